Context: an optimization exercise on an open-source flow, tuned for small area and a short achievable clock period. The choices shown serve that exercise and are no tape-out recipe. At most, simulation tests tie the RTL to the original design; equivalence was not proved. Order is by start time. A run may have started before the one above it ended, and the first run may already hold edits. Some runs may be left out. An edit can pass the tests and still lose a function that they never use. For runs 3 and 4, only the layout was checked, not whether the RTL still works. No activity file was given, so power comes from the tool's default toggle rates.

## design/flow/design.v

```verilog
`timescale 1ns / 1ps
module Mux16to1(r0, r1, r2, r3, r4, r5, r6, r7, r8, r9, r10, r11, r12, r13, r14, r15, ctrl, Bus_out);  
input [15:0] r0, r1, r2, r3, r4, r5, r6, r7, r8, r9, r10, r11, r12, r13, r14, r15; 
input [3:0]ctrl;
output reg [15:0]Bus_out;
	always @ (ctrl or r0 or r1 or r2 or r3 or r4 or r5 or r6 or r7 or r8 or r9 or r10 or r11 or r12 or r13 or r14 or r15)
	begin
		case(ctrl)
			4'b0000: Bus_out = r0;
			4'b0001: Bus_out = r1;
			4'b0010: Bus_out = r2;
			4'b0011: Bus_out = r3;
			4'b0100: Bus_out = r4;
			4'b0101: Bus_out = r5;
			4'b0110: Bus_out = r6;
			4'b0111: Bus_out = r7;
			4'b1000: Bus_out = r8;
			4'b1001: Bus_out = r9;
			4'b1010: Bus_out = r10;
			4'b1011: Bus_out = r11;
			4'b1100: Bus_out = r12;
			4'b1101: Bus_out = r13;
			4'b1110: Bus_out = r14;
			4'b1111: Bus_out = r15;	
		endcase
	end
endmodule
module regfile(D_in, wEnable, reset, clk, r);
	 input [15:0] D_in;
	 input clk, wEnable, reset;
	 output reg [15:0] r;
 always @( posedge clk )
	begin
	if (reset) r <= 4'b0000;
	else
		begin			
			if (wEnable)
			begin
				r <= D_in;
			end
			else
			begin
				r <= r;
			end
		end
	end
endmodule
module RegBank(ALUBus, r0, r1, r2, r3, r4, r5, r6, r7, r8, r9, r10, r11, r12, r13, r14, r15, regEnable, clk, reset);
	input clk, reset;
	input [15:0] ALUBus;
	input [15:0] regEnable;
	output [15:0] r0, r1, r2, r3, r4, r5, r6, r7, r8, r9, r10, r11, r12, r13, r14, r15;
	wire [15:0] in1 = 16'b0;							 
	wire [15:0] in2 = 16'b0000_0000_0000_0001;	 
regfile Inst0(
	.D_in(ALUBus),						 
	.wEnable(regEnable[0]),
	.reset(reset), 
	.clk(clk),
	.r(r0));
regfile Inst1(
	.D_in(ALUBus),						 
	.wEnable(regEnable[1]),
	.reset(reset), 
	.clk(clk),
	.r(r1));
regfile Inst2(
	.D_in(ALUBus),
	.wEnable(regEnable[2]),
	.reset(reset), 
	.clk(clk),
	.r(r2));
regfile Inst3(
	.D_in(ALUBus),
	.wEnable(regEnable[3]),
	.reset(reset), 
	.clk(clk),
	.r(r3));
regfile Inst4(
	.D_in(ALUBus),
	.wEnable(regEnable[4]),
	.reset(reset), 
	.clk(clk),
	.r(r4));
regfile Inst5(
	.D_in(ALUBus),
	.wEnable(regEnable[5]),
	.reset(reset), 
	.clk(clk),
	.r(r5));
regfile Inst6(
	.D_in(ALUBus),
	.wEnable(regEnable[6]),
	.reset(reset), 
	.clk(clk),
	.r(r6));
regfile Inst7(
	.D_in(ALUBus),
	.wEnable(regEnable[7]),
	.reset(reset), 
	.clk(clk),
	.r(r7));
regfile Inst8(
	.D_in(ALUBus),
	.wEnable(regEnable[8]),
	.reset(reset), 
	.clk(clk),
	.r(r8));
regfile Inst9(
	.D_in(ALUBus),
	.wEnable(regEnable[9]),
	.reset(reset), 
	.clk(clk),
	.r(r9));
regfile Inst10(
	.D_in(ALUBus),
	.wEnable(regEnable[10]),
	.reset(reset), 
	.clk(clk),
	.r(r10));
regfile Inst11(
	.D_in(ALUBus),
	.wEnable(regEnable[11]),
	.reset(reset), 
	.clk(clk),
	.r(r11));
regfile Inst12(
	.D_in(ALUBus),
	.wEnable(regEnable[12]),
	.reset(reset), 
	.clk(clk),
	.r(r12));
regfile Inst13(
	.D_in(ALUBus),
	.wEnable(regEnable[13]),
	.reset(reset), 
	.clk(clk),
	.r(r13));
regfile Inst14(
	.D_in(ALUBus),
	.wEnable(regEnable[14]),
	.reset(reset), 
	.clk(clk),
	.r(r14));
regfile Inst15(
	.D_in(ALUBus),
	.wEnable(regEnable[15]),
	.reset(reset), 
	.clk(clk),
	.r(r15));
endmodule
module flagsUpdate(clk, flagsOut, flagsIn);
	input [4:0] flagsIn;
	input clk;
	output reg [4:0] flagsOut;
	always @(posedge clk)
	begin
		flagsOut <= flagsIn;
	end
endmodule
module _3710alu(A, B, C, Cin, inst, Flags);
input [15:0] A, B, inst;
input Cin;
output reg [15:0] C;
output reg [4:0] Flags;
reg [7:0] Opcode;
reg [15:0] tempB;
parameter ADD = 8'b0000_0101;
parameter ADDU = 8'b0000_0110;
parameter ADDC = 8'b0000_0111;
parameter ADDCU = 8'b0000_0100;
parameter SUB = 8'b0000_1001;
parameter CMP = 8'b0000_1011;
parameter AND = 8'b0000_0001;
parameter OR = 8'b0000_0010;
parameter XOR = 8'b0000_0011;
parameter NOT = 8'b0000_1111;
parameter NOP_WAIT = 8'b0000_0000;  
parameter LSH = 8'b1000_0100;
parameter RSH = 8'b1000_1111;
parameter ADDI = 8'b0101_xxxx;
parameter ADDUI = 8'b0110_xxxx;
parameter ADDCI = 8'b0111_xxxx;
parameter SUBI = 8'b1001_xxxx;
parameter ADDCUI = 8'b1011_xxxx;
always@ (A, B, Cin, inst)
begin
  Opcode = {inst[15:12],inst[7:4]};
	C = 16'b0;
	Flags = 5'b0;
	casex(Opcode)
		ADD:
			begin
			C = $signed(A) + $signed(B);
			if (C == 16'b0) Flags[3] = 1'b1;
			else Flags[3] = 1'b0;
			if($signed(A) & $signed(B) & $signed(C)) Flags[2] = 1'b1;
			else Flags [2] = 1'b0;
			Flags[1:0] = 2'b00; Flags[4] = 1'b0;
			tempB = 16'b0;
			end
		ADDU:
			begin
			{Flags[0], C} = A + B;
			if ({Flags[0], C} == 17'b0) Flags[3] = 1'b1;
			else Flags[3] = 1'b0;
			Flags[2:1] = 2'b00; Flags[4] = 1'b0;
			tempB = 16'b0;
			end
		ADDC:
			begin
			C = $signed(A) + $signed(B) + {15'b0, Cin};
			if (C == 16'b0) Flags[3] = 1'b1;
			else Flags[3] = 1'b0;
			if($signed(A) & $signed(B) & $signed(C)) Flags[2] = 1'b1;
			else Flags[2] = 1'b0;
			Flags[1:0] = 2'b00; Flags[4] = 1'b0;
			tempB = 16'b0;
			end
		ADDCU:
			begin
			{Flags[0], C} = A + B + {15'b0, Cin};
			if ({Flags[0], C} == 17'b0) Flags[3] = 1'b1;
			else Flags[3] = 1'b0;
			Flags[2:1] = 2'b00; Flags[4] = 1'b0;
			tempB = 16'b0;
			end
		ADDCUI:
			begin
			if (inst[7] == 1'b1) tempB = {8'b1, inst[7:0]};
			else tempB = {8'b0, inst[7:0]};
			{Flags[0], C} = A + tempB + {15'b0, Cin};
			if ({Flags[0], C} == 17'b0) Flags[3] = 1'b1;
			else Flags[3] = 1'b0;
			Flags[2:1] = 2'b00; Flags[4] = 1'b0;
			end
		SUB:  
			begin
			C = $signed(A) - $signed(B);
			if (C == 16'b0) Flags[3] = 1'b1;
			else Flags[3] = 1'b0;
			if($signed(A) & $signed(B) & $signed(C)) Flags[2] = 1'b1;
			else Flags[2] = 1'b0;
			Flags[1:0] = 2'b00; Flags[4] = 1'b0;
			tempB = 16'b0;
			end
		CMP:
			begin
			if ($signed(A) < $signed(B)) begin Flags[4] = 1'b1; Flags[1] = 1'b1; end
			else begin Flags[4] = 1'b0; Flags[1] = 1'b0; end
			C = 16'b0;
			Flags[3:2] = 2'b00; Flags[0] = 1'b0;
			tempB = 16'b0;
			end
		AND:
			begin
			C = A & B;
			Flags = 5'b0;
			tempB = 16'b0;
			end
		OR:
			begin
			C = A | B;
			Flags = 5'b0;
			tempB = 16'b0;
			end
		XOR:
			begin
			C = A ^ B;
			Flags = 5'b0;
			tempB = 16'b0;
			end
		NOT:
			begin
			C = ~A;
			Flags = 5'b0;
			tempB = 16'b0;
			end
		NOP_WAIT:
			begin
			tempB = 16'b0;
			end
		LSH:
			begin
			C = A << B;
			Flags = 5'b0;
			tempB = 16'b0;
			end
		RSH:
			begin
			C = A >> B;
			Flags = 5'b0;
			tempB = 16'b0;
			end
		ADDI:
			begin
			if (inst[7] == 1'b1) tempB = {8'b1, inst[7:0]};
			else tempB = {8'b0, inst[7:0]};
			C = $signed(A) + tempB;
			if (C == 16'b0) Flags[3] = 1'b1;
			else Flags[3] = 1'b0;
			if ( $signed(A) & tempB & $signed(C) ) Flags[2] = 1'b1;
			else Flags[2] = 1'b0;
			Flags[4] = 1'b0; Flags[1:0] = 1'b0;
			end
		ADDUI:
			begin
			{Flags[0], C} = A + {inst[7:0]};
         if ({Flags[0], C} == 17'b0) Flags[3] = 1'b1;
         else Flags[3] = 1'b0;
         Flags[2:1] = 2'b00; Flags[4] = 1'b0;
         tempB = 16'b0;
			end
		ADDCI:
			begin
			if (inst[7] == 1'b1) tempB = {8'b1, inst[7:0]};
			else tempB = {8'b0, inst[7:0]};
			C = $signed(A) + tempB + {15'b0, Cin};
			if (C == 16'b0) Flags[3] = 1'b1;
         else Flags[3] = 1'b0;
         if($signed(A) & tempB & $signed(C)) Flags[2] = 1'b1;
         else Flags[2] = 1'b0;
         Flags[1:0] = 2'b00; Flags[4] = 1'b0;
			end
		SUBI:
			begin
			if (inst[7] == 1'b0) tempB = {8'b1, inst[7:0]};
			else tempB = {8'b0, inst[7:0]};
			C = $signed(A) - tempB;
			if (C == 16'b0) Flags[3] = 1'b1;
			else Flags[3] = 1'b0;
			if ( $signed(A) & $signed(tempB) & $signed(C) ) Flags[2] = 1'b1;
			else Flags[2] = 1'b0;
			Flags[4] = 1'b0; Flags[1:0] = 1'b0;
			end
		default:
			begin
				C = 16'b0;
				Flags = 5'b0;
				tempB = 16'b0;
			end
		endcase
	end
endmodule
module FSM (
	DOUT,
	clk,
	reset,
	LD_mux,
	LD_PC,
	PC_mux,
	opcode_out,
	Reg_en,
	Mux_A,
	Mux_B,
	Flag_en,
	PC_en,
	wen,
	uartSel
);
input clk, reset;
input [15:0] DOUT;
output reg LD_mux, PC_mux, PC_en, wen, LD_PC, uartSel;
output reg [15:0] Reg_en;
output reg [7:0] opcode_out;
output reg [4:0] Flag_en;
output reg [3:0] Mux_A, Mux_B;
reg [3:0] state;
reg [3:0] DOUT1;
parameter reset1 = 4'b1111;  
parameter first = 4'b0000;  
parameter r1 = 4'b0001;
parameter r2 = 4'b0010;
parameter store1 = 4'b0011;
parameter store2 = 4'b0100;
parameter store1int = 4'b1110;
parameter load1 = 4'b0101;
parameter load2 = 4'b0110;
parameter jump1 = 4'b0111;
parameter jump2 = 4'b1000;
parameter jal1 = 4'b1010;
parameter jal2 = 4'b1011;
parameter jal3 = 4'b1100;
parameter stop = 4'b1001;
always@ (posedge clk)
begin
	case(state)
	reset1:
		if (reset)
			state <= reset1;
		else
			state <= first;
	first:
		if (reset)
			state <= reset1;
		else
		begin
			if(DOUT[15:12] == 4'b0100)
			begin
				if(DOUT[7:4] == 4'b0000)
				begin
				  state <= load1;
				end
				else if(DOUT[7:4] == 4'b0100)
				begin
				  state <= store1;
				end
				else if(DOUT[7:4] == 4'b1100)
				begin
				  state <= jump1;
				end
				else if(DOUT[7:4] == 4'b1000)
				begin
				  state <= jal1;
				end
			end
			else  
			begin
				state <= r1;
			end
		end
	r1:
		if (reset)
			state <= reset1;
		else
			state <= r2;
	r2:
		if (reset)
			state <= reset1;
		else
			state <= reset1;
	store1:
		if (reset)
			state <= reset1;
		else
			state <= store1int;
	store1int:
		if (reset)
			state <= reset1;
		else
			state <= store2;
	store2:
		if (reset)
			state <= reset1;
		else
			state <= reset1;  
	load1:
		if (reset)
			state <= reset1;
		else
			state <= load2;
	load2:
		if (reset)
			state <= reset1;
		else
			state <= reset1;
	jump1:
		if (reset)
			state <= reset1;
		else
			state <= jump2;
	jump2:
		if (reset)
			state <= reset1;
		else
			state <= first;
	jal1:
		if (reset)
			state <= reset1;
		else
			state <= jal2;
	jal2:
		if (reset)
			state <= reset1;
		else
			state <= jal3;
	jal3:
		if (reset)
			state <= reset1;
		else
			state <= first;
	stop:
		if(reset)
			state <= reset1;
		else
			state <= stop;
	default:
		state <= reset1;
	endcase
end
always@ (posedge clk)
begin
	if (state == load1)
		DOUT1 <= DOUT[11:8];
end
always@(*)
begin
	case(state)
	reset1: begin
		PC_en = 1'b0;
		LD_mux = 1'b0;
		LD_PC = 1'b0;
		Reg_en = 16'b0000_0000_0000_0000;
		Flag_en = 5'b00000;
		PC_mux = 1'b1;
		wen = 1'b0;
		Mux_A = 4'b000;
		Mux_B = 4'b000;
		opcode_out = 8'b0000_0000;
		uartSel = 1'b0;
		end
    first: begin
	   PC_en = 1'b0;
	   Reg_en = 16'b0000_0000_0000_0000;
	   Flag_en = 4'b0000;
	   PC_mux = 1'b1;
		LD_mux = 1'b0;
		LD_PC = 1'b0;
		wen = 1'b0;
		Mux_A = 4'b000;
		Mux_B = 4'b000;
		opcode_out = 8'b0000_0000;
		uartSel = 1'b0;
	   end
    r1: begin
        Mux_A = 4'b000;
		  Mux_B = 4'b000;
		  Reg_en = 16'b0;
        opcode_out = {DOUT[15:12], DOUT[7:4]};  
		  PC_en = 1'b0;
		  LD_mux = 1'b0;
		  LD_PC = 1'b0;
		  Flag_en = 5'b00000;
		  PC_mux = 1'b1;
		  wen = 1'b0;
		  uartSel = 1'b0;
		  end
    r2: begin
		PC_en = 1'b1;  
		LD_mux = 1'b0;
		LD_PC = 1'b0;
		Mux_A = DOUT[11:8];  
      Mux_B = DOUT [3:0];
		  case(DOUT[11:8])
			4'b0000: Reg_en = 16'b0000_0000_0000_0001;
			4'b0001: Reg_en = 16'b0000_0000_0000_0010;
			4'b0010: Reg_en = 16'b0000_0000_0000_0100;
			4'b0011: Reg_en = 16'b0000_0000_0000_1000;
			4'b0100: Reg_en = 16'b0000_0000_0001_0000;
			4'b0101: Reg_en = 16'b0000_0000_0010_0000;
			4'b0110: Reg_en = 16'b0000_0000_0100_0000;
			4'b0111: Reg_en = 16'b0000_0000_1000_0000;
			4'b1000: Reg_en = 16'b0000_0001_0000_0000;
			4'b1001: Reg_en = 16'b0000_0010_0000_0000;
			4'b1010: Reg_en = 16'b0000_0100_0000_0000;
			4'b1011: Reg_en = 16'b0000_1000_0000_0000;
			4'b1100: Reg_en = 16'b0001_0000_0000_0000;
			4'b1101: Reg_en = 16'b0010_0000_0000_0000;
			4'b1110: Reg_en = 16'b0100_0000_0000_0000;
			4'b1111: Reg_en = 16'b1000_0000_0000_0000;
			default: Reg_en = 16'b0000_0000_0000_0000;
			endcase
		Flag_en = 5'b00000;
		PC_mux = 1'b1;
		wen = 1'b0;
		opcode_out = 8'b0000_0000;
		uartSel = 1'b0;
		end
    store1: begin
        PC_mux = 1'b0;
        Mux_A = DOUT[3:0];  
        Mux_B = DOUT[11:8];  
		  uartSel = 1'b1;
        wen = 1'b1;
        Reg_en = 16'b0000_0000_0000_0000;
        PC_en = 1'b0;
		  LD_mux = 1'b0;
		  LD_PC = 1'b0;
		  Flag_en = 5'b00000;
		  opcode_out = 8'b0000_0000;
 		  end
	 store1int: begin
        PC_mux = 1'b0;
        Mux_A = DOUT[3:0];  
        Mux_B = DOUT[11:8];  
		  uartSel = 1'b1;
        wen = 1'b1;
        Reg_en = 16'b0000_0000_0000_0000;
        PC_en = 1'b0;
		  LD_mux = 1'b0;
		  LD_PC = 1'b0;
		  Flag_en = 5'b00000;
		  opcode_out = 8'b0000_0000;
 		  end
    store2: begin
        PC_en = 1'b1;
        PC_mux = 1'b1;
		  uartSel = 1'b0;
        wen = 1'b0;
		  LD_mux = 1'b0;
		  LD_PC = 1'b0;
		  Reg_en = 16'b0000_0000_0000_0000;
		  Flag_en = 5'b00000;
		  Mux_A = 4'b000;
		  Mux_B = 4'b000;
		  opcode_out = 8'b0000_0000;
		  end
    load1: begin
        PC_en = 1'b0;
        Mux_A = DOUT[3:0];
        Mux_B = 4'b0000;  
        wen = 1'b0;
        LD_mux = 1'b1;
        PC_mux = 1'b0;
        Reg_en = 16'b0000_0000_0000_0000;
		  LD_PC = 1'b0;
	     Flag_en = 5'b00000;
		  opcode_out = 8'b0000_0000;
		  uartSel = 1'b0;
		  end
    load2: begin
		  LD_PC = 1'b0;
		  case(DOUT1[3:0])
		  4'b0000: Reg_en = 16'b0000_0000_0000_0001;
		  4'b0001: Reg_en = 16'b0000_0000_0000_0010;
		  4'b0010: Reg_en = 16'b0000_0000_0000_0100;
		  4'b0011: Reg_en = 16'b0000_0000_0000_1000;
		  4'b0100: Reg_en = 16'b0000_0000_0001_0000;
		  4'b0101: Reg_en = 16'b0000_0000_0010_0000;
	  	  4'b0110: Reg_en = 16'b0000_0000_0100_0000;
		  4'b0111: Reg_en = 16'b0000_0000_1000_0000;
		  4'b1000: Reg_en = 16'b0000_0001_0000_0000;
		  4'b1001: Reg_en = 16'b0000_0010_0000_0000;
		  4'b1010: Reg_en = 16'b0000_0100_0000_0000;
		  4'b1011: Reg_en = 16'b0000_1000_0000_0000;
		  4'b1100: Reg_en = 16'b0001_0000_0000_0000;
		  4'b1101: Reg_en = 16'b0010_0000_0000_0000;
		  4'b1110: Reg_en = 16'b0100_0000_0000_0000;
		  4'b1111: Reg_en = 16'b1000_0000_0000_0000;
		  default: Reg_en = 16'b0000_0000_0000_0000;
		  endcase
        PC_en = 1'b1;
        PC_mux = 1'b1;
		  LD_mux = 1'b1;
		  Flag_en = 5'b00000;
		  wen = 1'b0;
		  Mux_A = 4'b000;
		  Mux_B = 4'b000;
		  opcode_out = 8'b0000_0000;
		  uartSel = 1'b0;
	     end
    jump1: begin
		LD_mux = 1'b1;
      PC_en = 1'b1;
      PC_mux = 1'b1;
      Reg_en = 16'b0000_0000_0000_0000;
      Flag_en = 4'b0000;
      Mux_A = DOUT[3:0];
		LD_PC = 1'b1;
		wen = 1'b0;
		Mux_B = 4'b0;
		opcode_out = 8'b0000_0000;
		uartSel = 1'b0;
		end
    jump2: begin
        PC_en = 1'b0;
        PC_mux = 1'b1;
		  LD_PC = 1'b0;
		  LD_mux = 1'b0;
		  Reg_en = 16'b0000_0000_0000_0000;
		  Flag_en = 5'b00000;
		  wen = 1'b0;
		  Mux_A = 4'b000;
		  Mux_B = 4'b000;
		  opcode_out = 8'b0000_0000;
		  uartSel = 1'b0;
		  end
		jal1: 
		begin
		LD_mux = 1'b1;
        PC_en = 1'b1;
        PC_mux = 1'b1;
        Reg_en = 16'b1000_0000_0000_0000;
        Flag_en = 4'b0000;
        Mux_A = 4'b0000;
		Mux_B = 4'b0000;
		LD_PC = 1'b0;
		wen = 1'b0;
		opcode_out = 8'b0000_0000;
		uartSel = 1'b0;
		end
	    jal2: begin
        LD_mux = 1'b1;
        PC_en = 1'b1;
        PC_mux = 1'b1;
        Reg_en = 16'b0000_0000_0000_0000;
        Flag_en = 4'b0000;
        Mux_A = DOUT[3:0];
				LD_PC = 1'b0;
				wen = 1'b0;
		Mux_B = 4'b000;
				opcode_out = 8'b0000_0000;
				uartSel = 1'b0;
		  end
    	jal3: begin
        PC_en = 1'b0;
        PC_mux = 1'b1;
				LD_PC = 1'b0;
				LD_mux = 1'b0;
				Reg_en = 16'b0000_0000_0000_0000;
				Flag_en = 5'b00000;
				wen = 1'b0;
		Mux_A = 4'b0000;
		Mux_B = 4'b0000;
				opcode_out = 8'b0000_0000;
				uartSel = 1'b0;
		  end
		stop: begin
			PC_en = 1'b0;
			LD_mux = 1'b0;
			LD_PC = 1'b0;
			Reg_en = 16'b0000_0000_0000_0000;
			Flag_en = 5'b00000;
			PC_mux = 1'b1;
			wen = 1'b0;
			Mux_A = 4'b000;
			Mux_B = 4'b000;
			opcode_out = 8'b0000_0000;
			uartSel = 1'b0;
		end
		default: begin
		PC_en = 1'b0;
		LD_mux = 1'b0;
		LD_PC = 1'b0;
		Reg_en = 16'b0000_0000_0000_0000;
		Flag_en = 5'b00000;
		PC_mux = 1'b0;
		wen = 1'b0;
		Mux_A = 4'b000;
		Mux_B = 4'b000;
		opcode_out = 8'b0000_0000;
		uartSel = 1'b0;
		end
endcase
end
endmodule
`timescale 1ns / 1ps
module mux(
  a,
  b,
  sel,
  out
);
	output reg[15:0] out;
	input [15:0] a, b;
	input sel;
	always @(a or b or sel)
		if (sel == 1'b0) out = a;
		else out = b;
endmodule
module pc (clk, reset, PC_en, LD_pc_out, PC_out, LD_PC);
input clk, reset, PC_en, LD_PC;
input [15:0] LD_pc_out;
output reg [15:0] PC_out;
always @ ( posedge clk)
  begin
    if (reset) 
	 begin
	 PC_out <= 16'b0000_0000_0000_0000;
	 end
	 if(PC_en)
	 begin
	  if(LD_PC)
		 begin
			PC_out <= LD_pc_out;
		 end
	  else 
		 begin
			PC_out <= PC_out + 1'b1;
		 end
      end
	end
endmodule
module cpuDatapath(clk, reset, uart, mem_rdata, mem_addr, mem_wdata, mem_we);
input clk, reset;
input [7:0] uart;
input [15:0] mem_rdata;
output [15:0] mem_addr;
output [15:0] mem_wdata;
output mem_we;
wire [15:0] DOUT, regEnable, PC_out;
wire LD_mux, PC_mux, we_a, PC_en;
wire [7:0]  opcode_out;
wire [4:0] Flag_en;
wire LD_PC;
wire [15:0] LD_pc_out;
wire[15:0] memAddr;
wire [15:0] aluOut, regFileInput;
wire [4:0] ALUtoFlags, flags_output;
wire [15:0]r0, r1, r2, r3, r4, r5, r6, r7, r8, r9, r10, r11, r12, r13, r14, r15;
wire [15:0]muxtoALUA, muxtoALUB;
wire [3:0] ctrlA, ctrlB;
wire Cin = 1'b0;
wire uartSel;
wire [15:0] uarttoALU;
wire [15:0] trueUart = {8'b0, uart[7:0]};
assign DOUT = mem_rdata;
assign mem_addr = memAddr;
assign mem_wdata = uarttoALU;
assign mem_we = we_a;
mux ld_mux (
  .b(DOUT),
  .a(aluOut),
  .sel(LD_mux),
  .out(regFileInput)
);
mux pc_mux (
  .b(PC_out),
  .a(muxtoALUA),
  .sel(PC_mux),
  .out(memAddr)
);
mux ld_pc_mux (
  .b(muxtoALUA),
  .a(PC_out),
  .sel(LD_PC),
  .out(LD_pc_out)
);
pc programcounter (
    .clk(clk),
    .reset(reset),
    .PC_en(PC_en),
    .LD_pc_out(LD_pc_out),
    .PC_out(PC_out),
    .LD_PC(LD_PC)
  );
FSM mainFsm(
  .clk(clk),
  .reset(reset),
  .DOUT(DOUT),
  .LD_mux(LD_mux),
  .PC_mux(PC_mux),
  .PC_en(PC_en),
  .wen(we_a),  
  .Mux_A(ctrlA),
  .Mux_B(ctrlB),
  .Reg_en(regEnable),
  .opcode_out(opcode_out),
  .Flag_en(Flag_en),
  .LD_PC(LD_PC),
  .uartSel(uartSel)
);
RegBank reg_bank(
  .ALUBus(regFileInput),
  .regEnable(regEnable),
  .clk(clk),
  .reset(reset),
  .r0(r0),
  .r1(r1),
  .r2(r2),
  .r3(r3),
  .r4(r4),
  .r5(r5),
  .r6(r6),
  .r7(r7),
  .r8(r8),
  .r9(r9),
  .r10(r10),
  .r11(r11),
  .r12(r12),
  .r13(r13),
  .r14(r14),
  .r15(r15)
);
Mux16to1 muxA(
	.r0(r0),
	.r1(r1),
	.r2(r2),
	.r3(r3),
	.r4(r4),
	.r5(r5),
	.r6(r6),
	.r7(r7),
	.r8(r8),
	.r9(r9),
	.r10(r10),
	.r11(r11),
	.r12(r12),
	.r13(r13),
	.r14(r14),
	.r15(r15),
   .ctrl(ctrlA),
	.Bus_out(muxtoALUA)
);
Mux16to1 muxB(
	.r0(r0),
	.r1(r1),
	.r2(r2),
	.r3(r3),
	.r4(r4),
	.r5(r5),
	.r6(r6),
	.r7(r7),
	.r8(r8),
	.r9(r9),
	.r10(r10),
	.r11(r11),
	.r12(r12),
	.r13(r13),
	.r14(r14),
	.r15(r15),
   .ctrl(ctrlB),
	.Bus_out(muxtoALUB)
);
mux uartMux (
	.a(muxtoALUB),
	.b(trueUart),
	.sel(uartSel),
	.out(uarttoALU)
);
_3710alu alu(
	.A(muxtoALUA),
	.B(uarttoALU),
	.Cin(Cin),
	.inst(DOUT),
	.C(aluOut),  
	.Flags(ALUtoFlags)
);
flagsUpdate flags(
	.flagsIn(ALUtoFlags),
	.flagsOut(flags_output),
	.clk(clk)
);
endmodule
```

## design/flow/run.sh

```bash
#!/bin/bash
# synth_recipe.tcl (not shown) runs the flow's synth.tcl, then flattens the netlist and writes it again
# the make line also repeats each setting of config.mk as NAME=value (left out here)
make -C /OpenROAD-flow-scripts/flow DESIGN_CONFIG=/design/flow/config.mk WORK_HOME=/design/flow/orfs CLKGATE_MAP_FILE= SYNTH_SCRIPT=/design/flow/synth_recipe.tcl finish
```

## design/flow/config.mk

```make
export PLATFORM = sky130hd
export DESIGN_NAME = cpuDatapath
export DESIGN_NICKNAME = cpuDatapath
export VERILOG_FILES = /design/flow/design.v
export SDC_FILE = /design/flow/constraint.sdc
export NUM_CORES = 4
export LEC_CHECK = 0
export CAP_MARGIN = 20
export CORE_MARGIN = 2
export CORE_UTILIZATION = 45
export PLACE_DENSITY = 0.6
export SLEW_MARGIN = 20
```

## design/flow/constraint.sdc

```tcl
create_clock -name core_clock -period 10.0 [get_ports {clk}]
set_input_delay 2.0000 -clock core_clock [delete_from_list [all_inputs] [get_ports {clk}]]
set_output_delay 2.0000 -clock core_clock [all_outputs]
set_load 0.01 [all_outputs]
```

==> key figures, run 1 <==
Status
  • Status: finished clean

GRT
  • Largest net degree at the start of global routing: 102
  • First-pass GRT wire length: 185800 um
  • M2 GR Usage: 71.70%
  • Met3 usage: 15.93%
  • Total GRT Usage: 48.47%
  • Vias in the first global route: 24830
  • Overflow after GRT: 0
  • M1 GR Usage: 57.73%
  • Initial antenna violation count: 8
  • GR peak layer: met2

Synth
  • Synthesized cell area: 23100 um2
  • Syn Area/Cell: 8.146 um2
  • Number of synthesized register bits: 296
  • Sequential area share after synthesis: 26.69%
  • Ys flop type: dfxtp_1
  • Distinct cells, synth: 128
  • Cell count after synthesis: 2836
  • Ys async rst share: 0%
  • EDFF count, synth: 24
  • Yosys warns: 7

Drt
  • Iter 0 DRT Violations: 4342
  • ANT nets after route: 0
  • WL per Instance: 37.51 um
  • # DRC: 0
  • Via count: 26620
  • Routed WL: 133400 um
  • DR vias/cell: 7.483
  • TritonRoute pass-1 iters: 9

Power
  • P per Cell Area: 453.0 nW/um2
  • Peak VDD IR: 0.2373 mV
  • Switch share: 57.53%
  • Internal power: 5.007 mW
  • Pleak: 8.814 nW
  • Clock group share of total power: 11.5%
  • Switching power total: 6.783 mW
  • Pwr Total: 11.79 mW
  • Comb power frac: 77.0%
  • Seq pwr share: 11.5%

Setup path
  • Worst Path Arrival: 7260 ps
  • CP top delay family: buffers and inverters
  • CP max-delay cell: a211oi_2
  • CP bufs+invs: 5
  • Slowest Stage Delay on Critical Path: 1040 ps
  • Worst R2R Path Depth: 23
  • Required time worst endpoint: 8000 ps
  • Worst Setup End Kind: output pin
  • Largest fanout on the critical path: 14
  • Type of element launching the critical path: input pin
  • Critical path depth: 12
  • CP Cell Sequence: clkdlybuf4s50_1, buf_4, nand2_1, a211oi_2, buf_4, nand2_1, o21ai_0, a211oi_1, nor3_2, inv_2, o21ai_0, clkdlybuf4s50_1
  • Crit Path Class: in -> out

Floorplanning
  • DIE AREA: 53170 um2
  • IO Pins: 59
  • # rows: 83
  • Placeable Area: 50990 um2
  • Die Ht: 230.6 um
  • Die X: 230.6 um
  • Starting density of the core: 45.31%

STA
  • Final period utilization: 92.56%
  • Period minus WS final: 9256 ps
  • Unrepaired setup endpoints after global routing: no
  • Max-slew violations: 0
  • Max frequency: 108.0 MHz
  • Worst relative slew slack: 9.482%
  • Worst slew pin tran: 1347 ps
  • Final worst slack: 744.5 ps
  • Final setup fails: 0
  • Setup Skew: 25.45 ps
  • Setup TNS: 0 ps
  • Final Hold Fails: 0

Clock network
  • Clock Sinks: 296
  • Reg clk slew, reported paths: 60 ps
  • Deepest clock path buffer count: 3
  • CTS tree: built
  • Post-CTS Hold Buffers: 0
  • Post-CTS setup buffer count: 0
  • Post-CTS Resized: 0
  • H-tree levels: 2
  • Clock root cell: clkbuf_16
  • Clock Latency Late Sink: 570 ps
  • Inserted Clock Buffers: 36

Place
  • Pre-CTS setup slack: 702.2 ps
  • IO Port Bufs: 58
  • DP HPWL: 95630 um
  • Routability cong.: 1.138

Hold path
  • Worst min-delay path class: reg -> reg
  • WHS Path Cells: 2

Flow run
  • Max-Cap Viols: 0

Final layout
  • Nets@finish: 2944
  • Synth-to-Final Area Change: 12.65%
  • Share of layout cells above drive strength 1: 14.72%
  • Fill cells: 4882
-- synth_stat cells, types with 18 or more instances --
master,instances,area (um2)
or3_1,18,112.6
a21oi_1,113,565.5
and3_1,29,181.4
nand4_1,42,262.8
dfxtp_1,272,5445
nand2_1,162,608.1
a311oi_1,19,166.4
buf_1,28,105.1
nor2_1,241,904.6
buf_2,75,375.4
a22o_1,24,210.2
a221oi_1,28,245.2
nor3_1,62,310.3
mux2_2,20,225.2
a211oi_1,94,705.7
inv_1,54,202.7
ha_1,65,813.3
o22ai_1,91,569.3
a31oi_1,33,206.5
mux2i_1,96,960.9
nand3_1,118,590.6
o32ai_1,72,630.6
edfxtp_1,24,720.7
nor3b_1,24,180.2
xnor2_1,49,429.2
clkbuf_1,135,506.7
a22oi_1,30,225.2
o211ai_1,19,142.6
nand2b_1,169,1057
o2111ai_1,19,166.4
o21ai_0,138,690.7
-- kinds of logic (layout without fill, tap and decap cells) --
logic type,Yosys count,in the layout,share of synthesized area (%)
compound gates,955,955,31.79
xor+xnor,61,61,2.313
fa+ha+maj,67,67,3.694
buf+inv,339,376,6.710
flops,296,296,26.69
mux,119,119,5.378
other cells,0,4,0
simple gates,999,999,23.43
-- worst paths after layout --
check                                    startpoint                                 end  slack [ps]
hold reg to reg   reg_bank.Inst14.r[9]$_SDFFE_PP0P_   reg_bank.Inst14.r[9]$_SDFFE_PP0P_         500
setup / recovery                       mem_rdata[8]                        mem_addr[14]         740
setup reg to reg         mainFsm.state[0]$_DFFE_PP_  reg_bank.Inst10.r[14]$_SDFFE_PP0P_        1700
hold / removal    reg_bank.Inst14.r[9]$_SDFFE_PP0P_   reg_bank.Inst14.r[9]$_SDFFE_PP0P_         500
-- worst reg2reg max path, delay by kind of cell, from the launching register on --
family	cells	cell delay (ps)
AOI/OAI and AO/OA	13	3920
and+or+nand+nor	5	1990
buffers and inverters	3	910
DFF	1	710
adders and majority gates	1	390
xor gates and xnor gates	1	200
-- registers in the layout (all words and copies together) (netlist names), named ones only --
signal / flops
reg_bank.Inst14.r: 16
reg_bank.Inst9.r: 16
mainFsm.state: 4
reg_bank.Inst12.r: 16
reg_bank.Inst0.r: 16
programcounter.PC_out: 16
mainFsm.DOUT1: 4
reg_bank.Inst2.r: 16
reg_bank.Inst13.r: 16
reg_bank.Inst7.r: 16
reg_bank.Inst1.r: 16
reg_bank.Inst6.r: 16
reg_bank.Inst10.r: 16
reg_bank.Inst8.r: 16
reg_bank.Inst11.r: 16
reg_bank.Inst5.r: 16
reg_bank.Inst3.r: 16
reg_bank.Inst4.r: 16
reg_bank.Inst15.r: 16
-- power groups by stage --
| stage | clock [mW] | sequential, mW | combinational (mW) |
|---|---|---|---|
| 5_1_grt | 1.39 | 1.37 | 9.33 |
| 6_report | 1.35 | 1.36 | 9.08 |
| 3_5_place_dp | 0 | 1.38 | 8.56 |
| 2_1_floorplan | 0 | 1.34 | 5.25 |
| 3_3_place_gp | 0 | 1.38 | 8.52 |
| 4_1_cts | 1.35 | 1.36 | 8.60 |
-- cells in the final DEF (no fill, tap or decap), types with 30 or more instances in the layout --
cell,count
nand2_1,161
a211oi_1,93
a31oi_1,31
nand4_1,42
nor2_1,239
ha_1,65
buf_4,185
o21ai_0,137
clkdlybuf4s50_1,57
nor3_1,61
dfxtp_1,272
o32ai_1,72
xnor2_1,49
nand2b_1,168
clkbuf_16,37
mux2i_1,96
a21oi_1,111
inv_1,54
a22oi_1,30
o22ai_1,91
nand3_1,117
-- area by class of cell --
type | count | area, um2 | area share [%]
Antenna cell | 4 | 10.01 | 0.03846
Clock buffer | 50 | 1035 | 3.976
Clock inverter | 10 | 136.4 | 0.5241
Inverter | 69 | 259.0 | 0.9952
Multi-Input combinational cell | 2201 | 15530 | 59.68
Sequential cell | 296 | 6166 | 23.69
Tap cell | 680 | 850.8 | 3.269
Timing Repair Buffer | 247 | 2036 | 7.822
-- stage by stage --
step           std cells  util, %  hold WS (ps)  instance area [um2]
6_report            3557    51.04         499.9                26020
3_5_place_dp        3493    48.68         493.8                24820
3_3_place_gp        3492    48.63         487.7                24800
2_1_floorplan       2836        -         446.1                23100
5_1_grt             3553    51.02         521.3                26010
4_1_cts             3553    50.97         501.5                25990
-- per-layer routing --
layer | wire (um) | part of all wire, % | vias up
met5 | 98 | 0.073 | -
met4 | 13440 | 10 | 10
met3 | 17170 | 13 | 720
met2 | 54860 | 41 | 2334
met1 | 47860 | 36 | 12650
li1 | - | - | 10910
==> inputs of run 2 (changes only) <==
==> design/flow/design.v (replaced) <==
module regfile(clk, reset, wen, wsel, wdata, rsel, rdata);
input clk, reset, wen;
input [3:0] wsel, rsel;
input [15:0] wdata;
output [15:0] rdata;
wire [255:0] all;
wire [15:0] wd = reset ? 16'b0 : wdata;
genvar i;
generate for (i = 0; i < 16; i = i + 1) begin : regs
	reg [15:0] q;
	always @(posedge clk)
		if (reset | (wen & (wsel == i)))
			q <= wd;
	assign all[16*i +: 16] = q;
end endgenerate
assign rdata = all[16*rsel +: 16];
endmodule
module _3710alu(A, B, inst, C);
input [15:0] A, B, inst;
output reg [15:0] C;
wire [3:0] hi = inst[15:12];
wire [3:0] lo = inst[7:4];
wire [7:0] imm = inst[7:0];
wire rform  = (hi == 4'b0000);
wire immadd = (hi == 4'b0101) | (hi == 4'b0111) | (hi == 4'b1011) | (hi == 4'b0110);
wire immsub = (hi == 4'b1001);
wire sub    = immsub | (rform & (lo == 4'b1001));
wire b8     = (hi == 4'b0110) ? 1'b0 : (imm[7] ^ immsub);
wire [15:0] opb = (immadd | immsub) ? {7'b0, b8, imm} : B;
wire [15:0] sum = A + (opb ^ {16{sub}}) + {15'b0, sub};
wire right = lo[0];
wire [15:0] ar;
wire [15:0] sl;
genvar i;
generate for (i = 0; i < 16; i = i + 1) begin : rev
	assign ar[i] = right ? A[15-i] : A[i];
end endgenerate
assign sl = (|B[15:4]) ? 16'b0 : (ar << B[3:0]);
wire [15:0] shres;
generate for (i = 0; i < 16; i = i + 1) begin : rev2
	assign shres[i] = right ? sl[15-i] : sl[i];
end endgenerate
always @(*)
begin
	C = 16'b0;
	if (immadd | immsub)
		C = sum;
	else if (rform)
		case (lo)
		4'b0101, 4'b0110, 4'b0111, 4'b0100, 4'b1001: C = sum;
		4'b0001: C = A & B;
		4'b0010: C = A | B;
		4'b0011: C = A ^ B;
		4'b1111: C = ~A;
		default: C = 16'b0;
		endcase
	else if (hi == 4'b1000 && (lo == 4'b0100 || lo == 4'b1111))
		C = shres;
end
endmodule
module FSM (clk, reset, rdata, state);
input clk, reset;
input [15:0] rdata;
output reg [3:0] state;
localparam RST   = 4'd0,  FIRST = 4'd1,  R1   = 4'd2,  R2   = 4'd3,
           L1    = 4'd4,  L2    = 4'd5,  J1   = 4'd6,  J2   = 4'd7,
           S1    = 4'd8,  S1I   = 4'd9,  S2   = 4'd10, JAL1 = 4'd12,
           JAL2  = 4'd13, JAL3  = 4'd14;
always @(posedge clk)
begin
	if (reset)
		state <= RST;
	else
		case (state)
		RST:   state <= FIRST;
		FIRST:
			if (rdata[15:12] == 4'b0100)
				case (rdata[7:4])
				4'b0000: state <= L1;
				4'b0100: state <= S1;
				4'b1100: state <= J1;
				4'b1000: state <= JAL1;
				default: state <= FIRST;
				endcase
			else
				state <= R1;
		R1:    state <= R2;
		R2:    state <= RST;
		S1:    state <= S1I;
		S1I:   state <= S2;
		S2:    state <= RST;
		L1:    state <= L2;
		L2:    state <= RST;
		J1:    state <= J2;
		J2:    state <= FIRST;
		JAL1:  state <= JAL2;
		JAL2:  state <= JAL3;
		JAL3:  state <= FIRST;
		default: state <= RST;
		endcase
end
endmodule
module cpuDatapath(clk, reset, uart, mem_rdata, mem_addr, mem_wdata, mem_we);
input clk, reset;
input [7:0] uart;
input [15:0] mem_rdata;
output [15:0] mem_addr;
output [15:0] mem_wdata;
output mem_we;
localparam RST   = 4'd0,  FIRST = 4'd1,  R1   = 4'd2,  R2   = 4'd3,
           L1    = 4'd4,  L2    = 4'd5,  J1   = 4'd6,  J2   = 4'd7,
           S1    = 4'd8,  S1I   = 4'd9,  S2   = 4'd10, JAL1 = 4'd12,
           JAL2  = 4'd13, JAL3  = 4'd14;
wire [3:0] state;
reg [15:0] pc, ir, p1, p2;
wire [15:0] rd, alu;
FSM mainFsm(.clk(clk), .reset(reset), .rdata(mem_rdata), .state(state));
wire st_r2   = (state == R2);
wire st_jal1 = (state == JAL1);
wire addr_r  = (state == S1) | (state == S1I) | (state == L1);
wire pc_en   = st_r2 | (state == S2) | (state == L2) | (state == J1) |
               st_jal1 | (state == JAL2);
wire wen     = st_r2 | (state == L2) | st_jal1;
wire [3:0] rsel = (state == S1) ? uart[3:0] :
                  (state == R1) ? mem_rdata[11:8] : mem_rdata[3:0];
wire [3:0] wsel = st_jal1 ? 4'b1111 : ir[11:8];
regfile reg_bank(.clk(clk), .reset(reset), .wen(wen), .wsel(wsel),
	.wdata(st_r2 ? alu : mem_rdata), .rsel(rsel), .rdata(rd));
_3710alu alu0(.A(p1), .B(p2), .inst(ir), .C(alu));
always @(posedge clk)
begin
	ir <= mem_rdata;
	p1 <= rd;
	p2 <= p1;
	if (pc_en)
		pc <= (state == J1) ? p1 : pc + 16'd1;
	else if (reset)
		pc <= 16'b0;
end
assign mem_addr  = addr_r ? p1 : pc;
assign mem_we    = (state == S1) | (state == S1I);
assign mem_wdata = {8'b0, uart};
endmodule
==> run 2 against run 1 <==
Effect of this change: register-to-register slack improved by 3200 ps; sequential share of layout area grew 27 points; core utilization increased by 1.0 points; critical path type unchanged; critical path depth is 10 lower.
==> key figures, run 2 <==
Status
  • Status: finished clean (unchanged)

STA
  • Final period utilization: 50.90% (was 92.56%)
  • Worst relative slew slack: 29.01% (was 9.482%)
  • Setup Skew: 22.53 ps (was 25.45 ps)
  • Setup TNS: 0 ps (unchanged)
  • Unrepaired setup endpoints after global routing: no (unchanged)
  • Final Hold Fails: 0 (unchanged)
  • Max frequency: 196.5 MHz (was 108.0 MHz)
  • Period minus WS final: 5090 ps (was 9256 ps)
  • Worst slew pin tran: 1063 ps (was 1347 ps)
  • Max-slew violations: 0 (unchanged)
  • Final setup fails: 0 (unchanged)

Clock network
  • H-tree levels: 2 (unchanged)
  • Deepest clock path buffer count: 3 (unchanged)
  • Reg clk slew, reported paths: 60 ps (about the same)
  • Post-CTS Resized: 0 (unchanged)
  • Post-CTS Hold Buffers: 0 (unchanged)
  • Inserted Clock Buffers: 35 (was 36)
  • CTS tree: built (unchanged)
  • Clock Sinks: 324 (was 296)
  • Clock Latency Late Sink: 540 ps (was 570 ps)
  • Post-CTS setup buffer count: 0 (unchanged)
  • Clock root cell: clkbuf_16 (unchanged)

GRT
  • Overflow after GRT: 0 (unchanged)
  • Initial antenna violation count: 0 (was 8)
  • Largest net degree at the start of global routing: 65 (was 102)
  • Vias in the first global route: 9763 (was 24830)
  • First-pass GRT wire length: 60860 um (was 185800 um)
  • Total GRT Usage: 22.35% (was 48.47%)

Setup path
  • Worst R2R Path Depth: 15 (was 23)
  • CP top delay family: buffers and inverters (unchanged)
  • Cell mode on critical path: clkdlybuf4s50_1
  • Required time worst endpoint: 8000 ps (about the same)
  • Worst Setup End Kind: output pin (unchanged)
  • Critical path depth: 2 (was 12)
  • CP Cell Sequence: clkdlybuf4s50_1, clkdlybuf4s50_1 (was clkdlybuf4s50_1, buf_4, nand2_1, a211oi_2, buf_4, nand2_1, o21ai_0, a211oi_1, nor3_2, inv_2, o21ai_0, clkdlybuf4s50_1)
  • Type of element launching the critical path: input pin (unchanged)
  • R2R Setup Slk: 4940 ps (was 1700 ps)
  • Largest fanout on the critical path: 2 (was 14)
  • Worst Path Arrival: 3090 ps (was 7260 ps)
  • Slowest Stage Delay on Critical Path: 560 ps (was 1040 ps)
  • CP bufs+invs: 2 (was 5)
  • Crit Path Class: in -> out (unchanged)
  • CP max-delay cell: clkdlybuf4s50_1 (was a211oi_2)

Final layout
  • Reg with most FFs: reg_bank.regs.q
  • Share of layout cells above drive strength 1: 19.33% (was 14.72%)
  • Fill cells: 2930 (was 4882)
  • Antenna Cells: 0 (was 4)
  • Largest register FFs: 256
  • Synth-to-Final Area Change: 13.17% (was 12.65%)
  • Most common cell after layout, fill and taps aside: edfxtp_1 (was dfxtp_1)
  • Post-route cell area: 18070 um2 (was 26020 um2)
  • Most frequent cells in the layout: edfxtp_1, nand2_1, mux4_2 (was dfxtp_1, nor2_1, buf_4)
  • Nets@finish: 1276 (was 2944)

Place
  • IO Port Bufs: 42 (was 58)
  • Placed cell area: 16890 um2 (was 24820 um2)
  • Routability cong.: 0.9293 (was 1.138)
  • DP HPWL: 25360 um (was 95630 um)

Synth
  • Cell count after synthesis: 1161 (was 2836)
  • Syn Area/Cell: 13.75 um2 (was 8.146 um2)
  • Sequential area share after synthesis: 57.68% (was 26.69%)
  • Top cell type's share of synthesized area: 51.16% (was 23.57%)
  • Commonest cells in the netlist: edfxtp_1, nand2_1, mux4_2 (was dfxtp_1, nor2_1, nand2b_1)
  • Number of synthesized register bits: 324 (was 296)
  • Distinct cells, synth: 69 (was 128)
  • Synthesized cell area: 15970 um2 (was 23100 um2)
  • EDFF count, synth: 272 (was 24)
  • Ys async rst share: 0% (unchanged)
  • Yosys warns: 4 (was 7)
  • Ys flop type: edfxtp_1 (was dfxtp_1)
  • Cell with the most instances after synthesis: edfxtp_1 (was dfxtp_1)
  • Post-synth top area cell: edfxtp_1 (was dfxtp_1)
  • Top cells by area, synth: edfxtp_1, mux4_2, dfxtp_1 (was dfxtp_1, nand2b_1, mux2i_1)

Drt
  • DR vias/cell: 5.916 (was 7.483)
  • # DRC: 0 (unchanged)
  • WL per Instance: 23.99 um (was 37.51 um)
  • Via count: 9944 (was 26620)
  • Routed WL: 40330 um (was 133400 um)
  • TritonRoute pass-1 iters: 5 (was 9)
  • Iter 0 DRT Violations: 1009 (was 4342)
  • ANT nets after route: 0 (unchanged)

Floorplanning
  • Die Ht: 192.4 um (was 230.6 um)
  • Die X: 192.4 um (was 230.6 um)
  • Placeable Area: 34710 um2 (was 50990 um2)
  • IO Pins: 59 (unchanged)
  • DIE AREA: 37000 um2 (was 53170 um2)
  • # rows: 68 (was 83)
  • Starting density of the core: 46.00% (was 45.31%)

Power
  • Peak VDD IR: 0.1382 mV (was 0.2373 mV)
  • P per Cell Area: 211.6 nW/um2 (was 453.0 nW/um2)
  • Pleak: 6.538 nW (was 8.814 nW)
  • Pwr Total: 3.822 mW (was 11.79 mW)

Hold path
  • Worst min-delay path class: reg -> reg (unchanged)
  • WHS Path Cells: 0 (was 2)

Flow run
  • Max-Cap Viols: 0 (unchanged)
run 2: changes by cell type after synthesis, sizes merged, moves of 95 or more:
cell,before,now
buf,135,40
clkbuf,135,39
dfxtp,272,52
edfxtp,24,272
nand2b,169,8
nand3,121,14
nor2,250,68
run 2: cells by family (layout without fill, tap and decap cells):
logic type / count (synthesis) / after routing / synth area share [%]
flops: 324 / 324 / 57.68
other cells: 1 / 8 / 0.02349
compound gates: 224 / 224 / 9.192
mux: 146 / 146 / 15.62
fa+ha+maj: 50 / 50 / 3.965
xor+xnor: 47 / 47 / 2.578
buf+inv: 120 / 178 / 3.675
simple gates: 249 / 249 / 7.272
run 2: final cells by class:
type	instances	area (um2)	share of cell area, %
inverters	41	153.9	0.8517
repair buffers	74	679.4	3.760
clock inverters	20	207.7	1.150
well taps	455	569.3	3.151
flip-flops and latches	324	9209	50.97
multi-input cells	724	6314	34.94
clock buffers	43	935.9	5.180
run 2: per-layer routing:
metal | global-route usage (%) | share of wire, % | routed length (um) | vias up
li1 | - | - | - | 4549
met1 | 31.54 | 45 | 18000 | 5023
met2 | 35.38 | 47 | 18990 | 310
met3 | 4.092 | 6.0 | 2428 | 62
met4 | 6.753 | 2.2 | 906 | 0
met5 | 0 | 0 | 0 | -
run 2: power by group:
group | switching, mW | internal (mW)
combinational | 0.420 | 0.350
sequential | 0.150 | 1.61
clock | 0.536 | 0.753
run 2: path summary, 6_finish.rpt:
path / start / endpoint
worst max-delay path: uart[2] / mem_wdata[2]
worst min-delay path: p1[15]$_DFF_P_ / p2[15]$_DFF_P_
worst max register to register: ir[4]$_DFF_P_ / reg_bank.regs[2].q[12]$_DFFE_PP_
worst min register to register: p1[15]$_DFF_P_ / p2[15]$_DFF_P_
run 2: through the flow:
stage                     util [%]  std cells  worst slack (ps)  hold WS, ps
after detailed placement     48.67       1617              4679        549.3
after floorplan                  -       1168              5750        416.8
after global placement       48.53       1613              4721        553.1
after CTS                    51.96       1680              4783        557.5
after global routing         52.05       1681              4573        580.5
final                        52.05       1681              4910        558.9
==> inputs of run 3 (changes only) <==
--- a/design/flow/design.v
+++ b/design/flow/design.v
@@ -16,33 +16,40 @@
 assign rdata = all[16*rsel +: 16];
 endmodule
-module _3710alu(A, B, inst, C);
-input [15:0] A, B, inst;
+module aluPre(B, inst, OPB, SUB);
+input [15:0] B, inst;
+output [15:0] OPB;
+output SUB;
+wire [3:0] hi = inst[15:12];
+wire [3:0] lo = inst[7:4];
+wire [7:0] imm = inst[7:0];
+wire immadd = (hi == 4'b0101) | (hi == 4'b0111) | (hi == 4'b1011) | (hi == 4'b0110);
+wire immsub = (hi == 4'b1001);
+wire b8     = (hi == 4'b0110) ? 1'b0 : (imm[7] ^ immsub);
+assign SUB  = immsub | ((hi == 4'b0000) & (lo == 4'b1001));
+assign OPB  = ((immadd | immsub) ? {7'b0, b8, imm} : B) ^ {16{SUB}};
+endmodule
+module _3710alu(A, OPB, CIN, inst, C);
+input [15:0] A, OPB, inst;
+input CIN;
 output reg [15:0] C;
 wire [3:0] hi = inst[15:12];
 wire [3:0] lo = inst[7:4];
-wire [7:0] imm = inst[7:0];
 wire rform  = (hi == 4'b0000);
-wire immadd = (hi == 4'b0101) | (hi == 4'b0111) | (hi == 4'b1011) | (hi == 4'b0110);
-wire immsub = (hi == 4'b1001);
-wire sub    = immsub | (rform & (lo == 4'b1001));
-wire b8     = (hi == 4'b0110) ? 1'b0 : (imm[7] ^ immsub);
-wire [15:0] opb = (immadd | immsub) ? {7'b0, b8, imm} : B;
-wire [15:0] sum = A + (opb ^ {16{sub}}) + {15'b0, sub};
+wire immop  = (hi == 4'b0101) | (hi == 4'b0111) | (hi == 4'b1011) |
+              (hi == 4'b0110) | (hi == 4'b1001);
+wire [15:0] B = OPB;    
+wire [15:0] sum = A + OPB + {15'b0, CIN};
 wire right = lo[0];
-wire [15:0] ar;
-wire [15:0] sl;
+wire [15:0] ar, sl, shres;
 genvar i;
 generate for (i = 0; i < 16; i = i + 1) begin : rev
 	assign ar[i] = right ? A[15-i] : A[i];
+	assign shres[i] = right ? sl[15-i] : sl[i];
 end endgenerate
 assign sl = (|B[15:4]) ? 16'b0 : (ar << B[3:0]);
-wire [15:0] shres;
-generate for (i = 0; i < 16; i = i + 1) begin : rev2
-	assign shres[i] = right ? sl[15-i] : sl[i];
-end endgenerate
 always @(*)
 begin
 	C = 16'b0;
-	if (immadd | immsub)
+	if (immop)
 		C = sum;
 	else if (rform)
@@ -65,6 +72,6 @@
 localparam RST   = 4'd0,  FIRST = 4'd1,  R1   = 4'd2,  R2   = 4'd3,
            L1    = 4'd4,  L2    = 4'd5,  J1   = 4'd6,  J2   = 4'd7,
-           S1    = 4'd8,  S1I   = 4'd9,  S2   = 4'd10, JAL1 = 4'd12,
-           JAL2  = 4'd13, JAL3  = 4'd14;
+           S1    = 4'd8,  S1I   = 4'd9,  S2   = 4'd10, WB   = 4'd11,
+           JAL1  = 4'd12, JAL2  = 4'd13, JAL3 = 4'd14;
 always @(posedge clk)
 begin
@@ -73,5 +80,5 @@
 	else
 		case (state)
-		RST:   state <= FIRST;
+		RST, WB: state <= FIRST;
 		FIRST:
 			if (rdata[15:12] == 4'b0100)
@@ -86,5 +93,5 @@
 				state <= R1;
 		R1:    state <= R2;
-		R2:    state <= RST;
+		R2:    state <= WB;
 		S1:    state <= S1I;
 		S1I:   state <= S2;
@@ -110,27 +117,31 @@
 localparam RST   = 4'd0,  FIRST = 4'd1,  R1   = 4'd2,  R2   = 4'd3,
            L1    = 4'd4,  L2    = 4'd5,  J1   = 4'd6,  J2   = 4'd7,
-           S1    = 4'd8,  S1I   = 4'd9,  S2   = 4'd10, JAL1 = 4'd12,
-           JAL2  = 4'd13, JAL3  = 4'd14;
+           S1    = 4'd8,  S1I   = 4'd9,  S2   = 4'd10, WB   = 4'd11,
+           JAL1  = 4'd12, JAL2  = 4'd13, JAL3 = 4'd14;
 wire [3:0] state;
 reg [15:0] pc, ir, p1, p2;
-wire [15:0] rd, alu;
+reg cin;
+wire [15:0] rd, alu, opb;
+wire sub;
 FSM mainFsm(.clk(clk), .reset(reset), .rdata(mem_rdata), .state(state));
-wire st_r2   = (state == R2);
+wire st_wb   = (state == WB);
 wire st_jal1 = (state == JAL1);
 wire addr_r  = (state == S1) | (state == S1I) | (state == L1);
-wire pc_en   = st_r2 | (state == S2) | (state == L2) | (state == J1) |
+wire pc_en   = (state == R2) | (state == S2) | (state == L2) | (state == J1) |
                st_jal1 | (state == JAL2);
-wire wen     = st_r2 | (state == L2) | st_jal1;
+wire wen     = st_wb | (state == L2) | st_jal1;
 wire [3:0] rsel = (state == S1) ? uart[3:0] :
                   (state == R1) ? mem_rdata[11:8] : mem_rdata[3:0];
 wire [3:0] wsel = st_jal1 ? 4'b1111 : ir[11:8];
 regfile reg_bank(.clk(clk), .reset(reset), .wen(wen), .wsel(wsel),
-	.wdata(st_r2 ? alu : mem_rdata), .rsel(rsel), .rdata(rd));
-_3710alu alu0(.A(p1), .B(p2), .inst(ir), .C(alu));
+	.wdata(st_wb ? p2 : mem_rdata), .rsel(rsel), .rdata(rd));
+aluPre alu_pre(.B(p1), .inst(ir), .OPB(opb), .SUB(sub));
+_3710alu alu0(.A(p1), .OPB(p2), .CIN(cin), .inst(ir), .C(alu));
 always @(posedge clk)
 begin
 	ir <= mem_rdata;
 	p1 <= rd;
-	p2 <= p1;
+	p2 <= (state == R2) ? alu : opb;
+	cin <= sub;
 	if (pc_en)
 		pc <= (state == J1) ? p1 : pc + 16'd1;
==> run 3 against run 2 <==
Effect of this change: non-clock buffer count rose by 14; sequential cell count rose by 1; design area rose by 6.6%; combinational power rose by 56%; critical path type unchanged; die area rose by 6.3%; area after synthesis rose by 6.5%; critical endpoint is now mem_wdata[0]; clock power rose by 8%; first-iteration DRC count fell by 11%; wire length rose by 11%; largest cell class unchanged; register-to-register slack improved by 1300 ps; via count rose by 9.9%.
==> key figures, run 3 <==
GRT
  • Overflow after GRT: 0 (unchanged)
  • Vias in the first global route: 10750 (was 9763)
  • First-pass GRT wire length: 66890 um (was 60860 um)
  • Initial antenna violation count: 0 (unchanged)
  • Total GRT Usage: 22.92% (was 22.35%)
  • Largest net degree at the start of global routing: 65 (unchanged)

Synth
  • Post-synth top area cell: edfxtp_1 (unchanged)
  • Number of synthesized register bits: 325 (was 324)
  • Top cell type's share of synthesized area: 48.05% (was 51.16%)
  • Synthesized cell area: 17000 um2 (was 15970 um2)
  • EDFF count, synth: 272 (unchanged)
  • Cell count after synthesis: 1257 (was 1161)
  • Yosys warns: 4 (unchanged)
  • Sequential area share after synthesis: 54.29% (was 57.68%)
  • Distinct cells, synth: 90 (was 69)
  • Syn Area/Cell: 13.52 um2 (was 13.75 um2)
  • Cell with the most instances after synthesis: edfxtp_1 (unchanged)
  • Top cells by area, synth: edfxtp_1, mux4_2, dfxtp_1 (unchanged)
  • Commonest cells in the netlist: edfxtp_1, nand2_1, mux2i_1 (was edfxtp_1, nand2_1, mux4_2)
  • Ys async rst share: 0% (unchanged)
  • Ys flop type: edfxtp_1 (unchanged)

Floorplanning
  • IO Pins: 59 (unchanged)
  • Starting density of the core: 45.46% (was 46.00%)
  • DIE AREA: 39350 um2 (was 37000 um2)
  • Die X: 198.4 um (was 192.4 um)
  • Die Ht: 198.4 um (was 192.4 um)
  • Placeable Area: 37400 um2 (was 34710 um2)
  • # rows: 71 (was 68)

Clock network
  • Reg clk slew, reported paths: 70 ps (was 60 ps)
  • Clock Latency Late Sink: 540 ps (about the same)
  • CTS tree: built (unchanged)
  • Post-CTS Hold Buffers: 0 (unchanged)
  • Clock root cell: clkbuf_16 (unchanged)
  • Deepest clock path buffer count: 3 (unchanged)
  • Post-CTS Resized: 0 (unchanged)
  • Clock Sinks: 325 (was 324)
  • Inserted Clock Buffers: 36 (was 35)
  • H-tree levels: 2 (unchanged)
  • Post-CTS setup buffer count: 0 (unchanged)

STA
  • Setup Skew: 40.72 ps (was 22.53 ps)
  • Unrepaired setup endpoints after global routing: no (unchanged)
  • Setup TNS: 0 ps (unchanged)
  • Final Hold Fails: 0 (unchanged)
  • Worst slew pin tran: 1145 ps (was 1063 ps)
  • Final period utilization: 50.89% (was 50.90%)
  • Period minus WS final: 5089 ps (was 5090 ps)
  • Worst relative slew slack: 23.65% (was 29.01%)
  • Final setup fails: 0 (unchanged)
  • Max frequency: 196.5 MHz (about the same)
  • Max-slew violations: 0 (unchanged)

Setup path
  • CP max-delay cell: clkdlybuf4s50_1 (unchanged)
  • Type of element launching the critical path: input pin (unchanged)
  • CP Cell Sequence: clkdlybuf4s50_1, clkdlybuf4s50_1 (unchanged)
  • Cell mode on critical path: clkdlybuf4s50_1 (unchanged)
  • Largest fanout on the critical path: 2 (unchanged)
  • Worst Path Arrival: 3090 ps (about the same)
  • CP bufs+invs: 2 (unchanged)
  • Crit Path Class: in -> out (unchanged)
  • Slowest Stage Delay on Critical Path: 560 ps (about the same)
  • CP top delay family: buffers and inverters (unchanged)
  • Required time worst endpoint: 8000 ps (about the same)
  • Worst Setup End Kind: output pin (unchanged)

Place
  • Routability cong.: 0.9276 (was 0.9293)
  • IO Port Bufs: 42 (unchanged)
  • Placed cell count: 1758 (was 1617)
  • DP HPWL: 27660 um (was 25360 um)

Final layout
  • Nets@finish: 1346 (was 1276)
  • Share of layout cells above drive strength 1: 17.97% (was 19.33%)
  • Reg with most FFs: reg_bank.regs.q (unchanged)
  • Most common cell after layout, fill and taps aside: edfxtp_1 (unchanged)
  • Synth-to-Final Area Change: 13.33% (was 13.17%)
  • Largest register FFs: 256 (unchanged)
  • Antenna Cells: 0 (unchanged)
  • Final cell count without fillers: 1824 (was 1681)
  • Most frequent cells in the layout: edfxtp_1, nand2_1, mux2i_1 (was edfxtp_1, nand2_1, mux4_2)

Power
  • Pleak: 7.035 nW (was 6.538 nW)
  • P per Cell Area: 222.3 nW/um2 (was 211.6 nW/um2)
  • Peak VDD IR: 0.1350 mV (was 0.1382 mV)

Drt
  • Iter 0 DRT Violations: 902 (was 1009)
  • TritonRoute pass-1 iters: 5 (unchanged)
  • DR WL met2: 21770 um (was 18990 um)
  • DR vias/cell: 5.993 (was 5.916)
  • Routed WL: 44710 um (was 40330 um)
  • WL per Instance: 24.51 um (was 23.99 um)
  • Met3 WL: 2492 um (was 2428 um)
  • Via count: 10930 (was 9944)
  • M1 WL: 18830 um (was 18000 um)
  • # DRC: 0 (unchanged)
  • ANT nets after route: 0 (unchanged)
  • Highest routed layer: met4 (unchanged)

Status
  • Status: finished clean (unchanged)

Flow run
  • Max-Cap Viols: 0 (unchanged)

Hold path
  • Worst min-delay path class: reg -> reg (unchanged)
## run 3: where the power goes
group	internal [mW]	switching (mW)
Sequential	1.60	0.0966
Clock	0.824	0.565
Combinational	0.526	0.672
Total	2.95	1.33
## run 3: path summary, 6_finish.rpt
check | startpoint | end | slack, ps | depth (start not counted)
worst max-delay path | uart[0] | mem_wdata[0] | 4910 | 2
worst min-delay path | ir[2]$_DFF_P_ | p2[2]$_DFF_P_ | 630 | 3
worst max register to register | p2[1]$_DFF_P_ | p2[13]$_DFF_P_ | 6240 | 10
worst min register to register | ir[2]$_DFF_P_ | p2[2]$_DFF_P_ | 630 | 3
## run 3: cells by family (layout without fill, tap and decap cells)
kind of cell	Yosys count	count (layout)	share of synthesized area (%)
adder cells (fa/ha/maj)	35	35	2.664
AND/OR/NAND/NOR	274	274	7.919
XOR/XNOR	42	42	2.164
AO/OA/AOI/OAI	241	241	9.502
buffers and inverters	150	199	4.556
multiplexers	189	189	18.89
other	1	8	0.02206
flip-flops	325	325	54.29
## run 3: worst register-to-register path, stage by stage, from the launching register on
cell       delay, ps
dfxtp_1          310
buf_4            370
inv_2            190
ha_1             370
a211o_1          340
a2111oi_0        640
nor2_1           210
a31oi_1          470
mux2_2           420
o211ai_1         190
a22oi_1          100
## run 3: final cells by class
cell class | count | area [um2]
multi-input cells | 789 | 7211
fillers | 3152 | 18130
flip-flops and latches | 325 | 9230
clock buffers | 41 | 949.7
clock inverters | 25 | 306.5
inverters | 45 | 168.9
well taps | 511 | 639.4
repair buffers | 88 | 760.7
## run 3: routing by layer
layer	global-route usage [%]	vias up
met2	37.78	355
met1	30.87	5532
met3	2.930	96
met5	0	-
li1	-	4949
met4	9.329	0
## run 3: through the flow
stage	instance area, um2	total power, mW	setup slack [ps]	utilization, %	hold WS (ps)
3_5_place_dp	17970	2.904	4898	48.04	622.7
2_1_floorplan	17030	2.575	5881	-	574.0
4_1_cts	19220	4.299	4901	51.40	624.3
6_report	19270	4.282	4911	51.51	626.9
5_1_grt	19270	4.483	4880	51.51	668.4
3_3_place_gp	17960	2.886	4905	48.02	625.3
==> inputs of run 4 (changes only) <==
--- a/design/flow/config.mk
+++ b/design/flow/config.mk
@@ -10,3 +10,4 @@
 export CORE_UTILIZATION = 45
 export PLACE_DENSITY = 0.6
+export SETUP_SLACK_MARGIN = 5
 export SLEW_MARGIN = 20
==> run 4 against run 3 <==
Effect of this change: critical path depth stayed put; sequential cell count stayed put; worst setup slack better by 280 ps; critical path type unchanged; largest power group unchanged.
==> key figures, run 4 <==
Status
  • Status: finished clean (unchanged)

Setup path
  • Required time worst endpoint: 8000 ps (about the same)
  • CP max-delay cell: clkdlybuf4s50_1 (unchanged)
  • CP top delay family: buffers and inverters (unchanged)
  • CP bufs+invs: 2 (unchanged)
  • Slowest Stage Delay on Critical Path: 520 ps (was 560 ps)
  • Crit Path Class: in -> out (unchanged)
  • Worst reg2reg startpoint: p2[1]$_DFF_P_ (unchanged)
  • Largest fanout on the critical path: 2 (unchanged)
  • Worst Setup SP: uart[0] (unchanged)
  • Worst Path Arrival: 2810 ps (was 3090 ps)
  • Worst Setup End Kind: output pin (unchanged)
  • Type of element launching the critical path: input pin (unchanged)
  • CP Cell Sequence: clkdlybuf4s50_1, dlygate4sd2_1 (was clkdlybuf4s50_1, clkdlybuf4s50_1)

GRT
  • Vias in the first global route: 10740 (was 10750)
  • Largest net degree at the start of global routing: 65 (unchanged)
  • Overflow after GRT: 0 (unchanged)
  • Initial antenna violation count: 0 (unchanged)
  • Total GRT Usage: 22.92% (about the same)
  • First-pass GRT wire length: 66870 um (was 66890 um)

Final layout
  • Most common cell after layout, fill and taps aside: edfxtp_1 (unchanged)
  • Antenna Cells: 0 (unchanged)
  • Synth-to-Final Area Change: 13.31% (was 13.33%)
  • Largest register FFs: 256 (unchanged)
  • Share of layout cells above drive strength 1: 18.13% (was 17.97%)
  • Nets@finish: 1346 (unchanged)
  • Multi-input gate area: 7211 um2 (unchanged)
  • Most frequent cells in the layout: edfxtp_1, nand2_1, mux2i_1 (unchanged)
  • Fill cells: 3154 (was 3152)
  • Reg with most FFs: reg_bank.regs.q (unchanged)
  • Storage cell area: 9233 um2 (was 9230 um2)

Synth
  • Cell count after synthesis: 1257 (unchanged)
  • Commonest cells in the netlist: edfxtp_1, nand2_1, mux2i_1 (unchanged)
  • Top cell type's share of synthesized area: 48.05% (unchanged)
  • Top cells by area, synth: edfxtp_1, mux4_2, dfxtp_1 (unchanged)
  • Sequential area share after synthesis: 54.29% (unchanged)
  • Distinct cells, synth: 90 (unchanged)
  • EDFF count, synth: 272 (unchanged)
  • Syn Area/Cell: 13.52 um2 (unchanged)
  • Ys async rst share: 0% (unchanged)
  • Cell with the most instances after synthesis: edfxtp_1 (unchanged)
  • Number of synthesized register bits: 325 (unchanged)
  • Ys flop type: edfxtp_1 (unchanged)
  • Post-synth top area cell: edfxtp_1 (unchanged)
  • Yosys warns: 4 (unchanged)
  • Synthesized cell area: 17000 um2 (unchanged)

Clock network
  • Inserted Clock Buffers: 36 (unchanged)
  • Post-CTS Hold Buffers: 0 (unchanged)
  • Clock Sinks: 325 (unchanged)
  • Clock root cell: clkbuf_16 (unchanged)
  • Clock Latency Late Sink: 540 ps (about the same)
  • H-tree levels: 2 (unchanged)
  • Deepest clock path buffer count: 3 (unchanged)
  • Reg clk slew, reported paths: 60 ps (was 70 ps)
  • CTS tree: built (unchanged)

Power
  • Seq pwr share: 39.6% (about the same)
  • P per Cell Area: 222.3 nW/um2 (about the same)
  • Peak VDD IR: 0.1351 mV (was 0.1350 mV)
  • Switching power total: 1.334 mW (was 1.333 mW)
  • Comb power frac: 28.0% (about the same)
  • Pleak: 7.041 nW (was 7.035 nW)
  • Clock group share of total power: 32.5% (was 32.4%)
  • Internal power: 2.948 mW (was 2.949 mW)
  • Switch share: 31.15% (was 31.13%)

Floorplanning
  • Die X: 198.4 um (unchanged)
  • IO Pins: 59 (unchanged)
  • DIE AREA: 39350 um2 (unchanged)
  • Starting density of the core: 45.46% (unchanged)
  • Die Ht: 198.4 um (unchanged)
  • Placeable Area: 37400 um2 (unchanged)
  • # rows: 71 (unchanged)

Drt
  • DR vias/cell: 5.976 (was 5.993)
  • WL per Instance: 24.45 um (was 24.51 um)
  • Routed WL: 44600 um (was 44710 um)
  • Via count: 10900 (was 10930)
  • TritonRoute pass-1 iters: 5 (unchanged)
  • # DRC: 0 (unchanged)
  • ANT nets after route: 0 (unchanged)
  • Iter 0 DRT Violations: 889 (was 902)

Place
  • IO Port Bufs: 42 (unchanged)
  • DP HPWL: 27660 um (unchanged)
  • Routability cong.: 0.9276 (unchanged)

STA
  • Setup Skew: 42.84 ps (was 40.72 ps)
  • Final setup fails: 0 (unchanged)
  • Worst relative slew slack: 24.00% (was 23.65%)
  • Max-slew violations: 0 (unchanged)
  • Setup TNS: 0 ps (unchanged)
  • Worst slew pin tran: 1140 ps (was 1145 ps)
  • Unrepaired setup endpoints after global routing: no (unchanged)
  • Max frequency: 207.8 MHz (was 196.5 MHz)
  • Final period utilization: 48.13% (was 50.89%)
  • Hold WS: 597.0 ps (was 626.9 ps)
  • Period minus WS final: 4813 ps (was 5089 ps)
  • Final Hold Fails: 0 (unchanged)

Flow run
  • Max-Cap Viols: 0 (unchanged)

Hold path
  • Worst min-delay path class: reg -> reg (unchanged)
  • Hold Crit Start: mainFsm.state[2]$_SDFF_PP0_ (was ir[2]$_DFF_P_)
==> run 4: cell counts after synthesis <==
No cell type changed its count.
==> run 4: cell families after synthesis <==
family / after synthesis / share of synthesized area (%)
flip-flops: 325 / 54.29
other: 1 / 0.02206
AND/OR/NAND/NOR: 274 / 7.919
buffers and inverters: 150 / 4.556
AO/OA/AOI/OAI: 241 / 9.502
multiplexers: 189 / 18.89
adder cells (fa/ha/maj): 35 / 2.664
XOR/XNOR: 42 / 2.164
==> run 4: area by class of cell <==
type                            count  area share, %
Clock inverter                     25          1.591
Sequential cell                   325          47.93
Multi-Input combinational cell    789          37.43
Tap cell                          511          3.319
Inverter                           45         0.8769
Clock buffer                       41          4.930
Timing Repair Buffer               88          3.923
==> run 4: path summary, 6_finish.rpt <==
check,slack [ps],cells past startpoint,end
max,5190,2,mem_wdata[0]
min,600,2,mainFsm.state[2]$_SDFF_PP0_
max reg2reg,6250,10,p2[13]$_DFF_P_
min reg2reg,600,2,mainFsm.state[2]$_SDFF_PP0_
==> run 4: through the flow <==
step | cell area, um2 | std cells | worst slack [ps] | utilization (%) | total power, mW
6_report | 19260 | 1824 | 5187 | 51.51 | 4.283
5_1_grt | 19260 | 1824 | 5053 | 51.51 | 4.483
4_1_cts | 19220 | 1824 | 5116 | 51.38 | 4.298
3_5_place_dp | 17970 | 1758 | 4898 | 48.04 | 2.904
3_3_place_gp | 17960 | 1758 | 4905 | 48.02 | 2.886
2_1_floorplan | 17030 | 1264 | 5881 | - | 2.575
==> run 4: metal layers <==
metal | track usage, % | vias to the layer above | routed length [um]
met5 | 0 | - | 0
met2 | 37.78 | 333 | 21830
li1 | - | 4952 | -
met1 | 30.86 | 5516 | 18960
met3 | 2.930 | 100 | 2180
met4 | 9.329 | 0 | 1623
==> run 4: tightest hold or removal path, cell delays in order, from the launching register on <==
cell and delay (ps):
dfxtp_2 410, nand2_1 90, a21oi_1 50
==> run 4: power groups by stage <==
| stage | clock, mW | combinational [mW] | sequential (mW) |
|---|---|---|---|
| global placement | 0 | 1.17 | 1.72 |
| finish | 1.39 | 1.20 | 1.69 |
| floorplan | 0 | 0.894 | 1.68 |
| global route | 1.47 | 1.30 | 1.71 |
| CTS | 1.42 | 1.19 | 1.69 |
| detailed placement | 0 | 1.18 | 1.72 |
==> run 4: repair_timing <==
| action | CTS | global route |
|---|---|---|
| buffers inserted | 0 | 0 |
| endpoints found under the setup margin | 4 | 16 |
| hold endpoints to repair | 0 | 0 |
| pin swaps | 0 | 0 |
| gates resized for setup | 4 | 2 |
==> inputs of run 5 (changes only) <==
--- a/design/flow/design.v
+++ b/design/flow/design.v
@@ -14,5 +14,13 @@
 	assign all[16*i +: 16] = q;
 end endgenerate
-assign rdata = all[16*rsel +: 16];
+wire [15:0] oh = 16'b1 << rsel;
+reg [15:0] acc;
+integer j;
+always @(*) begin
+	acc = 16'b0;
+	for (j = 0; j < 16; j = j + 1)
+		acc = acc | (all[16*j +: 16] & {16{oh[j]}});
+end
+assign rdata = acc;
 endmodule
 module aluPre(B, inst, OPB, SUB);
@@ -29,7 +37,7 @@
 assign OPB  = ((immadd | immsub) ? {7'b0, b8, imm} : B) ^ {16{SUB}};
 endmodule
-module _3710alu(A, OPB, CIN, inst, C);
+module _3710alu(A, OPB, CIN, RIGHT, inst, C);
 input [15:0] A, OPB, inst;
-input CIN;
+input CIN, RIGHT;
 output reg [15:0] C;
 wire [3:0] hi = inst[15:12];
@@ -40,10 +48,9 @@
 wire [15:0] B = OPB;    
 wire [15:0] sum = A + OPB + {15'b0, CIN};
-wire right = lo[0];
 wire [15:0] ar, sl, shres;
 genvar i;
 generate for (i = 0; i < 16; i = i + 1) begin : rev
-	assign ar[i] = right ? A[15-i] : A[i];
-	assign shres[i] = right ? sl[15-i] : sl[i];
+	assign ar[i] = RIGHT ? A[15-i] : A[i];
+	assign shres[i] = RIGHT ? sl[15-i] : sl[i];
 end endgenerate
 assign sl = (|B[15:4]) ? 16'b0 : (ar << B[3:0]);
@@ -66,44 +73,52 @@
 end
 endmodule
-module FSM (clk, reset, rdata, state);
+module FSM (clk, reset, rdata, state, addr_r, we);
 input clk, reset;
 input [15:0] rdata;
 output reg [3:0] state;
+output reg addr_r, we;
 localparam RST   = 4'd0,  FIRST = 4'd1,  R1   = 4'd2,  R2   = 4'd3,
            L1    = 4'd4,  L2    = 4'd5,  J1   = 4'd6,  J2   = 4'd7,
            S1    = 4'd8,  S1I   = 4'd9,  S2   = 4'd10, WB   = 4'd11,
            JAL1  = 4'd12, JAL2  = 4'd13, JAL3 = 4'd14;
-always @(posedge clk)
+reg [3:0] nstate;
+always @(*)
 begin
 	if (reset)
-		state <= RST;
+		nstate = RST;
 	else
 		case (state)
-		RST, WB: state <= FIRST;
+		RST, WB: nstate = FIRST;
 		FIRST:
 			if (rdata[15:12] == 4'b0100)
 				case (rdata[7:4])
-				4'b0000: state <= L1;
-				4'b0100: state <= S1;
-				4'b1100: state <= J1;
-				4'b1000: state <= JAL1;
-				default: state <= FIRST;
+				4'b0000: nstate = L1;
+				4'b0100: nstate = S1;
+				4'b1100: nstate = J1;
+				4'b1000: nstate = JAL1;
+				default: nstate = FIRST;
 				endcase
 			else
-				state <= R1;
-		R1:    state <= R2;
-		R2:    state <= WB;
-		S1:    state <= S1I;
-		S1I:   state <= S2;
-		S2:    state <= RST;
-		L1:    state <= L2;
-		L2:    state <= RST;
-		J1:    state <= J2;
-		J2:    state <= FIRST;
-		JAL1:  state <= JAL2;
-		JAL2:  state <= JAL3;
-		JAL3:  state <= FIRST;
-		default: state <= RST;
+				nstate = R1;
+		R1:    nstate = R2;
+		R2:    nstate = WB;
+		S1:    nstate = S1I;
+		S1I:   nstate = S2;
+		S2:    nstate = RST;
+		L1:    nstate = L2;
+		L2:    nstate = RST;
+		J1:    nstate = J2;
+		J2:    nstate = FIRST;
+		JAL1:  nstate = JAL2;
+		JAL2:  nstate = JAL3;
+		JAL3:  nstate = FIRST;
+		default: nstate = RST;
 		endcase
+end
+always @(posedge clk)
+begin
+	state  <= nstate;
+	addr_r <= (nstate == S1) | (nstate == S1I) | (nstate == L1);
+	we     <= (nstate == S1) | (nstate == S1I);
 end
 endmodule
@@ -120,12 +135,14 @@
            JAL1  = 4'd12, JAL2  = 4'd13, JAL3 = 4'd14;
 wire [3:0] state;
-reg [15:0] pc, ir, p1, p2;
-reg cin;
+wire addr_r;
+reg [15:0] pc, p1, p2;
+reg [3:0] dreg;
+reg cin, right;
 wire [15:0] rd, alu, opb;
 wire sub;
-FSM mainFsm(.clk(clk), .reset(reset), .rdata(mem_rdata), .state(state));
+FSM mainFsm(.clk(clk), .reset(reset), .rdata(mem_rdata), .state(state),
+	.addr_r(addr_r), .we(mem_we));
 wire st_wb   = (state == WB);
 wire st_jal1 = (state == JAL1);
-wire addr_r  = (state == S1) | (state == S1I) | (state == L1);
 wire pc_en   = (state == R2) | (state == S2) | (state == L2) | (state == J1) |
                st_jal1 | (state == JAL2);
@@ -133,15 +150,17 @@
 wire [3:0] rsel = (state == S1) ? uart[3:0] :
                   (state == R1) ? mem_rdata[11:8] : mem_rdata[3:0];
-wire [3:0] wsel = st_jal1 ? 4'b1111 : ir[11:8];
+wire [3:0] wsel = st_jal1 ? 4'b1111 : dreg;
 regfile reg_bank(.clk(clk), .reset(reset), .wen(wen), .wsel(wsel),
 	.wdata(st_wb ? p2 : mem_rdata), .rsel(rsel), .rdata(rd));
-aluPre alu_pre(.B(p1), .inst(ir), .OPB(opb), .SUB(sub));
-_3710alu alu0(.A(p1), .OPB(p2), .CIN(cin), .inst(ir), .C(alu));
+aluPre alu_pre(.B(p1), .inst(mem_rdata), .OPB(opb), .SUB(sub));
+_3710alu alu0(.A(p1), .OPB(p2), .CIN(cin), .RIGHT(right), .inst(mem_rdata),
+	.C(alu));
 always @(posedge clk)
 begin
-	ir <= mem_rdata;
+	dreg <= mem_rdata[11:8];
+	right <= mem_rdata[4];
+	cin <= sub;
 	p1 <= rd;
 	p2 <= (state == R2) ? alu : opb;
-	cin <= sub;
 	if (pc_en)
 		pc <= (state == J1) ? p1 : pc + 16'd1;
@@ -150,5 +169,4 @@
 end
 assign mem_addr  = addr_r ? p1 : pc;
-assign mem_we    = (state == S1) | (state == S1I);
 assign mem_wdata = {8'b0, uart};
 endmodule
==> design/flow/flow/run.sh (new file) <==
#!/bin/bash
# Standard layout with two changes to how it is made:
# - the port buffers that buffer_ports inserts are buf_4 instead of the
#   library's slow default, so the uart to mem_wdata feed-through is fast;
# - the clock tree's leaf clusters and buffers are set below.
export BUFFER_PORTS_ARGS="-buffer_cell sky130_fd_sc_hd__buf_4"
export CTS_ARGS="-sink_clustering_enable -repair_clock_nets -dont_use_dummy_load -buf_list sky130_fd_sc_hd__clkbuf_16 -sink_clustering_size 30 -sink_clustering_max_diameter 120"
bash standard.sh > standard.log 2>&1
==> design/flow/standard.sh (new file) <==
#!/bin/bash
# synth_recipe.tcl (not shown) runs the flow's synth.tcl, then flattens the netlist and writes it again
# the make line also repeats each setting of config.mk as NAME=value (left out here)
make -C /OpenROAD-flow-scripts/flow DESIGN_CONFIG=/design/flow/config.mk WORK_HOME=/design/flow/orfs CLKGATE_MAP_FILE= SYNTH_SCRIPT=/design/flow/synth_recipe.tcl "${@:-finish}"
--- a/design/flow/config.mk
+++ b/design/flow/config.mk
@@ -10,4 +10,3 @@
 export CORE_UTILIZATION = 45
 export PLACE_DENSITY = 0.6
-export SETUP_SLACK_MARGIN = 5
 export SLEW_MARGIN = 20
removed: design/flow/run.sh
==> run 5 against run 4 <==
Effect of this change: largest power group unchanged; non-clock buffer count shrank 6; highest routed layer unchanged; clock skew rose by 8.5 ps; critical endpoint is now mem_wdata[2]; final cell count about the same; critical path type unchanged.
==> key figures, run 5 <==
Drt
  • TritonRoute pass-1 iters: 8 (was 5)
  • WL per Instance: 26.51 um (was 24.45 um)
  • ANT nets after route: 0 (unchanged)
  • DR vias/cell: 6.335 (was 5.976)
  • Routed WL: 48390 um (was 44600 um)
  • Via count: 11560 (was 10900)
  • # DRC: 0 (unchanged)
  • Iter 0 DRT Violations: 1497 (was 889)

Floorplanning
  • DIE AREA: 37040 um2 (was 39350 um2)
  • IO Pins: 59 (unchanged)
  • Placeable Area: 35310 um2 (was 37400 um2)
  • Starting density of the core: 45.26% (was 45.46%)
  • Die Ht: 192.4 um (was 198.4 um)
  • Die X: 192.4 um (was 198.4 um)
  • # rows: 69 (was 71)

Synth
  • Top cell type's share of synthesized area: 51.11% (was 48.05%)
  • Post-synth top area cell: edfxtp_1 (unchanged)
  • Sequential area share after synthesis: 56.62% (was 54.29%)
  • Ys flop type: edfxtp_1 (unchanged)
  • Commonest cells in the netlist: edfxtp_1, nand2_1, nor2_1 (was edfxtp_1, nand2_1, mux2i_1)
  • Cell count after synthesis: 1366 (was 1257)
  • Top cells by area, synth: edfxtp_1, dfxtp_1, nand2_1 (was edfxtp_1, mux4_2, dfxtp_1)
  • Distinct cells, synth: 81 (was 90)
  • Synthesized cell area: 15980 um2 (was 17000 um2)
  • Yosys warns: 4 (unchanged)
  • Ys async rst share: 0% (unchanged)
  • EDFF count, synth: 272 (unchanged)
  • Cell with the most instances after synthesis: edfxtp_1 (unchanged)
  • Number of synthesized register bits: 316 (was 325)
  • Syn Area/Cell: 11.70 um2 (was 13.52 um2)

Final layout
  • Share of layout cells above drive strength 1: 14.30% (was 18.13%)
  • Most common cell after layout, fill and taps aside: edfxtp_1 (unchanged)
  • Synth-to-Final Area Change: 7.610% (was 13.31%)
  • Nets@finish: 1427 (was 1346)
  • Largest register FFs: 256 (unchanged)
  • Final cell count without fillers: 1825 (was 1824)
  • Most frequent cells in the layout: edfxtp_1, nand2_1, buf_4 (was edfxtp_1, nand2_1, mux2i_1)
  • Reg with most FFs: reg_bank.regs.q (unchanged)
  • Antenna Cells: 0 (unchanged)

STA
  • Max frequency: 234.4 MHz (was 207.8 MHz)
  • Worst slew pin tran: 1152 ps (was 1140 ps)
  • Final setup fails: 0 (unchanged)
  • Final period utilization: 42.66% (was 48.13%)
  • Max-slew violations: 0 (unchanged)
  • Hold WS: 473.4 ps (was 597.0 ps)
  • Period minus WS final: 4266 ps (was 4813 ps)
  • Setup Skew: 51.36 ps (was 42.84 ps)
  • Setup TNS: 0 ps (unchanged)
  • Unrepaired setup endpoints after global routing: no (unchanged)
  • Final Hold Fails: 0 (unchanged)
  • Worst relative slew slack: 23.20% (was 24.00%)

Clock network
  • Clock Sinks: 316 (was 325)
  • Inserted Clock Buffers: 15 (was 36)
  • Post-CTS setup buffer count: 0 (unchanged)
  • CTS tree: built (unchanged)
  • Post-CTS Resized: 0 (was 4)
  • Clock Latency Late Sink: 520 ps (was 540 ps)
  • Clock root cell: clkbuf_16 (unchanged)
  • Deepest clock path buffer count: 3 (unchanged)
  • H-tree levels: 1 (was 2)
  • Post-CTS Hold Buffers: 0 (unchanged)
  • Reg clk slew, reported paths: 120 ps (was 60 ps)

Status
  • Status: finished clean (unchanged)

GRT
  • Largest net degree at the start of global routing: 48 (was 65)
  • Overflow after GRT: 0 (unchanged)
  • Vias in the first global route: 10900 (was 10740)
  • First-pass GRT wire length: 71080 um (was 66870 um)
  • Initial antenna violation count: 0 (unchanged)
  • Total GRT Usage: 26.16% (was 22.92%)

Setup path
  • CP bufs+invs: 2 (unchanged)
  • Worst Path Arrival: 2270 ps (was 2810 ps)
  • Crit Path Class: in -> out (unchanged)
  • Worst Setup End Kind: output pin (unchanged)
  • Type of element launching the critical path: input pin (unchanged)
  • CP Cell Sequence: buf_4, buf_4 (was clkdlybuf4s50_1, dlygate4sd2_1)
  • CP max-delay cell: buf_4 (was clkdlybuf4s50_1)
  • Worst R2R Path Depth: 7 (was 10)
  • CP top delay family: buffers and inverters (unchanged)
  • Largest fanout on the critical path: 5 (was 2)
  • Critical path depth: 2 (unchanged)
  • Cell mode on critical path: buf_4
  • Slowest Stage Delay on Critical Path: 140 ps (was 520 ps)
  • Required time worst endpoint: 8000 ps (about the same)

Place
  • DP HPWL: 30610 um (was 27660 um)
  • IO Port Bufs: 42 (unchanged)
  • Placed cell count: 1809 (was 1758)
  • Routability cong.: 0.9518 (was 0.9276)

Power
  • Clock group share of total power: 19.6% (was 32.5%)
  • Peak VDD IR: 0.1463 mV (was 0.1351 mV)
  • Comb power frac: 30.4% (was 28.0%)
  • Switch share: 34.47% (was 31.15%)
  • P per Cell Area: 199.2 nW/um2 (was 222.3 nW/um2)
  • Pleak: 6.209 nW (was 7.041 nW)
  • Switching power total: 1.180 mW (was 1.334 mW)
  • Internal power: 2.244 mW (was 2.948 mW)
  • Seq pwr share: 49.9% (was 39.6%)

Flow run
  • Max-Cap Viols: 0 (unchanged)

Hold path
  • Worst min-delay path class: reg -> reg (unchanged)
  • WHS Path Cells: 2 (unchanged)
[run 5: power by group through the flow]
stage	clock network, mW	logic, mW	registers, mW
2_1_floorplan	0	0.757	1.65
3_3_place_gp	0	1.02	1.73
3_5_place_dp	0	1.02	1.74
4_1_cts	0.680	1.03	1.70
5_1_grt	0.723	1.13	1.72
6_report	0.672	1.04	1.71
[run 5: layer usage]
metal	part of all wire [%]	track usage (%)
met1	43	36.47
met2	47	42.20
met3	6.2	2.473
met4	4.3	10.60
met5	0	0
[run 5: cells by family (layout without fill, tap and decap cells)]
| family | Yosys count | in the layout | share of synthesized area [%] |
|---|---|---|---|
| buffers and inverters | 154 | 145 | 4.502 |
| multiplexers | 78 | 78 | 6.741 |
| other | 1 | 8 | 0.02347 |
| XOR/XNOR | 43 | 43 | 2.357 |
| AND/OR/NAND/NOR | 384 | 384 | 11.14 |
| adder cells (fa/ha/maj) | 35 | 35 | 2.834 |
| AO/OA/AOI/OAI | 355 | 355 | 15.78 |
| flip-flops | 316 | 316 | 56.62 |
[run 5: path summary, 6_finish.rpt]
check	start	endpoint	slack (ps)
setup / recovery	uart[2]	mem_wdata[2]	5730
hold / removal	reg_bank.regs[9].q[15]$_DFFE_PP_	p1[15]$_DFF_P_	470
setup reg to reg	mainFsm.state[1]$_DFF_P_	p1[13]$_DFF_P_	6050
hold reg to reg	reg_bank.regs[9].q[15]$_DFFE_PP_	p1[15]$_DFF_P_	470
[run 5: per-stage QoR]
stage	setup slack [ps]	total power [mW]	cell area (um2)	util, %
5_1_grt	5728	3.573	17200	48.70
2_1_floorplan	5881	2.407	16010	-
4_1_cts	5710	3.412	17150	48.58
3_3_place_gp	5447	2.751	16760	47.48
6_report	5734	3.425	17200	48.70
3_5_place_dp	5367	2.757	16780	47.52
[run 5: layout make-up]
class | count | area [um2]
Sequential cell | 316 | 9049
Clock buffer | 15 | 375.4
Tap cell | 461 | 576.8
Fill cell | 3158 | 18110
Multi-Input combinational cell | 903 | 6396
Timing Repair Buffer | 82 | 619.3
Inverter | 48 | 180.2
==> inputs of run 6 (changes only) <==
==> design/flow/flow/run.sh (replaced) <==
#!/bin/bash
# Standard layout with two changes to how it is made:
# - the port buffers that buffer_ports inserts are buf_4 instead of the
#   library's slow default, so the uart to mem_wdata feed-through is fast;
# - the clock tree's leaf clusters and buffers are set below.
export BUFFER_PORTS_ARGS="-buffer_cell sky130_fd_sc_hd__buf_4"
export CTS_ARGS="-sink_clustering_enable -repair_clock_nets -dont_use_dummy_load -buf_list sky130_fd_sc_hd__clkbuf_8 -sink_clustering_size 16 -sink_clustering_max_diameter 80"
bash standard.sh > standard.log 2>&1
==> run 6 against run 5 <==
Effect of this change: design area decreased by 0.18%; via count up 0.28%; sequential cell count unchanged; global-route usage grew 0.054 points; core utilization decreased by 0.089 points; fmax barely moved; critical path type unchanged.
==> key figures, run 6 <==
Clock network
  • Reg clk slew, reported paths: 90 ps (was 120 ps)
  • Post-CTS Hold Buffers: 0 (unchanged)
  • Clock Latency Late Sink: 600 ps (was 520 ps)
  • Clock Sinks: 316 (unchanged)
  • CTS tree: built (unchanged)
  • Post-CTS setup buffer count: 0 (unchanged)
  • Clock root cell: clkbuf_8 (was clkbuf_16)
  • Deepest clock path buffer count: 3 (unchanged)
  • Inserted Clock Buffers: 25 (was 15)
  • Post-CTS Resized: 0 (unchanged)
  • H-tree levels: 1 (unchanged)

Drt
  • ANT nets after route: 0 (unchanged)
  • # DRC: 0 (unchanged)
  • Routed WL: 48410 um (was 48390 um)
  • Iter 0 DRT Violations: 1451 (was 1497)
  • WL per Instance: 26.38 um (was 26.51 um)
  • DR vias/cell: 6.318 (was 6.335)
  • TritonRoute pass-1 iters: 5 (was 8)
  • Via count: 11590 (was 11560)

Final layout
  • Nets@finish: 1437 (was 1427)
  • Most frequent cells in the layout: edfxtp_1, nand2_1, buf_4 (unchanged)
  • Synth-to-Final Area Change: 7.415% (was 7.610%)
  • Share of layout cells above drive strength 1: 14.92% (was 14.30%)
  • Reg with most FFs: reg_bank.regs.q (unchanged)
  • Most common cell after layout, fill and taps aside: edfxtp_1 (unchanged)
  • Largest register FFs: 256 (unchanged)
  • Antenna Cells: 0 (unchanged)
  • Multi-input gate area: 6396 um2 (unchanged)
  • Storage cell area: 9049 um2 (unchanged)
  • Fill cells: 3165 (was 3158)

Place
  • Routability cong.: 0.9518 (unchanged)
  • IO Port Bufs: 42 (unchanged)
  • DP HPWL: 30610 um (unchanged)
  • Pre-CTS setup slack: 5367 ps (unchanged)

GRT
  • Vias in the first global route: 10950 (was 10900)
  • Overflow after GRT: 0 (unchanged)
  • Largest net degree at the start of global routing: 48 (unchanged)
  • Initial antenna violation count: 0 (unchanged)
  • Total GRT Usage: 26.21% (was 26.16%)
  • First-pass GRT wire length: 71240 um (was 71080 um)

STA
  • Worst slew pin tran: 1135 ps (was 1152 ps)
  • Max-slew violations: 0 (unchanged)
  • Setup Skew: 66.70 ps (was 51.36 ps)
  • Hold WS: 476.2 ps (was 473.4 ps)
  • Worst relative slew slack: 24.32% (was 23.20%)
  • Final setup fails: 0 (unchanged)
  • Period minus WS final: 4267 ps (was 4266 ps)
  • Final period utilization: 42.67% (was 42.66%)
  • Final Hold Fails: 0 (unchanged)
  • Setup TNS: 0 ps (unchanged)
  • Unrepaired setup endpoints after global routing: no (unchanged)
  • Final worst slack: 5733 ps (was 5734 ps)
  • Max frequency: 234.3 MHz (was 234.4 MHz)

Setup path
  • CP max-delay cell: buf_4 (unchanged)
  • CP Cell Sequence: buf_4, buf_4 (unchanged)
  • CP bufs+invs: 2 (unchanged)
  • Type of element launching the critical path: input pin (unchanged)
  • CP top delay family: buffers and inverters (unchanged)
  • Worst Path Arrival: 2270 ps (about the same)
  • Slowest Stage Delay on Critical Path: 140 ps (about the same)
  • Worst Setup End Kind: output pin (unchanged)
  • Required time worst endpoint: 8000 ps (about the same)
  • Largest fanout on the critical path: 5 (unchanged)
  • Cell mode on critical path: buf_4 (unchanged)
  • Crit Path Class: in -> out (unchanged)

Flow run
  • Max-Cap Viols: 0 (unchanged)

Synth
  • Yosys warns: 4 (unchanged)
  • Synthesized cell area: 15980 um2 (unchanged)
  • Top cells by area, synth: edfxtp_1, dfxtp_1, nand2_1 (unchanged)
  • Sequential area share after synthesis: 56.62% (unchanged)
  • Syn Area/Cell: 11.70 um2 (unchanged)
  • Cell with the most instances after synthesis: edfxtp_1 (unchanged)
  • Post-synth top area cell: edfxtp_1 (unchanged)
  • Commonest cells in the netlist: edfxtp_1, nand2_1, nor2_1 (unchanged)
  • Ys flop type: edfxtp_1 (unchanged)
  • Ys async rst share: 0% (unchanged)
  • Number of synthesized register bits: 316 (unchanged)
  • Top cell type's share of synthesized area: 51.11% (unchanged)
  • Distinct cells, synth: 81 (unchanged)
  • EDFF count, synth: 272 (unchanged)
  • Cell count after synthesis: 1366 (unchanged)

Floorplanning
  • Die X: 192.4 um (unchanged)
  • Die Ht: 192.4 um (unchanged)
  • # rows: 69 (unchanged)
  • Starting density of the core: 45.26% (unchanged)
  • IO Pins: 59 (unchanged)
  • DIE AREA: 37040 um2 (unchanged)
  • Placeable Area: 35310 um2 (unchanged)

Power
  • Pleak: 6.204 nW (was 6.209 nW)
  • P per Cell Area: 196.8 nW/um2 (was 199.2 nW/um2)
  • Peak VDD IR: 0.1180 mV (was 0.1463 mV)

Hold path
  • Worst min-delay path class: reg -> reg (unchanged)

Status
  • Status: finished clean (unchanged)
-- run 6: routing by layer --
| layer | part of all wire [%] | global-route usage (%) |
|---|---|---|
| met1 | 42 | 36.27 |
| met2 | 47 | 42.50 |
| met3 | 6.6 | 2.546 |
| met4 | 4.3 | 10.72 |
| met5 | 0 | 0 |
-- run 6: logic make-up after synthesis --
family / Yosys count / synth area share (%)
compound gates: 355 / 15.78
xor+xnor: 43 / 2.357
fa+ha+maj: 35 / 2.834
buf+inv: 154 / 4.502
flops: 316 / 56.62
mux: 78 / 6.741
other cells: 1 / 0.02347
simple gates: 384 / 11.14
-- run 6: layout make-up --
class / instances / share of cell area, %
flip-flops and latches: 316 / 52.72
multi-input cells: 903 / 37.26
repair buffers: 82 / 3.608
well taps: 461 / 3.360
clock buffers: 25 / 2.005
inverters: 48 / 1.050
-- run 6: path summary, 6_finish.rpt --
path	start	endpoint	slack, ps	depth (start not counted)
setup / recovery	uart[2]	mem_wdata[2]	5730	2
hold / removal	reg_bank.regs[9].q[10]$_DFFE_PP_	p1[10]$_DFF_P_	480	2
setup reg to reg	mainFsm.state[1]$_DFF_P_	p1[13]$_DFF_P_	6030	7
hold reg to reg	reg_bank.regs[9].q[10]$_DFFE_PP_	p1[10]$_DFF_P_	480	2
-- run 6: metrics by stage --
stage	std cells	instance area (um2)	power, mW	util, %
2_1_floorplan	1373	16010	2.407	-
3_5_place_dp	1809	16780	2.757	47.52
3_3_place_gp	1809	16760	2.751	47.48
4_1_cts	1834	17120	3.369	48.49
5_1_grt	1835	17170	3.531	48.61
6_report	1835	17170	3.379	48.61
-- run 6: worst min-delay path, stage by stage (launching register included) --
cell and delay [ps]:
edfxtp_1 330, a22oi_1 60, nand4_1 60
-- run 6: where the power goes --
group	switching, mW	internal (mW)	total, mW
Sequential	0.154	1.56	1.71
Clock	0.403	0.223	0.626
Combinational	0.626	0.415	1.04
==> inputs of run 7 (changes only) <==
==> design/flow/flow/run.sh (replaced) <==
#!/bin/bash
# The standard layout (standard.sh, all steps) with three changes to how
# it is made; the design, clock, constraints and checks are untouched:
# - ABC maps the logic with an area-recovering script (abc_map.script here,
#   used through a copy of ORFS's scripts folder in which only
#   abc_speed.script is replaced);
# - the port buffers that buffer_ports inserts are buf_4 instead of the
#   library's slow default, so the uart to mem_wdata feed-through is fast;
# - the clock tree uses clkbuf_8 leaf clusters of up to 16 flip-flops and no
#   dummy loads.
set -e
rm -rf scripts_mod
cp -r "$FLOW_HOME/scripts" scripts_mod
cp flow/abc_map.script scripts_mod/abc_speed.script
export BUFFER_PORTS_ARGS="-buffer_cell sky130_fd_sc_hd__buf_4"
export CTS_ARGS="-sink_clustering_enable -repair_clock_nets -dont_use_dummy_load -buf_list sky130_fd_sc_hd__clkbuf_8 -sink_clustering_size 16 -sink_clustering_max_diameter 80"
bash standard.sh SCRIPTS_DIR="$PWD/scripts_mod" finish > standard.log 2>&1
==> design/flow/flow/abc_map.script (new file) <==
&get -n
&st
&dch
&nf -R 1000 -p
&put
buffer -c
topo
stime -c
upsize -c
dnsize -c
==> run 7 against run 6 <==
Effect of this change: still clean on timing, DRC and antenna; area after synthesis fell by 6.8%; first-iteration DRC count up 4.5%; die area fell by 6.6%; final cell count down 4.2%; sequential power increased by 5%; combinational power up about 50%; global-route usage up 0.11 points; design area shrank 5.6%; critical path type unchanged; largest power group unchanged; highest routed layer unchanged.
==> key figures, run 7 <==
Clock network
  • Post-CTS Resized: 0 (unchanged)
  • Post-CTS setup buffer count: 0 (unchanged)
  • Clock Latency Late Sink: 620 ps (was 600 ps)
  • CTS tree: built (unchanged)
  • H-tree levels: 1 (unchanged)
  • Deepest clock path buffer count: 3 (unchanged)
  • Clock Sinks: 316 (unchanged)
  • Reg clk slew, reported paths: 100 ps (was 90 ps)
  • Post-CTS Hold Buffers: 0 (unchanged)
  • Clock root cell: clkbuf_8 (unchanged)
  • Inserted Clock Buffers: 26 (was 25)

Hold path
  • WHS Path Cells: 2 (unchanged)
  • Hold Crit Start: reg_bank.regs[7].q[3]$_DFFE_PP_ (was reg_bank.regs[9].q[10]$_DFFE_PP_)
  • Hold path endpoint: p1[3]$_DFF_P_ (was p1[10]$_DFF_P_)
  • Worst min-delay path class: reg -> reg (unchanged)

Final layout
  • Multi-input gate area: 5498 um2 (was 6396 um2)
  • Synth-to-Final Area Change: 8.734% (was 7.415%)
  • Reg with most FFs: reg_bank.regs.q (unchanged)
  • Largest register FFs: 256 (unchanged)
  • Post-route cell area: 16200 um2 (was 17170 um2)
  • Final cell count without fillers: 1758 (was 1835)
  • Storage cell area: 9049 um2 (unchanged)
  • Most common cell after layout, fill and taps aside: edfxtp_1 (unchanged)
  • Most frequent cells in the layout: edfxtp_1, nand2_1, nor2_1 (was edfxtp_1, nand2_1, buf_4)
  • Final core utilization: 49.79% (was 48.61%)
  • Nets@finish: 1378 (was 1437)
  • Fill cells: 2979 (was 3165)
  • Share of layout cells above drive strength 1: 11.71% (was 14.92%)

STA
  • Final period utilization: 43.11% (was 42.67%)
  • Final Hold Fails: 0 (unchanged)
  • Setup Skew: 88.35 ps (was 66.70 ps)
  • Setup TNS: 0 ps (unchanged)
  • Max frequency: 232.0 MHz (was 234.3 MHz)
  • Hold WS: 514.3 ps (was 476.2 ps)
  • Worst slew pin tran: 1084 ps (was 1135 ps)
  • Final setup fails: 0 (unchanged)
  • Max-slew violations: 0 (unchanged)
  • Worst relative slew slack: 27.66% (was 24.32%)
  • Unrepaired setup endpoints after global routing: no (unchanged)
  • Period minus WS final: 4311 ps (was 4267 ps)

Setup path
  • CP top delay family: buffers and inverters (unchanged)
  • Type of element launching the critical path: input pin (unchanged)
  • Cell mode on critical path: buf_4 (unchanged)
  • Crit Path Class: in -> out (unchanged)
  • Worst Setup SP: uart[0] (was uart[2])
  • Worst reg2reg startpoint: p2[1]$_DFF_P_ (was mainFsm.state[1]$_DFF_P_)
  • CP Cell Sequence: buf_4, buf_4 (unchanged)
  • R2R Setup Slk: 6020 ps (was 6030 ps)
  • Reg-to-reg endpoint: p2[15]$_DFF_P_ (was p1[13]$_DFF_P_)
  • Largest fanout on the critical path: 3 (was 5)
  • Required time worst endpoint: 8000 ps (about the same)
  • Worst Path Arrival: 2310 ps (was 2270 ps)
  • Slowest Stage Delay on Critical Path: 160 ps (was 140 ps)
  • CP max-delay cell: buf_4 (unchanged)
  • CP bufs+invs: 2 (unchanged)
  • Worst R2R Path Depth: 17 (was 7)
  • Worst Setup End Kind: output pin (unchanged)

Synth
  • Yosys warns: 4 (unchanged)
  • EDFF count, synth: 272 (unchanged)
  • Commonest cells in the netlist: edfxtp_1, nor2_1, nand2_1 (was edfxtp_1, nand2_1, nor2_1)
  • Number of synthesized register bits: 316 (unchanged)
  • Synthesized cell area: 14900 um2 (was 15980 um2)
  • Cell count after synthesis: 1287 (was 1366)
  • Syn Area/Cell: 11.58 um2 (was 11.70 um2)
  • Ys async rst share: 0% (unchanged)
  • Ys flop type: edfxtp_1 (unchanged)
  • Cell with the most instances after synthesis: edfxtp_1 (unchanged)
  • Sequential area share after synthesis: 60.74% (was 56.62%)
  • Top cell type's share of synthesized area: 54.82% (was 51.11%)
  • Top cells by area, synth: edfxtp_1, dfxtp_1, a21oi_1 (was edfxtp_1, dfxtp_1, nand2_1)
  • Distinct cells, synth: 63 (was 81)
  • Post-synth top area cell: edfxtp_1 (unchanged)

Drt
  • # DRC: 0 (unchanged)
  • DR vias/cell: 6.180 (was 6.318)
  • Iter 0 DRT Violations: 1516 (was 1451)
  • Routed WL: 45190 um (was 48410 um)
  • ANT nets after route: 0 (unchanged)
  • Via count: 10870 (was 11590)
  • TritonRoute pass-1 iters: 8 (was 5)
  • WL per Instance: 25.71 um (was 26.38 um)

Power
  • P per Cell Area: 246.3 nW/um2 (was 196.8 nW/um2)
  • Pleak: 5.888 nW (was 6.204 nW)
  • Peak VDD IR: 0.1376 mV (was 0.1180 mV)

GRT
  • Largest net degree at the start of global routing: 44 (was 48)
  • Overflow after GRT: 0 (unchanged)
  • Total GRT Usage: 26.32% (was 26.21%)
  • Initial antenna violation count: 0 (unchanged)
  • First-pass GRT wire length: 66540 um (was 71240 um)
  • Vias in the first global route: 10210 (was 10950)

Place
  • IO Port Bufs: 42 (unchanged)
  • Placed cell area: 15820 um2 (was 16780 um2)
  • Placed cell count: 1731 (was 1809)
  • Routability cong.: 0.9664 (was 0.9518)
  • DP HPWL: 30750 um (was 30610 um)

Status
  • Status: finished clean (unchanged)

Flow run
  • Max-Cap Viols: 0 (unchanged)

Floorplanning
  • # rows: 66 (was 69)
  • Die Ht: 186.0 um (was 192.4 um)
  • Starting density of the core: 45.79% (was 45.26%)
  • IO Pins: 59 (unchanged)
  • Placeable Area: 32540 um2 (was 35310 um2)
  • DIE AREA: 34580 um2 (was 37040 um2)
  • Die X: 186.0 um (was 192.4 um)
run 7: changes by cell type in the layout (fill, tap and decap cells not counted), moves of 15 or more:
cell | previous run | this run
a211oi_1 | 22 | 5
a211oi_2 | 0 | 16
a21oi_1 | 62 | 106
a222oi_1 | 12 | 50
a22oi_1 | 40 | 19
mux2_2 | 27 | 1
mux4_2 | 21 | 0
nand2_1 | 170 | 126
nand3_1 | 34 | 19
nor2_1 | 80 | 124
o21ai_1 | 4 | 30
run 7: worst max-delay path by stage:
stage / endpoint / slack, ps / cells past startpoint
after CTS: mem_wdata[0] / 5700 / 2
final: mem_wdata[0] / 5690 / 2
after global routing: p2[13]$_DFF_P_ / 5620 / 17
after global placement: p1[12]$_DFF_P_ / 5500 / 12
after floorplan: mem_wdata[0] / 5880 / 1
after detailed placement: p1[12]$_DFF_P_ / 5560 / 12
run 7: through the flow:
stage	setup WS [ps]	total power, mW
6_report	5689	3.990
5_1_grt	5617	4.206
4_1_cts	5701	3.981
3_5_place_dp	5556	3.348
3_3_place_gp	5500	3.336
2_1_floorplan	5881	2.765
run 7: final cells by class:
| class | count | share of cell area (%) |
|---|---|---|
| diodes | 1 | 0.01545 |
| well taps | 442 | 3.414 |
| multi-input cells | 856 | 33.94 |
| repair buffers | 80 | 3.707 |
| inverters | 37 | 0.8573 |
| flip-flops and latches | 316 | 55.86 |
| clock buffers | 26 | 2.209 |
run 7: routing by layer:
| metal | part of all wire [%] | vias to the layer above | track usage, % |
|---|---|---|---|
| met3 | 7.7 | 101 | 3.561 |
| met2 | 46 | 510 | 41.50 |
| met1 | 41 | 5302 | 36.19 |
| met4 | 5.6 | 0 | 12.28 |
| li1 | - | 4952 | - |
| met5 | 0 | - | 0 |
run 7: report_power, final:
| group | internal [mW] | switching, mW |
|---|---|---|
| sequential | 1.60 | 0.191 |
| combinational | 0.550 | 1.01 |
| clock | 0.232 | 0.411 |
| total | 2.38 | 1.61 |
run 7: kinds of logic after synthesis:
family	after synthesis	share of synthesized area (%)
AO/OA/AOI/OAI	385	17.85
XOR/XNOR	42	2.469
adder cells (fa/ha/maj)	35	3.040
buffers and inverters	122	3.485
flip-flops	316	60.74
multiplexers	22	1.487
other	1	0.02517
AND/OR/NAND/NOR	364	10.90
run 7: worst min-delay path: stages, from the launching register on:
cell,delay [ps]
edfxtp_1,330
a221oi_1,100
nand2_1,60
==> inputs of run 8 (changes only) <==
--- a/design/flow/flow/run.sh
+++ b/design/flow/flow/run.sh
@@ -15,3 +15,3 @@
 export BUFFER_PORTS_ARGS="-buffer_cell sky130_fd_sc_hd__buf_4"
 export CTS_ARGS="-sink_clustering_enable -repair_clock_nets -dont_use_dummy_load -buf_list sky130_fd_sc_hd__clkbuf_8 -sink_clustering_size 16 -sink_clustering_max_diameter 80"
-bash standard.sh SCRIPTS_DIR="$PWD/scripts_mod" finish > standard.log 2>&1
+bash standard.sh SCRIPTS_DIR="$PWD/scripts_mod" SETUP_SLACK_MARGIN=5.75 finish > standard.log 2>&1
==> design/flow/flow/abc_map.script (replaced) <==
&get -n
&st
&dch
&nf -R 1000 -p
&put
topo
stime -c
dnsize -c
==> run 8 against run 7 <==
Effect of this change: core utilization increased by 1.0 points; area after synthesis fell by 2.0%; worst hold slack worse by 26 ps; sequential power hardly changed; largest cell class unchanged; largest power group unchanged; highest routed layer unchanged.
==> key figures, run 8 <==
STA
  • Max-slew violations: 0 (unchanged)
  • Worst relative slew slack: 25.09% (was 27.66%)
  • Setup Skew: 65.10 ps (was 88.35 ps)
  • Final setup fails: 0 (unchanged)
  • Unrepaired setup endpoints after global routing: yes (was no)
  • Final period utilization: 42.47% (was 43.11%)
  • Hold WS: 488.3 ps (was 514.3 ps)
  • Max frequency: 235.5 MHz (was 232.0 MHz)
  • Final worst slack: 5753 ps (was 5689 ps)
  • Final Hold Fails: 0 (unchanged)
  • Period minus WS final: 4247 ps (was 4311 ps)
  • Setup TNS: 0 ps (unchanged)
  • Worst slew pin tran: 1113 ps (was 1084 ps)

Setup path
  • Largest fanout on the critical path: 3 (unchanged)
  • CP top delay family: buffers and inverters (unchanged)
  • Worst Path Arrival: 2250 ps (was 2310 ps)
  • CP bufs+invs: 2 (unchanged)
  • CP max-delay cell: buf_4 (unchanged)
  • Worst Setup End Kind: output pin (unchanged)
  • Required time worst endpoint: 8000 ps (about the same)
  • CP Cell Sequence: buf_4, buf_6 (was buf_4, buf_4)
  • Crit Path Class: in -> out (unchanged)
  • Slowest Stage Delay on Critical Path: 130 ps (was 160 ps)
  • Type of element launching the critical path: input pin (unchanged)

Clock network
  • CTS tree: built (unchanged)
  • Clock Sinks: 316 (unchanged)
  • Reg clk slew, reported paths: 90 ps (was 100 ps)
  • Inserted Clock Buffers: 25 (was 26)
  • Deepest clock path buffer count: 3 (unchanged)
  • Clock root cell: clkbuf_8 (unchanged)
  • H-tree levels: 1 (unchanged)
  • Clock Latency Late Sink: 600 ps (was 620 ps)
  • Post-CTS setup buffer count: 0 (unchanged)

Synth
  • Number of synthesized register bits: 316 (unchanged)
  • Cell with the most instances after synthesis: edfxtp_1 (unchanged)
  • Cell count after synthesis: 1218 (was 1287)
  • Synthesized cell area: 14600 um2 (was 14900 um2)
  • EDFF count, synth: 272 (unchanged)
  • Yosys warns: 4 (unchanged)
  • Commonest cells in the netlist: edfxtp_1, nand2_1, nor2_1 (was edfxtp_1, nor2_1, nand2_1)
  • Top cell type's share of synthesized area: 55.96% (was 54.82%)
  • Syn Area/Cell: 11.98 um2 (was 11.58 um2)
  • Post-synth top area cell: edfxtp_1 (unchanged)
  • Top cells by area, synth: edfxtp_1, dfxtp_1, a21oi_1 (unchanged)
  • Ys flop type: edfxtp_1 (unchanged)
  • Sequential area share after synthesis: 61.99% (was 60.74%)
  • Ys async rst share: 0% (unchanged)
  • Distinct cells, synth: 51 (was 63)

Place
  • DP HPWL: 29420 um (was 30750 um)
  • IO Port Bufs: 42 (unchanged)
  • Placed cell count: 1681 (was 1731)
  • Pre-CTS setup slack: 5325 ps (was 5556 ps)
  • Routability cong.: 0.9459 (was 0.9664)
  • Placed cell area: 15670 um2 (was 15820 um2)

Drt
  • WL per Instance: 25.82 um (was 25.71 um)
  • TritonRoute pass-1 iters: 6 (was 8)
  • DR vias/cell: 6.305 (was 6.180)
  • Iter 0 DRT Violations: 1128 (was 1516)
  • ANT nets after route: 0 (unchanged)
  • Routed WL: 44110 um (was 45190 um)
  • # DRC: 0 (unchanged)
  • Via count: 10770 (was 10870)

Power
  • Pleak: 5.726 nW (was 5.888 nW)
  • P per Cell Area: 244.0 nW/um2 (was 246.3 nW/um2)
  • Peak VDD IR: 0.1382 mV (was 0.1376 mV)
  • Pwr Total: 3.933 mW (was 3.990 mW)

Floorplanning
  • IO Pins: 59 (unchanged)
  • Placeable Area: 31720 um2 (was 32540 um2)
  • Die X: 184.1 um (was 186.0 um)
  • # rows: 65 (was 66)
  • Die Ht: 184.1 um (was 186.0 um)
  • Starting density of the core: 46.02% (was 45.79%)
  • DIE AREA: 33890 um2 (was 34580 um2)

GRT
  • Total GRT Usage: 25.93% (was 26.32%)
  • Initial antenna violation count: 1 (was 0)
  • First-pass GRT wire length: 64900 um (was 66540 um)
  • Largest net degree at the start of global routing: 44 (unchanged)
  • Overflow after GRT: 0 (unchanged)
  • Vias in the first global route: 9961 (was 10210)

Final layout
  • Reg with most FFs: reg_bank.regs.q (unchanged)
  • Most common cell after layout, fill and taps aside: edfxtp_1 (unchanged)
  • Fill cells: 2784 (was 2979)
  • Share of layout cells above drive strength 1: 10.04% (was 11.71%)
  • Final core utilization: 50.82% (was 49.79%)
  • Final cell count without fillers: 1708 (was 1758)
  • Post-route cell area: 16120 um2 (was 16200 um2)
  • Most frequent cells in the layout: edfxtp_1, nand2_1, nor2_1 (unchanged)
  • Largest register FFs: 256 (unchanged)
  • Nets@finish: 1368 (was 1378)
  • Synth-to-Final Area Change: 10.44% (was 8.734%)

Flow run
  • Max-Cap Viols: 0 (unchanged)

Hold path
  • Worst min-delay path class: reg -> reg (unchanged)

Status
  • Status: finished clean (unchanged)
## run 8: metal layers
metal  track usage (%)  vias to the layer above  routed length, um
met5                 0                        -                  0
met2             42.69                      456              20900
li1                  -                     4932                  -
met1             35.02                     5293              18310
met4             11.26                        0               1975
met3             2.786                       88               2910
## run 8: path summary, 6_finish.rpt
kind / to / slack, ps / start / cells past startpoint
setup / recovery: mem_wdata[3] / 5750 / uart[3] / 2
hold / removal: p1[3]$_DFF_P_ / 490 / reg_bank.regs[6].q[3]$_DFFE_PP_ / 2
setup reg to reg: p2[13]$_DFF_P_ / 6120 / p2[2]$_DFF_P_ / 17
hold reg to reg: p1[3]$_DFF_P_ / 490 / reg_bank.regs[6].q[3]$_DFFE_PP_ / 2
## run 8: power breakdown
part	total, mW	internal (mW)	switching (mW)
Clock	0.625	0.223	0.402
Combinational	1.51	0.530	0.975
Sequential	1.80	1.60	0.199
## run 8: logic make-up (layout without fill, tap and decap cells)
logic type / count (synthesis) / in the layout / share of synthesized area (%)
simple gates: 364 / 364 / 11.07
other cells: 1 / 9 / 0.02569
mux: 22 / 22 / 1.517
compound gates: 385 / 385 / 17.99
flops: 316 / 316 / 61.99
buf+inv: 53 / 133 / 1.774
xor+xnor: 42 / 42 / 2.520
fa+ha+maj: 35 / 35 / 3.103
## run 8: area by class of cell
| type | instances | area [um2] | area share, % |
|---|---|---|---|
| Sequential cell | 316 | 9056 | 56.18 |
| Multi-Input combinational cell | 856 | 5505 | 34.15 |
| Timing Repair Buffer | 71 | 566.8 | 3.516 |
| Tap cell | 402 | 503.0 | 3.120 |
| Clock buffer | 25 | 344.1 | 2.134 |
| Inverter | 37 | 142.6 | 0.8848 |
| Antenna cell | 1 | 2.502 | 0.01552 |
## run 8: timing repair
item / CTS / global route
hold buffers: 0 / 0
endpoints found under the setup margin: 7 / 4
resized for setup: 11 / 5
==> inputs of run 9 (changes only) <==
--- a/design/flow/flow/run.sh
+++ b/design/flow/flow/run.sh
@@ -15,3 +15,3 @@
 export BUFFER_PORTS_ARGS="-buffer_cell sky130_fd_sc_hd__buf_4"
 export CTS_ARGS="-sink_clustering_enable -repair_clock_nets -dont_use_dummy_load -buf_list sky130_fd_sc_hd__clkbuf_8 -sink_clustering_size 16 -sink_clustering_max_diameter 80"
-bash standard.sh SCRIPTS_DIR="$PWD/scripts_mod" SETUP_SLACK_MARGIN=5.75 finish > standard.log 2>&1
+bash standard.sh SCRIPTS_DIR="$PWD/scripts_mod" SETUP_SLACK_MARGIN=5.9 finish > standard.log 2>&1
==> run 9 against run 8 <==
Effect of this change: via count grew 1.0%; design area rose by 0.60%; combinational power hardly changed.
==> key figures, run 9 <==
Place
  • IO Port Bufs: 42 (unchanged)
  • DP HPWL: 30410 um (was 29420 um)
  • Routability cong.: 0.9480 (was 0.9459)

Setup path
  • Worst Setup End Kind: output pin (unchanged)
  • Worst Setup SP: uart[0] (was uart[3])
  • Worst R2R Path Depth: 17 (unchanged)
  • Crit path capture: mem_wdata[0] (was mem_wdata[3])
  • Worst Path Arrival: 2210 ps (was 2250 ps)
  • CP top delay family: buffers and inverters (unchanged)
  • CP Cell Sequence: buf_8, buf_6 (was buf_4, buf_6)
  • Required time worst endpoint: 8000 ps (about the same)
  • Crit Path Class: in -> out (unchanged)
  • Largest fanout on the critical path: 2 (was 3)
  • R2R Setup Slk: 6140 ps (was 6120 ps)
  • Type of element launching the critical path: input pin (unchanged)
  • Reg-to-reg endpoint: p2[13]$_DFF_P_ (unchanged)
  • Slowest Stage Delay on Critical Path: 110 ps (was 130 ps)
  • CP bufs+invs: 2 (unchanged)
  • Critical path depth: 2 (unchanged)
  • CP max-delay cell: buf_6 (was buf_4)
  • Worst reg2reg startpoint: p1[1]$_DFF_P_ (was p2[2]$_DFF_P_)

Synth
  • Largest family of logic cells by synthesized area: compound AO/OA/AOI/OAI gates (unchanged)
  • Commonest cells in the netlist: edfxtp_1, nand2_1, nor2_1 (unchanged)
  • Distinct cells, synth: 51 (unchanged)
  • Cell with the most instances after synthesis: edfxtp_1 (unchanged)
  • Compound-Gate Fraction of Synth Area: 17.99% (unchanged)
  • Synthesized cell area: 14600 um2 (unchanged)
  • Post-synth top area cell: edfxtp_1 (unchanged)
  • Yosys warns: 4 (unchanged)
  • Post-Synth Simple-Gate Area: 11.07% (unchanged)
  • Syn Area/Cell: 11.98 um2 (unchanged)
  • Number of synthesized register bits: 316 (unchanged)
  • Cell count after synthesis: 1218 (unchanged)
  • Synth Area in XOR/XNOR: 2.520% (unchanged)
  • Top cells by area, synth: edfxtp_1, dfxtp_1, a21oi_1 (unchanged)
  • Multiplexer share of the synthesized area: 1.517% (unchanged)
  • Top cell type's share of synthesized area: 55.96% (unchanged)
  • EDFF count, synth: 272 (unchanged)
  • Ys async rst share: 0% (unchanged)
  • Sequential area share after synthesis: 61.99% (unchanged)
  • Ys flop type: edfxtp_1 (unchanged)
  • Post-Synth Adder-Cell Area: 3.103% (unchanged)

Clock network
  • Clock Sinks: 316 (unchanged)
  • Clock Latency Late Sink: 600 ps (about the same)
  • Reg clk slew, reported paths: 100 ps (was 90 ps)
  • CTS tree: built (unchanged)
  • Inserted Clock Buffers: 26 (was 25)
  • H-tree levels: 1 (unchanged)
  • Clock root cell: clkbuf_8 (unchanged)
  • Post-CTS Hold Buffers: 0 (unchanged)
  • Deepest clock path buffer count: 3 (unchanged)

STA
  • Final Hold Fails: 0 (unchanged)
  • Final setup fails: 0 (unchanged)
  • Setup Skew: 104.1 ps (was 65.10 ps)
  • Unrepaired setup endpoints after global routing: yes (unchanged)
  • Max frequency: 237.6 MHz (was 235.5 MHz)
  • Worst slew pin tran: 1145 ps (was 1113 ps)
  • Setup TNS: 0 ps (unchanged)
  • Worst relative slew slack: 22.96% (was 25.09%)
  • Period minus WS final: 4208 ps (was 4247 ps)
  • Final period utilization: 42.08% (was 42.47%)
  • Max-slew violations: 0 (unchanged)

Drt
  • Iter 0 DRT Violations: 1309 (was 1128)
  • WL per Instance: 26.11 um (was 25.82 um)
  • ANT nets after route: 0 (unchanged)
  • Routed WL: 44910 um (was 44110 um)
  • DR vias/cell: 6.326 (was 6.305)
  • Via count: 10880 (was 10770)
  • TritonRoute pass-1 iters: 6 (unchanged)
  • # DRC: 0 (unchanged)

Final layout
  • Most frequent cells in the layout: edfxtp_1, nand2_1, nor2_1 (unchanged)
  • Largest register FFs: 256 (unchanged)
  • Share of layout cells above drive strength 1: 10.86% (was 10.04%)
  • Most common cell after layout, fill and taps aside: edfxtp_1 (unchanged)
  • Synth-to-Final Area Change: 11.10% (was 10.44%)
  • Fill cells: 2792 (was 2784)
  • Reg with most FFs: reg_bank.regs.q (unchanged)
  • Nets@finish: 1380 (was 1368)
  • Final core utilization: 51.13% (was 50.82%)

Floorplanning
  • IO Pins: 59 (unchanged)
  • Placeable Area: 31720 um2 (unchanged)
  • Die X: 184.1 um (unchanged)
  • Die Ht: 184.1 um (unchanged)
  • # rows: 65 (unchanged)
  • DIE AREA: 33890 um2 (unchanged)
  • Starting density of the core: 46.02% (unchanged)

Power
  • P per Cell Area: 243.3 nW/um2 (was 244.0 nW/um2)
  • Pleak: 5.793 nW (was 5.726 nW)
  • Peak VDD IR: 0.1228 mV (was 0.1382 mV)

GRT
  • Total GRT Usage: 26.38% (was 25.93%)
  • Overflow after GRT: 0 (unchanged)
  • First-pass GRT wire length: 65320 um (was 64900 um)
  • Largest net degree at the start of global routing: 44 (unchanged)
  • Vias in the first global route: 10080 (was 9961)
  • Initial antenna violation count: 2 (was 1)

Status
  • Status: finished clean (unchanged)

Flow run
  • Max-Cap Viols: 0 (unchanged)

Hold path
  • Worst min-delay path class: reg -> reg (unchanged)
run 9: timing repair:
action                     CTS  global route
setup endpoints to repair   13             9
resized for setup           19             8
setup buffers                4             2
run 9: power breakdown:
part           total [mW]  leakage (nW)  internal [mW]  switching (mW)
Combinational        1.50          2.46          0.535           0.967
Clock               0.628         0.187          0.232           0.396
Sequential           1.82          3.14           1.60           0.211
Total                3.95          5.79           2.37            1.57
run 9: cells by family (layout without fill, tap and decap cells):
group,count (synthesis),in the layout
buffers and inverters,53,145
muxes,22,22
xor gates and xnor gates,42,42
DFF,316,316
and+or+nand+nor,364,364
AOI/OAI and AO/OA,385,385
adders and majority gates,35,35
other,1,9
run 9: layer usage:
layer | GRT usage, % | routed length (um) | share of wire [%]
met3 | 4.169 | 3483 | 7.8
met4 | 10.56 | 1976 | 4.4
met1 | 36.46 | 18670 | 42
met2 | 41.89 | 20790 | 46
met5 | 0 | 0 | 0
run 9: layout make-up:
class,instances,area [um2],share of cell area [%]
antenna,1,2.502,0.01543
inverter,37,146.4,0.9027
timing repair buffer,82,660.6,4.074
multi-input combinational,856,5488,33.84
tap,402,503.0,3.102
sequential,316,9059,55.86
clock buffer,26,357.8,2.207
run 9: worst min path at each step:
stage                     depth (start not counted)  slack (ps)                         startpoint              to
after detailed placement                          2         450  reg_bank.regs[12].q[14]$_DFFE_PP_  p1[14]$_DFF_P_
after CTS                                         2         480  reg_bank.regs[12].q[14]$_DFFE_PP_  p1[14]$_DFF_P_
after global placement                            2         450  reg_bank.regs[12].q[14]$_DFFE_PP_  p1[14]$_DFF_P_
after global routing                              2         520  reg_bank.regs[12].q[14]$_DFFE_PP_  p1[14]$_DFF_P_
final                                             2         480  reg_bank.regs[12].q[14]$_DFFE_PP_  p1[14]$_DFF_P_
after floorplan                                   2         430    reg_bank.regs[6].q[1]$_DFFE_PP_   p1[1]$_DFF_P_
run 9: worst reg2reg max path: cells and delay by family (launching register included):
kind,cells,cell delay [ps]
fa+ha+maj,1,350
compound gates,8,1860
flops,1,540
xor+xnor,1,170
simple gates,6,500
buf+inv,1,290
run 9: metrics by stage:
stage          instances  cell area [um2]  setup slack, ps  hold WS (ps)  total power [mW]
2_1_floorplan       1225            14660             5904         434.9             2.707
3_3_place_gp        1687            15700             5400         452.1             3.289
3_5_place_dp        1687            15710             5336         453.8             3.292
4_1_cts             1717            16150             5796         481.1             3.915
5_1_grt             1719            16210             5789         520.2             4.155
6_report            1720            16220             5792         479.8             3.945
==> inputs of run 10 (changes only) <==
--- a/design/flow/flow/run.sh
+++ b/design/flow/flow/run.sh
@@ -13,5 +13,5 @@
 cp -r "$FLOW_HOME/scripts" scripts_mod
 cp flow/abc_map.script scripts_mod/abc_speed.script
-export BUFFER_PORTS_ARGS="-buffer_cell sky130_fd_sc_hd__buf_4"
+export BUFFER_PORTS_ARGS="-buffer_cell sky130_fd_sc_hd__buf_1"
 export CTS_ARGS="-sink_clustering_enable -repair_clock_nets -dont_use_dummy_load -buf_list sky130_fd_sc_hd__clkbuf_8 -sink_clustering_size 16 -sink_clustering_max_diameter 80"
 bash standard.sh SCRIPTS_DIR="$PWD/scripts_mod" SETUP_SLACK_MARGIN=5.9 finish > standard.log 2>&1
==> run 10 against run 9 <==
Effect of this change: via count up 0.88%; clock skew down 1.1 ps; worst hold slack worse by 17 ps; area after synthesis unchanged; design area down 0.78%; core utilization down 0.40 points; critical path depth unchanged; fmax about the same; sequential cell count unchanged; critical endpoint unchanged; largest cell class unchanged; largest power group unchanged; highest routed layer unchanged.
==> key figures, run 10 <==
Setup path
  • Slowest Stage Delay on Critical Path: 110 ps (about the same)
  • Reg-to-reg endpoint: p2[14]$_DFF_P_ (was p2[13]$_DFF_P_)
  • CP top delay family: buffers and inverters (unchanged)
  • Worst Setup End Kind: output pin (unchanged)
  • Crit path capture: mem_wdata[0] (unchanged)
  • Worst reg2reg startpoint: p1[0]$_DFF_P_ (was p1[1]$_DFF_P_)
  • Crit Path Class: in -> out (unchanged)
  • Critical path depth: 2 (unchanged)
  • Worst R2R Path Depth: 15 (was 17)
  • Required time worst endpoint: 8000 ps (about the same)
  • CP bufs+invs: 2 (unchanged)
  • Largest fanout on the critical path: 2 (unchanged)
  • Worst Path Arrival: 2210 ps (about the same)
  • CP max-delay cell: buf_6 (unchanged)
  • R2R Setup Slk: 6110 ps (was 6140 ps)
  • Worst Setup SP: uart[0] (unchanged)
  • CP Cell Sequence: buf_8, buf_6 (unchanged)
  • Type of element launching the critical path: input pin (unchanged)

Synth
  • Distinct cells, synth: 51 (unchanged)
  • Sequential area share after synthesis: 61.99% (unchanged)
  • Syn Area/Cell: 11.98 um2 (unchanged)
  • Post-synth top area cell: edfxtp_1 (unchanged)
  • Commonest cells in the netlist: edfxtp_1, nand2_1, nor2_1 (unchanged)
  • EDFF count, synth: 272 (unchanged)
  • Ys async rst share: 0% (unchanged)
  • Ys flop type: edfxtp_1 (unchanged)
  • Number of synthesized register bits: 316 (unchanged)
  • Synthesized cell area: 14600 um2 (unchanged)
  • Cell count after synthesis: 1218 (unchanged)
  • Yosys warns: 4 (unchanged)
  • Top cell type's share of synthesized area: 55.96% (unchanged)
  • Top cells by area, synth: edfxtp_1, dfxtp_1, a21oi_1 (unchanged)
  • Cell with the most instances after synthesis: edfxtp_1 (unchanged)

Clock network
  • Reg clk slew, reported paths: 100 ps (about the same)
  • Clock Latency Late Sink: 620 ps (was 600 ps)
  • Inserted Clock Buffers: 26 (unchanged)
  • Post-CTS Hold Buffers: 0 (unchanged)
  • H-tree levels: 1 (unchanged)
  • Deepest clock path buffer count: 3 (unchanged)
  • CTS tree: built (unchanged)
  • Clock root cell: clkbuf_8 (unchanged)
  • Clock Sinks: 316 (unchanged)

GRT
  • Total GRT Usage: 26.49% (was 26.38%)
  • First-pass GRT wire length: 66030 um (was 65320 um)
  • Vias in the first global route: 10330 (was 10080)
  • Initial antenna violation count: 1 (was 2)
  • Largest net degree at the start of global routing: 44 (unchanged)
  • Overflow after GRT: 0 (unchanged)

Drt
  • Via count: 10980 (was 10880)
  • Highest routed layer: met4 (unchanged)
  • Iter 0 DRT Violations: 1288 (was 1309)
  • Routed WL: 44900 um (was 44910 um)
  • Met3 WL: 3781 um (was 3483 um)
  • # DRC: 0 (unchanged)
  • ANT nets after route: 0 (unchanged)
  • TritonRoute pass-1 iters: 9 (was 6)
  • DR vias/cell: 6.396 (was 6.326)
  • M1 WL: 17810 um (was 18670 um)
  • WL per Instance: 26.16 um (was 26.11 um)
  • DR WL met2: 21320 um (was 20790 um)

STA
  • Period minus WS final: 4210 ps (was 4208 ps)
  • Worst relative slew slack: 23.10% (was 22.96%)
  • Unrepaired setup endpoints after global routing: yes (unchanged)
  • Worst slew pin tran: 1151 ps (was 1145 ps)
  • Final Hold Fails: 0 (unchanged)
  • Max-slew violations: 0 (unchanged)
  • Setup Skew: 103.0 ps (was 104.1 ps)
  • Setup TNS: 0 ps (unchanged)
  • Final period utilization: 42.10% (was 42.08%)
  • Max frequency: 237.5 MHz (was 237.6 MHz)
  • Final setup fails: 0 (unchanged)

Floorplanning
  • Starting density of the core: 46.02% (unchanged)
  • Placeable Area: 31720 um2 (unchanged)
  • Die Ht: 184.1 um (unchanged)
  • # rows: 65 (unchanged)
  • Die X: 184.1 um (unchanged)
  • DIE AREA: 33890 um2 (unchanged)
  • IO Pins: 59 (unchanged)

Flow run
  • Max-Cap Viols: 0 (unchanged)

Power
  • Peak VDD IR: 0.1292 mV (was 0.1228 mV)
  • Internal power: 2.348 mW (was 2.371 mW)
  • Seq pwr share: 46.1% (was 46.0%)
  • Clock group share of total power: 16.0% (was 15.9%)
  • Pwr Total: 3.934 mW (was 3.945 mW)
  • Pleak: 5.654 nW (was 5.793 nW)
  • Switching power total: 1.586 mW (was 1.574 mW)
  • Switch share: 40.31% (was 39.90%)
  • P per Cell Area: 244.5 nW/um2 (was 243.3 nW/um2)
  • Comb power frac: 37.9% (was 38.1%)

Final layout
  • Nets@finish: 1377 (was 1380)
  • Reg with most FFs: reg_bank.regs.q (unchanged)
  • Share of layout cells above drive strength 1: 8.371% (was 10.86%)
  • Storage cell area: 9057 um2 (was 9059 um2)
  • Largest register FFs: 256 (unchanged)
  • Synth-to-Final Area Change: 10.23% (was 11.10%)
  • Most common cell after layout, fill and taps aside: edfxtp_1 (unchanged)
  • Antenna Cells: 0 (was 1)
  • Fill cells: 2825 (was 2792)
  • Most frequent cells in the layout: edfxtp_1, nand2_1, nor2_1 (unchanged)
  • Multi-input gate area: 5517 um2 (was 5488 um2)

Place
  • Routability cong.: 0.9259 (was 0.9480)
  • DP HPWL: 29920 um (was 30410 um)
  • IO Port Bufs: 42 (unchanged)

Hold path
  • Worst min-delay path class: reg -> reg (unchanged)

Status
  • Status: finished clean (unchanged)
run 10: cell types whose count changed in the layout (fill, tap and decap cells not counted), sizes merged:
cell and change:
diode -1, buf -3, clkinvlp -1, clkinv +1
run 10: kinds of logic (layout without fill, tap and decap cells):
group | count (synthesis) | after routing | share of synthesized area [%]
compound gates | 385 | 385 | 17.99
simple gates | 364 | 364 | 11.07
flops | 316 | 316 | 61.99
buf+inv | 53 | 142 | 1.774
xor+xnor | 42 | 42 | 2.520
fa+ha+maj | 35 | 35 | 3.103
mux | 22 | 22 | 1.517
other cells | 1 | 8 | 0.02569
run 10: per-layer routing:
metal	vias up	GRT usage, %
li1	4940	-
met2	577	43.76
met3	101	3.853
met1	5358	35.34
met5	-	0
met4	0	10.62
run 10: power groups by stage:
stage | logic (mW) | registers [mW] | clock network (mW)
after global routing | 1.62 | 1.83 | 0.686
after global placement | 1.45 | 1.83 | 0
after CTS | 1.46 | 1.80 | 0.649
after detailed placement | 1.45 | 1.83 | 0
final | 1.49 | 1.81 | 0.630
after floorplan | 0.959 | 1.75 | 0
run 10: cell type report:
class / count / area share [%]
sequential: 316 / 56.29
multi-input combinational: 856 / 34.28
timing repair buffer: 79 / 3.180
tap: 402 / 3.126
clock buffer: 26 / 2.224
inverter: 37 / 0.8942
run 10: what timing repair did:
item	4_1_cts	5_1_grt
endpoints found under the setup margin	21	9
endpoints found under the hold margin	0	0
gates resized for setup	31	6
setup buffers	5	3
pin swaps	1	0
run 10: metrics by stage:
stage | instances | instance area, um2 | utilization [%] | hold WS [ps] | setup slack [ps]
2_1_floorplan | 1225 | 14660 | - | 434.9 | 5904
3_3_place_gp | 1682 | 15500 | 48.88 | 449.3 | 5372
3_5_place_dp | 1682 | 15520 | 48.92 | 446.4 | 5273
4_1_cts | 1713 | 16000 | 50.45 | 464.7 | 5798
5_1_grt | 1716 | 16090 | 50.73 | 505.7 | 5788
6_report | 1716 | 16090 | 50.73 | 462.9 | 5790
run 10: worst min path at each step:
stage | startpoint | endpoint | slack (ps) | cells past startpoint
final | reg_bank.regs[12].q[12]$_DFFE_PP_ | p1[12]$_DFF_P_ | 460 | 2
after global routing | reg_bank.regs[7].q[5]$_DFFE_PP_ | p1[5]$_DFF_P_ | 510 | 2
after CTS | reg_bank.regs[12].q[12]$_DFFE_PP_ | p1[12]$_DFF_P_ | 460 | 2
after detailed placement | reg_bank.regs[7].q[3]$_DFFE_PP_ | p1[3]$_DFF_P_ | 450 | 2
after global placement | reg_bank.regs[7].q[3]$_DFFE_PP_ | p1[3]$_DFF_P_ | 450 | 2
after floorplan | reg_bank.regs[6].q[1]$_DFFE_PP_ | p1[1]$_DFF_P_ | 430 | 2
==> inputs of run 11 (changes only) <==
--- a/design/flow/flow/run.sh
+++ b/design/flow/flow/run.sh
@@ -13,5 +13,5 @@
 cp -r "$FLOW_HOME/scripts" scripts_mod
 cp flow/abc_map.script scripts_mod/abc_speed.script
-export BUFFER_PORTS_ARGS="-buffer_cell sky130_fd_sc_hd__buf_1"
+export BUFFER_PORTS_ARGS="-buffer_cell sky130_fd_sc_hd__buf_4"
 export CTS_ARGS="-sink_clustering_enable -repair_clock_nets -dont_use_dummy_load -buf_list sky130_fd_sc_hd__clkbuf_8 -sink_clustering_size 16 -sink_clustering_max_diameter 80"
 bash standard.sh SCRIPTS_DIR="$PWD/scripts_mod" SETUP_SLACK_MARGIN=5.9 finish > standard.log 2>&1
--- a/design/flow/config.mk
+++ b/design/flow/config.mk
@@ -8,5 +8,5 @@
 export CAP_MARGIN = 20
 export CORE_MARGIN = 2
-export CORE_UTILIZATION = 45
-export PLACE_DENSITY = 0.6
+export CORE_UTILIZATION = 65
+export PLACE_DENSITY = 0.75
 export SLEW_MARGIN = 20
==> run 11 against run 10 <==
Effect of this change: still clean on timing, DRC and antenna; critical path depth is the same; area after synthesis stayed put; synthesized cell count is the same; sequential share of layout area is 0.23 points higher; highest routed layer unchanged.
==> key figures, run 11 <==
Status
  • Status: finished clean (unchanged)

Clock network
  • Clock root cell: clkbuf_8 (unchanged)
  • Inserted Clock Buffers: 24 (was 26)
  • Clock Latency Late Sink: 560 ps (was 620 ps)
  • Reg clk slew, reported paths: 110 ps (was 100 ps)
  • CTS tree: built (unchanged)
  • H-tree levels: 1 (unchanged)
  • Clock Sinks: 316 (unchanged)
  • Post-CTS Hold Buffers: 0 (unchanged)
  • Deepest clock path buffer count: 3 (unchanged)

Setup path
  • R2R Setup Slk: 6060 ps (was 6110 ps)
  • CP Cell Sequence: buf_8, buf_6 (unchanged)
  • Crit Path Class: in -> out (unchanged)
  • Worst R2R Path Depth: 15 (unchanged)
  • Required time worst endpoint: 8000 ps (about the same)
  • Worst Setup End Kind: output pin (unchanged)
  • Type of element launching the critical path: input pin (unchanged)
  • Critical path depth: 2 (unchanged)
  • Crit path capture: mem_wdata[2] (was mem_wdata[0])
  • Reg-to-reg endpoint: p2[14]$_DFF_P_ (unchanged)
  • Worst Setup SP: uart[2] (was uart[0])
  • Worst Path Arrival: 2210 ps (about the same)
  • Largest fanout on the critical path: 2 (unchanged)
  • CP top delay family: buffers and inverters (unchanged)
  • Slowest Stage Delay on Critical Path: 110 ps (about the same)
  • CP bufs+invs: 2 (unchanged)
  • Worst reg2reg startpoint: p1[3]$_DFF_P_ (was p1[0]$_DFF_P_)
  • CP max-delay cell: buf_6 (unchanged)

Floorplanning
  • Die X: 153.9 um (was 184.1 um)
  • DIE AREA: 23670 um2 (was 33890 um2)
  • # rows: 54 (was 65)
  • Placeable Area: 21960 um2 (was 31720 um2)
  • IO Pins: 59 (unchanged)
  • Die Ht: 153.9 um (was 184.1 um)
  • Starting density of the core: 66.47% (was 46.02%)

Drt
  • Routed WL: 43380 um (was 44900 um)
  • DR vias/cell: 7.022 (was 6.396)
  • WL per Instance: 27.30 um (was 26.16 um)
  • TritonRoute pass-1 iters: 6 (was 9)
  • # DRC: 0 (unchanged)
  • ANT nets after route: 0 (unchanged)
  • Iter 0 DRT Violations: 1639 (was 1288)
  • Via count: 11160 (was 10980)

GRT
  • Overflow after GRT: 0 (unchanged)
  • Total GRT Usage: 36.50% (was 26.49%)
  • First-pass GRT wire length: 64160 um (was 66030 um)
  • Vias in the first global route: 10510 (was 10330)
  • Initial antenna violation count: 0 (was 1)
  • Largest net degree at the start of global routing: 44 (unchanged)

Power
  • Pleak: 5.758 nW (was 5.654 nW)
  • Peak VDD IR: 0.2164 mV (was 0.1292 mV)
  • P per Cell Area: 244.5 nW/um2 (about the same)

Synth
  • Post-Synth Adder-Cell Area: 3.103% (unchanged)
  • Yosys warns: 4 (unchanged)
  • Ys flop type: edfxtp_1 (unchanged)
  • EDFF count, synth: 272 (unchanged)
  • Synth Area in XOR/XNOR: 2.520% (unchanged)
  • Ys async rst share: 0% (unchanged)
  • Distinct cells, synth: 51 (unchanged)
  • Cell count after synthesis: 1218 (unchanged)
  • Sequential area share after synthesis: 61.99% (unchanged)
  • Top cell type's share of synthesized area: 55.96% (unchanged)
  • Syn Area/Cell: 11.98 um2 (unchanged)
  • Multiplexer share of the synthesized area: 1.517% (unchanged)
  • Post-Synth Simple-Gate Area: 11.07% (unchanged)
  • Synthesized cell area: 14600 um2 (unchanged)
  • Top cells by area, synth: edfxtp_1, dfxtp_1, a21oi_1 (unchanged)
  • Commonest cells in the netlist: edfxtp_1, nand2_1, nor2_1 (unchanged)
  • Number of synthesized register bits: 316 (unchanged)
  • Cell with the most instances after synthesis: edfxtp_1 (unchanged)
  • Largest family of logic cells by synthesized area: compound AO/OA/AOI/OAI gates (unchanged)
  • Compound-Gate Fraction of Synth Area: 17.99% (unchanged)
  • Post-synth top area cell: edfxtp_1 (unchanged)

Hold path
  • Hold Crit Start: reg_bank.regs[8].q[4]$_DFFE_PP_ (was reg_bank.regs[12].q[12]$_DFFE_PP_)
  • Worst min-delay path class: reg -> reg (unchanged)

Flow run
  • Max-Cap Viols: 0 (unchanged)

STA
  • Setup Skew: 40.73 ps (was 103.0 ps)
  • Max frequency: 237.7 MHz (was 237.5 MHz)
  • Hold WS: 486.2 ps (was 462.9 ps)
  • Final period utilization: 42.08% (was 42.10%)
  • Worst slew pin tran: 1176 ps (was 1151 ps)
  • Setup TNS: 0 ps (unchanged)
  • Final worst slack: 5792 ps (was 5790 ps)
  • Max-slew violations: 0 (unchanged)
  • Final Hold Fails: 0 (unchanged)
  • Period minus WS final: 4208 ps (was 4210 ps)
  • Final setup fails: 0 (unchanged)
  • Worst relative slew slack: 21.48% (was 23.10%)
  • Unrepaired setup endpoints after global routing: yes (unchanged)

Place
  • Pre-CTS setup slack: 5355 ps (was 5273 ps)
  • IO Port Bufs: 42 (unchanged)
  • DP HPWL: 29160 um (was 29920 um)
  • Placed cell count: 1556 (was 1682)
  • Routability cong.: 1.115 (was 0.9259)

Final layout
  • Final cell count without fillers: 1589 (was 1716)
  • Largest register FFs: 256 (unchanged)
  • Nets@finish: 1372 (was 1377)
  • Synth-to-Final Area Change: 9.806% (was 10.23%)
  • Most frequent cells in the layout: edfxtp_1, nor2_1, nand2_1 (was edfxtp_1, nand2_1, nor2_1)
  • Share of layout cells above drive strength 1: 9.931% (was 8.371%)
  • Antenna Cells: 0 (unchanged)
  • Most common cell after layout, fill and taps aside: edfxtp_1 (unchanged)
  • Reg with most FFs: reg_bank.regs.q (unchanged)
## run 11: cells by family after synthesis
kind of cell	count (synthesis)
AOI/OAI and AO/OA	385
buffers and inverters	53
other	1
and+or+nand+nor	364
adders and majority gates	35
muxes	22
xor gates and xnor gates	42
DFF	316
## run 11: worst min path at each step
stage                     endpoint  cells past startpoint
floorplan            p1[1]$_DFF_P_                      2
global placement    p1[14]$_DFF_P_                      2
detailed placement  p1[15]$_DFF_P_                      2
CTS                  p1[4]$_DFF_P_                      2
global route         p1[4]$_DFF_P_                      2
finish               p1[4]$_DFF_P_                      2
## run 11: area by class of cell
cell class,instances,area [um2]
inverter,37,141.4
multi-input combinational,856,5519
clock buffer,24,330.3
sequential,316,9059
fill,1517,5931
tap,280,350.3
timing repair buffer,76,628.1
## run 11: through the flow
step                      total power [mW]  cell area (um2)  utilization, %
after floorplan                      2.707            14660               -
after CTS                            3.845            15880           72.32
after global placement               3.258            15460           70.40
after detailed placement             3.270            15470           70.43
after global routing                 4.097            16030           72.99
final                                3.919            16030           72.99
## run 11: routing by layer
metal	track usage, %	part of all wire [%]	routed length, um
met5	0	0	0
met4	21.45	7.0	3052
met3	4.651	11	4737
met2	59.05	47	20210
met1	48.10	35	15380
## run 11: timing repair
| item | CTS | global route |
|---|---|---|
| resized for setup | 18 | 8 |
| endpoints found under the setup margin | 10 | 10 |
| buffers inserted | 4 | 4 |
## run 11: tightest hold or removal path: cells and delay by family (launching register included)
| family | cells | cell delay, ps |
|---|---|---|
| flops | 1 | 330 |
| compound gates | 1 | 70 |
| simple gates | 1 | 80 |
## run 11: power breakdown
part           switching (mW)  internal, mW
clock network           0.376         0.215
logic                   0.960         0.537
registers               0.226          1.61
==> inputs of run 12 (changes only) <==
--- a/design/flow/design.v
+++ b/design/flow/design.v
@@ -37,7 +37,7 @@
 assign OPB  = ((immadd | immsub) ? {7'b0, b8, imm} : B) ^ {16{SUB}};
 endmodule
-module _3710alu(A, OPB, CIN, RIGHT, inst, C);
-input [15:0] A, OPB, inst;
-input CIN, RIGHT;
+module _3710alu(A, OPB, CIN, RIGHT, inst, PASS, PB, C);
+input [15:0] A, OPB, inst, PB;
+input CIN, RIGHT, PASS;
 output reg [15:0] C;
 wire [3:0] hi = inst[15:12];
@@ -58,5 +58,7 @@
 begin
 	C = 16'b0;
-	if (immop)
+	if (PASS)
+		C = PB;
+	else if (immop)
 		C = sum;
 	else if (rform)
@@ -155,5 +157,5 @@
 aluPre alu_pre(.B(p1), .inst(mem_rdata), .OPB(opb), .SUB(sub));
 _3710alu alu0(.A(p1), .OPB(p2), .CIN(cin), .RIGHT(right), .inst(mem_rdata),
-	.C(alu));
+	.PASS(state != R2), .PB(opb), .C(alu));
 always @(posedge clk)
 begin
@@ -162,5 +164,5 @@
 	cin <= sub;
 	p1 <= rd;
-	p2 <= (state == R2) ? alu : opb;
+	p2 <= alu;
 	if (pc_en)
 		pc <= (state == J1) ? p1 : pc + 16'd1;
==> design/flow/flow/run.sh (replaced) <==
#!/bin/bash
# The standard layout (standard.sh, all steps) with three changes to how
# it is made; the design, clock, constraints and checks are untouched:
# - ABC maps the logic with an area-recovering script (abc_map.script here,
#   used through a copy of ORFS's scripts folder in which only
#   abc_speed.script is replaced);
# - the port buffers that buffer_ports inserts are buf_4 instead of the
#   library's slow default, so the uart to mem_wdata feed-through is fast;
# - the clock tree uses clkbuf_4 leaf clusters of up to 10 flip-flops and no
#   dummy loads.
set -e
rm -rf scripts_mod
cp -r "$FLOW_HOME/scripts" scripts_mod
cp flow/abc_map.script scripts_mod/abc_speed.script
export BUFFER_PORTS_ARGS="-buffer_cell sky130_fd_sc_hd__buf_1"
export CTS_ARGS="-sink_clustering_enable -repair_clock_nets -dont_use_dummy_load -buf_list sky130_fd_sc_hd__clkbuf_4 -sink_clustering_size 10 -sink_clustering_max_diameter 60"
bash standard.sh SCRIPTS_DIR="$PWD/scripts_mod" SETUP_SLACK_MARGIN=5.9 finish > standard.log 2>&1
==> run 12 against run 11 <==
Effect of this change: clock skew is 44 ps higher; design area fell by 1.1%; core utilization is 0.56 points lower; die area decreased by 0.62%; fmax is 0.26% lower; count of clock-buffer cells in the layout is 16 higher; worst setup slack got worse by 11 ps; final cell count rose by 2.8%; worst hold slack better by 1.9 ps; area after synthesis down 0.63%; sequential cell count is the same.
==> key figures, run 12 <==
Floorplanning
  • # rows: 54 (unchanged)
  • Starting density of the core: 66.26% (was 66.47%)
  • Placeable Area: 21890 um2 (was 21960 um2)
  • IO Pins: 59 (unchanged)
  • DIE AREA: 23520 um2 (was 23670 um2)
  • Die X: 153.4 um (was 153.9 um)
  • Die Ht: 153.4 um (was 153.9 um)

Setup path
  • Worst Path Arrival: 2220 ps (was 2210 ps)
  • Worst Setup End Kind: output pin (unchanged)
  • CP max-delay cell: buf_6 (unchanged)
  • CP top delay family: buffers and inverters (unchanged)
  • Crit Path Class: in -> out (unchanged)
  • CP bufs+invs: 2 (unchanged)
  • Slowest Stage Delay on Critical Path: 120 ps (was 110 ps)
  • Type of element launching the critical path: input pin (unchanged)
  • Worst R2R Path Depth: 17 (was 15)
  • CP Cell Sequence: buf_6, buf_6 (was buf_8, buf_6)
  • R2R Setup Slk: 6020 ps (was 6060 ps)
  • Critical path depth: 2 (unchanged)
  • Cell mode on critical path: buf_6
  • Required time worst endpoint: 8000 ps (about the same)
  • Largest fanout on the critical path: 2 (unchanged)

Clock network
  • CTS tree: built (unchanged)
  • Inserted Clock Buffers: 40 (was 24)
  • H-tree levels: 2 (was 1)
  • Reg clk slew, reported paths: 100 ps (was 110 ps)
  • Clock Sinks: 316 (unchanged)
  • Clock Latency Late Sink: 670 ps (was 560 ps)
  • Clock root cell: clkbuf_4 (was clkbuf_8)
  • Deepest clock path buffer count: 3 (unchanged)

Final layout
  • Most frequent cells in the layout: edfxtp_1, nand2_1, nor2_1 (was edfxtp_1, nor2_1, nand2_1)
  • Largest register FFs: 256 (unchanged)
  • Final cell count without fillers: 1634 (was 1589)
  • Most common cell after layout, fill and taps aside: edfxtp_1 (unchanged)
  • Reg with most FFs: reg_bank.regs.q (unchanged)
  • Nets@finish: 1416 (was 1372)
  • Synth-to-Final Area Change: 9.326% (was 9.806%)
  • Share of layout cells above drive strength 1: 10.13% (was 9.931%)
  • Fill cells: 1575 (was 1517)

Power
  • Pwr Total: 3.813 mW (was 3.919 mW)
  • P per Cell Area: 240.5 nW/um2 (was 244.5 nW/um2)
  • Pleak: 5.664 nW (was 5.758 nW)
  • Peak VDD IR: 0.1490 mV (was 0.2164 mV)

Synth
  • Largest family of logic cells by synthesized area: compound AO/OA/AOI/OAI gates (unchanged)
  • Commonest cells in the netlist: edfxtp_1, nand2_1, o21ai_0 (was edfxtp_1, nand2_1, nor2_1)
  • Distinct cells, synth: 49 (was 51)
  • Top cells by area, synth: edfxtp_1, dfxtp_1, o21ai_0 (was edfxtp_1, dfxtp_1, a21oi_1)
  • Top cell type's share of synthesized area: 56.31% (was 55.96%)
  • Synthesized cell area: 14500 um2 (was 14600 um2)
  • Number of synthesized register bits: 316 (unchanged)
  • Post-Synth Simple-Gate Area: 10.41% (was 11.07%)
  • Cell with the most instances after synthesis: edfxtp_1 (unchanged)
  • Ys async rst share: 0% (unchanged)
  • Synth Area in XOR/XNOR: 2.415% (was 2.520%)
  • Post-synth top area cell: edfxtp_1 (unchanged)
  • EDFF count, synth: 272 (unchanged)
  • Yosys warns: 4 (unchanged)
  • Cell count after synthesis: 1217 (was 1218)
  • Post-Synth Adder-Cell Area: 3.123% (was 3.103%)
  • Compound-Gate Fraction of Synth Area: 17.70% (was 17.99%)
  • Sequential area share after synthesis: 62.39% (was 61.99%)
  • Syn Area/Cell: 11.92 um2 (was 11.98 um2)
  • Ys flop type: edfxtp_1 (unchanged)
  • Multiplexer share of the synthesized area: 1.941% (was 1.517%)

STA
  • Setup TNS: 0 ps (unchanged)
  • Setup Skew: 84.58 ps (was 40.73 ps)
  • Worst slew pin tran: 1135 ps (was 1176 ps)
  • Final setup fails: 0 (unchanged)
  • Final Hold Fails: 0 (unchanged)
  • Worst relative slew slack: 24.31% (was 21.48%)
  • Max frequency: 237.0 MHz (was 237.7 MHz)
  • Final period utilization: 42.19% (was 42.08%)
  • Period minus WS final: 4219 ps (was 4208 ps)
  • Max-slew violations: 0 (unchanged)
  • Final worst slack: 5781 ps (was 5792 ps)
  • Unrepaired setup endpoints after global routing: yes (unchanged)

Drt
  • Routed WL: 42810 um (was 43380 um)
  • TritonRoute pass-1 iters: 9 (was 6)
  • ANT nets after route: 0 (unchanged)
  • Via count: 11230 (was 11160)
  • Iter 0 DRT Violations: 1496 (was 1639)
  • WL per Instance: 26.20 um (was 27.30 um)
  • # DRC: 0 (unchanged)
  • DR vias/cell: 6.872 (was 7.022)

Hold path
  • Worst min-delay path class: reg -> reg (unchanged)
  • WHS Path Cells: 2 (unchanged)

Status
  • Status: finished clean (unchanged)

GRT
  • First-pass GRT wire length: 63110 um (was 64160 um)
  • Largest net degree at the start of global routing: 44 (unchanged)
  • Total GRT Usage: 36.01% (was 36.50%)
  • Initial antenna violation count: 1 (was 0)
  • Overflow after GRT: 0 (unchanged)
  • Vias in the first global route: 10560 (was 10510)

Place
  • Pre-CTS setup slack: 5415 ps (was 5355 ps)
  • IO Port Bufs: 42 (unchanged)
  • Placed cell count: 1584 (was 1556)
  • Routability cong.: 1.043 (was 1.115)
  • DP HPWL: 28620 um (was 29160 um)

Flow run
  • Max-Cap Viols: 0 (unchanged)
-- run 12: metal layers --
layer	GRT usage, %	vias up	part of all wire (%)
met5	0	-	0
met4	22.02	0	7.0
met3	6.464	145	10
met2	56.48	742	46
met1	47.28	5307	37
li1	-	5035	-
-- run 12: what timing repair did --
action | 4_1_cts | 5_1_grt
hold buffers | 0 | 0
cloned | 0 | 0
resized for setup | 30 | 8
endpoints found under the setup margin | 24 | 19
pin swaps | 0 | 1
buffers inserted | 4 | 5
-- run 12: metrics by stage --
stage / util, % / hold slack [ps] / instance area [um2]
detailed placement: 70.23 / 471.7 / 15370
CTS: 72.11 / 489.7 / 15790
finish: 72.43 / 488.1 / 15860
global placement: 70.23 / 468.7 / 15370
global route: 72.43 / 521.1 / 15860
floorplan: - / 439.4 / 14570
-- run 12: report_power, final --
part,internal [mW],switching (mW)
Combinational,0.503,0.950
Sequential,1.60,0.194
Clock,0.185,0.383
-- run 12: area by class of cell --
cell class	count	area, um2	share of cell area, %
multi-input cells	847	5266	33.21
clock buffers	40	300.3	1.894
repair buffers	105	701.9	4.427
well taps	280	350.3	2.209
inverters	45	172.7	1.089
flip-flops and latches	316	9062	57.15
diodes	1	2.502	0.01578
-- run 12: final timing paths --
check,startpoint,end
worst max register to register,p1[1]$_DFF_P_,p2[13]$_DFF_P_
worst max-delay path,uart[0],mem_wdata[0]
worst min register to register,reg_bank.regs[12].q[15]$_DFFE_PP_,p1[15]$_DFF_P_
worst min-delay path,reg_bank.regs[12].q[15]$_DFFE_PP_,p1[15]$_DFF_P_
-- run 12: cell families (layout without fill, tap and decap cells) --
family / Yosys count / count (layout)
xor gates and xnor gates: 40 / 40
AOI/OAI and AO/OA: 392 / 392
adders and majority gates: 35 / 35
and+or+nand+nor: 344 / 344
buffers and inverters: 61 / 190
DFF: 316 / 316
muxes: 28 / 28
other: 1 / 9
==> inputs of run 13 (changes only) <==
==> design/flow/flow/run.sh (replaced) <==
#!/bin/bash
set -e
rm -rf scripts_mod
cp -r "$FLOW_HOME/scripts" scripts_mod
cp flow/abc_map.script scripts_mod/abc_speed.script
export BUFFER_PORTS_ARGS="-buffer_cell sky130_fd_sc_hd__buf_1"
export CTS_ARGS="-sink_clustering_enable -repair_clock_nets -dont_use_dummy_load -buf_list sky130_fd_sc_hd__clkbuf_4 -sink_clustering_size 10 -sink_clustering_max_diameter 60"
bash standard.sh SCRIPTS_DIR="$PWD/scripts_mod" SETUP_SLACK_MARGIN=5.9 finish > standard.log 2>&1
==> run 13 against run 12 <==
Effect of this change: count of clock-buffer cells in the layout unchanged; fmax unchanged; worst hold slack unchanged; first-iteration DRC count unchanged; combinational power about the same; design area unchanged; sequential share of layout area unchanged; clock power about the same; global-route usage unchanged; critical path type unchanged.
==> key figures, run 13 <==
Status
  • Status: finished clean (unchanged)

Clock network
  • Inserted Clock Buffers: 40 (unchanged)
  • H-tree levels: 2 (unchanged)
  • CTS tree: built (unchanged)
  • Clock Latency Late Sink: 670 ps (about the same)
  • Post-CTS Hold Buffers: 0 (unchanged)
  • Deepest clock path buffer count: 3 (unchanged)
  • Clock root cell: clkbuf_4 (unchanged)
  • Reg clk slew, reported paths: 100 ps (about the same)
  • Clock Sinks: 316 (unchanged)

Synth
  • Ys async rst share: 0% (unchanged)
  • Cell with the most instances after synthesis: edfxtp_1 (unchanged)
  • Number of synthesized register bits: 316 (unchanged)
  • Top cells by area, synth: edfxtp_1, dfxtp_1, o21ai_0 (unchanged)
  • Commonest cells in the netlist: edfxtp_1, nand2_1, o21ai_0 (unchanged)
  • Yosys warns: 4 (unchanged)
  • Synthesized cell area: 14500 um2 (unchanged)
  • EDFF count, synth: 272 (unchanged)
  • Ys flop type: edfxtp_1 (unchanged)
  • Syn Area/Cell: 11.92 um2 (unchanged)
  • Post-synth top area cell: edfxtp_1 (unchanged)
  • Top cell type's share of synthesized area: 56.31% (unchanged)
  • Distinct cells, synth: 49 (unchanged)
  • Cell count after synthesis: 1217 (unchanged)
  • Sequential area share after synthesis: 62.39% (unchanged)

Setup path
  • Worst Setup End Kind: output pin (unchanged)
  • Cell mode on critical path: buf_6 (unchanged)
  • CP bufs+invs: 2 (unchanged)
  • Crit Path Class: in -> out (unchanged)
  • Required time worst endpoint: 8000 ps (about the same)
  • Largest fanout on the critical path: 2 (unchanged)
  • Worst reg2reg startpoint: p1[1]$_DFF_P_ (unchanged)
  • CP Cell Sequence: buf_6, buf_6 (unchanged)
  • Worst Path Arrival: 2220 ps (about the same)
  • CP max-delay cell: buf_6 (unchanged)
  • CP top delay family: buffers and inverters (unchanged)
  • Worst Setup SP: uart[0] (unchanged)
  • Type of element launching the critical path: input pin (unchanged)
  • Slowest Stage Delay on Critical Path: 120 ps (about the same)

Final layout
  • Most frequent cells in the layout: edfxtp_1, nand2_1, nor2_1 (unchanged)
  • Synth-to-Final Area Change: 9.326% (unchanged)
  • Final cell count without fillers: 1634 (unchanged)
  • Share of layout cells above drive strength 1: 10.13% (unchanged)
  • Largest register FFs: 256 (unchanged)
  • Most common cell after layout, fill and taps aside: edfxtp_1 (unchanged)
  • Nets@finish: 1416 (unchanged)
  • Reg with most FFs: reg_bank.regs.q (unchanged)

STA
  • Period minus WS final: 4219 ps (unchanged)
  • Max-slew violations: 0 (unchanged)
  • Final Hold Fails: 0 (unchanged)
  • Final setup fails: 0 (unchanged)
  • Setup Skew: 84.58 ps (unchanged)
  • Worst relative slew slack: 24.31% (unchanged)
  • Setup TNS: 0 ps (unchanged)
  • Max frequency: 237.0 MHz (unchanged)
  • Worst slew pin tran: 1135 ps (unchanged)
  • Unrepaired setup endpoints after global routing: yes (unchanged)
  • Final period utilization: 42.19% (unchanged)

Drt
  • Routed WL: 42810 um (unchanged)
  • DR vias/cell: 6.872 (unchanged)
  • ANT nets after route: 0 (unchanged)
  • WL per Instance: 26.20 um (unchanged)
  • Iter 0 DRT Violations: 1496 (unchanged)
  • # DRC: 0 (unchanged)
  • TritonRoute pass-1 iters: 9 (unchanged)
  • Via count: 11230 (unchanged)

Place
  • IO Port Bufs: 42 (unchanged)
  • DP HPWL: 28620 um (unchanged)
  • Placed cell count: 1584 (unchanged)
  • Routability cong.: 1.043 (unchanged)

Floorplanning
  • IO Pins: 59 (unchanged)
  • Starting density of the core: 66.26% (unchanged)
  • # rows: 54 (unchanged)
  • Die X: 153.4 um (unchanged)
  • Placeable Area: 21890 um2 (unchanged)
  • Die Ht: 153.4 um (unchanged)
  • DIE AREA: 23520 um2 (unchanged)

GRT
  • Total GRT Usage: 36.01% (unchanged)
  • Largest net degree at the start of global routing: 44 (unchanged)
  • Overflow after GRT: 0 (unchanged)
  • Vias in the first global route: 10560 (unchanged)
  • Initial antenna violation count: 1 (unchanged)
  • First-pass GRT wire length: 63110 um (unchanged)

Hold path
  • Hold Crit Start: reg_bank.regs[12].q[15]$_DFFE_PP_ (unchanged)
  • Worst min-delay path class: reg -> reg (unchanged)

Power
  • Peak VDD IR: 0.1490 mV (unchanged)
  • P per Cell Area: 240.5 nW/um2 (unchanged)
  • Pleak: 5.664 nW (unchanged)

Flow run
  • Max-Cap Viols: 0 (unchanged)
## run 13: cell counts after synthesis
Identical to the previous run, type by type.
## run 13: cell type report
cell class                      instances  area (um2)
Sequential cell                       316        9062
Antenna cell                            1       2.502
Timing Repair Buffer                  105       701.9
Fill cell                            1575        6035
Multi-Input combinational cell        847        5266
Tap cell                              280       350.3
Inverter                               45       172.7
Clock buffer                           40       300.3
## run 13: logic make-up after synthesis
kind of cell	share of synthesized area, %
AOI/OAI and AO/OA	17.70
xor gates and xnor gates	2.415
adders and majority gates	3.123
buffers and inverters	1.993
DFF	62.39
muxes	1.941
other	0.02586
and+or+nand+nor	10.41
## run 13: worst min-delay path, stage by stage, from the launching register on
cell and delay (ps):
edfxtp_1 330, a21oi_1 60, nand3_1 80
## run 13: per-stage QoR
step | area (um2) | util, % | total power, mW | hold slack, ps | setup WS [ps]
floorplan | 14570 | - | 2.664 | 439.4 | 5904
detailed placement | 15370 | 70.23 | 3.201 | 471.7 | 5415
finish | 15860 | 72.43 | 3.813 | 488.1 | 5781
global route | 15860 | 72.43 | 3.992 | 521.1 | 5706
global placement | 15370 | 70.23 | 3.186 | 468.7 | 5536
CTS | 15790 | 72.11 | 3.761 | 489.7 | 5787
## run 13: final timing paths
| check | to | cells after the start | slack [ps] |
|---|---|---|---|
| setup / recovery | mem_wdata[0] | 2 | 5780 |
| hold / removal | p1[15]$_DFF_P_ | 2 | 490 |
| setup reg to reg | p2[13]$_DFF_P_ | 17 | 6020 |
| hold reg to reg | p1[15]$_DFF_P_ | 2 | 490 |
## run 13: what timing repair did
| action | 4_1_cts | 5_1_grt |
|---|---|---|
| endpoints found under the setup margin | 24 | 19 |
| gates resized for setup | 30 | 8 |
| pin swaps | 0 | 1 |
| buffers inserted | 4 | 5 |
## run 13: routing by layer
layer / global-route usage [%] / vias to the layer above / wire (um) / share of wire (%)
li1: - / 5035 / - / -
met3: 6.464 / 145 / 4477 / 10
met2: 56.48 / 742 / 19650 / 46
met5: 0 / - / 0 / 0
met4: 22.02 / 0 / 3015 / 7.0
met1: 47.28 / 5307 / 15680 / 37
## run 13: report_power, final
| part | internal [mW] | switching [mW] |
|---|---|---|
| registers | 1.60 | 0.194 |
| logic | 0.503 | 0.950 |
| clock network | 0.185 | 0.383 |
==> inputs of run 14 (changes only) <==
--- a/design/flow/config.mk
+++ b/design/flow/config.mk
@@ -6,7 +6,7 @@
 export NUM_CORES = 4
 export LEC_CHECK = 0
-export CAP_MARGIN = 20
+export CAP_MARGIN = 0
 export CORE_MARGIN = 2
 export CORE_UTILIZATION = 65
 export PLACE_DENSITY = 0.75
-export SLEW_MARGIN = 20
+export SLEW_MARGIN = 0
==> run 14 against run 13 <==
Effect of this change: fmax is essentially flat; sequential share of layout area about the same; non-clock buffer count did not move; clock skew up 7.0 ps; wire length barely moved; combinational power about the same; design area about the same; via count rose by 0.23%; worst hold slack got worse by 12 ps; register-to-register slack about the same; die area is the same; power about the same.
==> key figures, run 14 <==
Setup path
  • R2R Setup Slk: 6020 ps (about the same)
  • Worst Path Arrival: 2220 ps (about the same)
  • Type of element launching the critical path: input pin (unchanged)
  • Reg-to-reg endpoint: p2[13]$_DFF_P_ (unchanged)
  • CP bufs+invs: 2 (unchanged)
  • CP Cell Sequence: buf_6, buf_6 (unchanged)
  • Largest fanout on the critical path: 2 (unchanged)
  • Worst Setup End Kind: output pin (unchanged)
  • Cell mode on critical path: buf_6 (unchanged)
  • CP max-delay cell: buf_6 (unchanged)
  • Required time worst endpoint: 8000 ps (about the same)
  • Worst R2R Path Depth: 17 (unchanged)
  • CP top delay family: buffers and inverters (unchanged)
  • Slowest Stage Delay on Critical Path: 120 ps (about the same)
  • Worst reg2reg startpoint: p1[1]$_DFF_P_ (unchanged)
  • Crit Path Class: in -> out (unchanged)

Clock network
  • Deepest clock path buffer count: 3 (unchanged)
  • H-tree levels: 2 (unchanged)
  • Post-CTS Hold Buffers: 0 (unchanged)
  • Inserted Clock Buffers: 40 (unchanged)
  • CTS tree: built (unchanged)
  • Clock root cell: clkbuf_4 (unchanged)
  • Reg clk slew, reported paths: 110 ps (was 100 ps)
  • Clock Sinks: 316 (unchanged)
  • Clock Latency Late Sink: 680 ps (was 670 ps)

GRT
  • Total GRT Usage: 36.01% (unchanged)
  • Overflow after GRT: 0 (unchanged)
  • Vias in the first global route: 10560 (unchanged)
  • First-pass GRT wire length: 63110 um (unchanged)
  • Initial antenna violation count: 1 (unchanged)
  • Largest net degree at the start of global routing: 44 (unchanged)

Floorplanning
  • IO Pins: 59 (unchanged)
  • Die Ht: 153.4 um (unchanged)
  • # rows: 54 (unchanged)
  • Starting density of the core: 66.26% (unchanged)
  • Die X: 153.4 um (unchanged)
  • DIE AREA: 23520 um2 (unchanged)
  • Placeable Area: 21890 um2 (unchanged)

Synth
  • Top cells by area, synth: edfxtp_1, dfxtp_1, o21ai_0 (unchanged)
  • Cell count after synthesis: 1217 (unchanged)
  • Cell with the most instances after synthesis: edfxtp_1 (unchanged)
  • Yosys warns: 4 (unchanged)
  • Post-synth top area cell: edfxtp_1 (unchanged)
  • Commonest cells in the netlist: edfxtp_1, nand2_1, o21ai_0 (unchanged)
  • Ys flop type: edfxtp_1 (unchanged)
  • Ys async rst share: 0% (unchanged)
  • Distinct cells, synth: 49 (unchanged)
  • Syn Area/Cell: 11.92 um2 (unchanged)
  • Synthesized cell area: 14500 um2 (unchanged)
  • Top cell type's share of synthesized area: 56.31% (unchanged)
  • Sequential area share after synthesis: 62.39% (unchanged)
  • EDFF count, synth: 272 (unchanged)
  • Number of synthesized register bits: 316 (unchanged)

Place
  • DP HPWL: 28620 um (unchanged)
  • Routability cong.: 1.043 (unchanged)
  • IO Port Bufs: 42 (unchanged)
  • Placed cell count: 1584 (unchanged)

Final layout
  • Share of layout cells above drive strength 1: 9.978% (was 10.13%)
  • Nets@finish: 1416 (unchanged)
  • Final cell count without fillers: 1634 (unchanged)
  • Reg with most FFs: reg_bank.regs.q (unchanged)
  • Most frequent cells in the layout: edfxtp_1, nand2_1, nor2_1 (unchanged)
  • Synth-to-Final Area Change: 9.274% (was 9.326%)
  • Most common cell after layout, fill and taps aside: edfxtp_1 (unchanged)
  • Largest register FFs: 256 (unchanged)
  • Final core utilization: 72.40% (was 72.43%)

Drt
  • Routed WL: 42830 um (was 42810 um)
  • Via count: 11260 (was 11230)
  • ANT nets after route: 0 (unchanged)
  • DR vias/cell: 6.888 (was 6.872)
  • TritonRoute pass-1 iters: 6 (was 9)
  • WL per Instance: 26.21 um (was 26.20 um)
  • Iter 0 DRT Violations: 1518 (was 1496)
  • # DRC: 0 (unchanged)

Power
  • Peak VDD IR: 0.1491 mV (was 0.1490 mV)
  • P per Cell Area: 240.7 nW/um2 (was 240.5 nW/um2)
  • Pleak: 5.665 nW (was 5.664 nW)

STA
  • Setup Skew: 91.54 ps (was 84.58 ps)
  • Setup TNS: 0 ps (unchanged)
  • Period minus WS final: 4218 ps (was 4219 ps)
  • Final period utilization: 42.18% (was 42.19%)
  • Max-slew violations: 0 (unchanged)
  • Worst slew pin tran: 1294 ps (was 1135 ps)
  • Final Hold Fails: 0 (unchanged)
  • Hold WS: 476.3 ps (was 488.1 ps)
  • Final setup fails: 0 (unchanged)
  • Worst relative slew slack: 13.75% (was 24.31%)
  • Max frequency: 237.1 MHz (was 237.0 MHz)
  • Unrepaired setup endpoints after global routing: yes (unchanged)

Hold path
  • Hold Crit Start: reg_bank.regs[11].q[0]$_DFFE_PP_ (was reg_bank.regs[12].q[15]$_DFFE_PP_)
  • WHS Path Cells: 2 (unchanged)
  • Hold path endpoint: p1[0]$_DFF_P_ (was p1[15]$_DFF_P_)
  • Worst min-delay path class: reg -> reg (unchanged)

Status
  • Status: finished clean (unchanged)

Flow run
  • Max-Cap Viols: 0 (unchanged)
[run 14: cell counts after synthesis]
Identical to the previous run, type by type.
[run 14: layout make-up]
cell class,instances,area (um2)
Sequential cell,316,9062
Fill cell,1577,6042
Timing Repair Buffer,105,701.9
Antenna cell,1,2.502
Tap cell,280,350.3
Multi-Input combinational cell,847,5259
Inverter,45,172.7
Clock buffer,40,300.3
[run 14: logic make-up after synthesis]
logic type      Yosys count  synth area share, %
compound gates          392                17.70
simple gates            344                10.41
flops                   316                62.39
buf+inv                  61                1.993
xor+xnor                 40                2.415
fa+ha+maj                35                3.123
mux                      28                1.941
other cells               1              0.02586
[run 14: per-stage QoR]
stage / cell area, um2 / power, mW / worst slack, ps
floorplan: 14570 / 2.664 / 5904
global placement: 15370 / 3.186 / 5536
detailed placement: 15370 / 3.201 / 5415
CTS: 15790 / 3.761 / 5787
global route: 15850 / 3.991 / 5706
finish: 15850 / 3.815 / 5782
[run 14: power breakdown]
part | switching, mW | total, mW | internal, mW
clock | 0.386 | 0.571 | 0.185
combinational | 0.948 | 1.45 | 0.503
sequential | 0.194 | 1.79 | 1.60
total | 1.53 | 3.82 | 2.29
[run 14: repair_timing]
action	CTS	global route
endpoints found under the setup margin	24	19
gates resized for setup	30	8
pin swaps	0	1
setup buffers	4	5
cloned	0	0
[run 14: worst max-delay path by stage]
| stage | end | depth (start not counted) | start |
|---|---|---|---|
| 3_5_place_dp | p2[9]$_DFF_P_ | 9 | mem_rdata[7] |
| 4_1_cts | mem_wdata[0] | 2 | uart[0] |
| 2_1_floorplan | mem_wdata[0] | 1 | uart[0] |
| 6_report | mem_wdata[0] | 2 | uart[0] |
| 3_3_place_gp | p2[9]$_DFF_P_ | 9 | mem_rdata[7] |
| 5_1_grt | p2[13]$_DFF_P_ | 17 | p1[1]$_DFF_P_ |
[run 14: metal layers]
metal	global-route usage (%)	part of all wire [%]	vias to the layer above
li1	-	-	5027
met3	6.464	11	142
met1	47.28	36	5339
met2	56.48	46	747
met5	0	0	-
met4	22.02	6.9	0
==> inputs of run 15 (changes only) <==
==> design/flow/flow/run.sh (replaced) <==
#!/bin/bash
set -e
rm -rf scripts_mod
cp -r "$FLOW_HOME/scripts" scripts_mod
cp flow/abc_map.script scripts_mod/abc_speed.script
export BUFFER_PORTS_ARGS="-buffer_cell sky130_fd_sc_hd__buf_1"
export PLACE_PINS_ARGS=" -group_pins {uart[0] mem_wdata[0]} -group_pins {uart[1] mem_wdata[1]} -group_pins {uart[2] mem_wdata[2]} -group_pins {uart[3] mem_wdata[3]} -group_pins {uart[4] mem_wdata[4]} -group_pins {uart[5] mem_wdata[5]} -group_pins {uart[6] mem_wdata[6]} -group_pins {uart[7] mem_wdata[7]}"
export CTS_ARGS="-sink_clustering_enable -repair_clock_nets -dont_use_dummy_load -buf_list sky130_fd_sc_hd__clkbuf_8 -sink_clustering_size 16 -sink_clustering_max_diameter 80"
bash standard.sh SCRIPTS_DIR="$PWD/scripts_mod" SETUP_SLACK_MARGIN=5.9 finish > standard.log 2>&1
--- a/design/flow/config.mk
+++ b/design/flow/config.mk
@@ -6,7 +6,7 @@
 export NUM_CORES = 4
 export LEC_CHECK = 0
-export CAP_MARGIN = 0
+export CAP_MARGIN = 20
 export CORE_MARGIN = 2
 export CORE_UTILIZATION = 65
 export PLACE_DENSITY = 0.75
-export SLEW_MARGIN = 0
+export SLEW_MARGIN = 20
==> run 15 against run 14 <==
Effect of this change: design area is 0.10% lower; non-clock buffer count is 8 lower; still clean on timing, DRC and antenna; clock skew is 13 ps lower; sequential power hardly changed; global-route usage is 0.54 points higher.
==> key figures, run 15 <==
Status
  • Status: finished clean (unchanged)

Power
  • Seq pwr share: 47.5% (was 47.0%)
  • Comb power frac: 37.1% (was 38.0%)
  • P per Cell Area: 240.7 nW/um2 (about the same)
  • Switch share: 39.55% (was 40.07%)
  • Peak VDD IR: 0.1537 mV (was 0.1491 mV)
  • Pleak: 5.610 nW (was 5.665 nW)
  • Clock group share of total power: 15.4% (was 15.0%)
  • Internal power: 2.304 mW (was 2.286 mW)
  • Switching power total: 1.507 mW (was 1.529 mW)

Floorplanning
  • Starting density of the core: 66.26% (unchanged)
  • Placeable Area: 21890 um2 (unchanged)
  • IO Pins: 59 (unchanged)
  • Die Ht: 153.4 um (unchanged)
  • # rows: 54 (unchanged)
  • DIE AREA: 23520 um2 (unchanged)
  • Die X: 153.4 um (unchanged)

Drt
  • ANT nets after route: 0 (unchanged)
  • TritonRoute pass-1 iters: 9 (was 6)
  • # DRC: 0 (unchanged)
  • Routed WL: 43140 um (was 42830 um)
  • Via count: 11230 (was 11260)
  • WL per Instance: 26.81 um (was 26.21 um)
  • DR vias/cell: 6.979 (was 6.888)
  • Iter 0 DRT Violations: 1521 (was 1518)

STA
  • Setup TNS: 0 ps (unchanged)
  • Final period utilization: 42.07% (was 42.18%)
  • Max frequency: 237.7 MHz (was 237.1 MHz)
  • Final Hold Fails: 0 (unchanged)
  • Unrepaired setup endpoints after global routing: yes (unchanged)
  • Setup Skew: 78.32 ps (was 91.54 ps)
  • Worst relative slew slack: 28.02% (was 13.75%)
  • Period minus WS final: 4207 ps (was 4218 ps)
  • Hold WS: 485.7 ps (was 476.3 ps)
  • Max-slew violations: 0 (unchanged)
  • Final setup fails: 0 (unchanged)
  • Worst slew pin tran: 1079 ps (was 1294 ps)

Synth
  • Synthesized cell area: 14500 um2 (unchanged)
  • Syn Area/Cell: 11.92 um2 (unchanged)
  • Yosys warns: 4 (unchanged)
  • Post-synth top area cell: edfxtp_1 (unchanged)
  • Number of synthesized register bits: 316 (unchanged)
  • EDFF count, synth: 272 (unchanged)
  • Cell count after synthesis: 1217 (unchanged)
  • Top cell type's share of synthesized area: 56.31% (unchanged)
  • Distinct cells, synth: 49 (unchanged)
  • Ys async rst share: 0% (unchanged)
  • Cell with the most instances after synthesis: edfxtp_1 (unchanged)
  • Commonest cells in the netlist: edfxtp_1, nand2_1, o21ai_0 (unchanged)
  • Sequential area share after synthesis: 62.39% (unchanged)
  • Top cells by area, synth: edfxtp_1, dfxtp_1, o21ai_0 (unchanged)
  • Ys flop type: edfxtp_1 (unchanged)

Setup path
  • Worst Path Arrival: 2210 ps (was 2220 ps)
  • Largest fanout on the critical path: 2 (unchanged)
  • R2R Setup Slk: 5990 ps (was 6020 ps)
  • Crit Path Class: in -> out (unchanged)
  • Worst Setup End Kind: output pin (unchanged)
  • Slowest Stage Delay on Critical Path: 110 ps (was 120 ps)
  • Worst R2R Path Depth: 16 (was 17)
  • Reg-to-reg endpoint: p2[11]$_DFF_P_ (was p2[13]$_DFF_P_)
  • CP bufs+invs: 2 (unchanged)
  • CP Cell Sequence: buf_8, buf_6 (was buf_6, buf_6)
  • Worst reg2reg startpoint: p1[1]$_DFF_P_ (unchanged)
  • CP max-delay cell: buf_6 (unchanged)
  • Type of element launching the critical path: input pin (unchanged)
  • Required time worst endpoint: 8000 ps (about the same)
  • CP top delay family: buffers and inverters (unchanged)

Place
  • DP HPWL: 29140 um (was 28620 um)
  • IO Port Bufs: 42 (unchanged)
  • Routability cong.: 0.9899 (was 1.043)
  • Placed cell area: 15350 um2 (was 15370 um2)

Final layout
  • Storage cell area: 9061 um2 (was 9062 um2)
  • Most common cell after layout, fill and taps aside: edfxtp_1 (unchanged)
  • Largest register FFs: 256 (unchanged)
  • Reg with most FFs: reg_bank.regs.q (unchanged)
  • Most frequent cells in the layout: edfxtp_1, nand2_1, o21ai_0 (was edfxtp_1, nand2_1, nor2_1)
  • Synth-to-Final Area Change: 9.162% (was 9.274%)
  • Nets@finish: 1392 (was 1416)
  • Post-route cell area: 15830 um2 (was 15850 um2)
  • Multi-input gate area: 5274 um2 (was 5259 um2)
  • Share of layout cells above drive strength 1: 8.653% (was 9.978%)
  • Final core utilization: 72.33% (was 72.40%)
  • Fill cells: 1538 (was 1577)
  • Antenna Cells: 0 (was 1)

GRT
  • Vias in the first global route: 10510 (was 10560)
  • First-pass GRT wire length: 64120 um (was 63110 um)
  • Largest net degree at the start of global routing: 44 (unchanged)
  • Overflow after GRT: 0 (unchanged)
  • Total GRT Usage: 36.55% (was 36.01%)
  • Initial antenna violation count: 0 (was 1)

Clock network
  • Clock root cell: clkbuf_8 (was clkbuf_4)
  • CTS tree: built (unchanged)
  • Clock Latency Late Sink: 580 ps (was 680 ps)
  • Deepest clock path buffer count: 3 (unchanged)
  • Reg clk slew, reported paths: 90 ps (was 110 ps)
  • Clock Sinks: 316 (unchanged)
  • H-tree levels: 1 (was 2)
  • Inserted Clock Buffers: 24 (was 40)

Hold path
  • Worst min-delay path class: reg -> reg (unchanged)
  • WHS Path Cells: 2 (unchanged)
  • Hold path endpoint: p1[10]$_DFF_P_ (was p1[0]$_DFF_P_)
  • Hold Crit Start: reg_bank.regs[8].q[10]$_DFFE_PP_ (was reg_bank.regs[11].q[0]$_DFFE_PP_)

Flow run
  • Max-Cap Viols: 0 (unchanged)
## run 15: cell counts after synthesis
Identical to the previous run, type by type.
## run 15: cell type report
| cell class | count | area share (%) |
|---|---|---|
| sequential | 316 | 57.23 |
| tap | 280 | 2.213 |
| inverter | 45 | 1.083 |
| clock buffer | 24 | 2.086 |
| multi-input combinational | 847 | 33.31 |
| timing repair buffer | 97 | 4.078 |
## run 15: repair_timing
item	CTS	global route
pin swaps	0	1
hold buffers	0	0
endpoints found under the setup margin	11	28
gates resized for setup	30	8
buffers inserted	4	3
## run 15: routing by layer
metal,vias up,track usage (%),part of all wire (%)
met5,-,0,0
met4,0,19.40,6.1
met3,133,5.330,9.6
met2,679,60.12,48
met1,5443,47.59,36
li1,4974,-,-
## run 15: cells by family (layout without fill, tap and decap cells)
group / count (synthesis) / count (layout) / synth area share (%)
XOR/XNOR: 40 / 40 / 2.415
multiplexers: 28 / 28 / 1.941
buffers and inverters: 61 / 166 / 1.993
AND/OR/NAND/NOR: 344 / 344 / 10.41
AO/OA/AOI/OAI: 392 / 392 / 17.70
flip-flops: 316 / 316 / 62.39
other: 1 / 8 / 0.02586
adder cells (fa/ha/maj): 35 / 35 / 3.123
## run 15: stage by stage
stage	instances	total power, mW	setup WS (ps)
after detailed placement	1578	3.198	5440
after global routing	1609	3.991	5700
after floorplan	1224	2.664	5904
after CTS	1606	3.769	5799
final	1609	3.812	5793
after global placement	1578	3.184	5533
## run 15: worst max path at each step
stage | from | end | slack, ps | cells after the start
floorplan | uart[0] | mem_wdata[0] | 5900 | 1
global placement | mem_rdata[7] | p2[9]$_DFF_P_ | 5530 | 9
detailed placement | mem_rdata[7] | p2[9]$_DFF_P_ | 5440 | 9
CTS | uart[1] | mem_wdata[1] | 5800 | 2
global route | p1[1]$_DFF_P_ | p2[13]$_DFF_P_ | 5700 | 17
finish | uart[1] | mem_wdata[1] | 5790 | 2
## run 15: power by group through the flow
stage	Clock (mW)	Combinational (mW)	Sequential [mW]
global placement	0	1.37	1.82
finish	0.587	1.42	1.81
detailed placement	0	1.37	1.82
global route	0.631	1.54	1.82
floorplan	0	0.924	1.74
CTS	0.590	1.38	1.80
==> inputs of run 16 (changes only) <==
--- a/design/flow/flow/run.sh
+++ b/design/flow/flow/run.sh
@@ -7,3 +7,3 @@
 export PLACE_PINS_ARGS=" -group_pins {uart[0] mem_wdata[0]} -group_pins {uart[1] mem_wdata[1]} -group_pins {uart[2] mem_wdata[2]} -group_pins {uart[3] mem_wdata[3]} -group_pins {uart[4] mem_wdata[4]} -group_pins {uart[5] mem_wdata[5]} -group_pins {uart[6] mem_wdata[6]} -group_pins {uart[7] mem_wdata[7]}"
 export CTS_ARGS="-sink_clustering_enable -repair_clock_nets -dont_use_dummy_load -buf_list sky130_fd_sc_hd__clkbuf_8 -sink_clustering_size 16 -sink_clustering_max_diameter 80"
-bash standard.sh SCRIPTS_DIR="$PWD/scripts_mod" SETUP_SLACK_MARGIN=5.9 finish > standard.log 2>&1
+bash standard.sh SCRIPTS_DIR="$PWD/scripts_mod" SETUP_SLACK_MARGIN=6.1 finish > standard.log 2>&1
==> run 16 against run 15 <==
Effect of this change: power is 1.3% higher; critical path depth unchanged; count of clock-buffer cells in the layout did not move; design area rose by 0.84%.
==> key figures, run 16 <==
Setup path
  • CP top delay family: buffers and inverters (unchanged)
  • Crit Path Class: in -> out (unchanged)
  • Largest fanout on the critical path: 2 (unchanged)
  • Slowest Stage Delay on Critical Path: 110 ps (about the same)
  • R2R Setup Slk: 6290 ps (was 5990 ps)
  • CP max-delay cell: buf_6 (unchanged)
  • Type of element launching the critical path: input pin (unchanged)
  • CP bufs+invs: 2 (unchanged)
  • CP Cell Sequence: buf_8, buf_6 (unchanged)
  • Required time worst endpoint: 8000 ps (about the same)
  • Worst Path Arrival: 2210 ps (about the same)
  • Worst Setup End Kind: output pin (unchanged)

Place
  • Routability cong.: 1.029 (was 0.9899)
  • DP HPWL: 28680 um (was 29140 um)
  • IO Port Bufs: 42 (unchanged)
  • Placed cell count: 1587 (was 1578)

STA
  • Max frequency: 237.5 MHz (was 237.7 MHz)
  • Worst slew pin tran: 1015 ps (was 1079 ps)
  • Hold WS: 469.9 ps (was 485.7 ps)
  • Final period utilization: 42.10% (was 42.07%)
  • Setup TNS: 0 ps (unchanged)
  • Max-slew violations: 0 (unchanged)
  • Setup Skew: 53.93 ps (was 78.32 ps)
  • Final setup fails: 0 (unchanged)
  • Unrepaired setup endpoints after global routing: yes (unchanged)
  • Final Hold Fails: 0 (unchanged)
  • Period minus WS final: 4210 ps (was 4207 ps)
  • Worst relative slew slack: 31.95% (was 28.02%)

Synth
  • Number of synthesized register bits: 316 (unchanged)
  • Sequential area share after synthesis: 62.39% (unchanged)
  • Cell with the most instances after synthesis: edfxtp_1 (unchanged)
  • Syn Area/Cell: 11.92 um2 (unchanged)
  • Ys flop type: edfxtp_1 (unchanged)
  • Top cell type's share of synthesized area: 56.31% (unchanged)
  • Distinct cells, synth: 49 (unchanged)
  • Commonest cells in the netlist: edfxtp_1, nand2_1, o21ai_0 (unchanged)
  • EDFF count, synth: 272 (unchanged)
  • Cell count after synthesis: 1217 (unchanged)
  • Top cells by area, synth: edfxtp_1, dfxtp_1, o21ai_0 (unchanged)
  • Synthesized cell area: 14500 um2 (unchanged)
  • Ys async rst share: 0% (unchanged)
  • Yosys warns: 4 (unchanged)
  • Post-synth top area cell: edfxtp_1 (unchanged)

Floorplanning
  • Die Ht: 153.4 um (unchanged)
  • Die X: 153.4 um (unchanged)
  • Starting density of the core: 66.26% (unchanged)
  • # rows: 54 (unchanged)
  • IO Pins: 59 (unchanged)
  • DIE AREA: 23520 um2 (unchanged)
  • Placeable Area: 21890 um2 (unchanged)

GRT
  • Vias in the first global route: 10540 (was 10510)
  • Overflow after GRT: 0 (unchanged)
  • Initial antenna violation count: 0 (unchanged)
  • First-pass GRT wire length: 63940 um (was 64120 um)
  • Largest net degree at the start of global routing: 44 (unchanged)
  • Total GRT Usage: 36.27% (was 36.55%)

Drt
  • TritonRoute pass-1 iters: 5 (was 9)
  • DR vias/cell: 6.889 (was 6.979)
  • WL per Instance: 26.77 um (was 26.81 um)
  • Via count: 11150 (was 11230)
  • ANT nets after route: 0 (unchanged)
  • # DRC: 0 (unchanged)
  • Iter 0 DRT Violations: 1452 (was 1521)
  • Routed WL: 43350 um (was 43140 um)

Final layout
  • Nets@finish: 1402 (was 1392)
  • Fill cells: 1523 (was 1538)
  • Share of layout cells above drive strength 1: 10.16% (was 8.653%)
  • Most frequent cells in the layout: edfxtp_1, nand2_1, nor2_1 (was edfxtp_1, nand2_1, o21ai_0)
  • Most common cell after layout, fill and taps aside: edfxtp_1 (unchanged)
  • Final cell count without fillers: 1619 (was 1609)
  • Largest register FFs: 256 (unchanged)
  • Synth-to-Final Area Change: 10.08% (was 9.162%)
  • Reg with most FFs: reg_bank.regs.q (unchanged)
  • Antenna Cells: 0 (unchanged)

Clock network
  • CTS tree: built (unchanged)
  • Clock root cell: clkbuf_8 (unchanged)
  • Clock Sinks: 316 (unchanged)
  • Deepest clock path buffer count: 3 (unchanged)
  • Reg clk slew, reported paths: 100 ps (was 90 ps)
  • H-tree levels: 1 (unchanged)
  • Clock Latency Late Sink: 590 ps (was 580 ps)
  • Inserted Clock Buffers: 24 (unchanged)

Hold path
  • Worst min-delay path class: reg -> reg (unchanged)

Status
  • Status: finished clean (unchanged)

Power
  • Peak VDD IR: 0.1489 mV (was 0.1537 mV)
  • Pleak: 5.688 nW (was 5.610 nW)
  • P per Cell Area: 241.8 nW/um2 (was 240.7 nW/um2)

Flow run
  • Max-Cap Viols: 0 (unchanged)
-- run 16: cell counts after synthesis --
No cell type changed its count.
-- run 16: logic make-up after synthesis --
group	synth area share [%]
simple gates	10.41
other cells	0.02586
flops	62.39
compound gates	17.70
fa+ha+maj	3.123
buf+inv	1.993
xor+xnor	2.415
mux	1.941
-- run 16: worst paths after layout --
kind	startpoint	cells after the start	to
worst min register to register	reg_bank.regs[7].q[6]$_DFFE_PP_	2	p1[6]$_DFF_P_
worst min-delay path	reg_bank.regs[7].q[6]$_DFFE_PP_	2	p1[6]$_DFF_P_
worst max register to register	p2[2]$_DFF_P_	17	p2[13]$_DFF_P_
worst max-delay path	uart[0]	2	mem_wdata[0]
-- run 16: repair_timing --
item                       in CTS  in global routing
hold buffers                    0                  0
setup buffers                   5                  3
gates resized for setup        34                 23
setup endpoints to repair      25                 25
pin swaps                       1                  0
-- run 16: area by class of cell --
cell class	count	area, um2	share of cell area, %
flip-flops and latches	316	9069	56.80
well taps	280	350.3	2.194
multi-input cells	847	5316	33.30
inverters	45	178.9	1.121
clock buffers	24	330.3	2.069
repair buffers	107	720.7	4.514
-- run 16: where the power goes --
| group | internal [mW] | total, mW | switching (mW) |
|---|---|---|---|
| Sequential | 1.60 | 1.81 | 0.204 |
| Combinational | 0.510 | 1.46 | 0.951 |
| Clock | 0.215 | 0.596 | 0.381 |
| Total | 2.33 | 3.86 | 1.53 |
-- run 16: routing by layer --
| metal | track usage (%) | vias up | share of wire (%) |
|---|---|---|---|
| li1 | - | 4996 | - |
| met3 | 4.848 | 146 | 9.9 |
| met1 | 47.72 | 5324 | 36 |
| met4 | 20.62 | 0 | 7.0 |
| met2 | 58.78 | 687 | 47 |
| met5 | 0 | - | 0 |
-- run 16: through the flow --
step	setup slack (ps)	cell area [um2]	utilization [%]	power (mW)
floorplan	5904	14570	-	2.664
global placement	5414	15390	70.30	3.184
detailed placement	5321	15390	70.32	3.195
CTS	5799	15850	72.42	3.779
global route	5789	15970	72.93	4.020
finish	5790	15970	72.93	3.861
==> inputs of run 17 (changes only) <==
--- a/design/flow/design.v
+++ b/design/flow/design.v
@@ -1,7 +1,7 @@
-module regfile(clk, reset, wen, wsel, wdata, rsel, rdata);
+module regfile(clk, reset, wen, wsel, wdata, asel, adata, bsel, bdata);
 input clk, reset, wen;
-input [3:0] wsel, rsel;
+input [3:0] wsel, asel, bsel;
 input [15:0] wdata;
-output [15:0] rdata;
+output [15:0] adata, bdata;
 wire [255:0] all;
 wire [15:0] wd = reset ? 16'b0 : wdata;
@@ -14,43 +14,38 @@
 	assign all[16*i +: 16] = q;
 end endgenerate
-wire [15:0] oh = 16'b1 << rsel;
-reg [15:0] acc;
+wire [15:0] aoh = 16'b1 << asel;
+wire [15:0] boh = 16'b1 << bsel;
+reg [15:0] aacc, bacc;
 integer j;
 always @(*) begin
-	acc = 16'b0;
-	for (j = 0; j < 16; j = j + 1)
-		acc = acc | (all[16*j +: 16] & {16{oh[j]}});
+	aacc = 16'b0;
+	bacc = 16'b0;
+	for (j = 0; j < 16; j = j + 1) begin
+		aacc = aacc | (all[16*j +: 16] & {16{aoh[j]}});
+		bacc = bacc | (all[16*j +: 16] & {16{boh[j]}});
+	end
 end
-assign rdata = acc;
+assign adata = aacc;
+assign bdata = bacc;
 endmodule
-module aluPre(B, inst, OPB, SUB);
-input [15:0] B, inst;
-output [15:0] OPB;
-output SUB;
+module _3710alu(A, B, inst, C);
+input [15:0] A, B, inst;
+output reg [15:0] C;
 wire [3:0] hi = inst[15:12];
 wire [3:0] lo = inst[7:4];
 wire [7:0] imm = inst[7:0];
+wire rform  = (hi == 4'b0000);
 wire immadd = (hi == 4'b0101) | (hi == 4'b0111) | (hi == 4'b1011) | (hi == 4'b0110);
 wire immsub = (hi == 4'b1001);
+wire sub    = immsub | (rform & (lo == 4'b1001));
 wire b8     = (hi == 4'b0110) ? 1'b0 : (imm[7] ^ immsub);
-assign SUB  = immsub | ((hi == 4'b0000) & (lo == 4'b1001));
-assign OPB  = ((immadd | immsub) ? {7'b0, b8, imm} : B) ^ {16{SUB}};
-endmodule
-module _3710alu(A, OPB, CIN, RIGHT, inst, PASS, PB, C);
-input [15:0] A, OPB, inst, PB;
-input CIN, RIGHT, PASS;
-output reg [15:0] C;
-wire [3:0] hi = inst[15:12];
-wire [3:0] lo = inst[7:4];
-wire rform  = (hi == 4'b0000);
-wire immop  = (hi == 4'b0101) | (hi == 4'b0111) | (hi == 4'b1011) |
-              (hi == 4'b0110) | (hi == 4'b1001);
-wire [15:0] B = OPB;    
-wire [15:0] sum = A + OPB + {15'b0, CIN};
+wire [15:0] opb = (immadd | immsub) ? {7'b0, b8, imm} : B;
+wire [15:0] sum = A + (opb ^ {16{sub}}) + {15'b0, sub};
+wire right = lo[0];
 wire [15:0] ar, sl, shres;
 genvar i;
 generate for (i = 0; i < 16; i = i + 1) begin : rev
-	assign ar[i] = RIGHT ? A[15-i] : A[i];
-	assign shres[i] = RIGHT ? sl[15-i] : sl[i];
+	assign ar[i] = right ? A[15-i] : A[i];
+	assign shres[i] = right ? sl[15-i] : sl[i];
 end endgenerate
 assign sl = (|B[15:4]) ? 16'b0 : (ar << B[3:0]);
@@ -58,7 +53,5 @@
 begin
 	C = 16'b0;
-	if (PASS)
-		C = PB;
-	else if (immop)
+	if (immadd | immsub)
 		C = sum;
 	else if (rform)
@@ -138,9 +131,7 @@
 wire [3:0] state;
 wire addr_r;
-reg [15:0] pc, p1, p2;
+reg [15:0] pc, p2;
 reg [3:0] dreg;
-reg cin, right;
-wire [15:0] rd, alu, opb;
-wire sub;
+wire [15:0] ra, rb, alu;
 FSM mainFsm(.clk(clk), .reset(reset), .rdata(mem_rdata), .state(state),
 	.addr_r(addr_r), .we(mem_we));
@@ -150,25 +141,19 @@
                st_jal1 | (state == JAL2);
 wire wen     = st_wb | (state == L2) | st_jal1;
-wire [3:0] rsel = (state == S1) ? uart[3:0] :
-                  (state == R1) ? mem_rdata[11:8] : mem_rdata[3:0];
 wire [3:0] wsel = st_jal1 ? 4'b1111 : dreg;
 regfile reg_bank(.clk(clk), .reset(reset), .wen(wen), .wsel(wsel),
-	.wdata(st_wb ? p2 : mem_rdata), .rsel(rsel), .rdata(rd));
-aluPre alu_pre(.B(p1), .inst(mem_rdata), .OPB(opb), .SUB(sub));
-_3710alu alu0(.A(p1), .OPB(p2), .CIN(cin), .RIGHT(right), .inst(mem_rdata),
-	.PASS(state != R2), .PB(opb), .C(alu));
+	.wdata(st_wb ? p2 : mem_rdata),
+	.asel(mem_rdata[11:8]), .adata(ra), .bsel(mem_rdata[3:0]), .bdata(rb));
+_3710alu alu0(.A(ra), .B(rb), .inst(mem_rdata), .C(alu));
 always @(posedge clk)
 begin
 	dreg <= mem_rdata[11:8];
-	right <= mem_rdata[4];
-	cin <= sub;
-	p1 <= rd;
 	p2 <= alu;
 	if (pc_en)
-		pc <= (state == J1) ? p1 : pc + 16'd1;
+		pc <= (state == J1) ? rb : pc + 16'd1;
 	else if (reset)
 		pc <= 16'b0;
 end
-assign mem_addr  = addr_r ? p1 : pc;
+assign mem_addr  = addr_r ? rb : pc;
 assign mem_wdata = {8'b0, uart};
 endmodule
--- a/design/flow/flow/run.sh
+++ b/design/flow/flow/run.sh
@@ -7,3 +7,3 @@
 export PLACE_PINS_ARGS=" -group_pins {uart[0] mem_wdata[0]} -group_pins {uart[1] mem_wdata[1]} -group_pins {uart[2] mem_wdata[2]} -group_pins {uart[3] mem_wdata[3]} -group_pins {uart[4] mem_wdata[4]} -group_pins {uart[5] mem_wdata[5]} -group_pins {uart[6] mem_wdata[6]} -group_pins {uart[7] mem_wdata[7]}"
 export CTS_ARGS="-sink_clustering_enable -repair_clock_nets -dont_use_dummy_load -buf_list sky130_fd_sc_hd__clkbuf_8 -sink_clustering_size 16 -sink_clustering_max_diameter 80"
-bash standard.sh SCRIPTS_DIR="$PWD/scripts_mod" SETUP_SLACK_MARGIN=6.1 finish > standard.log 2>&1
+bash standard.sh SCRIPTS_DIR="$PWD/scripts_mod" SETUP_SLACK_MARGIN=4.5 finish > standard.log 2>&1
==> run 17 against run 16 <==
Effect of this change: power down 21%; final cell count up 15%; die area up 6.9%; synthesized cell count up 12%; clock power down 4.5%; sequential share of layout area down 9.8 points; critical endpoint is now mem_addr[0]; critical path depth up 13; global-route usage up 5.6 points; worst setup slack worse by 2500 ps; register-to-register slack worse by 1300 ps; fmax down 38%; worst hold slack better by 220 ps.
==> key figures, run 17 <==
Clock network
  • Deepest clock path buffer count: 3 (unchanged)
  • H-tree levels: 1 (unchanged)
  • Inserted Clock Buffers: 22 (was 24)
  • Clock Latency Late Sink: 590 ps (about the same)
  • Clock root cell: clkbuf_8 (unchanged)
  • CTS tree: built (unchanged)
  • Clock Sinks: 298 (was 316)
  • Reg clk slew, reported paths: 110 ps (was 100 ps)

Setup path
  • Largest fanout on the critical path: 16 (was 2)
  • R2R Setup Slk: 4970 ps (was 6290 ps)
  • Required time worst endpoint: 8000 ps (about the same)
  • CP bufs+invs: 7 (was 2)
  • Critical path depth: 15 (was 2)
  • CP Cell Sequence: buf_6, buf_8, buf_4, buf_4, nand3_1, nor2_1, buf_6, a221o_1, a221o_1, a221o_1, a221o_1, a221oi_4, buf_6, a21oi_4, buf_6 (was buf_8, buf_6)
  • Slowest Stage Delay on Critical Path: 350 ps (was 110 ps)
  • Type of element launching the critical path: input pin (unchanged)
  • CP top delay family: compound AO/OA/AOI/OAI gates (was buffers and inverters)
  • Worst Path Arrival: 4740 ps (was 2210 ps)
  • Worst Setup End Kind: output pin (unchanged)
  • CP max-delay cell: a221o_1 (was buf_6)
  • Crit Path Class: in -> out (unchanged)
  • Worst R2R Path Depth: 24 (was 17)

Drt
  • ANT nets after route: 0 (unchanged)
  • # DRC: 0 (unchanged)
  • WL per Instance: 28.96 um (was 26.77 um)
  • DR vias/cell: 7.511 (was 6.889)
  • Iter 0 DRT Violations: 2924 (was 1452)
  • Via count: 14000 (was 11150)
  • Routed WL: 53990 um (was 43350 um)
  • TritonRoute pass-1 iters: 13 (was 5)

Place
  • Placed cell count: 1757 (was 1587)
  • DP HPWL: 33510 um (was 28680 um)
  • Routability cong.: 0.9722 (was 1.029)
  • IO Port Bufs: 34 (was 42)

GRT
  • Largest net degree at the start of global routing: 67 (was 44)
  • Initial antenna violation count: 0 (unchanged)
  • Overflow after GRT: 0 (unchanged)
  • Total GRT Usage: 41.85% (was 36.27%)
  • First-pass GRT wire length: 77200 um (was 63940 um)
  • Vias in the first global route: 12800 (was 10540)

STA
  • Setup TNS: 0 ps (unchanged)
  • Final Hold Fails: 0 (unchanged)
  • Worst slew pin tran: 1142 ps (was 1015 ps)
  • Worst relative slew slack: 23.36% (was 31.95%)
  • Period minus WS final: 6745 ps (was 4210 ps)
  • Final period utilization: 67.45% (was 42.10%)
  • Unrepaired setup endpoints after global routing: yes (unchanged)
  • Setup Skew: 70.97 ps (was 53.93 ps)
  • Final setup fails: 0 (unchanged)
  • Max frequency: 148.3 MHz (was 237.5 MHz)
  • Max-slew violations: 0 (unchanged)

Final layout
  • Final core utilization: 78.76% (was 72.93%)
  • Final cell count without fillers: 1864 (was 1619)
  • Synth-to-Final Area Change: 19.00% (was 10.08%)
  • Top flop regs: reg_bank.regs.q: 256 flops, p2: 16 flops, pc: 16 flops
  • Antenna Cells: 0 (unchanged)
  • Nets@finish: 1621 (was 1402)
  • Largest register FFs: 256 (unchanged)
  • Share of layout cells above drive strength 1: 20.52% (was 10.16%)
  • Most frequent cells in the layout: edfxtp_1, nor2_1, nand2_1 (was edfxtp_1, nand2_1, nor2_1)
  • Most common cell after layout, fill and taps aside: edfxtp_1 (unchanged)
  • Reg with most FFs: reg_bank.regs.q (unchanged)

Synth
  • Ys flop type: edfxtp_1 (unchanged)
  • Top cells by area, synth: edfxtp_1, a222oi_1, nor2_1 (was edfxtp_1, dfxtp_1, o21ai_0)
  • Cell with the most instances after synthesis: edfxtp_1 (unchanged)
  • Post-synth top area cell: edfxtp_1 (unchanged)
  • Top cell type's share of synthesized area: 52.58% (was 56.31%)
  • Ys async rst share: 0% (unchanged)
  • Number of synthesized register bits: 298 (was 316)
  • Syn Area/Cell: 11.40 um2 (was 11.92 um2)
  • Synthesized cell area: 15530 um2 (was 14500 um2)
  • EDFF count, synth: 272 (unchanged)
  • Yosys warns: 4 (unchanged)
  • Distinct cells, synth: 54 (was 49)
  • Cell count after synthesis: 1363 (was 1217)
  • Sequential area share after synthesis: 55.93% (was 62.39%)
  • Commonest cells in the netlist: edfxtp_1, nor2_1, nand2_1 (was edfxtp_1, nand2_1, o21ai_0)

Power
  • P per Cell Area: 164.5 nW/um2 (was 241.8 nW/um2)
  • Peak VDD IR: 0.1403 mV (was 0.1489 mV)
  • Pleak: 6.746 nW (was 5.688 nW)

Floorplanning
  • Die X: 158.6 um (was 153.4 um)
  • Die Ht: 158.6 um (was 153.4 um)
  • # rows: 56 (was 54)
  • IO Pins: 59 (unchanged)
  • DIE AREA: 25150 um2 (was 23520 um2)
  • Placeable Area: 23470 um2 (was 21890 um2)
  • Starting density of the core: 66.18% (was 66.26%)

Hold path
  • Worst min-delay path class: reg -> reg (unchanged)
  • WHS Path Cells: 2 (unchanged)

Flow run
  • Max-Cap Viols: 0 (unchanged)

Status
  • Status: finished clean (unchanged)
## run 17: kinds of logic after synthesis
kind of cell | count (synthesis) | synth area share [%]
mux | 31 | 2.014
xor+xnor | 43 | 2.424
flops | 298 | 55.93
simple gates | 454 | 13.52
compound gates | 431 | 20.41
buf+inv | 57 | 1.764
other cells | 1 | 0.02414
fa+ha+maj | 48 | 3.914
## run 17: where the power goes
| group | switching (mW) | internal [mW] |
|---|---|---|
| logic | 0.554 | 0.361 |
| registers | 0.0799 | 1.48 |
| clock network | 0.371 | 0.198 |
## run 17: what timing repair did
action,CTS,global route
pin swaps,44,78
endpoints found under the setup margin,32,32
hold buffers,0,0
buffers inserted,44,41
gates resized for setup,86,142
## run 17: final timing paths
path                                   startpoint                  endpoint
hold / removal           mainFsm.state[2]$_DFF_P_  mainFsm.state[2]$_DFF_P_
hold reg to reg          mainFsm.state[2]$_DFF_P_  mainFsm.state[2]$_DFF_P_
setup / recovery                     mem_rdata[0]               mem_addr[0]
setup reg to reg  reg_bank.regs[0].q[0]$_DFFE_PP_            p2[14]$_DFF_P_
## run 17: through the flow
stage               total power, mW  worst slack (ps)  area (um2)  hold slack (ps)
global route                  3.133              3214       18490            783.5
floorplan                     2.006              3582       15820            571.3
global placement              2.228              2168       16660            631.2
finish                        3.040              3255       18490            689.6
CTS                           2.835              3383       17580            691.2
detailed placement            2.237              2053       16660            661.9
## run 17: final cells by class
cell class / count / area (um2)
Fill cell: 1479 / 4986
Clock buffer: 22 / 302.8
Timing Repair Buffer: 169 / 1348
Sequential cell: 298 / 8690
Tap cell: 319 / 399.1
Multi-Input combinational cell: 1015 / 7556
Inverter: 41 / 191.4
## run 17: layer usage
metal | track usage [%] | vias up | wire length, um
li1 | - | 5889 | -
met1 | 53.78 | 6611 | 18350
met2 | 66.40 | 1272 | 25090
met3 | 10.21 | 229 | 7386
met4 | 21.58 | 0 | 3156
met5 | 0 | - | 0
## run 17: worst reg2reg max path, cell delays in order, from the launching register on
cell      delay (ps)
edfxtp_1         400
a222oi_1         330
nand4_1          150
a221o_1          330
a221o_1          280
a221o_1          250
a221o_1          290
a221oi_4         270
buf_6            170
nand2_4           50
o21ai_4          100
o21ai_2          110
fa_2             430
o21ai_2          180
a21o_1           150
a21o_1           180
a31oi_4          100
o21a_1           220
o21ai_2          160
a21o_1           150
a21oi_2           50
xnor2_1          140
a21oi_1          140
o21ai_1           90
a21o_1           170
==> inputs of run 18 (changes only) <==
==> design/flow/flow/abc_map.script (replaced) <==
&get -n
&st
&dch
&nf -R 1000 -p
&put
buffer -c
topo
stime -c
upsize -c
dnsize -c
==> run 18 against run 17 <==
Effect of this change: combinational power about the same; sequential power hardly changed; synthesized cell count grew 7.6%; final cell count increased by 1.4%; fmax is 1.1% higher; critical path type unchanged; critical endpoint is now mem_addr[3].
==> key figures, run 18 <==
Status
  • Status: finished clean (unchanged)

Clock network
  • CTS tree: built (unchanged)
  • Clock Latency Late Sink: 570 ps (was 590 ps)
  • Inserted Clock Buffers: 23 (was 22)
  • Post-CTS Hold Buffers: 0 (unchanged)
  • Reg clk slew, reported paths: 110 ps (about the same)
  • Clock root cell: clkbuf_8 (unchanged)
  • Clock Sinks: 298 (unchanged)
  • Deepest clock path buffer count: 3 (unchanged)
  • H-tree levels: 1 (unchanged)

Synth
  • Synthesized cell area: 15990 um2 (was 15530 um2)
  • Syn Area/Cell: 10.91 um2 (was 11.40 um2)
  • Yosys warns: 4 (unchanged)
  • Distinct cells, synth: 69 (was 54)
  • Top cell type's share of synthesized area: 51.07% (was 52.58%)
  • Ys async rst share: 0% (unchanged)
  • Number of synthesized register bits: 298 (unchanged)
  • EDFF count, synth: 272 (unchanged)
  • Sequential area share after synthesis: 54.32% (was 55.93%)
  • Commonest cells in the netlist: edfxtp_1, nor2_1, nand2_1 (unchanged)
  • Post-synth top area cell: edfxtp_1 (unchanged)
  • Top cells by area, synth: edfxtp_1, a222oi_1, ha_1 (was edfxtp_1, a222oi_1, nor2_1)
  • Cell count after synthesis: 1466 (was 1363)
  • Ys flop type: edfxtp_1 (unchanged)
  • Cell with the most instances after synthesis: edfxtp_1 (unchanged)

Final layout
  • Most common cell after layout, fill and taps aside: edfxtp_1 (unchanged)
  • Fill cells: 1594 (was 1479)
  • Synth-to-Final Area Change: 15.58% (was 19.00%)
  • Most frequent cells in the layout: edfxtp_1, nor2_1, nand2_1 (unchanged)
  • Post-route cell area: 18490 um2 (unchanged)
  • Reg with most FFs: reg_bank.regs.q (unchanged)
  • Storage cell area: 8688 um2 (was 8690 um2)
  • Top flop regs: reg_bank.regs.q: 256 flops, p2: 16 flops, pc: 16 flops (unchanged)
  • Multi-input gate area: 7371 um2 (was 7556 um2)
  • Antenna Cells: 0 (unchanged)
  • Share of layout cells above drive strength 1: 21.97% (was 20.52%)
  • Nets@finish: 1642 (was 1621)
  • Largest register FFs: 256 (unchanged)

GRT
  • M1 GR Usage: 52.49% (was 53.78%)
  • Met3 usage: 9.375% (was 10.21%)
  • Initial antenna violation count: 0 (unchanged)
  • GR peak layer: met2 (unchanged)
  • Overflow after GRT: 0 (unchanged)
  • First-pass GRT wire length: 80030 um (was 77200 um)
  • M2 GR Usage: 66.17% (was 66.40%)
  • Total GRT Usage: 41.84% (was 41.85%)
  • Vias in the first global route: 12900 (was 12800)
  • Largest net degree at the start of global routing: 67 (unchanged)

Setup path
  • R2R Setup Slk: 4930 ps (was 4970 ps)
  • Crit Path Class: in -> out (unchanged)
  • Type of element launching the critical path: input pin (unchanged)
  • Slowest Stage Delay on Critical Path: 310 ps (was 350 ps)
  • Required time worst endpoint: 8000 ps (about the same)
  • Worst reg2reg startpoint: reg_bank.regs[0].q[0]$_DFFE_PP_ (unchanged)
  • Crit path capture: mem_addr[3] (was mem_addr[0])
  • Cell mode on critical path: buf_6
  • Reg-to-reg endpoint: p2[14]$_DFF_P_ (unchanged)
  • Worst Setup End Kind: output pin (unchanged)
  • Worst R2R Path Depth: 26 (was 24)
  • Worst Path Arrival: 4670 ps (was 4740 ps)
  • Largest fanout on the critical path: 5 (was 16)
  • CP Cell Sequence: buf_6, buf_8, nor2b_4, nor3b_4, buf_4, buf_6, buf_6, buf_6, a222oi_1, nand3_1, a221oi_2, nand2_1, a221oi_2, nand4_1, inv_2, a21oi_2, buf_1 (was buf_6, buf_8, buf_4, buf_4, nand3_1, nor2_1, buf_6, a221o_1, a221o_1, a221o_1, a221o_1, a221oi_4, buf_6, a21oi_4, buf_6)
  • Worst Setup SP: mem_rdata[0] (unchanged)
  • CP max-delay cell: a222oi_1 (was a221o_1)

STA
  • Max-slew violations: 0 (unchanged)
  • Unrepaired setup endpoints after global routing: yes (unchanged)
  • Hold WS: 682.1 ps (was 689.6 ps)
  • Setup TNS: 0 ps (unchanged)
  • Worst relative slew slack: 25.91% (was 23.36%)
  • Period minus WS final: 6673 ps (was 6745 ps)
  • Setup Skew: 28.44 ps (was 70.97 ps)
  • Final setup fails: 0 (unchanged)
  • Final worst slack: 3327 ps (was 3255 ps)
  • Final Hold Fails: 0 (unchanged)
  • Final period utilization: 66.73% (was 67.45%)
  • Max frequency: 149.9 MHz (was 148.3 MHz)
  • Worst slew pin tran: 1110 ps (was 1142 ps)

Place
  • Routability cong.: 0.9928 (was 0.9722)
  • Placed cell area: 16730 um2 (was 16660 um2)
  • Pre-CTS setup slack: 1999 ps (was 2053 ps)
  • IO Port Bufs: 34 (unchanged)
  • DP HPWL: 35110 um (was 33510 um)

Floorplanning
  • Starting density of the core: 65.96% (was 66.18%)
  • # rows: 57 (was 56)
  • IO Pins: 59 (unchanged)
  • Placeable Area: 24250 um2 (was 23470 um2)
  • Die X: 160.9 um (was 158.6 um)
  • DIE AREA: 25880 um2 (was 25150 um2)
  • Die Ht: 160.9 um (was 158.6 um)

Drt
  • Routed WL: 56120 um (was 53990 um)
  • # DRC: 0 (unchanged)
  • TritonRoute pass-1 iters: 10 (was 13)
  • WL per Instance: 29.69 um (was 28.96 um)
  • DR vias/cell: 7.485 (was 7.511)
  • Iter 0 DRT Violations: 3086 (was 2924)
  • ANT nets after route: 0 (unchanged)
  • Via count: 14150 (was 14000)

Power
  • Pleak: 6.992 nW (was 6.746 nW)
  • Pwr Total: 3.040 mW (about the same)
  • P per Cell Area: 164.4 nW/um2 (was 164.5 nW/um2)
  • Peak VDD IR: 0.1606 mV (was 0.1403 mV)

Flow run
  • Max-Cap Viols: 0 (unchanged)

Hold path
  • Worst min-delay path class: reg -> reg (unchanged)
[run 18: area by class of cell]
class | instances | area share [%]
Tap cell | 324 | 2.193
Sequential cell | 298 | 47.00
Clock buffer | 23 | 1.712
Timing Repair Buffer | 189 | 8.264
Multi-Input combinational cell | 1015 | 39.87
Inverter | 41 | 0.9611
[run 18: worst max-delay path: cells and delay by family]
kind,cells,cell delay [ps]
AO/OA/AOI/OAI,4,790
AND/OR/NAND/NOR,5,880
buffers and inverters,8,980
[run 18: worst min-delay path by stage]
stage,from,endpoint,slack (ps),cells past startpoint
6_report,mainFsm.state[2]$_DFF_P_,mainFsm.state[2]$_DFF_P_,680,2
5_1_grt,mainFsm.state[2]$_DFF_P_,mainFsm.state[2]$_DFF_P_,760,2
4_1_cts,mainFsm.state[2]$_DFF_P_,mainFsm.state[2]$_DFF_P_,670,2
3_5_place_dp,mainFsm.state[2]$_DFF_P_,mainFsm.state[2]$_DFF_P_,630,2
3_3_place_gp,mainFsm.state[2]$_DFF_P_,mainFsm.state[2]$_DFF_P_,640,2
2_1_floorplan,mainFsm.state[2]$_DFF_P_,mainFsm.state[2]$_DFF_P_,570,2
[run 18: power by group]
group	switching (mW)	internal (mW)	leakage, nW
registers	0.0694	1.48	2.98
logic	0.555	0.359	3.85
clock network	0.375	0.207	0.165
total	1.00	2.04	6.99
[run 18: cell families after synthesis]
| family | after synthesis | synth area share, % |
|---|---|---|
| flops | 298 | 54.32 |
| simple gates | 454 | 13.20 |
| fa+ha+maj | 48 | 3.802 |
| mux | 31 | 1.956 |
| buf+inv | 160 | 4.224 |
| other cells | 1 | 0.02345 |
| xor+xnor | 43 | 2.355 |
| compound gates | 431 | 20.12 |
[run 18: metal layers]
layer | wire length (um) | up-vias
li1 | - | 5904
met1 | 19180 | 6717
met2 | 25280 | 1233
met3 | 7122 | 292
met4 | 4541 | 0
met5 | 0 | -
[run 18: repair_timing]
item,in CTS,in global routing
pin swaps,79,46
setup buffers,80,26
resized for setup,123,44
setup endpoints to repair,32,32
[run 18: through the flow]
stage	util [%]	std cells
after floorplan	-	1473
after global placement	68.97	1760
after detailed placement	69.00	1760
after CTS	74.66	1863
after global routing	76.24	1890
final	76.24	1890
==> inputs of run 19 (changes only) <==
--- a/design/flow/design.v
+++ b/design/flow/design.v
@@ -131,6 +131,5 @@
 wire [3:0] state;
 wire addr_r;
-reg [15:0] pc, p2;
-reg [3:0] dreg;
+reg [15:0] pc, p1, p2, ir;
 wire [15:0] ra, rb, alu;
 FSM mainFsm(.clk(clk), .reset(reset), .rdata(mem_rdata), .state(state),
@@ -141,13 +140,14 @@
                st_jal1 | (state == JAL2);
 wire wen     = st_wb | (state == L2) | st_jal1;
-wire [3:0] wsel = st_jal1 ? 4'b1111 : dreg;
+wire [3:0] wsel = st_jal1 ? 4'b1111 : ir[11:8];
 regfile reg_bank(.clk(clk), .reset(reset), .wen(wen), .wsel(wsel),
-	.wdata(st_wb ? p2 : mem_rdata),
+	.wdata(st_wb ? alu : mem_rdata),
 	.asel(mem_rdata[11:8]), .adata(ra), .bsel(mem_rdata[3:0]), .bdata(rb));
-_3710alu alu0(.A(ra), .B(rb), .inst(mem_rdata), .C(alu));
+_3710alu alu0(.A(p1), .B(p2), .inst(ir), .C(alu));
 always @(posedge clk)
 begin
-	dreg <= mem_rdata[11:8];
-	p2 <= alu;
+	ir <= mem_rdata;
+	p1 <= ra;
+	p2 <= rb;
 	if (pc_en)
 		pc <= (state == J1) ? rb : pc + 16'd1;
==> design/flow/flow/abc_map.script (replaced) <==
&get -n
&st
&dch
&nf -R 20 -p
&put
buffer -c
topo
stime -c
upsize -c
dnsize -c
==> run 19 against run 18 <==
Effect of this change: sequential cell count up 28; global-route usage down 2.5 points; largest cell class unchanged; clock power up 6.5%; power down 0.23%; sequential power up 12%; area after synthesis up 5.1%; still clean on timing, DRC and antenna; worst setup slack better by 680 ps; via count down 3.3%; critical path type unchanged; first-iteration DRC count down 21%.
==> key figures, run 19 <==
Synth
  • Top cell type's share of synthesized area: 48.60% (was 51.07%)
  • Post-synth top area cell: edfxtp_1 (unchanged)
  • EDFF count, synth: 272 (unchanged)
  • Ys async rst share: 0% (unchanged)
  • Number of synthesized register bits: 326 (was 298)
  • Distinct cells, synth: 69 (unchanged)
  • Synthesized cell area: 16810 um2 (was 15990 um2)
  • Commonest cells in the netlist: edfxtp_1, nand2_1, nor2_1 (was edfxtp_1, nor2_1, nand2_1)
  • Cell with the most instances after synthesis: edfxtp_1 (unchanged)
  • Yosys warns: 4 (unchanged)
  • Syn Area/Cell: 11.27 um2 (was 10.91 um2)
  • Top cells by area, synth: edfxtp_1, dfxtp_1, a222oi_1 (was edfxtp_1, a222oi_1, ha_1)
  • Cell count after synthesis: 1491 (was 1466)
  • Sequential area share after synthesis: 55.03% (was 54.32%)
  • Ys flop type: edfxtp_1 (unchanged)

Drt
  • ANT nets after route: 0 (unchanged)
  • Met3 WL: 6456 um (was 7122 um)
  • DR WL met2: 24990 um (was 25280 um)
  • Routed WL: 53540 um (was 56120 um)
  • M1 WL: 18990 um (was 19180 um)
  • DR vias/cell: 7.376 (was 7.485)
  • WL per Instance: 28.86 um (was 29.69 um)
  • Iter 0 DRT Violations: 2435 (was 3086)
  • # DRC: 0 (unchanged)
  • Highest routed layer: met4 (unchanged)
  • Via count: 13680 (was 14150)
  • TritonRoute pass-1 iters: 10 (unchanged)

Flow run
  • Max-Cap Viols: 0 (unchanged)

Hold path
  • Hold Crit Start: reg_bank.regs[14].q[9]$_DFFE_PP_ (was mainFsm.state[2]$_DFF_P_)
  • Hold path endpoint: p1[9]$_DFF_P_ (was mainFsm.state[2]$_DFF_P_)
  • WHS Path Cells: 1 (was 2)
  • Worst min-delay path class: reg -> reg (unchanged)

Power
  • Peak VDD IR: 0.1792 mV (was 0.1606 mV)
  • Pleak: 6.898 nW (was 6.992 nW)
  • P per Cell Area: 163.8 nW/um2 (was 164.4 nW/um2)
  • Pwr Total: 3.033 mW (was 3.040 mW)

Setup path
  • Required time worst endpoint: 8000 ps (about the same)
  • Worst R2R Path Depth: 16 (was 26)
  • Worst reg2reg startpoint: ir[4]$_DFF_P_ (was reg_bank.regs[0].q[0]$_DFFE_PP_)
  • Type of element launching the critical path: input pin (unchanged)
  • Worst Path Arrival: 3990 ps (was 4670 ps)
  • Worst Setup End Kind: output pin (unchanged)
  • Reg-to-reg endpoint: reg_bank.regs[1].q[14]$_DFFE_PP_ (was p2[14]$_DFF_P_)
  • Crit Path Class: in -> out (unchanged)
  • Largest fanout on the critical path: 5 (unchanged)
  • R2R Setup Slk: 4960 ps (was 4930 ps)

Floorplanning
  • # rows: 58 (was 57)
  • Starting density of the core: 66.55% (was 65.96%)
  • Die Ht: 164.8 um (was 160.9 um)
  • Die X: 164.8 um (was 160.9 um)
  • IO Pins: 59 (unchanged)
  • Placeable Area: 25250 um2 (was 24250 um2)
  • DIE AREA: 27160 um2 (was 25880 um2)

STA
  • Max-slew violations: 0 (unchanged)
  • Final setup fails: 0 (unchanged)
  • Final period utilization: 59.91% (was 66.73%)
  • Worst relative slew slack: 15.25% (was 25.91%)
  • Period minus WS final: 5991 ps (was 6673 ps)
  • Setup Skew: 107.5 ps (was 28.44 ps)
  • Worst slew pin tran: 1254 ps (was 1110 ps)
  • Setup TNS: 0 ps (unchanged)
  • Final Hold Fails: 0 (unchanged)
  • Max frequency: 166.9 MHz (was 149.9 MHz)
  • Unrepaired setup endpoints after global routing: yes (unchanged)

Clock network
  • Reg clk slew, reported paths: 100 ps (was 110 ps)
  • Post-CTS Hold Buffers: 0 (unchanged)
  • Inserted Clock Buffers: 24 (was 23)
  • Deepest clock path buffer count: 3 (unchanged)
  • H-tree levels: 1 (unchanged)
  • CTS tree: built (unchanged)
  • Clock Latency Late Sink: 640 ps (was 570 ps)
  • Clock Sinks: 326 (was 298)
  • Clock root cell: clkbuf_8 (unchanged)

Final layout
  • Post-route cell area: 18510 um2 (was 18490 um2)
  • Nets@finish: 1602 (was 1642)
  • Largest register FFs: 256 (unchanged)
  • Most frequent cells in the layout: edfxtp_1, nand2_1, nor2_1 (was edfxtp_1, nor2_1, nand2_1)
  • Fill cells: 1747 (was 1594)
  • Reg with most FFs: reg_bank.regs.q (unchanged)
  • Most common cell after layout, fill and taps aside: edfxtp_1 (unchanged)
  • Share of layout cells above drive strength 1: 16.08% (was 21.97%)
  • Synth-to-Final Area Change: 10.14% (was 15.58%)
  • Final core utilization: 73.30% (was 76.24%)

GRT
  • First-pass GRT wire length: 78610 um (was 80030 um)
  • Initial antenna violation count: 1 (was 0)
  • Vias in the first global route: 12950 (was 12900)
  • Total GRT Usage: 39.33% (was 41.84%)
  • Overflow after GRT: 0 (unchanged)
  • Largest net degree at the start of global routing: 42 (was 67)

Place
  • IO Port Bufs: 34 (unchanged)
  • DP HPWL: 35300 um (was 35110 um)
  • Placed cell area: 17400 um2 (was 16730 um2)
  • Routability cong.: 0.9752 (was 0.9928)

Status
  • Status: finished clean (unchanged)
run 19: changes by cell type after synthesis, moves of 10 or more:
cell,delta
a211oi_1,+17
a221o_1,+24
a221oi_1,-20
a22oi_1,-15
dfxtp_1,+28
mux4_2,+10
nand2_1,+14
nand4_1,-11
nor2_1,-47
o22ai_1,+10
run 19: worst max path at each step:
stage,slack [ps],start,to,cells past startpoint
2_1_floorplan,4470,mem_rdata[1],mem_addr[13],7
3_3_place_gp,3260,mem_rdata[0],mem_addr[0],10
3_5_place_dp,3270,mem_rdata[0],mem_addr[0],10
4_1_cts,4070,mem_rdata[1],mem_addr[0],10
5_1_grt,3940,mem_rdata[1],mem_addr[6],11
6_report,4010,mem_rdata[1],mem_addr[0],10
run 19: cells by family (layout without fill, tap and decap cells):
logic type | Yosys count | after routing | share of synthesized area [%]
AOI/OAI and AO/OA | 446 | 446 | 19.88
xor gates and xnor gates | 40 | 40 | 2.084
adders and majority gates | 50 | 50 | 3.767
buffers and inverters | 163 | 189 | 4.020
DFF | 326 | 326 | 55.03
muxes | 35 | 35 | 2.866
other | 1 | 9 | 0.02231
and+or+nand+nor | 430 | 430 | 12.33
run 19: repair_timing:
action | CTS | global route
gates cloned | 3 | 0
pin swaps | 40 | 26
gates resized for setup | 111 | 19
endpoints found under the setup margin | 32 | 48
setup buffers | 31 | 2
run 19: layout make-up:
| type | count | area [um2] | share of cell area [%] |
|---|---|---|---|
| Timing Repair Buffer | 113 | 918.4 | 4.961 |
| Sequential cell | 326 | 9249 | 49.96 |
| Tap cell | 330 | 412.9 | 2.230 |
| Multi-Input combinational cell | 1009 | 7400 | 39.97 |
| Clock buffer | 24 | 330.3 | 1.784 |
| Inverter | 52 | 198.9 | 1.075 |
| Antenna cell | 1 | 2.502 | 0.01352 |
run 19: routing by layer:
metal / GRT usage (%) / up-vias
met2: 64.83 / 1048
met4: 19.88 / 0
met5: 0 / -
li1: - / 5915
met1: 50.32 / 6512
met3: 6.981 / 208
run 19: per-stage QoR:
step                      hold slack, ps  setup WS, ps  std cells
after detailed placement           492.1          3267       1791
final                              527.6          4009       1855
after global placement             479.8          3260       1791
after floorplan                    452.4          4473       1498
after global routing               536.1          3939       1854
after CTS                          520.6          4072       1849
run 19: power by group:
group	switching (mW)	total, mW	internal (mW)	leakage, nW
Clock	0.405	0.620	0.215	0.173
Combinational	0.419	0.687	0.268	3.50
Sequential	0.131	1.73	1.59	3.23
run 19: worst max-delay path, stage by stage:
cell      delay, ps
buf_12          100
nor2b_4         120
nor3b_4         160
buf_6           150
a222oi_1        290
nand4_1         150
a221oi_2        280
nand3_2         270
mux2_4          340
buf_6           120

==> what the ideal ports hide <==
The results above use ideal ports. As a check the final layouts listed here were re-extracted and re-timed, cells and wires unchanged.
Step 1: set_driving_cell puts a clkbuf_16 on clk and a buf_2 on each other input, an assumption about the parent block.
Step 2, shift: input delay + t, output delay - t, t = (earliest + latest rising clock arrival at the registers) / 2. This alone moves slack from input paths to output paths.
Slacks: ideal / step 1 / step 2; pairs: ideal / step 1.
| run | t, ns | slack for setup (ns) | worst setup path at the end | pins driven straight from the clock port |
|---|---|---|---|---|
| run 1 | 0.622 | 0.744 / 0.701 / 0.297 | input to register | 1 |
| run 2 | 0.578 | 4.910 / 4.885 / 4.752 | input to register | 1 |
| run 3 | 0.576 | 4.911 / 4.889 / 4.889 | input to output | 1 |
| run 4 | 0.576 | 5.187 / 5.164 / 5.165 | input to output | 1 |
| run 5 | 0.552 | 5.734 / 5.712 / 5.399 | input to register | 1 |
| run 6 | 0.617 | 5.733 / 5.711 / 5.383 | input to register | 1 |
| run 7 | 0.625 | 5.689 / 5.666 / 5.496 | input to register | 1 |
| run 8 | 0.617 | 5.753 / 5.728 / 5.459 | input to register | 1 |
| run 9 | 0.596 | 5.792 / 5.744 / 5.477 | input to register | 1 |
| run 10 | 0.619 | 5.790 / 5.740 / 5.374 | input to register | 1 |
| run 11 | 0.589 | 5.792 / 5.740 / 5.536 | input to register | 1 |
| run 12 | 0.669 | 5.781 / 5.710 / 5.340 | input to register | 1 |
| run 13 | 0.669 | 5.781 / 5.710 / 5.340 | input to register | 1 |
| run 14 | 0.672 | 5.782 / 5.711 / 5.370 | input to register | 1 |
| run 15 | 0.589 | 5.793 / 5.752 / 5.506 | input to register | 1 |
| run 16 | 0.603 | 5.790 / 5.743 / 5.620 | input to register | 1 |
| run 17 | 0.599 | 3.255 / 3.214 / 2.901 | input to register | 1 |
| run 18 | 0.604 | 3.327 / 3.288 / 2.878 | input to register | 1 |
| run 19 | 0.631 | 4.009 / 3.942 / 3.942 | input to output | 1 |
After both steps setup and hold are still met in every run listed. For run 18, which loses most, drivers alone change the setup slack by -0.039 ns; drivers and shift together by -0.449 ns.
